From an optimization exercise on the open Yosys and OpenROAD flow, aimed at small area, a short achievable clock period and few clock cycles per item; shortcuts taken in it are not production practice.
RTL that was checked went through simulation tests only; none was proved equivalent to the original.
The runs stand in the order in which they began. Some may have run side by side, so a run need not build on the results above it, and the first need not be the original design.
Some runs may be left out. An edit can pass the tests and still lose a function that they never use.
Only the layout flow was run in runs 5 to 10; the RTL was not checked for function there.

## flow/config.mk

```make
export PLATFORM = sky130hd
export DESIGN_NAME = sorting_top
export DESIGN_NICKNAME = sorting_top
export VERILOG_FILES = /design/flow/design.v
export SDC_FILE = /design/flow/constraint.sdc
export NUM_CORES = 4
export LEC_CHECK = 0
export CAP_MARGIN = 20
export CORE_MARGIN = 2
export CORE_UTILIZATION = 40
export SLEW_MARGIN = 20
```

## flow/constraint.sdc

```tcl
create_clock -name core_clock -period 5.0 [get_ports {clk}]
set_input_delay 1.0000 -clock core_clock [delete_from_list [all_inputs] [get_ports {clk}]]
set_output_delay 1.0000 -clock core_clock [all_outputs]
set_load 0.01 [all_outputs]
```

## flow/design.v

```verilog
module counter #(
    parameter N = 4  
)(
    input wire clk,
    input wire rst,
    input wire ld,         
    input wire en,         
    input wire [N-1:0] d,  
    output reg [N-1:0] q   
);
   always @(posedge clk) begin
    if (rst) begin
        q <= 0;  
    end else begin
        if (ld) begin
            q <= d;  
        end else if (en) begin
            q <= q + 1;  
        end
    end
end
endmodule
module regn #(parameter N = 16) (  
    input wire clk,                
    input wire rst,                
	input wire en,
    input wire [N-1:0] d,          
    output reg [N-1:0] q           
);
    always @(posedge clk) begin
        if (rst) begin
            q <= 0;  
        end else if (en) begin
            q <= d;  
        end
    end
endmodule
module RAM #(
    parameter addr_width = 2,   
    parameter data_width = 8    
)(
    input wire clk,                      
    input wire rst,                      
    input wire we,                       
    input wire [addr_width-1:0] addr,    
    input wire [data_width-1:0] din,     
    output wire [data_width-1:0] dout    
);
    reg [data_width-1:0] ram_memory [0:(2**addr_width)-1];
    reg [addr_width-1:0] addr_reg;
    integer i;
    always @(posedge clk) begin
        if (rst) begin
            for (i = 0; i < (2**addr_width); i = i + 1) begin
                ram_memory[i] <= 0;
            end
        end else if (we) begin
            ram_memory[addr] <= din;  
        end
        addr_reg <= addr;             
    end
    assign dout = ram_memory[addr_reg];
endmodule
module datapath #( 
    parameter N = 8,  
    parameter L = 4   
) (
    input wire clk,            
    input wire rst,            
    input wire busy,           
    input wire Rd,             
    input wire WrInit,         
    input wire [L-1:0] RAddr,  
    input wire [N-1:0] DataIn, 
    input wire Wr,             
    input wire Li,             
    input wire Ei,             
    input wire Lj,             
    input wire Ej,             
    input wire EA, EB,         
    input wire Asel,           
    input wire Csel,           
    input wire Bout,           
    output wire [N-1:0] DataOut,  
    output wire zi, 
    output wire zj,
    output wire AgtB
);
    localparam K = 16;
    wire [L-1:0] cntr_i, cntr_j, mux1_out, mux2_out, addr;
    wire [N-1:0] regA_out, regB_out, mux3_out, mux4_out, ABmux, din, Mij, regA_in;
    wire we;
    counter #(.N(L)) counter_inst1 (.clk(clk), .rst(rst), .ld(Li), .en(Ei), .d({L{1'b0}}), .q(cntr_i));
    assign zi = (cntr_i == K-2) ? 1'b1 : 1'b0;
    counter #(.N(L)) counter_inst2 (.clk(clk), .rst(rst), .ld(Lj), .en(Ej), .d(cntr_i + 1'b1), .q(cntr_j));
    assign zj = (cntr_j == K-1) ? 1'b1 : 1'b0;
    assign mux1_out = (Csel == 1'b0) ? cntr_i : cntr_j;
    assign mux2_out = (busy) ? mux1_out : RAddr;
    assign mux3_out = (busy == 1'b0) ? DataIn : ABmux;
    assign mux4_out = (Bout == 1'b0) ? regA_out : regB_out;
    assign addr = mux2_out;
    assign din = mux3_out;
    assign ABmux = mux4_out;
    assign we = WrInit | Wr;
    RAM #(.addr_width(L), .data_width(N)) RAM_inst (.clk(clk), .rst(rst), .we(we), .addr(addr), .din(din), .dout(Mij));
    assign regA_in = (Asel) ? regB_out : Mij;
    regn #(.N(N)) reg_A (.clk(clk), .rst(rst), .en(EA), .d(regA_in), .q(regA_out));
    regn #(.N(N)) reg_B (.clk(clk), .rst(rst), .en(EB), .d(Mij), .q(regB_out));
    assign AgtB = (regA_out > regB_out);
    assign DataOut = (Rd) ? Mij : {N{1'b0}};
endmodule
module controller (
    input wire clk,          
    input wire rst,          
    input wire start,        
    input wire AgtB,         
    input wire zi,           
    input wire zj,           
    output wire Wr,          
    output wire Li,          
    output wire Ei,          
    output wire Lj,          
    output wire Ej,          
    output wire EA,          
    output wire EB,          
    output wire Asel,        
    output wire Bout,        
    output wire Csel,        
    output wire busy,        
    output wire done         
);
    reg [3:0] state;
    localparam IDLE = 4'd0,   
               LDI  = 4'd1,   
               LDA  = 4'd2,   
               LDB  = 4'd3,   
               CMP  = 4'd4,   
               SWJ  = 4'd5,   
               SWI  = 4'd6,   
               DONE = 4'd7,   
               PRJ  = 4'd8;   
    wire [3:0] next_pair = zj ? (zi ? DONE : LDI) : PRJ;
    always @(posedge clk) begin
        if (rst) begin
            state <= IDLE;
        end else begin
            case (state)
                IDLE: if (start) state <= LDI;
                LDI:  state <= LDA;
                LDA:  state <= LDB;
                LDB:  state <= CMP;
                CMP:  if (AgtB) state <= SWJ; else state <= next_pair;
                SWJ:  state <= SWI;
                SWI:  state <= next_pair;
                PRJ:  state <= LDB;
                DONE: if (start) state <= LDI;
                default: state <= IDLE;
            endcase
        end
    end
    wire pair_end = ((state == CMP) && !AgtB) || (state == SWI);
    assign Wr   = (state == SWJ) || (state == SWI);
    assign Li   = (state == IDLE) || (state == DONE);
    assign Ei   = pair_end && zj && !zi;
    assign Lj   = (state == LDI);
    assign Ej   = pair_end && !zj;
    assign EA   = (state == LDA) || (state == SWI);
    assign Asel = (state == SWI);
    assign EB   = (state == LDB);
    assign Bout = (state == SWI);
    assign Csel = (state == LDA) || (state == LDB) || (state == CMP) ||
                  (state == SWJ) || (state == PRJ);
    assign busy = (state != IDLE) && (state != DONE);
    assign done = (state == DONE);
endmodule
module sorting_top #(
    parameter N = 8,
    parameter L = 4
)(
    input wire clk,
    input wire rst,
    input wire Rd,
    input wire WrInit,
    input wire [L-1:0] RAddr,
    input wire [N-1:0] DataIn,
    input wire start,
    output wire [N-1:0] DataOut,
    output wire done
);
    wire Wr, Li, Ei, Lj, Ej, EA, EB, Asel, Csel, Bout, busy;
    wire zi, zj, AgtB;
    datapath #(.N(N), .L(L)) dp (
        .clk(clk), .rst(rst), .busy(busy), .Rd(Rd), .WrInit(WrInit), .RAddr(RAddr), .DataIn(DataIn),
        .Wr(Wr), .Li(Li), .Ei(Ei), .Lj(Lj), .Ej(Ej), .EA(EA), .EB(EB), .Asel(Asel), .Csel(Csel), .Bout(Bout),
        .DataOut(DataOut), .zi(zi), .zj(zj), .AgtB(AgtB)
    );
    controller ctrl (
        .clk(clk), .rst(rst), .start(start), .AgtB(AgtB), .zi(zi), .zj(zj),
        .Wr(Wr), .Li(Li), .Ei(Ei), .Lj(Lj), .Ej(Ej), .EA(EA), .EB(EB), .Asel(Asel), .Bout(Bout), .Csel(Csel),
        .busy(busy), .done(done)
    );
endmodule
```

## flow/run.sh

```bash
#!/bin/bash
# synth_recipe.tcl (not shown) runs the flow's synth.tcl, then flattens the netlist and writes it again
# the make line also repeats each setting of config.mk as NAME=value (left out here)
make -C /OpenROAD-flow-scripts/flow DESIGN_CONFIG=/design/flow/config.mk WORK_HOME=/design/flow/orfs CLKGATE_MAP_FILE= SYNTH_SCRIPT=/design/flow/synth_recipe.tcl finish
```

==> results.sh, run 1 <==
export IMPL_path_clk_slew_ns=0.07
export IMPL_rsz0062_at_grt="false"
export IMPL_route_vias_total=5256
export IMPL_use_met3_pct=4.272
export IMPL_clkSinkCount=160
export IMPL_r2r_cells=5
export IMPL_initial_core_util_pct=40.52
export IMPL_synth_cells=633
export IMPL_drc=0
export IMPL_io_buffers=25
export IMPL_io_pins=26
export IMPL_critPathRequiredTime_ns=4.00
export IMPL_syn_area_um2=7860
export IMPL_worstPathArrival_ns=3.28
export IMPL_hold_path_class="reg -> reg"
export IMPL_ys_warn_count=4
export IMPL_clk_latency_ns=0.43
export IMPL_synthFlopType="edfxtp_1"
export IMPL_synth_top_cell_by_area="edfxtp_1"
export IMPL_diodes=0
export IMPL_end_kind="output pin"
export IMPL_grt_pass1_vias=5068
export IMPL_ys_types=63
export IMPL_r2r_end="dp.RAM_inst.ram_memory[9][4]"
export IMPL_dr_pass1_iters=5
export IMPL_die_w_um=144.2
export IMPL_fin_ws_ns=0.7223
export IMPL_wl_per_cell_um=21.36
export IMPL_clk_path_buf_depth=2
export IMPL_report_final_slew_viol_count=0
export IMPL_period_share_pct=85.55
export IMPL_core_rowCount=51
export IMPL_cts_tree="yes"
export IMPL_dp_hpwl_um=14170
export IMPL_cts_resized=0
export IMPL_tightest_slew_ns=0.8195
export IMPL_ctsHoldBuffers=0
export IMPL_hold_depth=2
export IMPL_start_kind="flip-flop"
export IMPL_netlist_area_leader_share_pct=48.90
export IMPL_fin_crit_ns=4.278
export IMPL_setup_viol=0
export IMPL_nNetsFinal=678
export IMPL_fin_area_um2=8977
export IMPL_synth_edff_count=128
export IMPL_status="timing/DRC/antenna clean"
export IMPL_rr_startpoint="ctrl.state[3]"
export IMPL_gp_congestion=0.9537
export IMPL_top_usage_layer="met2"
export IMPL_path_class="reg -> out"
export IMPL_h_tree_depth=4
export IMPL_pre_cts_slack_ns=1.137
export IMPL_skew_ns=0.006712
export IMPL_grtUsageMet2_pct=32.38
export IMPL_drt_iter0_markers=599
export IMPL_hold_viol=0
export IMPL_area_delta_synth_final_pct=14.22
export IMPL_drt_antenna_violating_nets=0
export IMPL_use_met1_pct=27.72
export IMPL_grt_overflow=0
export IMPL_via_per_inst=5.664
export IMPL_synth_yosys_seq_area_share_pct=57.05
export IMPL_max_cap_viol_count=0
export IMPL_finalWirelength_um=19820
export IMPL_syn_area_per_cell_um2=12.42
export IMPL_regToRegSetupSlack_ns=1.50
export IMPL_ys_top_cells_by_area="edfxtp_1, mux4_2, dfxtp_1"
export IMPL_crit_path_max_fanout=17
export IMPL_die_area_um2=20790
export IMPL_grt_pass1_wl_um=30560
export IMPL_slew_headroom_pct=45.11
export IMPL_cts_setup_buffers=0
export IMPL_antenna_found_initial=0
export IMPL_dieHeight_um=144.2
export IMPL_numCtsBuffers=17
export IMPL_grt_max_degree=33
export IMPL_clockRootBuffer="clkbuf_16"
export IMPL_place_area_um2=8376
export IMPL_worstHoldStart="dp.reg_A.q[0]"
export IMPL_drive_gt1_share_pct=17.80
export IMPL_synth_nets=661
export IMPL_synth_ff_latch_count=160
export IMPL_grt_use_total_pct=20.32
export IMPL_coreArea_um2=19400
export IMPL_min_to="dp.reg_A.q[0]"
export IMPL_timing_fmax_mhz=233.8
export IMPL_tns_ns=0
export IMPL_async_flop_share_pct=0
==> layout by cell type (no fill, tap or decap), types with 4 or more instances in the layout <==
| cell | instances |
|---|---|
| and3_1 | 5 |
| and2_1 | 10 |
| a21oi_2 | 7 |
| a211o_1 | 4 |
| ha_1 | 11 |
| nand3_1 | 8 |
| nand2_1 | 16 |
| a22o_1 | 8 |
| nor3_1 | 6 |
| mux4_2 | 40 |
| a21oi_1 | 13 |
| a211oi_1 | 11 |
| inv_8 | 4 |
| inv_1 | 17 |
| clkdlybuf4s50_1 | 25 |
| edfxtp_1 | 128 |
| mux2i_1 | 15 |
| o21ai_0 | 7 |
| dfxtp_1 | 31 |
| nor2_1 | 153 |
| buf_4 | 16 |
| nand2b_1 | 22 |
| clkbuf_16 | 17 |
| o31ai_1 | 5 |
| clkinv_4 | 5 |
| nand2_2 | 8 |
==> flip-flops by register name (all words and copies together) (netlist names), named ones only <==
| signal | count |
|---|---|
| ctrl.state | 4 |
| dp.RAM_inst.ram_memory | 128 |
| dp.counter_inst1.q | 4 |
| dp.counter_inst2.q | 4 |
| dp.reg_A.q | 8 |
| dp.reg_B.q | 8 |
==> cells by family (layout without fill, tap and decap cells) <==
kind of cell    count (synthesis)  count (layout)  synth area share [%]
buf+inv                        60              90                 3.247
fa+ha+maj                      11              11                 1.751
compound gates                 89              89                 8.739
mux                            55              55                 13.37
flops                         160             160                 57.05
xor+xnor                        4               4                0.4458
simple gates                  254             254                 15.39
==> Yosys cell counts, types with 4 or more instances <==
master and count:
o31ai_1 5, nand2_1 16, nor3_1 6, o21ai_0 7, buf_1 5, mux4_2 40, and3_1 5, clkbuf_1 18
a211o_1 4, a21oi_2 6, dfxtp_1 32, a211oi_1 11, inv_1 17, a21oi_1 14, edfxtp_1 128, buf_2 17
nand2b_1 22, a22o_1 8, nand2_2 8, mux2i_1 15, and2_1 10, ha_1 11, nor2_1 153, nand3_1 8
==> worst max-delay path, cell delays in order, from the launching register on <==
cell	delay (ns)
dfxtp_2	0.70
buf_4	0.40
mux4_2	0.54
mux4_2	0.54
and2_1	0.18
clkdlybuf4s50_1	0.47
==> through the flow <==
stage / hold WS [ns] / cells / util [%]
6_report: 0.5040 / 928 / 46.28
5_1_grt: 0.5335 / 928 / 46.28
4_1_cts: 0.5097 / 928 / 46.28
3_5_place_dp: 0.5005 / 896 / 43.18
3_3_place_gp: 0.4894 / 896 / 43.18
2_1_floorplan: 0.4781 / 633 / -
==> layer usage <==
layer  wire, µm  vias to the layer above
li1           -                     2387
met1       8432                     2624
met2       9418                      214
met3       1541                       31
met4        429                        0
met5          0                        -
==> layout make-up <==
cell class,count,area (µm²)
Multi-Input combinational cell,413,3124
Clock buffer,17,425.4
Tap cell,265,331.6
Inverter,17,63.81
Fill cell,1737,10420
Clock inverter,15,176.4
Sequential cell,160,4486
Timing Repair Buffer,41,370.4
==> worst max path at each step <==
stage                         start         end  slack (ns)  cells past startpoint
final                     flip-flop  DataOut[5]        0.72                      5
after global routing      flip-flop  DataOut[6]        0.51                      5
after CTS                 flip-flop  DataOut[0]        0.66                      5
after floorplan           flip-flop  DataOut[0]        1.99                      5
after detailed placement  flip-flop  DataOut[5]        1.14                      5
after global placement    flip-flop  DataOut[1]        1.18                      5
Testbench counts, summed over its fixed seeds: cycles 50,660, sorts 96.
Power of run 1 is not shown: the default activity estimate is doubtful for this run.
==> run 2, diff against run 1 <==
==> flow/design.v (replaced) <==
module sorting_top #(
    parameter N = 8,
    parameter L = 4
)(
    input wire clk,
    input wire rst,
    input wire Rd,
    input wire WrInit,
    input wire [L-1:0] RAddr,
    input wire [N-1:0] DataIn,
    input wire start,
    output wire [N-1:0] DataOut,
    output wire done
);
    localparam K = 16;
    reg [N-1:0] r [0:K-1];    
    reg [L-1:0] o;            
    reg [L-1:0] rp;           
    reg         busy;
    reg [3:0]   cnt;
    reg         done_r;
    wire idle = ~busy | done_r;
    wire go   = start & idle;
    wire wr   = WrInit & ~start & idle;
    wire run  = busy | go;
    wire [L-1:0] o1 = o + 1'b1;             
    wire [L-1:0] wp = RAddr + o1;           
    function automatic gt8(input [N-1:0] a, input [N-1:0] b);
        integer n;
        reg c;
        begin
            c = 1'b0;
            for (n = 0; n < N; n = n + 1)
                c = (a[n] & ~b[n]) | ((a[n] | ~b[n]) & c);
            gt8 = c;
        end
    endfunction
    wire [K/2-1:0] sw;
    genvar j;
    generate
        for (j = 0; j < K/2; j = j + 1) begin : g_ce
            assign sw[j] = run && (o != 2*j+1) && gt8(r[2*j], r[2*j+1]);
        end
    endgenerate
    integer i;
    always @(posedge clk) begin
        for (i = 0; i < K; i = i + 1) begin
            if (rst)
                r[i] <= {N{1'b0}};
            else if (wr && wp == i[L-1:0])
                r[i] <= DataIn;
            else if (i % 2 == 1)            
                r[i] <= sw[i/2] ? r[i] : r[i-1];
            else                            
                r[i] <= sw[((i+K-2)%K)/2] ? r[(i+K-2)%K] : r[(i+K-1)%K];
        end
    end
    always @(posedge clk) begin
        rp <= RAddr + o1;
        if (rst) o <= {L{1'b0}};
        else     o <= o1;
        if (rst) begin
            busy <= 1'b0;
            cnt <= 4'd0;
            done_r <= 1'b0;
        end else if (go) begin
            busy <= 1'b1;
            cnt <= 4'd0;
            done_r <= 1'b0;
        end else if (busy) begin
            cnt <= cnt + 4'd1;
            if (cnt == 4'd13) done_r <= 1'b1;
            if (cnt == 4'd14) busy <= 1'b0;
        end
    end
    assign DataOut = Rd ? r[rp] : {N{1'b0}};
    assign done = done_r;
endmodule
==> results.sh, run 2 <==
export IMPL_diodes=0
export IMPL_slowest_stage="dfxtp_1"
export IMPL_synth_xor_area_share_pct=0.9401
export IMPL_yosys_top_cells_count="nand2_1, nor2_1, dfxtp_1"
export IMPL_yosysMostFrequentCell="nand2_1"
export IMPL_numCtsBuffers=17
export IMPL_report_final_slew_viol_count=0
export IMPL_regToRegSetupSlack_ns=1.98
export IMPL_area_delta_synth_final_pct=10.33
export IMPL_clk_path_buf_depth=2
export IMPL_ctsHoldBuffers=0
export IMPL_synth_compound_area_share_pct=27.73
export IMPL_clkSinkCount=142
export IMPL_critPathRequiredTime_ns=4.00
export IMPL_io_pins=26
export IMPL_period_share_pct=89.21
export IMPL_dieHeight_um=153.3
export IMPL_max_stage_delay_ns=1.00
export IMPL_wl_per_cell_um=21.50
export IMPL_nNetsFinal=1139
export IMPL_synth_top_cell_by_area="dfxtp_1"
export IMPL_clockRootBuffer="clkbuf_16"
export IMPL_synthMuxAreaShare_pct=8.559
export IMPL_synth_top_family_by_area="compound AO/OA/AOI/OAI gates"
export IMPL_yosys_area_share_adder_pct=3.424
export IMPL_critPathTopFamily="buffers and inverters"
export IMPL_dr_pass1_iters=5
export IMPL_synth_edff_count=0
export IMPL_die_w_um=153.3
export IMPL_regMostFlops="r"
export IMPL_cts_resized=0
export IMPL_syn_area_per_cell_um2=7.829
export IMPL_tns_ns=0
export IMPL_drc=0
export IMPL_worstPathArrival_ns=3.46
export IMPL_pre_cts_slack_ns=1.157
export IMPL_coreArea_um2=21820
export IMPL_ys_warn_count=2
export IMPL_synthSimpleGateAreaFrac_pct=21.00
export IMPL_setup_viol=0
export IMPL_hold_path_class="reg -> reg"
export IMPL_synth_nets=1165
export IMPL_status="timing/DRC/antenna clean"
export IMPL_die_area_um2=23500
export IMPL_final_common_cell="nand2_1"
export IMPL_slew_headroom_pct=25.69
export IMPL_grt_max_degree=49
export IMPL_grt_pass1_vias=7687
export IMPL_cts_setup_buffers=0
export IMPL_tightest_slew_ns=1.111
export IMPL_drt_antenna_violating_nets=0
export IMPL_syn_area_um2=8917
export IMPL_grt_use_total_pct=25.67
export IMPL_end_kind="output pin"
export IMPL_gp_congestion=1.065
export IMPL_timing_fmax_mhz=224.2
export IMPL_skew_ns=0.008629
export IMPL_hold_viol=0
export IMPL_path_class="reg -> out"
export IMPL_synth_yosys_seq_area_share_pct=31.88
export IMPL_layout_common_cells="nand2_1, nor2_1, dfxtp_1"
export IMPL_path_clk_slew_ns=0.06
export IMPL_via_per_inst=5.950
export IMPL_fin_crit_ns=4.460
export IMPL_largest_reg_flops=128
export IMPL_h_tree_depth=4
export IMPL_drive_gt1_share_pct=9.520
export IMPL_synth_ff_latch_count=142
export IMPL_crit_path_max_fanout=30
export IMPL_ys_top_cells_by_area="dfxtp_1, mux2i_1, nand2_1"
export IMPL_io_buffers=25
export IMPL_grt_pass1_wl_um=46530
export IMPL_fill_cells=2175
export IMPL_synth_cells=1139
export IMPL_max_cap_viol_count=0
export IMPL_route_vias_total=8354
export IMPL_ys_types=64
export IMPL_drt_iter0_markers=831
export IMPL_dp_hpwl_um=21380
export IMPL_antenna_found_initial=0
export IMPL_clk_latency_ns=0.43
export IMPL_path_buf_inv=2
export IMPL_async_flop_share_pct=0
export IMPL_start_kind="flip-flop"
export IMPL_netlist_area_leader_share_pct=31.88
export IMPL_rsz0062_at_grt="false"
export IMPL_initial_core_util_pct=40.86
export IMPL_grt_overflow=0
export IMPL_cts_tree="yes"
export IMPL_synthFlopType="dfxtp_1"
export IMPL_finalWirelength_um=30190
export IMPL_worstPathCellList="buf_4 -> nand2b_1 -> o21ai_0 -> a31oi_1 -> clkdlybuf4s50_1"
export IMPL_fin_ws_ns=0.5397
export IMPL_core_rowCount=54
## run 2: cells by family after synthesis
| logic type | Yosys count |
|---|---|
| buffers and inverters | 141 |
| AO/OA/AOI/OAI | 312 |
| flip-flops | 142 |
| AND/OR/NAND/NOR | 437 |
| adder cells (fa/ha/maj) | 26 |
| XOR/XNOR | 8 |
| multiplexers | 73 |
## run 2: per-stage QoR
step	hold WS, ns	instance area, µm²	util [%]	instances
floorplan	0.4449	8917	-	1139
global placement	0.4756	9246	42.37	1374
detailed placement	0.4888	9246	42.37	1374
CTS	0.5036	9843	45.10	1404
global route	0.5239	9838	45.08	1404
finish	0.5105	9838	45.08	1404
## run 2: metal layers
layer,routed length [µm],vias to the layer above,global-route usage [%]
met4,914,0,9.568
met2,13020,315,38.90
met3,2178,61,4.763
met5,0,-,0
li1,-,4010,-
met1,14080,3968,36.27
## run 2: layout make-up
class,instances,area (µm²),share of cell area [%]
clock inverter,9,136.4,1.386
multi-input combinational,856,5498,55.88
inverter,60,225.2,2.289
sequential,142,2843,28.89
clock buffer,21,460.4,4.680
tap,280,350.3,3.561
timing repair buffer,36,325.3,3.307
## run 2: worst paths after layout
kind / from / end / cells past startpoint
hold / removal: o[0] / o[0] / 1
setup / recovery: rp[3] / DataOut[7] / 5
hold reg to reg: o[0] / o[0] / 1
setup reg to reg: o[0] / r[7][7] / 10
Testbench counts for the RTL of run 2, summed over its fixed seeds: cycles 4,520, sorts 96.
Power of run 2 is not shown: the default activity estimate is doubtful for this run.
==> run 3, diff against run 2 <==
--- a/flow/config.mk
+++ b/flow/config.mk
@@ -8,4 +8,5 @@
 export CAP_MARGIN = 20
 export CORE_MARGIN = 2
 export CORE_UTILIZATION = 40
+export SETUP_SLACK_MARGIN = 2.6
 export SLEW_MARGIN = 20
==> results.sh, run 3 <==
export IMPL_rr_startpoint="o[1]"
export IMPL_via_per_inst=6.413
export IMPL_yosys_top_cells_count="nand2_1, nor2_1, dfxtp_1"
export IMPL_antenna_found_initial=0
export IMPL_synth_yosys_seq_area_share_pct=31.88
export IMPL_drt_iter0_markers=1104
export IMPL_slowest_stage="dfxtp_4"
export IMPL_rsz0062_at_grt="true"
export IMPL_synth_top_cell_by_area="dfxtp_1"
export IMPL_dr_wl_met3_um=3411
export IMPL_cts_tree="yes"
export IMPL_tightest_slew_ns=1.091
export IMPL_grt_max_degree=78
export IMPL_core_rowCount=54
export IMPL_grt_use_total_pct=28.78
export IMPL_ys_warn_count=2
export IMPL_largest_reg_flops=128
export IMPL_netlist_area_leader_share_pct=31.88
export IMPL_drc=0
export IMPL_start_kind="flip-flop"
export IMPL_gp_congestion=0.9696
export IMPL_hold_path_class="reg -> reg"
export IMPL_ys_types=64
export IMPL_path_clk_slew_ns=0.07
export IMPL_coreArea_um2=21820
export IMPL_cp_startpoint="rp[2]"
export IMPL_clkSinkCount=142
export IMPL_tns_ns=0
export IMPL_period_share_pct=65.44
export IMPL_grt_pass1_wl_um=52430
export IMPL_regMostFlops="r"
export IMPL_clk_path_buf_depth=2
export IMPL_dieHeight_um=153.3
export IMPL_hold_viol=0
export IMPL_synth_nets=1165
export IMPL_diodes=0
export IMPL_clockRootBuffer="clkbuf_16"
export IMPL_io_buffers=25
export IMPL_synthFlopType="dfxtp_1"
export IMPL_synth_cells=1139
export IMPL_setup_viol=0
export IMPL_area_delta_synth_final_pct=43.37
export IMPL_clk_latency_ns=0.44
export IMPL_worstPathArrival_ns=2.27
export IMPL_drive_gt1_share_pct=39.82
export IMPL_grt_pass1_vias=8515
export IMPL_whs_ns=0.4882
export IMPL_max_stage_delay_ns=0.42
export IMPL_io_pins=26
export IMPL_skew_ns=0.01181
export IMPL_synth_edff_count=0
export IMPL_max_cap_viol_count=0
export IMPL_nNetsFinal=1231
export IMPL_worstPathCellList="buf_12 -> nor2b_4 -> nor2b_2 -> a32oi_1 -> o22a_1 -> a31oi_2 -> buf_2"
export IMPL_fin_crit_ns=3.272
export IMPL_syn_area_um2=8917
export IMPL_h_tree_depth=4
export IMPL_status="timing/DRC/antenna clean"
export IMPL_path_class="reg -> out"
export IMPL_critPathRequiredTime_ns=4.00
export IMPL_route_met2_wl_um=16120
export IMPL_die_area_um2=23500
export IMPL_crit_path_max_fanout=6
export IMPL_dr_pass1_iters=6
export IMPL_final_common_cell="nand2_1"
export IMPL_end_kind="output pin"
export IMPL_initial_core_util_pct=40.86
export IMPL_synth_ff_latch_count=142
export IMPL_async_flop_share_pct=0
export IMPL_drt_antenna_violating_nets=0
export IMPL_route_vias_total=9606
export IMPL_layout_common_cells="nand2_1, dfxtp_1, nor2_4"
export IMPL_grt_overflow=0
export IMPL_wl_per_cell_um=24.61
export IMPL_die_w_um=153.3
export IMPL_worstHoldStart="o[0]"
export IMPL_wl_met1_um=15390
export IMPL_syn_area_per_cell_um2=7.829
export IMPL_yosysMostFrequentCell="nand2_1"
export IMPL_ctsHoldBuffers=0
export IMPL_report_final_slew_viol_count=0
export IMPL_numCtsBuffers=17
export IMPL_timing_fmax_mhz=305.6
export IMPL_slew_headroom_pct=27.26
export IMPL_ys_top_cells_by_area="dfxtp_1, mux2i_1, nand2_1"
export IMPL_finalWirelength_um=36860
export IMPL_routed_top_layer="met4"
export IMPL_dp_hpwl_um=21220
[run 3: cell counts after synthesis]
No cell type changed its count.
[run 3: cell families (layout without fill, tap and decap cells)]
logic type	after synthesis	in the layout	synth area share (%)
multiplexers	73	73	8.559
flip-flops	142	142	31.88
AO/OA/AOI/OAI	312	312	27.73
buffers and inverters	141	204	6.468
AND/OR/NAND/NOR	437	453	21.00
XOR/XNOR	8	8	0.9401
adder cells (fa/ha/maj)	26	26	3.424
[run 3: routing by layer]
| layer | up-vias | track usage (%) |
|---|---|---|
| met1 | 4668 | 41.12 |
| met2 | 557 | 43.11 |
| li1 | 4239 | - |
| met4 | 0 | 11.77 |
| met5 | - | 0 |
| met3 | 142 | 4.593 |
[run 3: area by class of cell]
cell class / instances / area (µm²)
well taps: 280 / 350.3
clock inverters: 13 / 93.84
flip-flops and latches: 142 / 2856
multi-input cells: 872 / 7611
repair buffers: 112 / 1202
inverters: 60 / 227.7
fillers: 1811 / 9039
clock buffers: 19 / 442.9
[run 3: path summary, 6_finish.rpt]
kind / to / slack (ns) / depth (start not counted)
worst max-delay path: DataOut[1] / 1.73 / 7
worst min-delay path: o[0] / 0.49 / 1
worst max register to register: r[8][2] / 2.37 / 14
worst min register to register: o[0] / 0.49 / 1
[run 3: per-stage QoR]
stage	utilization (%)	setup WS, ns	cells	area [µm²]
5_1_grt	58.58	1.682	1498	12780
4_1_cts	53.30	1.778	1482	11630
2_1_floorplan	-	2.302	1139	9159
3_3_place_gp	42.85	1.244	1373	9351
3_5_place_dp	42.85	1.240	1373	9351
6_report	58.58	1.728	1498	12780
[run 3: timing repair]
item	CTS	global route
hold endpoints to repair	0	0
pin swaps	58	40
gates cloned	15	5
setup buffers	62	10
gates resized for setup	285	233
setup endpoints to repair	136	136
[run 3: worst max-delay path: cells and delay by family (launching register included)]
| kind | cells | cell delay (ns) |
|---|---|---|
| compound gates | 3 | 0.63 |
| buf+inv | 2 | 0.32 |
| simple gates | 2 | 0.45 |
| flops | 1 | 0.42 |
Power of run 3 is not shown: the default activity estimate is doubtful for this run.
==> run 4, diff against run 3 <==
--- a/flow/config.mk
+++ b/flow/config.mk
@@ -8,5 +8,5 @@
 export CAP_MARGIN = 20
 export CORE_MARGIN = 2
 export CORE_UTILIZATION = 40
-export SETUP_SLACK_MARGIN = 2.6
+export SETUP_SLACK_MARGIN = 2.0
 export SLEW_MARGIN = 20
==> results.sh, run 4 <==
export IMPL_slew_headroom_pct=24.55
export IMPL_regMostFlops="r"
export IMPL_fin_area_um2=11130
export IMPL_grt_max_degree=123
export IMPL_numCtsBuffers=17
export IMPL_gp_congestion=0.9760
export IMPL_report_final_slew_viol_count=0
export IMPL_finalWirelength_um=31880
export IMPL_place_area_um2=9251
export IMPL_wl_per_cell_um=21.79
export IMPL_dr_pass1_iters=6
export IMPL_yosys_top_cells_count="nand2_1, nor2_1, dfxtp_1"
export IMPL_syn_area_per_cell_um2=7.829
export IMPL_route_vias_total=8791
export IMPL_worstPathArrival_ns=2.20
export IMPL_timing_fmax_mhz=312.9
export IMPL_status="timing/DRC/antenna clean"
export IMPL_skew_ns=0.007793
export IMPL_hold_depth=2
export IMPL_end_kind="output pin"
export IMPL_cts_tree="yes"
export IMPL_h_tree_depth=4
export IMPL_synth_cells=1139
export IMPL_grt_pass1_vias=8119
export IMPL_ctsHoldBuffers=0
export IMPL_tightest_slew_ns=1.128
export IMPL_nNetsFinal=1196
export IMPL_max_cap_viol_count=0
export IMPL_rsz0062_at_grt="true"
export IMPL_async_flop_share_pct=0
export IMPL_r2r_cells=13
export IMPL_io_buffers=25
export IMPL_hold_path_class="reg -> reg"
export IMPL_clkSinkCount=142
export IMPL_largest_reg_flops=128
export IMPL_use_met3_pct=5.585
export IMPL_drive_gt1_share_pct=23.50
export IMPL_ys_types=64
export IMPL_synth_ff_latch_count=142
export IMPL_tns_ns=0
export IMPL_synth_nets=1165
export IMPL_grt_pass1_wl_um=48270
export IMPL_crit_path_max_fanout=12
export IMPL_top_usage_layer="met2"
export IMPL_area_delta_synth_final_pct=24.86
export IMPL_setup_viol=0
export IMPL_netlist_area_leader_share_pct=31.88
export IMPL_yosysMostFrequentCell="nand2_1"
export IMPL_initial_core_util_pct=40.86
export IMPL_via_per_inst=6.009
export IMPL_fin_crit_ns=3.196
export IMPL_dieHeight_um=153.3
export IMPL_layout_common_cells="nor2_1, nand2_1, dfxtp_1"
export IMPL_diodes=0
export IMPL_clockRootBuffer="clkbuf_16"
export IMPL_core_rowCount=54
export IMPL_grt_use_total_pct=26.59
export IMPL_drc=0
export IMPL_ys_top_cells_by_area="dfxtp_1, mux2i_1, nand2_1"
export IMPL_synth_edff_count=0
export IMPL_coreArea_um2=21820
export IMPL_drt_iter0_markers=860
export IMPL_ys_warn_count=2
export IMPL_syn_area_um2=8917
export IMPL_synth_top_cell_by_area="dfxtp_1"
export IMPL_die_w_um=153.3
export IMPL_period_share_pct=63.92
export IMPL_clk_path_buf_depth=2
export IMPL_dp_hpwl_um=21370
export IMPL_start_kind="flip-flop"
export IMPL_path_class="reg -> out"
export IMPL_synth_yosys_seq_area_share_pct=31.88
export IMPL_synthFlopType="dfxtp_1"
export IMPL_drt_antenna_violating_nets=0
export IMPL_path_clk_slew_ns=0.07
export IMPL_antenna_found_initial=1
export IMPL_die_area_um2=23500
export IMPL_grt_overflow=0
export IMPL_hold_viol=0
export IMPL_grtUsageMet2_pct=40.52
export IMPL_clk_latency_ns=0.44
export IMPL_use_met1_pct=36.26
export IMPL_final_common_cell="nor2_1"
export IMPL_critPathRequiredTime_ns=4.00
export IMPL_io_pins=26
-- run 4: cell counts after synthesis --
No cell type changed its count.
-- run 4: layout make-up --
class,instances,area [µm²]
Inverter,60,229.0
Clock inverter,12,183.9
Fill cell,2087,10690
Multi-Input combinational cell,857,6140
Sequential cell,142,2858
Tap cell,280,350.3
Timing Repair Buffer,92,907.1
Clock buffer,20,466.7
-- run 4: routing by layer --
| layer | wire (µm) | up-vias | part of all wire (%) |
|---|---|---|---|
| li1 | - | 4138 | - |
| met1 | 14380 | 4233 | 45 |
| met2 | 14230 | 339 | 45 |
| met3 | 2081 | 79 | 6.5 |
| met4 | 1179 | 2 | 3.7 |
| met5 | 12 | - | 0.038 |
-- run 4: worst max-delay path: stages, from the launching register on --
cell and delay, ns:
dfxtp_4 0.41, buf_12 0.15, mux4_2 0.56, a21oi_2 0.18
a21oi_2 0.08, o221a_2 0.25, buf_6 0.12
-- run 4: cells by family (layout without fill, tap and decap cells) --
| group | Yosys count | count (layout) | synth area share (%) |
|---|---|---|---|
| and+or+nand+nor | 437 | 438 | 21.00 |
| AOI/OAI and AO/OA | 312 | 312 | 27.73 |
| DFF | 142 | 142 | 31.88 |
| buffers and inverters | 141 | 184 | 6.468 |
| muxes | 73 | 73 | 8.559 |
| adders and majority gates | 26 | 26 | 3.424 |
| xor gates and xnor gates | 8 | 8 | 0.9401 |
-- run 4: what timing repair did --
action,in CTS,in global routing
endpoints found under the setup margin,136,135
gates cloned,2,1
buffers inserted,30,25
resized for setup,150,75
pin swaps,21,28
-- run 4: per-stage QoR --
step	setup slack [ns]	util, %	cells	hold WS (ns)
2_1_floorplan	2.114	-	1139	0.4449
3_3_place_gp	1.171	42.39	1373	0.4695
3_5_place_dp	1.120	42.39	1373	0.4840
4_1_cts	1.828	48.42	1437	0.4996
5_1_grt	1.769	51.02	1463	0.5236
6_report	1.804	51.02	1463	0.4987
-- run 4: path summary, 6_finish.rpt --
kind,end,from,slack (ns)
worst max-delay path,DataOut[4],rp[2],1.80
worst min-delay path,done_r,done_r,0.50
worst max register to register,r[6][2],o[1],2.30
worst min register to register,done_r,done_r,0.50
Power of run 4 is not shown: the default activity estimate is doubtful for this run.
==> run 5, diff against run 4 <==
--- a/flow/design.v
+++ b/flow/design.v
@@ -15,7 +15,7 @@
     localparam K = 16;
     reg [N-1:0] r [0:K-1];    
     reg [L-1:0] o;            
-    reg [L-1:0] rp;           
+    reg [N-1:0] rdat;         
     reg         busy;
     reg [3:0]   cnt;
     reg         done_r;
@@ -42,6 +42,10 @@
             assign sw[j] = run && (o != 2*j+1) && gt8(r[2*j], r[2*j+1]);
         end
     endgenerate
+    wire [2:0]   rj = wp[L-1:1] - {2'b0, ~wp[0]};    
+    wire [N-1:0] rx = r[{rj, 1'b0}];
+    wire [N-1:0] ry = r[{rj, 1'b1}];
+    wire [N-1:0] rv = (sw[rj] ^ ~wp[0]) ? ry : rx;
     integer i;
     always @(posedge clk) begin
         for (i = 0; i < K; i = i + 1) begin
@@ -56,7 +60,7 @@
         end
     end
     always @(posedge clk) begin
-        rp <= RAddr + o1;
+        rdat <= wr ? DataIn : rv;
         if (rst) o <= {L{1'b0}};
         else     o <= o1;
         if (rst) begin
@@ -73,6 +77,6 @@
             if (cnt == 4'd14) busy <= 1'b0;
         end
     end
-    assign DataOut = Rd ? r[rp] : {N{1'b0}};
+    assign DataOut = Rd ? rdat : {N{1'b0}};
     assign done = done_r;
 endmodule
--- a/flow/config.mk
+++ b/flow/config.mk
@@ -8,5 +8,5 @@
 export CAP_MARGIN = 20
 export CORE_MARGIN = 2
 export CORE_UTILIZATION = 40
-export SETUP_SLACK_MARGIN = 2.0
+export SETUP_SLACK_MARGIN = 2.6
 export SLEW_MARGIN = 20
==> results.sh, run 5 <==
export IMPL_die_w_um=157.7
export IMPL_core_rowCount=56
export IMPL_grt_pass1_wl_um=55310
export IMPL_tightest_slew_ns=1.329
export IMPL_clk_path_buf_depth=2
export IMPL_yosys_top_cells_count="nor2_1, dfxtp_1, a211oi_1"
export IMPL_synth_compound_area_share_pct=23.42
export IMPL_synth_top_family_by_area="compound AO/OA/AOI/OAI gates"
export IMPL_regMostFlops="r"
export IMPL_die_area_um2=24860
export IMPL_coreArea_um2=23330
export IMPL_final_common_cell="dfxtp_1"
export IMPL_hold_viol=0
export IMPL_end_kind="flip-flop"
export IMPL_finalWirelength_um=37640
export IMPL_path_clk_slew_ns=0.06
export IMPL_synthFlopType="dfxtp_1"
export IMPL_grt_use_total_pct=29.58
export IMPL_critPathRequiredTime_ns=5.30
export IMPL_hold_path_class="reg -> reg"
export IMPL_multi_input_area_um2=7521
export IMPL_synth_ff_latch_count=146
export IMPL_max_cap_viol_count=0
export IMPL_grt_max_degree=69
export IMPL_ys_warn_count=2
export IMPL_nNetsFinal=1261
export IMPL_report_final_slew_viol_count=0
export IMPL_status="timing/DRC/antenna clean"
export IMPL_numCtsBuffers=17
export IMPL_fill_cells=1937
export IMPL_start_kind="primary input"
export IMPL_tns_ns=0
export IMPL_antenna_found_initial=0
export IMPL_syn_area_um2=9447
export IMPL_synth_cells=1159
export IMPL_syn_area_per_cell_um2=8.151
export IMPL_synth_top_cell_by_area="dfxtp_1"
export IMPL_r2r_end="rdat[0]"
export IMPL_drt_iter0_markers=1090
export IMPL_seq_area_um2=2934
export IMPL_drt_antenna_violating_nets=0
export IMPL_synth_yosys_seq_area_share_pct=30.94
export IMPL_synthSimpleGateAreaFrac_pct=19.31
export IMPL_yosysMostFrequentCell="nor2_1"
export IMPL_grt_overflow=0
export IMPL_yosys_area_share_adder_pct=3.364
export IMPL_min_to="o[0]"
export IMPL_ys_top_cells_by_area="dfxtp_1, mux2i_1, a211oi_1"
export IMPL_dp_hpwl_um=23090
export IMPL_ys_types=67
export IMPL_clockRootBuffer="clkbuf_16"
export IMPL_dr_pass1_iters=5
export IMPL_clkSinkCount=146
export IMPL_layout_common_cells="dfxtp_1, nor2_1, mux2i_1"
export IMPL_crit_path_max_fanout=4
export IMPL_r2r_cells=17
export IMPL_h_tree_depth=4
export IMPL_rr_startpoint="o[0]"
export IMPL_reg_top3="r x128, rdat x8"
export IMPL_area_delta_synth_final_pct=39.60
export IMPL_dieHeight_um=157.7
export IMPL_diodes=0
export IMPL_place_area_um2=10480
export IMPL_drc=0
export IMPL_netlist_area_leader_share_pct=30.94
export IMPL_synth_edff_count=0
export IMPL_wl_per_cell_um=24.13
export IMPL_route_vias_total=9875
export IMPL_io_pins=26
export IMPL_fin_crit_ns=3.578
export IMPL_io_buffers=25
export IMPL_fin_area_um2=13190
export IMPL_largest_reg_flops=128
export IMPL_worstHoldStart="o[0]"
export IMPL_rsz0062_at_grt="true"
export IMPL_hold_depth=1
export IMPL_initial_core_util_pct=40.49
export IMPL_path_class="in -> reg"
export IMPL_timing_fmax_mhz=279.5
export IMPL_synth_xor_area_share_pct=1.497
export IMPL_worstPathArrival_ns=3.88
export IMPL_drive_gt1_share_pct=33.92
export IMPL_skew_ns=0.01440
export IMPL_async_flop_share_pct=0
export IMPL_period_share_pct=71.56
export IMPL_synth_nets=1191
export IMPL_clk_latency_ns=0.44
export IMPL_ctsHoldBuffers=0
export IMPL_cts_tree="yes"
export IMPL_grt_pass1_vias=9150
export IMPL_gp_congestion=0.9018
export IMPL_via_per_inst=6.330
export IMPL_slew_headroom_pct=11.14
export IMPL_setup_viol=0
export IMPL_regToRegSetupSlack_ns=1.54
export IMPL_synthMuxAreaShare_pct=15.31
[run 5: final cells by class]
| cell class | instances | area share (%) |
|---|---|---|
| inverters | 59 | 1.784 |
| multi-input cells | 874 | 57.03 |
| flip-flops and latches | 146 | 22.25 |
| clock inverters | 13 | 1.044 |
| well taps | 319 | 3.027 |
| repair buffers | 131 | 11.61 |
| clock buffers | 18 | 3.254 |
[run 5: timing repair]
| action | in CTS | in global routing |
|---|---|---|
| gates cloned | 11 | 4 |
| pin swaps | 78 | 43 |
| resized for setup | 171 | 131 |
| setup buffers | 52 | 27 |
| hold endpoints to repair | 0 | 0 |
| setup endpoints to repair | 144 | 144 |
[run 5: critical path, cell delays in order]
cell      delay (ns)
buf_6           0.08
ha_4            0.13
inv_2           0.03
fa_2            0.58
inv_2           0.07
ha_4            0.32
buf_8           0.12
buf_12          0.10
mux4_2          0.49
mux2i_1         0.15
nor2_1          0.05
a21oi_1         0.11
nor2_1          0.06
a221oi_2        0.22
nand2_1         0.12
nor3_2          0.20
a211oi_2        0.05
[run 5: how the worst max path moves through the flow]
stage / slack (ns) / from / endpoint / depth (start not counted)
floorplan: 1.03 / RAddr[0] / rdat[1] / 15
global placement: 0.19 / RAddr[0] / rdat[1] / 13
detailed placement: 0.08 / RAddr[0] / rdat[1] / 13
CTS: 1.50 / RAddr[0] / rdat[1] / 11
global route: 1.31 / RAddr[0] / rdat[5] / 17
finish: 1.42 / RAddr[0] / rdat[0] / 17
[run 5: cell families (layout without fill, tap and decap cells)]
group                    Yosys count  in the layout
multiplexers                     112            112
AO/OA/AOI/OAI                    308            308
AND/OR/NAND/NOR                  402            414
buffers and inverters            151            221
adder cells (fa/ha/maj)           27             27
flip-flops                       146            146
XOR/XNOR                          13             13
[run 5: layer usage]
metal | GRT usage, % | vias up | routed length (µm)
met5 | 0 | - | 0
met4 | 11.34 | 0 | 1610
met3 | 5.256 | 120 | 3068
met2 | 47.16 | 532 | 17260
met1 | 39.83 | 4802 | 15710
li1 | - | 4421 | -
[run 5: per-stage QoR]
stage / instances / util [%] / setup slack, ns / hold WS [ns]
floorplan: 1159 / - / 1.026 / 0.4407
global placement: 1435 / 44.93 / 0.1910 / 0.4566
detailed placement: 1435 / 44.93 / 0.07941 / 0.4651
CTS: 1529 / 52.53 / 1.501 / 0.4933
global route: 1560 / 56.52 / 1.313 / 0.5177
finish: 1560 / 56.52 / 1.422 / 0.4932
Power of run 5 is not shown: the default activity estimate is doubtful for this run.
==> run 6, diff against run 5 <==
--- a/flow/design.v
+++ b/flow/design.v
@@ -17,13 +17,11 @@
     reg [L-1:0] o;            
     reg [N-1:0] rdat;         
     reg         busy;
-    reg [3:0]   cnt;
     reg         done_r;
     wire idle = ~busy | done_r;
     wire go   = start & idle;
     wire wr   = WrInit & ~start & idle;
-    wire run  = busy | go;
-    wire [L-1:0] o1 = o + 1'b1;             
+    wire [L-1:0] o1 = (go ? {L{1'b0}} : o) + 1'b1;    
     wire [L-1:0] wp = RAddr + o1;           
     function automatic gt8(input [N-1:0] a, input [N-1:0] b);
         integer n;
@@ -39,7 +37,7 @@
     genvar j;
     generate
         for (j = 0; j < K/2; j = j + 1) begin : g_ce
-            assign sw[j] = run && (o != 2*j+1) && gt8(r[2*j], r[2*j+1]);
+            assign sw[j] = (go || (busy && o != 2*j+1)) && gt8(r[2*j], r[2*j+1]);
         end
     endgenerate
     wire [2:0]   rj = wp[L-1:1] - {2'b0, ~wp[0]};    
@@ -65,16 +63,13 @@
         else     o <= o1;
         if (rst) begin
             busy <= 1'b0;
-            cnt <= 4'd0;
             done_r <= 1'b0;
         end else if (go) begin
             busy <= 1'b1;
-            cnt <= 4'd0;
             done_r <= 1'b0;
         end else if (busy) begin
-            cnt <= cnt + 4'd1;
-            if (cnt == 4'd13) done_r <= 1'b1;
-            if (cnt == 4'd14) busy <= 1'b0;
+            if (o == 4'd14) done_r <= 1'b1;
+            if (o == 4'd15) busy <= 1'b0;
         end
     end
     assign DataOut = Rd ? rdat : {N{1'b0}};
--- a/flow/config.mk
+++ b/flow/config.mk
@@ -8,5 +8,5 @@
 export CAP_MARGIN = 20
 export CORE_MARGIN = 2
 export CORE_UTILIZATION = 40
-export SETUP_SLACK_MARGIN = 2.6
+export SETUP_SLACK_MARGIN = 2.0
 export SLEW_MARGIN = 20
==> results.sh, run 6 <==
export IMPL_status="timing/DRC/antenna clean"
export IMPL_pre_cts_slack_ns=0.1147
export IMPL_area_delta_synth_final_pct=23.20
export IMPL_timing_fmax_mhz=262.5
export IMPL_grt_overflow=0
export IMPL_clk_latency_ns=0.44
export IMPL_gp_congestion=0.9561
export IMPL_fin_ws_ns=1.190
export IMPL_die_w_um=153.6
export IMPL_end_kind="flip-flop"
export IMPL_setup_viol=0
export IMPL_tightest_slew_ns=1.200
export IMPL_synth_yosys_seq_area_share_pct=31.77
export IMPL_die_area_um2=23580
export IMPL_via_per_inst=6.110
export IMPL_reg_top3="r x128, rdat x8, o x4"
export IMPL_ys_top_cells_by_area="dfxtp_1, mux2i_1, a211oi_1"
export IMPL_crit_top_cell="ha_4"
export IMPL_core_rowCount=54
export IMPL_fill_cells=2156
export IMPL_clk_path_buf_depth=2
export IMPL_synth_edff_count=0
export IMPL_async_flop_share_pct=0
export IMPL_final_common_cell="nor2_1"
export IMPL_cts_tree="yes"
export IMPL_yosysMostFrequentCell="nor2_1"
export IMPL_synth_top_cell_by_area="dfxtp_1"
export IMPL_report_final_slew_viol_count=0
export IMPL_antenna_found_initial=0
export IMPL_largest_reg_flops=128
export IMPL_ys_types=74
export IMPL_skew_ns=0.01166
export IMPL_h_tree_depth=4
export IMPL_path_clk_slew_ns=0.07
export IMPL_critPathRequiredTime_ns=5.28
export IMPL_synth_cells=1165
export IMPL_grt_pass1_vias=8262
export IMPL_hold_path_class="reg -> reg"
export IMPL_hold_viol=0
export IMPL_start_kind="primary input"
export IMPL_yosys_top_cells_count="nor2_1, dfxtp_1, nand2_1"
export IMPL_wl_per_cell_um=23.14
export IMPL_io_pins=26
export IMPL_synthFlopType="dfxtp_1"
export IMPL_clockRootBuffer="clkbuf_16"
export IMPL_netlist_area_leader_share_pct=31.77
export IMPL_drt_antenna_violating_nets=0
export IMPL_fin_crit_ns=3.810
export IMPL_drc=0
export IMPL_diodes=0
export IMPL_syn_area_um2=8949
export IMPL_layout_common_cells="nor2_1, dfxtp_1, nand2_1"
export IMPL_io_buffers=25
export IMPL_slowest_stage="fa_2"
export IMPL_nNetsFinal=1218
export IMPL_slew_headroom_pct=19.77
export IMPL_rsz0062_at_grt="true"
export IMPL_period_share_pct=76.20
export IMPL_drive_gt1_share_pct=16.87
export IMPL_syn_area_per_cell_um2=7.681
export IMPL_finalWirelength_um=34320
export IMPL_regMostFlops="r"
export IMPL_coreArea_um2=21890
export IMPL_worstPathArrival_ns=4.09
export IMPL_post_route_util_pct=50.36
export IMPL_path_buf_inv=5
export IMPL_grt_use_total_pct=28.18
export IMPL_grt_max_degree=80
export IMPL_max_stage_delay_ns=0.46
export IMPL_tns_ns=0
export IMPL_drt_iter0_markers=987
export IMPL_dieHeight_um=153.6
export IMPL_ys_warn_count=2
export IMPL_path_class="in -> reg"
export IMPL_clkSinkCount=142
export IMPL_crit_path_max_fanout=13
export IMPL_dp_hpwl_um=23570
export IMPL_initial_core_util_pct=40.88
export IMPL_numCtsBuffers=17
export IMPL_max_cap_viol_count=0
export IMPL_worstPathCellList="buf_8 -> nand2_4 -> nand2_2 -> inv_2 -> ha_4 -> inv_2 -> fa_2 -> ha_4 -> ha_4 -> buf_4 -> xor3_2 -> buf_12 -> nor2_1 -> a21oi_1 -> o21ai_0 -> a221o_1 -> nand3_1 -> a31oi_1"
export IMPL_synth_nets=1193
export IMPL_synth_ff_latch_count=142
export IMPL_route_vias_total=9061
export IMPL_dr_pass1_iters=7
export IMPL_critPathTopFamily="adder cells"
export IMPL_grt_pass1_wl_um=50970
-- run 6: changes by cell type in the layout (fill, tap and decap cells not counted), moves of 14 or more --
cell	previous run	this run
nand3_1	26	66
nand2_1	66	97
nor2_4	30	11
o21ai_0	20	34
buf_12	27	2
nor2_2	21	2
a211oi_1	26	82
mux4_2	26	3
a211oi_2	79	20
nor2_1	136	169
nand3_4	26	1
-- run 6: routing by layer --
metal | wire length (µm) | global-route usage, % | up-vias
met5 | 0 | 0 | -
met4 | 1279 | 10.57 | 0
met3 | 2326 | 4.791 | 63
met2 | 15380 | 43.47 | 348
met1 | 15330 | 39.55 | 4402
li1 | - | - | 4248
-- run 6: what timing repair did --
action	in CTS	in global routing
gates cloned	2	3
resized for setup	57	72
pin swaps	20	39
setup buffers	15	10
setup endpoints to repair	144	144
hold buffers	0	0
-- run 6: path summary, 6_finish.rpt --
kind | start | endpoint | cells past startpoint | slack [ns]
setup / recovery | start | rdat[4] | 18 | 1.19
hold / removal | r[9][3] | r[10][3] | 2 | 0.49
setup reg to reg | done_r | rdat[4] | 16 | 1.27
hold reg to reg | r[9][3] | r[10][3] | 2 | 0.49
-- run 6: kinds of logic after synthesis --
| logic type | synth area share (%) |
|---|---|
| AOI/OAI and AO/OA | 24.73 |
| xor gates and xnor gates | 1.328 |
| adders and majority gates | 3.356 |
| buffers and inverters | 6.180 |
| DFF | 31.77 |
| muxes | 9.368 |
| and+or+nand+nor | 23.27 |
-- run 6: tightest hold or removal path: cells and delay by family (launching register included) --
kind / cells / cell delay (ns)
simple gates: 1 / 0.05
flops: 1 / 0.31
compound gates: 1 / 0.08
-- run 6: layout make-up --
class	count	area [µm²]	share of cell area, %
flip-flops and latches	142	2844	25.80
clock buffers	18	439.2	3.984
clock inverters	14	170.2	1.544
inverters	53	202.7	1.839
well taps	280	350.3	3.178
repair buffers	95	955.9	8.671
multi-input cells	881	6062	54.99
-- run 6: stage by stage --
step / hold WS, ns / area, µm² / instances
final: 0.4936 / 11020 / 1483
after global routing: 0.5289 / 11020 / 1483
after CTS: 0.4845 / 10540 / 1470
after detailed placement: 0.4748 / 9590 / 1421
after global placement: 0.4700 / 9590 / 1421
after floorplan: 0.4586 / 9042 / 1165
Power of run 6 is not shown: the default activity estimate is doubtful for this run.
==> run 7, diff against run 6 <==
==> flow/design.v (replaced) <==
module sorting_top #(
    parameter N = 8,
    parameter L = 4
)(
    input wire clk,
    input wire rst,
    input wire Rd,
    input wire WrInit,
    input wire [L-1:0] RAddr,
    input wire [N-1:0] DataIn,
    input wire start,
    output wire [N-1:0] DataOut,
    output wire done
);
    localparam K = 16;
    reg [N-1:0] r [0:K-1];    
    reg [L-1:0] o;            
    reg [N-1:0] rdat;         
    reg         busy;
    reg         done_r;
    wire go  = start & ~busy;
    wire wr  = WrInit & ~start & ~busy;
    wire rot = go | busy;     
    function automatic gt8(input [N-1:0] a, input [N-1:0] b);
        integer n;
        reg c;
        begin
            c = 1'b0;
            for (n = 0; n < N; n = n + 1)
                c = (a[n] & ~b[n]) | ((a[n] | ~b[n]) & c);
            gt8 = c;
        end
    endfunction
    wire [K/2-1:0] sw;
    genvar j;
    generate
        for (j = 0; j < K/2; j = j + 1) begin : g_ce
            assign sw[j] = rot && (o != 2*j+1) && gt8(r[2*j], r[2*j+1]);
        end
    endgenerate
    integer i;
    always @(posedge clk) begin
        for (i = 0; i < K; i = i + 1) begin
            if (rst)
                r[i] <= {N{1'b0}};
            else if (rot) begin
                if (i % 2 == 1)             
                    r[i] <= sw[i/2] ? r[i] : r[i-1];
                else                        
                    r[i] <= sw[((i+K-2)%K)/2] ? r[(i+K-2)%K] : r[(i+K-1)%K];
            end else if (wr && RAddr == i[L-1:0])
                r[i] <= DataIn;
        end
    end
    always @(posedge clk) begin
        rdat <= wr ? DataIn : r[RAddr];
        if (rst || !rot) o <= {L{1'b0}};
        else             o <= o + 1'b1;
        if (rst) begin
            busy <= 1'b0;
            done_r <= 1'b0;
        end else if (go) begin
            busy <= 1'b1;
            done_r <= 1'b0;
        end else if (busy && o == 4'd15) begin
            busy <= 1'b0;
            done_r <= 1'b1;
        end
    end
    assign DataOut = Rd ? rdat : {N{1'b0}};
    assign done = done_r;
endmodule
--- a/flow/config.mk
+++ b/flow/config.mk
@@ -8,5 +8,5 @@
 export CAP_MARGIN = 20
 export CORE_MARGIN = 2
 export CORE_UTILIZATION = 40
-export SETUP_SLACK_MARGIN = 2.0
+export SETUP_SLACK_MARGIN = 2.4
 export SLEW_MARGIN = 20
==> results.sh, run 7 <==
export IMPL_initial_core_util_pct=40.78
export IMPL_setup_viol=0
export IMPL_slew_headroom_pct=36.77
export IMPL_io_buffers=25
export IMPL_start_kind="primary input"
export IMPL_hold_viol=0
export IMPL_timing_fmax_mhz=387.6
export IMPL_synth_top_family_by_area="compound AO/OA/AOI/OAI gates"
export IMPL_grt_max_degree=79
export IMPL_grt_use_total_pct=30.68
export IMPL_finalWirelength_um=40090
export IMPL_h_tree_depth=4
export IMPL_ys_top_cells_by_area="dfxtp_1, mux2i_1, a21oi_1"
export IMPL_critPathRequiredTime_ns=5.35
export IMPL_synthSimpleGateAreaFrac_pct=22.02
export IMPL_synth_compound_area_share_pct=31.63
export IMPL_io_pins=26
export IMPL_synth_nets=1267
export IMPL_dieHeight_um=158.9
export IMPL_ys_types=72
export IMPL_async_flop_share_pct=0
export IMPL_regToRegSetupSlack_ns=2.52
export IMPL_route_vias_total=10354
export IMPL_path_clk_slew_ns=0.06
export IMPL_ctsHoldBuffers=0
export IMPL_dp_hpwl_um=27170
export IMPL_gp_congestion=1.018
export IMPL_numCtsBuffers=17
export IMPL_fin_crit_ns=2.580
export IMPL_via_per_inst=6.637
export IMPL_reg_top3="r x128, rdat x8, o x4"
export IMPL_grt_pass1_wl_um=59150
export IMPL_ys_warn_count=2
export IMPL_largest_reg_flops=128
export IMPL_cts_tree="yes"
export IMPL_rsz0062_at_grt="true"
export IMPL_clk_latency_ns=0.44
export IMPL_die_area_um2=25260
export IMPL_clockRootBuffer="clkbuf_16"
export IMPL_worstPathCellList="clkdlybuf4s50_1 -> nand2_1 -> nor2_1 -> a21oi_1 -> o221ai_1"
export IMPL_clk_path_buf_depth=2
export IMPL_path_class="in -> reg"
export IMPL_drive_gt1_share_pct=12.83
export IMPL_end_kind="flip-flop"
export IMPL_synth_xor_area_share_pct=0.1824
export IMPL_area_delta_synth_final_pct=12.90
export IMPL_dp_cells=1513
export IMPL_yosys_top_cells_count="dfxtp_1, nor2_1, a21oi_1"
export IMPL_slowest_stage="clkdlybuf4s50_1"
export IMPL_synth_yosys_seq_area_share_pct=29.61
export IMPL_max_cap_viol_count=0
export IMPL_skew_ns=0.01032
export IMPL_worstHoldStart="o[0]"
export IMPL_r2r_end="r[14][5]"
export IMPL_synth_cells=1248
export IMPL_max_stage_delay_ns=0.91
export IMPL_netlist_area_leader_share_pct=29.61
export IMPL_worstPathArrival_ns=2.93
export IMPL_r2r_cells=8
export IMPL_synth_top_cell_by_area="dfxtp_1"
export IMPL_synthFlopType="dfxtp_1"
export IMPL_die_w_um=158.9
export IMPL_nNetsFinal=1245
export IMPL_fill_cells=2369
export IMPL_grt_overflow=0
export IMPL_stdcell_count=1560
export IMPL_synth_ff_latch_count=142
export IMPL_drt_antenna_violating_nets=0
export IMPL_antenna_found_initial=1
export IMPL_yosysMostFrequentCell="dfxtp_1"
export IMPL_synthMuxAreaShare_pct=7.493
export IMPL_dr_pass1_iters=6
export IMPL_coreArea_um2=23540
export IMPL_wl_per_cell_um=25.70
export IMPL_layout_common_cells="dfxtp_1, nor2_1, a21oi_1"
export IMPL_synth_edff_count=0
export IMPL_hold_path_class="reg -> reg"
export IMPL_rr_startpoint="o[0]"
export IMPL_yosys_area_share_adder_pct=2.450
export IMPL_clkSinkCount=142
export IMPL_status="timing/DRC/antenna clean"
export IMPL_regMostFlops="r"
export IMPL_period_share_pct=51.61
export IMPL_drt_iter0_markers=1364
export IMPL_grt_pass1_vias=9131
export IMPL_tns_ns=0
export IMPL_tightest_slew_ns=0.9469
export IMPL_crit_path_max_fanout=9
export IMPL_final_common_cell="dfxtp_1"
export IMPL_core_rowCount=56
export IMPL_report_final_slew_viol_count=0
export IMPL_min_to="o[0]"
export IMPL_hold_depth=1
export IMPL_drc=0
export IMPL_syn_area_um2=9602
export IMPL_syn_area_per_cell_um2=7.694
run 7: per-stage QoR:
stage / cell area [µm²] / setup WS [ns] / hold WS [ns] / util [%]
6_report: 10840 / 2.420 / 0.4763 / 46.05
5_1_grt: 10840 / 2.366 / 0.4877 / 46.04
4_1_cts: 10780 / 2.401 / 0.4716 / 45.81
3_5_place_dp: 10040 / 0.9319 / 0.4642 / 42.63
3_3_place_gp: 10040 / 1.022 / 0.4479 / 42.63
2_1_floorplan: 9607 / 2.389 / 0.4337 / -
run 7: layout make-up:
class	instances	area [µm²]	share of cell area, %
multi-input cells	950	6317	58.28
flip-flops and latches	142	2843	26.22
repair buffers	64	506.7	4.675
clock buffers	24	491.7	4.536
well taps	319	399.1	3.682
inverters	51	195.2	1.801
clock inverters	8	82.58	0.7618
diodes	2	5.005	0.04617
run 7: logic make-up after synthesis:
family                     Yosys count
adders and majority gates           22
AOI/OAI and AO/OA                  432
and+or+nand+nor                    425
buffers and inverters              158
xor gates and xnor gates             2
muxes                               67
DFF                                142
run 7: worst max path at each step:
| stage | from | endpoint | slack, ns | depth (start not counted) |
|---|---|---|---|---|
| finish | DataIn[0] | r[8][0] | 2.42 | 5 |
| global route | WrInit | r[7][2] | 2.37 | 9 |
| CTS | Rd | DataOut[0] | 2.40 | 3 |
| detailed placement | WrInit | r[11][1] | 0.93 | 8 |
| global placement | WrInit | r[11][7] | 1.02 | 8 |
| floorplan | RAddr[0] | r[12][6] | 2.39 | 6 |
run 7: what timing repair did:
action,CTS,global route
endpoints found under the setup margin,144,101
gates resized for setup,67,30
pin swaps,3,2
gates cloned,2,0
setup buffers,8,3
run 7: layer usage:
| layer | GRT usage (%) | vias to the layer above | share of wire, % |
|---|---|---|---|
| met5 | 0 | - | 0 |
| met4 | 12.85 | 0 | 3.9 |
| met3 | 6.017 | 99 | 9.4 |
| met2 | 46.45 | 582 | 44 |
| met1 | 42.71 | 5034 | 43 |
| li1 | - | 4639 | - |
run 7: worst max-delay path, delay by kind of cell:
kind / cells / cell delay, ns
AOI/OAI and AO/OA: 2 / 0.24
buffers and inverters: 1 / 0.91
and+or+nand+nor: 2 / 0.77
Power of run 7 is not shown: the default activity estimate is doubtful for this run.
==> run 8, diff against run 7 <==
--- a/flow/config.mk
+++ b/flow/config.mk
@@ -8,5 +8,5 @@
 export CAP_MARGIN = 20
 export CORE_MARGIN = 2
 export CORE_UTILIZATION = 40
-export SETUP_SLACK_MARGIN = 2.4
+export SETUP_SLACK_MARGIN = 2.0
 export SLEW_MARGIN = 20
==> results.sh, run 8 <==
export IMPL_status="timing/DRC/antenna clean"
export IMPL_yosys_top_cells_count="dfxtp_1, nor2_1, a21oi_1"
export IMPL_drt_iter0_markers=1370
export IMPL_regMostFlops="r"
export IMPL_path_class="in -> out"
export IMPL_path_clk_slew_ns=0.06
export IMPL_io_buffers=25
export IMPL_fin_ws_ns=2.055
export IMPL_tightest_slew_ns=1.059
export IMPL_slowest_stage="clkdlybuf4s50_1"
export IMPL_cts_tree="yes"
export IMPL_ctsHoldBuffers=0
export IMPL_max_stage_delay_ns=0.53
export IMPL_tns_ns=0
export IMPL_ys_top_cells_by_area="dfxtp_1, mux2i_1, a21oi_1"
export IMPL_crit_path_max_fanout=8
export IMPL_dp_hpwl_um=26790
export IMPL_period_share_pct=58.91
export IMPL_antenna_found_initial=0
export IMPL_synthFlopType="dfxtp_1"
export IMPL_rr_startpoint="r[15][2]"
export IMPL_drt_antenna_violating_nets=0
export IMPL_clk_path_buf_depth=2
export IMPL_layout_common_cells="dfxtp_1, nor2_1, a21oi_1"
export IMPL_clkSinkCount=142
export IMPL_slew_headroom_pct=28.62
export IMPL_synth_ff_latch_count=142
export IMPL_synth_nets=1267
export IMPL_drive_gt1_share_pct=10.53
export IMPL_yosys_area_share_adder_pct=2.450
export IMPL_drc=0
export IMPL_synth_compound_area_share_pct=31.63
export IMPL_hold_viol=0
export IMPL_ys_warn_count=2
export IMPL_synth_edff_count=0
export IMPL_die_w_um=158.9
export IMPL_route_vias_total=10165
export IMPL_skew_ns=0.01197
export IMPL_synth_xor_area_share_pct=0.1824
export IMPL_finalWirelength_um=39220
export IMPL_seq_area_um2=2843
export IMPL_dr_pass1_iters=7
export IMPL_synth_top_cell_by_area="dfxtp_1"
export IMPL_synth_top_family_by_area="compound AO/OA/AOI/OAI gates"
export IMPL_worstPathCellList="clkdlybuf4s15_1 -> and2_1 -> clkdlybuf4s50_1"
export IMPL_syn_area_per_cell_um2=7.694
export IMPL_grt_overflow=0
export IMPL_diodes=0
export IMPL_die_area_um2=25260
export IMPL_whs_ns=0.4768
export IMPL_coreArea_um2=23540
export IMPL_area_delta_synth_final_pct=12.29
export IMPL_critPathRequiredTime_ns=4.00
export IMPL_clockRootBuffer="clkbuf_16"
export IMPL_syn_area_um2=9602
export IMPL_synth_yosys_seq_area_share_pct=29.61
export IMPL_final_common_cell="dfxtp_1"
export IMPL_rsz0062_at_grt="false"
export IMPL_end_kind="output pin"
export IMPL_hold_path_class="reg -> reg"
export IMPL_min_to="o[0]"
export IMPL_grt_pass1_wl_um=58730
export IMPL_dp_cells=1513
export IMPL_synth_cells=1248
export IMPL_worstPathArrival_ns=1.95
export IMPL_initial_core_util_pct=40.78
export IMPL_yosysMostFrequentCell="dfxtp_1"
export IMPL_regToRegSetupSlack_ns=2.33
export IMPL_r2r_cells=7
export IMPL_start_kind="primary input"
export IMPL_pre_cts_slack_ns=1.047
export IMPL_dieHeight_um=158.9
export IMPL_fin_crit_ns=2.945
export IMPL_io_pins=26
export IMPL_r2r_end="r[15][6]"
export IMPL_largest_reg_flops=128
export IMPL_synthSimpleGateAreaFrac_pct=22.02
export IMPL_via_per_inst=6.541
export IMPL_ys_types=72
export IMPL_max_cap_viol_count=0
export IMPL_async_flop_share_pct=0
export IMPL_h_tree_depth=4
export IMPL_clk_latency_ns=0.44
export IMPL_hold_depth=1
export IMPL_setup_viol=0
export IMPL_fill_cells=2407
export IMPL_stdcell_count=1554
export IMPL_netlist_area_leader_share_pct=29.61
export IMPL_wl_per_cell_um=25.24
export IMPL_grt_use_total_pct=30.22
export IMPL_worstHoldStart="o[0]"
export IMPL_synthMuxAreaShare_pct=7.493
export IMPL_grt_pass1_vias=9306
export IMPL_report_final_slew_viol_count=0
export IMPL_core_rowCount=56
export IMPL_nNetsFinal=1241
export IMPL_reg_top3="r x128, rdat x8, o x4"
export IMPL_numCtsBuffers=17
export IMPL_gp_congestion=1.074
export IMPL_grt_max_degree=89
export IMPL_multi_input_area_um2=6237
export IMPL_timing_fmax_mhz=339.5
## run 8: logic make-up after synthesis
group | after synthesis
mux | 67
xor+xnor | 2
flops | 142
compound gates | 432
simple gates | 425
fa+ha+maj | 22
buf+inv | 158
## run 8: through the flow
| step | util [%] | area [µm²] |
|---|---|---|
| 2_1_floorplan | - | 9602 |
| 3_3_place_gp | 42.67 | 10040 |
| 3_5_place_dp | 42.67 | 10040 |
| 4_1_cts | 45.69 | 10760 |
| 5_1_grt | 45.80 | 10780 |
| 6_report | 45.80 | 10780 |
## run 8: how the worst max path moves through the flow
stage	start	endpoint	slack (ns)	cells after the start
floorplan	RAddr[0]	r[0][5]	2.31	6
global placement	RAddr[0]	r[5][7]	1.06	6
detailed placement	WrInit	r[11][0]	1.05	9
CTS	start	r[1][7]	1.98	6
global route	Rd	DataOut[7]	2.01	3
finish	Rd	DataOut[0]	2.05	3
## run 8: critical path, delay by kind of cell
family	cells	cell delay, ns
buffers and inverters	2	0.78
AND/OR/NAND/NOR	1	0.16
## run 8: routing by layer
metal  vias to the layer above  routed length, µm  global-route usage [%]
met2                       535              16820                   44.82
met3                       128               3379                   6.147
li1                       4616                  -                       -
met4                         0               2135                   16.24
met1                      4886              16890                   41.31
met5                         -                  0                       0
## run 8: cell type report
cell class	instances	area share, %
clock inverters	13	1.543
repair buffers	58	4.746
multi-input cells	952	57.85
well taps	319	3.702
flip-flops and latches	142	26.37
clock buffers	19	4.015
inverters	51	1.776
## run 8: timing repair
action	in CTS	in global routing
gates cloned	4	0
pin swaps	3	2
setup endpoints to repair	116	40
resized for setup	25	8
buffers inserted	3	2
Power of run 8 is not shown: the default activity estimate is doubtful for this run.
==> run 9, diff against run 8 <==
--- a/flow/config.mk
+++ b/flow/config.mk
@@ -8,5 +8,5 @@
 export CAP_MARGIN = 20
 export CORE_MARGIN = 2
 export CORE_UTILIZATION = 40
-export SETUP_SLACK_MARGIN = 2.0
+export SETUP_SLACK_MARGIN = 2.8
 export SLEW_MARGIN = 20
==> results.sh, run 9 <==
export IMPL_fin_crit_ns=2.353
export IMPL_report_final_slew_viol_count=0
export IMPL_skew_ns=0.01350
export IMPL_synth_top_cell_by_area="dfxtp_1"
export IMPL_syn_area_per_cell_um2=7.694
export IMPL_initial_core_util_pct=40.78
export IMPL_nNetsFinal=1325
export IMPL_via_per_inst=6.705
export IMPL_slew_headroom_pct=47.10
export IMPL_start_kind="primary input"
export IMPL_regMostFlops="r"
export IMPL_ys_types=72
export IMPL_largest_reg_flops=128
export IMPL_dieHeight_um=158.9
export IMPL_h_tree_depth=4
export IMPL_max_stage_delay_ns=0.13
export IMPL_ys_top_cells_by_area="dfxtp_1, mux2i_1, a21oi_1"
export IMPL_netlist_area_leader_share_pct=29.61
export IMPL_grt_max_degree=83
export IMPL_dp_hpwl_um=26530
export IMPL_rsz0062_at_grt="true"
export IMPL_grt_overflow=0
export IMPL_grt_pass1_wl_um=62920
export IMPL_layout_common_cells="dfxtp_1, nor2_1, a21oi_1"
export IMPL_whs_ns=0.4727
export IMPL_slowest_stage="and2_4"
export IMPL_io_buffers=25
export IMPL_end_kind="output pin"
export IMPL_path_clk_slew_ns=0.06
export IMPL_yosys_top_cells_count="dfxtp_1, nor2_1, a21oi_1"
export IMPL_grt_pass1_vias=9922
export IMPL_synth_ff_latch_count=142
export IMPL_critPathRequiredTime_ns=4.00
export IMPL_yosysMostFrequentCell="dfxtp_1"
export IMPL_ys_warn_count=2
export IMPL_finalWirelength_um=43180
export IMPL_timing_fmax_mhz=425.0
export IMPL_hold_path_class="reg -> reg"
export IMPL_core_rowCount=56
export IMPL_synth_yosys_seq_area_share_pct=29.61
export IMPL_status="timing/DRC/antenna clean"
export IMPL_dr_pass1_iters=6
export IMPL_cts_tree="yes"
export IMPL_period_share_pct=47.05
export IMPL_clkSinkCount=142
export IMPL_io_pins=26
export IMPL_drive_gt1_share_pct=24.91
export IMPL_synth_edff_count=0
export IMPL_tns_ns=0
export IMPL_drt_antenna_violating_nets=0
export IMPL_clockRootBuffer="clkbuf_16"
export IMPL_synthFlopType="dfxtp_1"
export IMPL_worstPathArrival_ns=1.35
export IMPL_wl_per_cell_um=26.39
export IMPL_path_class="in -> out"
export IMPL_die_area_um2=25260
export IMPL_synth_nets=1267
export IMPL_clk_latency_ns=0.44
export IMPL_gp_congestion=0.9840
export IMPL_clk_path_buf_depth=2
export IMPL_numCtsBuffers=17
export IMPL_hold_viol=0
export IMPL_tightest_slew_ns=0.7936
export IMPL_grt_use_total_pct=32.59
export IMPL_die_w_um=158.9
export IMPL_drc=0
export IMPL_reg_top3="r x128, rdat x8, o x4"
export IMPL_final_common_cell="dfxtp_1"
export IMPL_antenna_found_initial=0
export IMPL_synth_cells=1248
export IMPL_crit_path_max_fanout=8
export IMPL_route_vias_total=10969
export IMPL_ctsHoldBuffers=0
export IMPL_coreArea_um2=23540
export IMPL_area_delta_synth_final_pct=29.29
export IMPL_syn_area_um2=9602
export IMPL_diodes=0
export IMPL_setup_viol=0
export IMPL_async_flop_share_pct=0
export IMPL_max_cap_viol_count=0
export IMPL_worstPathCellList="buf_8 -> and2_4 -> buf_6"
export IMPL_drt_iter0_markers=1442
==> run 9: timing repair <==
item / 4_1_cts / 5_1_grt
cloned: 12 / 3
pin swaps: 30 / 38
setup endpoints to repair: 150 / 108
gates resized for setup: 153 / 79
setup buffers: 54 / 26
==> run 9: metrics by stage <==
stage / instances / util (%) / setup WS [ns] / instance area, µm²
2_1_floorplan: 1248 / - / 2.463 / 10090
3_3_place_gp: 1511 / 43.71 / 1.303 / 10290
3_5_place_dp: 1511 / 43.71 / 1.249 / 10290
4_1_cts: 1607 / 50.58 / 2.631 / 11910
5_1_grt: 1636 / 52.73 / 2.637 / 12410
6_report: 1636 / 52.73 / 2.647 / 12410
==> run 9: area by class of cell <==
class	instances	area, µm²
well taps	319	399.1
fillers	2195	11130
multi-input cells	955	6867
clock inverters	5	81.33
flip-flops and latches	142	2872
clock buffers	25	495.5
repair buffers	139	1496
inverters	51	203.9
==> run 9: kinds of logic after synthesis <==
logic type      after synthesis  synth area share, %
xor+xnor                      2               0.1825
mux                          67                7.493
simple gates                425                22.02
buf+inv                     158                6.620
flops                       142                29.61
fa+ha+maj                    22                2.450
compound gates              432                31.63
==> run 9: worst max-delay path, delay by kind of cell <==
family        cells  cell delay (ns)
buf+inv           2             0.22
simple gates      1             0.13
==> run 9: path summary, 6_finish.rpt <==
check	endpoint	start	depth (start not counted)	slack, ns
max reg2reg	r[15][5]	r[14][2]	7	2.79
max	DataOut[2]	Rd	3	2.65
min	o[0]	o[0]	1	0.47
min reg2reg	o[0]	o[0]	1	0.47
==> run 9: metal layers <==
| metal | GRT usage (%) | routed length [µm] | vias up |
|---|---|---|---|
| li1 | - | - | 4817 |
| met5 | 0 | 0 | - |
| met1 | 43.00 | 16900 | 5258 |
| met4 | 18.39 | 2919 | 0 |
| met2 | 49.56 | 18690 | 719 |
| met3 | 6.929 | 4667 | 175 |
Power of run 9 is not shown: the default activity estimate is doubtful for this run.
==> run 10, diff against run 9 <==
--- a/flow/config.mk
+++ b/flow/config.mk
@@ -8,5 +8,5 @@
 export CAP_MARGIN = 20
 export CORE_MARGIN = 2
 export CORE_UTILIZATION = 40
-export SETUP_SLACK_MARGIN = 2.8
+export SETUP_SLACK_MARGIN = 3.2
 export SLEW_MARGIN = 20
==> results.sh, run 10 <==
export IMPL_grt_use_total_pct=35.74
export IMPL_grt_pass1_wl_um=69370
export IMPL_die_area_um2=25260
export IMPL_synth_ff_latch_count=142
export IMPL_max_stage_delay_ns=0.13
export IMPL_hold_viol=0
export IMPL_ys_top_cells_by_area="dfxtp_1, mux2i_1, a21oi_1"
export IMPL_dr_pass1_iters=6
export IMPL_nNetsFinal=1458
export IMPL_slowest_stage="and2_4"
export IMPL_cts_tree="yes"
export IMPL_drt_antenna_violating_nets=0
export IMPL_tns_ns=0
export IMPL_clkSinkCount=142
export IMPL_dieHeight_um=158.9
export IMPL_syn_area_per_cell_um2=7.694
export IMPL_clk_path_buf_depth=2
export IMPL_grt_max_degree=81
export IMPL_r2r_end="r[6][3]"
export IMPL_regMostFlops="r"
export IMPL_drc=0
export IMPL_async_flop_share_pct=0
export IMPL_ys_warn_count=2
export IMPL_worstHoldStart="o[0]"
export IMPL_max_cap_viol_count=0
export IMPL_synth_edff_count=0
export IMPL_core_rowCount=56
export IMPL_gp_congestion=0.9969
export IMPL_hold_depth=1
export IMPL_slew_headroom_pct=56.46
export IMPL_clockRootBuffer="clkbuf_16"
export IMPL_yosys_top_cells_count="dfxtp_1, nor2_1, a21oi_1"
export IMPL_timing_fmax_mhz=425.7
export IMPL_die_w_um=158.9
export IMPL_crit_path_max_fanout=8
export IMPL_area_delta_synth_final_pct=63.11
export IMPL_dp_hpwl_um=27060
export IMPL_netlist_area_leader_share_pct=29.61
export IMPL_io_buffers=25
export IMPL_largest_reg_flops=128
export IMPL_tightest_slew_ns=0.6463
export IMPL_status="timing/DRC/antenna clean"
export IMPL_grt_overflow=0
export IMPL_worstPathCellList="buf_12 -> and2_4 -> buf_6"
export IMPL_io_pins=26
export IMPL_final_common_cell="buf_4"
export IMPL_min_to="o[0]"
export IMPL_path_clk_slew_ns=0.07
export IMPL_skew_ns=0.01140
export IMPL_finalWirelength_um=50260
export IMPL_rr_startpoint="r[5][0]"
export IMPL_initial_core_util_pct=40.78
export IMPL_path_class="in -> out"
export IMPL_drive_gt1_share_pct=47.14
export IMPL_r2r_cells=9
export IMPL_synth_top_cell_by_area="dfxtp_1"
export IMPL_route_vias_total=12175
export IMPL_via_per_inst=6.875
export IMPL_clk_latency_ns=0.45
export IMPL_period_share_pct=46.98
export IMPL_synthFlopType="dfxtp_1"
export IMPL_antenna_found_initial=1
export IMPL_layout_common_cells="buf_4, dfxtp_1, buf_6"
export IMPL_regToRegSetupSlack_ns=2.81
export IMPL_synth_yosys_seq_area_share_pct=29.61
export IMPL_report_final_slew_viol_count=0
export IMPL_worstPathArrival_ns=1.35
export IMPL_fin_crit_ns=2.349
export IMPL_start_kind="primary input"
export IMPL_yosysMostFrequentCell="dfxtp_1"
export IMPL_reg_top3="r x128, rdat x8, o x4"
export IMPL_hold_path_class="reg -> reg"
export IMPL_synth_nets=1267
export IMPL_ys_types=72
export IMPL_critPathRequiredTime_ns=4.00
export IMPL_setup_viol=0
export IMPL_syn_area_um2=9602
export IMPL_coreArea_um2=23540
export IMPL_end_kind="output pin"
export IMPL_rsz0062_at_grt="true"
export IMPL_synth_cells=1248
export IMPL_wl_per_cell_um=28.38
export IMPL_ctsHoldBuffers=0
export IMPL_grt_pass1_vias=11155
export IMPL_numCtsBuffers=17
export IMPL_h_tree_depth=4
export IMPL_drt_iter0_markers=1891
-- run 10: cells by family after synthesis --
group                    synth area share (%)
AO/OA/AOI/OAI                           31.63
buffers and inverters                   6.620
AND/OR/NAND/NOR                         22.02
flip-flops                              29.61
XOR/XNOR                               0.1825
multiplexers                            7.493
adder cells (fa/ha/maj)                 2.450
-- run 10: cell type report --
cell class | instances | area, µm²
Clock buffer | 20 | 446.7
Antenna cell | 1 | 2.502
Timing Repair Buffer | 268 | 3264
Sequential cell | 142 | 2925
Multi-Input combinational cell | 958 | 8263
Inverter | 51 | 212.7
Timing Repair inverter | 1 | 5.005
Fill cell | 1763 | 7881
Tap cell | 319 | 399.1
Clock inverter | 11 | 142.6
-- run 10: how the worst max path moves through the flow --
stage	start	slack, ns	endpoint	cells after the start
2_1_floorplan	start	2.46	r[13][6]	9
3_3_place_gp	RAddr[1]	1.39	r[6][4]	8
3_5_place_dp	RAddr[1]	1.28	r[6][4]	8
4_1_cts	Rd	2.65	DataOut[6]	3
5_1_grt	Rd	2.64	DataOut[2]	3
6_report	Rd	2.65	DataOut[5]	3
-- run 10: repair_timing --
item,4_1_cts,5_1_grt
endpoints found under the setup margin,150,145
resized for setup,470,196
pin swaps,137,95
cloned,24,6
setup buffers,154,44
-- run 10: metrics by stage --
| stage | utilization [%] | setup WS, ns | hold WS [ns] | instance area [µm²] | std cells |
|---|---|---|---|---|---|
| final | 66.52 | 2.651 | 0.5095 | 15660 | 1771 |
| after global routing | 66.52 | 2.640 | 0.5616 | 15660 | 1771 |
| after CTS | 60.97 | 2.648 | 0.4772 | 14360 | 1720 |
| after detailed placement | 43.99 | 1.285 | 0.4585 | 10360 | 1511 |
| after global placement | 43.98 | 1.389 | 0.4479 | 10350 | 1511 |
| after floorplan | - | 2.464 | 0.4337 | 10270 | 1248 |
-- run 10: worst max-delay path: cells and delay by family --
kind,cells,cell delay [ns]
AND/OR/NAND/NOR,1,0.13
buffers and inverters,2,0.22
-- run 10: routing by layer --
metal	wire (µm)	up-vias	share of wire, %	GRT usage (%)
li1	-	5094	-	-
met3	5957	280	12	9.872
met4	4134	2	8.2	24.59
met5	57	-	0.11	0
met2	21880	892	44	53.81
met1	18230	5907	36	44.49
Power of run 10 is not shown: the default activity estimate is doubtful for this run.
==> run 11, diff against run 10 <==
--- a/flow/design.v
+++ b/flow/design.v
@@ -32,28 +32,57 @@
         end
     endfunction
     wire [K/2-1:0] sw;
-    genvar j;
+    genvar j, b;
     generate
         for (j = 0; j < K/2; j = j + 1) begin : g_ce
             assign sw[j] = rot && (o != 2*j+1) && gt8(r[2*j], r[2*j+1]);
         end
     endgenerate
+    wire [N-1:0] nx [0:K-1];
+    generate
+        for (j = 0; j < K; j = j + 1) begin : g_slot
+            wire ws = wr && RAddr == j;                  
+            if (j % 2 == 1) begin : g_lo                  
+                wire s_l = ~rst & rot & ~sw[j/2];          
+                wire s_d = ~rst & ws;                      
+                wire s_h = ~rst & ~s_l & ~ws;              
+                for (b = 0; b < N; b = b + 1) begin : g_b
+                    ao222 u_ao (.a(s_l), .x(r[j-1][b]), .c(s_d), .y(DataIn[b]),
+                                .e(s_h), .z(r[j][b]), .q(nx[j][b]));
+                end
+            end else begin : g_hi                          
+                wire s_2 = ~rst & rot & sw[((j+K-2)%K)/2];   
+                wire s_1 = ~rst & rot & ~sw[((j+K-2)%K)/2];  
+                wire s_d = ~rst & ws;
+                wire s_h = ~rst & ~rot & ~ws;
+                for (b = 0; b < N; b = b + 1) begin : g_b
+                    ao2222 u_ao (.a(s_2), .w(r[(j+K-2)%K][b]), .c(s_1), .x(r[(j+K-1)%K][b]),
+                                 .e(s_d), .y(DataIn[b]), .g(s_h), .z(r[j][b]), .q(nx[j][b]));
+                end
+            end
+        end
+    endgenerate
+    wire [K-1:0] rhot;
+    wire [N-1:0] rsel;
+    generate
+        for (j = 0; j < K; j = j + 1) begin : g_rhot
+            assign rhot[j] = RAddr == j;
+        end
+        for (b = 0; b < N; b = b + 1) begin : g_rmux
+            wire [K-1:0] col;
+            for (j = 0; j < K; j = j + 1) begin : g_col
+                assign col[j] = r[j][b];
+            end
+            ao16 u_rm (.s(rhot), .d(col), .q(rsel[b]));
+        end
+    endgenerate
     integer i;
     always @(posedge clk) begin
-        for (i = 0; i < K; i = i + 1) begin
-            if (rst)
-                r[i] <= {N{1'b0}};
-            else if (rot) begin
-                if (i % 2 == 1)             
-                    r[i] <= sw[i/2] ? r[i] : r[i-1];
-                else                        
-                    r[i] <= sw[((i+K-2)%K)/2] ? r[(i+K-2)%K] : r[(i+K-1)%K];
-            end else if (wr && RAddr == i[L-1:0])
-                r[i] <= DataIn;
-        end
+        for (i = 0; i < K; i = i + 1)
+            r[i] <= nx[i];
     end
     always @(posedge clk) begin
-        rdat <= wr ? DataIn : r[RAddr];
+        rdat <= wr ? DataIn : rsel;
         if (rst || !rot) o <= {L{1'b0}};
         else             o <= o + 1'b1;
         if (rst) begin
@@ -70,3 +99,22 @@
     assign DataOut = Rd ? rdat : {N{1'b0}};
     assign done = done_r;
 endmodule
+module ao222 (
+    input wire a, x, c, y, e, z,
+    output wire q
+);
+    assign q = (a & x) | (c & y) | (e & z);
+endmodule
+module ao2222 (
+    input wire a, w, c, x, e, y, g, z,
+    output wire q
+);
+    assign q = (a & w) | (c & x) | (e & y) | (g & z);
+endmodule
+module ao16 (
+    input wire [15:0] s,
+    input wire [15:0] d,
+    output wire q
+);
+    assign q = |(s & d);
+endmodule
--- a/flow/config.mk
+++ b/flow/config.mk
@@ -8,5 +8,7 @@
 export CAP_MARGIN = 20
 export CORE_MARGIN = 2
 export CORE_UTILIZATION = 40
-export SETUP_SLACK_MARGIN = 3.2
+export SETUP_SLACK_MARGIN = 2.4
 export SLEW_MARGIN = 20
+export SYNTH_HIERARCHICAL = 1
+export SYNTH_MINIMUM_KEEP_SIZE = 0
==> results.sh, run 11 <==
export IMPL_status="timing/DRC/antenna clean"
export IMPL_gp_congestion=1.097
export IMPL_synth_ff_latch_count=142
export IMPL_ctsHoldBuffers=0
export IMPL_syn_area_per_cell_um2=8.749
export IMPL_end_kind="flip-flop"
export IMPL_drive_gt1_share_pct=18.89
export IMPL_die_area_um2=20550
export IMPL_final_common_cell="dfxtp_1"
export IMPL_path_class="in -> reg"
export IMPL_grt_use_total_pct=31.50
export IMPL_synth_top_cell_by_area="dfxtp_1"
export IMPL_clockRootBuffer="clkbuf_16"
export IMPL_hold_path_class="reg -> reg"
export IMPL_worstPathArrival_ns=2.89
export IMPL_io_buffers=25
export IMPL_fill_cells=1847
export IMPL_fin_crit_ns=2.569
export IMPL_ys_types=45
export IMPL_skew_ns=0.008082
export IMPL_h_tree_depth=4
export IMPL_route_vias_total=8118
export IMPL_max_cap_viol_count=0
export IMPL_synth_edff_count=0
export IMPL_synth_nets=907
export IMPL_grt_pass1_vias=7477
export IMPL_regMostFlops="r"
export IMPL_coreArea_um2=18890
export IMPL_drt_iter0_markers=1409
export IMPL_grt_overflow=0
export IMPL_numCtsBuffers=17
export IMPL_clk_latency_ns=0.43
export IMPL_synthFlopType="dfxtp_1"
export IMPL_path_clk_slew_ns=0.06
export IMPL_yosys_top_cells_count="dfxtp_1, a22oi_1, inv_1"
export IMPL_layout_common_cells="dfxtp_1, a22oi_1, inv_1"
export IMPL_timing_fmax_mhz=389.3
export IMPL_critPathRequiredTime_ns=5.32
export IMPL_start_kind="primary input"
export IMPL_dp_hpwl_um=22430
export IMPL_drc=0
export IMPL_initial_core_util_pct=41.12
export IMPL_period_share_pct=51.37
export IMPL_syn_area_um2=7769
export IMPL_synth_yosys_seq_area_share_pct=36.59
export IMPL_clk_path_buf_depth=2
export IMPL_antenna_found_initial=0
export IMPL_dieHeight_um=143.4
export IMPL_finalWirelength_um=31830
export IMPL_synth_cells=888
export IMPL_area_delta_synth_final_pct=22.34
export IMPL_largest_reg_flops=128
export IMPL_yosysMostFrequentCell="dfxtp_1"
export IMPL_netlist_area_leader_share_pct=36.59
export IMPL_async_flop_share_pct=0
export IMPL_io_pins=26
export IMPL_tns_ns=0
export IMPL_ys_top_cells_by_area="dfxtp_1, a22oi_1, a222oi_1"
export IMPL_grt_max_degree=18
export IMPL_ys_warn_count=9
export IMPL_tightest_slew_ns=1.128
export IMPL_dr_pass1_iters=7
export IMPL_crit_path_max_fanout=10
export IMPL_clkSinkCount=142
export IMPL_setup_viol=0
export IMPL_slew_headroom_pct=24.57
export IMPL_report_final_slew_viol_count=0
export IMPL_hold_viol=0
export IMPL_drt_antenna_violating_nets=0
export IMPL_via_per_inst=6.665
export IMPL_core_rowCount=50
export IMPL_die_w_um=143.4
export IMPL_grt_pass1_wl_um=47700
export IMPL_reg_top3="r x128, rdat x8, o x4"
export IMPL_rsz0062_at_grt="true"
export IMPL_wl_per_cell_um=26.14
export IMPL_cts_tree="yes"
export IMPL_nNetsFinal=964
export IMPL_diodes=0
[run 11: cell types whose count changed in the layout (fill, tap and decap cells not counted), sizes merged, moves of 23 or more]
| cell | before | now |
|---|---|---|
| a22oi | 15 | 129 |
| a222oi | 1 | 65 |
| nor2 | 138 | 57 |
| nor3 | 38 | 6 |
| inv | 48 | 114 |
| a21oi | 108 | 25 |
| o21ai | 59 | 17 |
| a21o | 24 | 1 |
| a22o | 7 | 35 |
| mux2i | 55 | 0 |
| o221ai | 37 | 5 |
| a31oi | 35 | 8 |
| buf | 251 | 26 |
[run 11: what timing repair did]
action,4_1_cts,5_1_grt
setup endpoints to repair,144,111
buffers inserted,7,8
gates resized for setup,119,27
pin swaps,8,9
gates cloned,0,1
[run 11: path summary, 6_finish.rpt]
path | startpoint | end | slack (ns) | cells after the start
worst min-delay path | o[0] | o[0] | 0.46 | 1
worst max register to register | r[3][0] | r[3][0] | 2.50 | 8
worst max-delay path | RAddr[3] | rdat[3] | 2.43 | 7
worst min register to register | o[0] | o[0] | 0.46 | 1
[run 11: cell type report]
type / instances / area, µm² / share of cell area [%]
Clock buffer: 25 / 475.5 / 5.003
Clock inverter: 7 / 110.1 / 1.159
Inverter: 114 / 427.9 / 4.502
Multi-Input combinational cell: 620 / 4868 / 51.22
Sequential cell: 142 / 2848 / 29.96
Tap cell: 260 / 325.3 / 3.423
Timing Repair Buffer: 50 / 449.2 / 4.726
[run 11: per-module statistics from Yosys (local to each module, per instance)]
module       copies in the design  flops+latches  area (µm²)  cells
ao222                          64              0       13.76      2
ao2222                         64              0       18.77      3
ao16                            8              0       101.3      9
sorting_top                     1            142        4876    496
[run 11: cell families after synthesis]
logic type,after synthesis,synth area share (%)
DFF,142,36.59
and+or+nand+nor,240,14.87
xor gates and xnor gates,1,0.1128
buffers and inverters,127,6.136
muxes,8,1.160
AOI/OAI and AO/OA,348,38.19
adders and majority gates,22,2.947
[run 11: worst max-delay path: stages]
cell	delay, ns
clkdlybuf4s18_2	0.35
nand2_4	0.28
nor2_1	0.18
a22o_1	0.32
a221oi_4	0.30
nand4_1	0.16
mux2_2	0.29
[run 11: layer usage]
layer	global-route usage (%)	up-vias	wire [µm]
li1	-	3615	-
met1	43.03	3928	13470
met2	47.42	485	13940
met3	7.531	90	3109
met4	13.47	0	1319
met5	0	-	0
[run 11: stage by stage]
step | instances | area (µm²) | setup WS (ns) | util (%) | hold slack, ns
5_1_grt | 1218 | 9504 | 2.358 | 50.30 | 0.5031
2_1_floorplan | 888 | 7792 | 2.401 | - | 0.4334
6_report | 1218 | 9504 | 2.432 | 50.30 | 0.4646
4_1_cts | 1209 | 9370 | 2.401 | 49.60 | 0.4738
3_3_place_gp | 1170 | 8391 | 1.312 | 44.41 | 0.4691
3_5_place_dp | 1170 | 8391 | 1.229 | 44.41 | 0.4602
Testbench counts for the RTL of run 11, summed over its fixed seeds: cycles 4,616, sorts 96.
Power of run 11 is not shown: the default activity estimate is doubtful for this run.
==> run 12, diff against run 11 <==
--- a/flow/config.mk
+++ b/flow/config.mk
@@ -8,7 +8,7 @@
 export CAP_MARGIN = 20
 export CORE_MARGIN = 2
 export CORE_UTILIZATION = 40
-export SETUP_SLACK_MARGIN = 2.4
+export SETUP_SLACK_MARGIN = 2.6
 export SLEW_MARGIN = 20
 export SYNTH_HIERARCHICAL = 1
 export SYNTH_MINIMUM_KEEP_SIZE = 0
==> results.sh, run 12 <==
export IMPL_multi_input_area_um2=5094
export IMPL_die_area_um2=20550
export IMPL_wl_met1_um=13320
export IMPL_synth_cells=888
export IMPL_tns_ns=0
export IMPL_layout_common_cells="a22oi_1, dfxtp_1, inv_1"
export IMPL_clk_latency_ns=0.43
export IMPL_wl_per_cell_um=25.93
export IMPL_r2r_cells=8
export IMPL_period_share_pct=47.63
export IMPL_synth_top_cell_by_area="dfxtp_1"
export IMPL_max_cap_viol_count=0
export IMPL_synthFlopType="dfxtp_1"
export IMPL_synth_compound_area_share_pct=38.19
export IMPL_grt_overflow=0
export IMPL_drc=0
export IMPL_initial_core_util_pct=41.12
export IMPL_clk_path_buf_depth=2
export IMPL_regToRegSetupSlack_ns=2.62
export IMPL_area_delta_synth_final_pct=27.64
export IMPL_cp_num_cells=8
export IMPL_via_per_inst=6.571
export IMPL_grt_pass1_vias=7329
export IMPL_h_tree_depth=4
export IMPL_async_flop_share_pct=0
export IMPL_hold_path_class="reg -> reg"
export IMPL_crit_path_max_fanout=5
export IMPL_route_vias_total=8122
export IMPL_synth_edff_count=0
export IMPL_critPathRequiredTime_ns=5.31
export IMPL_antenna_found_initial=0
export IMPL_dr_pass1_iters=7
export IMPL_ctsHoldBuffers=0
export IMPL_coreArea_um2=18890
export IMPL_netlist_area_leader_share_pct=36.59
export IMPL_finalWirelength_um=32050
export IMPL_clkSinkCount=142
export IMPL_crit_top_cell="maj3_2"
export IMPL_largest_reg_flops=128
export IMPL_max_stage_delay_ns=0.36
export IMPL_regMostFlops="r"
export IMPL_fill_cells=1800
export IMPL_cp_startpoint="r[3][0]"
export IMPL_timing_fmax_mhz=419.9
export IMPL_synth_yosys_seq_area_share_pct=36.59
export IMPL_synth_top_family_by_area="compound AO/OA/AOI/OAI gates"
export IMPL_critPathTopFamily="adder cells"
export IMPL_ys_types=45
export IMPL_tightest_slew_ns=1.191
export IMPL_cts_tree="yes"
export IMPL_dp_hpwl_um=22220
export IMPL_clockRootBuffer="clkbuf_16"
export IMPL_synth_xor_area_share_pct=0.1127
export IMPL_setup_viol=0
export IMPL_ys_top_cells_by_area="dfxtp_1, a22oi_1, a222oi_1"
export IMPL_dieHeight_um=143.4
export IMPL_synthMuxAreaShare_pct=1.160
export IMPL_rsz0062_at_grt="true"
export IMPL_start_kind="flip-flop"
export IMPL_path_buf_inv=1
export IMPL_worstPathCellList="nand2b_4 -> maj3_2 -> maj3_2 -> maj3_2 -> a31o_4 -> and2_2 -> a222oi_1 -> inv_1"
export IMPL_routed_top_layer="met4"
export IMPL_drt_antenna_violating_nets=0
export IMPL_fin_crit_ns=2.382
export IMPL_ys_warn_count=9
export IMPL_reg_top3="r x128, rdat x8, o x4"
export IMPL_slew_headroom_pct=20.32
export IMPL_synth_ff_latch_count=142
export IMPL_final_common_cell="a22oi_1"
export IMPL_end_kind="flip-flop"
export IMPL_r2r_end="r[3][0]"
export IMPL_route_met2_wl_um=14170
export IMPL_diodes=0
export IMPL_io_buffers=25
export IMPL_die_w_um=143.4
export IMPL_slowest_stage="dfxtp_4"
export IMPL_grt_max_degree=18
export IMPL_grt_use_total_pct=31.33
export IMPL_synthSimpleGateAreaFrac_pct=14.87
export IMPL_yosys_top_cells_count="dfxtp_1, a22oi_1, inv_1"
export IMPL_core_rowCount=50
export IMPL_drive_gt1_share_pct=26.33
export IMPL_drt_iter0_markers=1354
export IMPL_yosysMostFrequentCell="dfxtp_1"
export IMPL_rr_startpoint="r[3][0]"
export IMPL_grt_pass1_wl_um=47220
export IMPL_worstPathArrival_ns=2.69
export IMPL_seq_area_um2=2872
export IMPL_io_pins=26
export IMPL_dr_wl_met3_um=3188
export IMPL_syn_area_per_cell_um2=8.749
export IMPL_synth_nets=907
export IMPL_path_clk_slew_ns=0.06
export IMPL_gp_congestion=1.023
export IMPL_yosys_area_share_adder_pct=2.947
export IMPL_numCtsBuffers=17
export IMPL_report_final_slew_viol_count=0
export IMPL_status="timing/DRC/antenna clean"
export IMPL_hold_viol=0
export IMPL_path_class="reg -> reg"
export IMPL_nNetsFinal=982
export IMPL_syn_area_um2=7769
export IMPL_skew_ns=0.01119
export IMPL_crit_end="r[3][0]"
-- run 12: final cells by class --
cell class,instances,share of cell area [%]
Clock buffer,22,4.580
Timing Repair Buffer,68,6.334
Sequential cell,142,28.96
Clock inverter,10,1.161
Tap cell,260,3.281
Multi-Input combinational cell,620,51.37
Inverter,114,4.315
-- run 12: stage by stage --
step / cells / setup slack, ns / util [%] / instance area (µm²) / hold slack [ns]
floorplan: 888 / 2.595 / - / 7885 / 0.4332
CTS: 1221 / 2.571 / 50.78 / 9594 / 0.4687
global placement: 1164 / 1.285 / 44.50 / 8408 / 0.4477
global route: 1236 / 2.551 / 52.48 / 9916 / 0.5138
finish: 1236 / 2.618 / 52.48 / 9916 / 0.4717
detailed placement: 1164 / 1.268 / 44.50 / 8408 / 0.4621
-- run 12: worst min path at each step --
stage | from | slack, ns | end | depth (start not counted)
global route | o[0] | 0.51 | o[0] | 1
detailed placement | o[0] | 0.46 | o[0] | 1
floorplan | o[0] | 0.43 | o[0] | 1
finish | o[0] | 0.47 | o[0] | 1
global placement | o[0] | 0.45 | o[0] | 1
CTS | o[0] | 0.47 | o[0] | 1
-- run 12: per-module statistics from Yosys (local to each module, per instance) --
module       cells inside  area (µm²)
ao2222                  3       18.77
ao16                    9       101.3
ao222                   2       13.76
sorting_top           496        4876
-- run 12: repair_timing --
item | in CTS | in global routing
gates resized for setup | 171 | 54
endpoints found under the setup margin | 144 | 137
setup buffers | 25 | 13
cloned | 0 | 2
pin swaps | 12 | 34
-- run 12: layer usage --
layer  up-vias  track usage, %
li1       3644               -
met1      3928           43.39
met2       472           46.29
met3        78           7.398
met4         0           13.93
met5         -               0
-- run 12: cells by family after synthesis --
| family | Yosys count |
|---|---|
| DFF | 142 |
| adders and majority gates | 22 |
| xor gates and xnor gates | 1 |
| and+or+nand+nor | 240 |
| muxes | 8 |
| buffers and inverters | 127 |
| AOI/OAI and AO/OA | 348 |
Power of run 12 is not shown: the default activity estimate is doubtful for this run.
==> run 13, diff against run 12 <==
--- a/flow/config.mk
+++ b/flow/config.mk
@@ -8,7 +8,7 @@
 export CAP_MARGIN = 20
 export CORE_MARGIN = 2
 export CORE_UTILIZATION = 40
-export SETUP_SLACK_MARGIN = 2.6
+export SETUP_SLACK_MARGIN = 2.8
 export SLEW_MARGIN = 20
 export SYNTH_HIERARCHICAL = 1
 export SYNTH_MINIMUM_KEEP_SIZE = 0
==> results.sh, run 13 <==
export IMPL_status="timing/DRC/antenna clean"
export IMPL_crit_path_max_fanout=8
export IMPL_grt_overflow=0
export IMPL_seq_area_um2=2925
export IMPL_core_rowCount=50
export IMPL_die_w_um=143.4
export IMPL_grt_use_total_pct=33.09
export IMPL_drt_iter0_markers=1130
export IMPL_synth_top_cell_by_area="dfxtp_1"
export IMPL_nNetsFinal=1007
export IMPL_clkSinkCount=142
export IMPL_multi_input_area_um2=5460
export IMPL_via_per_inst=6.588
export IMPL_path_class="in -> out"
export IMPL_crit_end="DataOut[6]"
export IMPL_synth_ff_latch_count=142
export IMPL_period_share_pct=47.09
export IMPL_start_kind="primary input"
export IMPL_finalWirelength_um=33780
export IMPL_timing_fmax_mhz=424.7
export IMPL_setup_viol=0
export IMPL_fin_crit_ns=2.355
export IMPL_gp_congestion=1.076
export IMPL_area_delta_synth_final_pct=37.64
export IMPL_io_buffers=25
export IMPL_drive_gt1_share_pct=36.16
export IMPL_die_area_um2=20550
export IMPL_syn_area_um2=7769
export IMPL_tightest_slew_ns=1.141
export IMPL_ctsHoldBuffers=0
export IMPL_r2r_cells=8
export IMPL_end_kind="output pin"
export IMPL_synth_nets=907
export IMPL_h_tree_depth=4
export IMPL_netlist_area_leader_share_pct=36.59
export IMPL_r2r_end="r[3][7]"
export IMPL_rr_startpoint="r[3][0]"
export IMPL_numCtsBuffers=17
export IMPL_tns_ns=0
export IMPL_grt_pass1_wl_um=50050
export IMPL_fill_cells=1709
export IMPL_hold_viol=0
export IMPL_layout_common_cells="inv_1, dfxtp_1, a22oi_1"
export IMPL_cp_startpoint="Rd"
export IMPL_async_flop_share_pct=0
export IMPL_coreArea_um2=18890
export IMPL_skew_ns=0.008654
export IMPL_final_common_cell="inv_1"
export IMPL_synth_cells=888
export IMPL_slew_headroom_pct=23.92
export IMPL_io_pins=26
export IMPL_drt_antenna_violating_nets=0
export IMPL_yosysMostFrequentCell="dfxtp_1"
export IMPL_drc=0
export IMPL_regToRegSetupSlack_ns=2.68
export IMPL_cts_tree="yes"
export IMPL_initial_core_util_pct=41.12
export IMPL_clk_path_buf_depth=2
export IMPL_synthFlopType="dfxtp_1"
export IMPL_antenna_found_initial=0
export IMPL_largest_reg_flops=128
export IMPL_diodes=0
export IMPL_regMostFlops="r"
export IMPL_dr_pass1_iters=9
export IMPL_grt_max_degree=18
export IMPL_yosys_top_cells_count="dfxtp_1, a22oi_1, inv_1"
export IMPL_clk_latency_ns=0.43
export IMPL_hold_path_class="reg -> reg"
export IMPL_synth_edff_count=0
export IMPL_max_cap_viol_count=0
export IMPL_dp_hpwl_um=22810
export IMPL_critPathRequiredTime_ns=4.00
export IMPL_clockRootBuffer="clkbuf_16"
export IMPL_ys_top_cells_by_area="dfxtp_1, a22oi_1, a222oi_1"
export IMPL_place_area_um2=8611
export IMPL_ys_types=45
export IMPL_grt_pass1_vias=7834
export IMPL_synth_yosys_seq_area_share_pct=36.59
export IMPL_syn_area_per_cell_um2=8.749
export IMPL_dieHeight_um=143.4
export IMPL_ys_warn_count=9
export IMPL_report_final_slew_viol_count=0
export IMPL_wl_per_cell_um=26.79
export IMPL_fin_area_um2=10690
export IMPL_rsz0062_at_grt="true"
export IMPL_path_clk_slew_ns=0.06
export IMPL_worstPathArrival_ns=1.35
export IMPL_route_vias_total=8307
export IMPL_reg_top3="r x128, rdat x8, o x4"
## run 13: changes by cell type in the layout (fill, tap and decap cells not counted), sizes merged
cell           previous run  this run
buf                      51        80
bufinv                    2         4
clkbuf                   26        24
clkdlybuf4s50             8         0
clkinvlp                  3         2
dlygate4sd2               0         7
clkinv                    5         4
clkdlybuf4s15             2         0
a21oi                    25        26
## run 13: layout make-up
type                            instances  area share (%)
Clock buffer                           22           4.528
Clock inverter                         10           1.486
Inverter                              114           4.002
Multi-Input combinational cell        621           51.06
Sequential cell                       142           27.36
Tap cell                              260           3.042
Timing Repair Buffer                   92           8.519
## run 13: layer usage
metal  GRT usage (%)  routed length [µm]
met1           44.08               14380
met2           51.73               15280
met3           7.198                2506
met4           14.14                1622
met5               0                   0
## run 13: cells by family after synthesis
family	share of synthesized area, %
DFF	36.59
AOI/OAI and AO/OA	38.19
buffers and inverters	6.136
muxes	1.160
xor gates and xnor gates	0.1128
and+or+nand+nor	14.87
adders and majority gates	2.947
## run 13: critical path: stages
cell and delay [ns]:
buf_8 0.11, and2_4 0.13, buf_6 0.12
## run 13: worst min path at each step
stage	end	startpoint	depth (start not counted)	slack, ns
CTS	o[0]	o[0]	1	0.47
floorplan	o[0]	o[0]	1	0.43
global route	r[12][3]	r[12][3]	2	0.53
finish	o[0]	o[0]	1	0.47
global placement	o[0]	o[0]	1	0.45
detailed placement	o[0]	o[0]	1	0.46
## run 13: timing repair
action / in CTS / in global routing
gates cloned: 4 / 0
pin swaps: 50 / 70
endpoints found under the setup margin: 150 / 134
gates resized for setup: 206 / 98
setup buffers: 39 / 25
## run 13: per-stage QoR
stage | hold WS (ns) | setup slack [ns] | utilization [%] | std cells
floorplan | 0.4333 | 2.623 | - | 888
global route | 0.5317 | 2.585 | 56.60 | 1261
global placement | 0.4460 | 1.101 | 45.58 | 1161
finish | 0.4707 | 2.645 | 56.60 | 1261
detailed placement | 0.4628 | 1.133 | 45.58 | 1161
CTS | 0.4703 | 2.633 | 53.68 | 1236
## run 13: Yosys stat by module (local to each module, per instance)
| module | cell area [µm²] | copies in the design | flops+latches | cells |
|---|---|---|---|---|
| ao222 | 13.76 | 64 | 0 | 2 |
| ao2222 | 18.77 | 64 | 0 | 3 |
| ao16 | 101.3 | 8 | 0 | 9 |
| sorting_top | 4876 | 1 | 142 | 496 |
Power of run 13 is not shown: the default activity estimate is doubtful for this run.
==> run 14, diff against run 13 <==
--- a/flow/config.mk
+++ b/flow/config.mk
@@ -8,7 +8,10 @@
 export CAP_MARGIN = 20
 export CORE_MARGIN = 2
 export CORE_UTILIZATION = 40
-export SETUP_SLACK_MARGIN = 2.8
+export CTS_BUF_LIST = sky130_fd_sc_hd__clkbuf_8
+export CTS_CLUSTER_DIAMETER = 60
+export CTS_CLUSTER_SIZE = 20
+export SETUP_SLACK_MARGIN = 2.6
 export SLEW_MARGIN = 20
 export SYNTH_HIERARCHICAL = 1
 export SYNTH_MINIMUM_KEEP_SIZE = 0
==> results.sh, run 14 <==
export IMPL_hold_viol=0
export IMPL_nNetsFinal=985
export IMPL_layout_common_cells="dfxtp_1, a22oi_1, inv_1"
export IMPL_path_class="in -> reg"
export IMPL_drc=0
export IMPL_syn_area_um2=7769
export IMPL_grt_pass1_wl_um=47110
export IMPL_final_common_cell="dfxtp_1"
export IMPL_pre_cts_slack_ns=1.268
export IMPL_dp_hpwl_um=22220
export IMPL_grt_max_degree=18
export IMPL_netlist_area_leader_share_pct=36.59
export IMPL_die_area_um2=20550
export IMPL_largest_reg_flops=128
export IMPL_skew_ns=0.01632
export IMPL_core_rowCount=50
export IMPL_drt_iter0_markers=1360
export IMPL_h_tree_depth=4
export IMPL_synth_edff_count=0
export IMPL_numCtsBuffers=17
export IMPL_finalWirelength_um=32050
export IMPL_drt_antenna_violating_nets=0
export IMPL_tightest_slew_ns=1.201
export IMPL_clkSinkCount=142
export IMPL_synth_ff_latch_count=142
export IMPL_ctsHoldBuffers=0
export IMPL_max_cap_viol_count=0
export IMPL_cts_tree="yes"
export IMPL_dr_pass1_iters=9
export IMPL_syn_area_per_cell_um2=8.749
export IMPL_rsz0062_at_grt="true"
export IMPL_grt_overflow=0
export IMPL_synth_yosys_seq_area_share_pct=36.59
export IMPL_yosysMostFrequentCell="dfxtp_1"
export IMPL_antenna_found_initial=0
export IMPL_ys_top_cells_by_area="dfxtp_1, a22oi_1, a222oi_1"
export IMPL_dieHeight_um=143.4
export IMPL_coreArea_um2=18890
export IMPL_synth_nets=907
export IMPL_gp_congestion=1.023
export IMPL_grt_use_total_pct=31.17
export IMPL_regMostFlops="r"
export IMPL_clk_path_buf_depth=2
export IMPL_critPathRequiredTime_ns=5.34
export IMPL_ys_warn_count=9
export IMPL_multi_input_area_um2=5100
export IMPL_period_share_pct=47.82
export IMPL_fin_crit_ns=2.391
export IMPL_end_kind="flip-flop"
export IMPL_clockRootBuffer="clkbuf_8"
export IMPL_area_delta_synth_final_pct=25.69
export IMPL_setup_viol=0
export IMPL_reg_top3="r x128, rdat x8, o x4"
export IMPL_report_final_slew_viol_count=0
export IMPL_seq_area_um2=2885
export IMPL_fill_cells=1844
export IMPL_io_buffers=25
export IMPL_via_per_inst=6.508
export IMPL_path_clk_slew_ns=0.08
export IMPL_wl_per_cell_um=25.87
export IMPL_clk_latency_ns=0.47
export IMPL_synthFlopType="dfxtp_1"
export IMPL_worstPathArrival_ns=2.73
export IMPL_start_kind="primary input"
export IMPL_drive_gt1_share_pct=26.46
export IMPL_diodes=0
export IMPL_tns_ns=0
export IMPL_grt_pass1_vias=7383
export IMPL_slew_headroom_pct=19.71
export IMPL_async_flop_share_pct=0
export IMPL_die_w_um=143.4
export IMPL_yosys_top_cells_count="dfxtp_1, a22oi_1, inv_1"
export IMPL_timing_fmax_mhz=418.3
export IMPL_fin_ws_ns=2.609
export IMPL_initial_core_util_pct=41.12
export IMPL_status="timing/DRC/antenna clean"
export IMPL_stdcell_count=1239
export IMPL_io_pins=26
export IMPL_ys_types=45
export IMPL_dp_cells=1164
export IMPL_synth_top_cell_by_area="dfxtp_1"
export IMPL_synth_cells=888
export IMPL_crit_path_max_fanout=10
export IMPL_hold_path_class="reg -> reg"
export IMPL_route_vias_total=8064
run 14: area by class of cell:
type	instances	share of cell area (%)
inverter	114	4.382
tap	260	3.332
clock buffer	18	2.537
multi-input combinational	620	52.23
timing repair buffer	71	6.638
clock inverter	14	1.333
sequential	142	29.55
run 14: critical path, stage by stage:
cell and delay (ns):
buf_2 0.31, nand2b_4 0.24, nor2_2 0.09, a22o_1 0.29, a221oi_2 0.36, nand4_1 0.13
mux2_2 0.30
run 14: kinds of logic after synthesis:
kind of cell,share of synthesized area [%]
adder cells (fa/ha/maj),2.947
AND/OR/NAND/NOR,14.87
flip-flops,36.59
multiplexers,1.160
XOR/XNOR,0.1128
buffers and inverters,6.136
AO/OA/AOI/OAI,38.19
run 14: final timing paths:
check                               from  endpoint  slack (ns)  cells after the start
worst max register to register   r[9][0]   r[9][0]        2.64                      9
worst max-delay path            RAddr[3]   rdat[6]        2.61                      7
worst min register to register      o[0]      o[0]        0.48                      1
worst min-delay path                o[0]      o[0]        0.48                      1
run 14: timing repair:
action,4_1_cts,5_1_grt
pin swaps,10,29
cloned,0,3
setup endpoints to repair,144,136
buffers inserted,24,15
resized for setup,161,69
run 14: through the flow:
step	util [%]	instance area [µm²]	hold slack (ns)
detailed placement	44.50	8408	0.4621
floorplan	-	7885	0.4332
global route	51.68	9764	0.5188
global placement	44.50	8408	0.4477
CTS	49.59	9369	0.4732
finish	51.68	9764	0.4761
run 14: layer usage:
layer	global-route usage [%]	vias up	part of all wire [%]
met5	0	-	0
met4	13.42	0	4.1
met3	7.331	83	9.5
met1	42.91	3888	42
met2	46.59	447	44
li1	-	3646	-
run 14: Yosys stat by module, one instance, submodules excluded:
module | times used | cells inside | flip-flops and latches | cell area (µm²)
ao2222 | 64 | 3 | 0 | 18.77
sorting_top | 1 | 496 | 142 | 4876
ao222 | 64 | 2 | 0 | 13.76
ao16 | 8 | 9 | 0 | 101.3
Power of run 14 is not shown: the default activity estimate is doubtful for this run.
==> run 15, diff against run 14 <==
--- a/flow/design.v
+++ b/flow/design.v
@@ -66,14 +66,14 @@
     wire [N-1:0] rsel;
     generate
         for (j = 0; j < K; j = j + 1) begin : g_rhot
-            assign rhot[j] = RAddr == j;
+            assign rhot[j] = ~wr && RAddr == j;
         end
         for (b = 0; b < N; b = b + 1) begin : g_rmux
             wire [K-1:0] col;
             for (j = 0; j < K; j = j + 1) begin : g_col
                 assign col[j] = r[j][b];
             end
-            ao16 u_rm (.s(rhot), .d(col), .q(rsel[b]));
+            ao17 u_rm (.s({wr, rhot}), .d({DataIn[b], col}), .q(rsel[b]));
         end
     endgenerate
     integer i;
@@ -82,7 +82,7 @@
             r[i] <= nx[i];
     end
     always @(posedge clk) begin
-        rdat <= wr ? DataIn : rsel;
+        rdat <= rsel;
         if (rst || !rot) o <= {L{1'b0}};
         else             o <= o + 1'b1;
         if (rst) begin
@@ -111,9 +111,9 @@
 );
     assign q = (a & w) | (c & x) | (e & y) | (g & z);
 endmodule
-module ao16 (
-    input wire [15:0] s,
-    input wire [15:0] d,
+module ao17 (
+    input wire [16:0] s,
+    input wire [16:0] d,
     output wire q
 );
     assign q = |(s & d);
==> results.sh, run 15 <==
export IMPL_grt_max_degree=18
export IMPL_largest_reg_flops=128
export IMPL_reg_top3="r x128, rdat x8, o x4"
export IMPL_stdcell_count=1175
export IMPL_h_tree_depth=4
export IMPL_use_met3_pct=8.786
export IMPL_critPathRequiredTime_ns=5.32
export IMPL_layout_common_cells="a22oi_1, dfxtp_1, inv_1"
export IMPL_die_w_um=140.4
export IMPL_fill_cells=1617
export IMPL_start_kind="primary input"
export IMPL_synth_edff_count=0
export IMPL_status="timing/DRC/antenna clean"
export IMPL_yosysMostFrequentCell="a22oi_1"
export IMPL_core_rowCount=49
export IMPL_syn_area_per_cell_um2=8.642
export IMPL_max_cap_viol_count=0
export IMPL_dp_cells=1113
export IMPL_antenna_found_initial=1
export IMPL_yosys_top_cells_count="a22oi_1, dfxtp_1, inv_1"
export IMPL_fin_crit_ns=2.394
export IMPL_skew_ns=0.01250
export IMPL_coreArea_um2=18090
export IMPL_dieHeight_um=140.4
export IMPL_grt_use_total_pct=31.01
export IMPL_timing_fmax_mhz=417.7
export IMPL_tightest_slew_ns=0.8422
export IMPL_synth_cells=861
export IMPL_report_final_slew_viol_count=0
export IMPL_setup_viol=0
export IMPL_path_clk_slew_ns=0.08
export IMPL_regMostFlops="r"
export IMPL_synth_ff_latch_count=142
export IMPL_initial_core_util_pct=41.14
export IMPL_hold_path_class="reg -> reg"
export IMPL_drt_iter0_markers=1569
export IMPL_cts_tree="yes"
export IMPL_drc=0
export IMPL_via_per_inst=6.800
export IMPL_synthFlopType="dfxtp_1"
export IMPL_path_class="in -> reg"
export IMPL_clkSinkCount=142
export IMPL_synth_top_cell_by_area="dfxtp_1"
export IMPL_final_common_cell="a22oi_1"
export IMPL_ys_types=49
export IMPL_top_usage_layer="met2"
export IMPL_io_pins=26
export IMPL_slew_headroom_pct=43.76
export IMPL_die_area_um2=19710
export IMPL_io_buffers=25
export IMPL_grt_overflow=0
export IMPL_area_delta_synth_final_pct=27.54
export IMPL_use_met1_pct=42.55
export IMPL_clk_latency_ns=0.47
export IMPL_rsz0062_at_grt="true"
export IMPL_tns_ns=0
export IMPL_numCtsBuffers=17
export IMPL_ys_warn_count=9
export IMPL_syn_area_um2=7441
export IMPL_nNetsFinal=952
export IMPL_end_kind="flip-flop"
export IMPL_grtUsageMet2_pct=45.07
export IMPL_route_vias_total=7990
export IMPL_crit_path_max_fanout=10
export IMPL_diodes=0
export IMPL_hold_viol=0
export IMPL_dr_pass1_iters=7
export IMPL_drive_gt1_share_pct=23.57
export IMPL_clockRootBuffer="clkbuf_8"
export IMPL_grt_pass1_vias=7311
export IMPL_worstPathArrival_ns=2.71
export IMPL_netlist_area_leader_share_pct=38.20
export IMPL_gp_congestion=1.026
export IMPL_ys_top_cells_by_area="dfxtp_1, a22oi_1, a222oi_1"
export IMPL_dp_hpwl_um=21150
export IMPL_wl_per_cell_um=26.17
export IMPL_drt_antenna_violating_nets=0
export IMPL_async_flop_share_pct=0
export IMPL_synth_nets=880
export IMPL_clk_path_buf_depth=2
export IMPL_grt_pass1_wl_um=46030
export IMPL_period_share_pct=47.88
export IMPL_synth_yosys_seq_area_share_pct=38.20
export IMPL_ctsHoldBuffers=0
export IMPL_finalWirelength_um=30740
[run 15: cells by family (layout without fill, tap and decap cells)]
logic type | count (synthesis) | after routing | share of synthesized area, %
compound gates | 324 | 324 | 36.04
xor+xnor | 2 | 2 | 0.2355
fa+ha+maj | 27 | 27 | 3.766
buf+inv | 132 | 216 | 6.659
flops | 142 | 142 | 38.20
simple gates | 234 | 235 | 15.10
[run 15: layout make-up]
cell class              count  area (µm²)  share of cell area, %
clock buffers              19       261.5                  2.755
clock inverters            13       219.0                  2.307
inverters                 121       454.2                  4.786
multi-input cells         588        4825                  50.84
flip-flops and latches    142        2872                  30.26
well taps                 229       286.5                  3.019
repair buffers             63       573.1                  6.038
[run 15: modules after synthesis (local to each module, per instance)]
module	cell area, µm²	cells inside
ao2222	18.77	3
ao17	87.58	11
sorting_top	4658	453
ao222	13.76	2
[run 15: final timing paths]
kind | startpoint | endpoint | slack [ns] | depth (start not counted)
setup reg to reg | o[2] | r[13][7] | 2.64 | 8
hold / removal | o[0] | o[0] | 0.47 | 1
hold reg to reg | o[0] | o[0] | 0.47 | 1
setup / recovery | RAddr[1] | rdat[7] | 2.61 | 7
[run 15: through the flow]
stage	hold WS (ns)	area, µm²	setup WS, ns	utilization [%]
finish	0.4664	9490	2.606	52.47
global route	0.4916	9490	2.517	52.47
CTS	0.4732	9080	2.597	50.20
detailed placement	0.4553	8238	1.196	45.55
global placement	0.4494	8238	1.274	45.55
floorplan	0.4334	7684	2.464	-
[run 15: what timing repair did]
item / 4_1_cts / 5_1_grt
gates resized for setup: 129 / 77
buffers inserted: 11 / 18
setup endpoints to repair: 144 / 141
pin swaps: 11 / 26
hold endpoints to repair: 0 / 0
cloned: 0 / 1
[run 15: routing by layer]
layer	share of wire [%]	vias to the layer above	wire length (µm)
li1	-	3532	-
met1	41	3790	12520
met2	43	572	13240
met3	12	94	3716
met4	4.1	2	1262
met5	0.023	-	7
[run 15: worst max-delay path, stage by stage]
cell,delay (ns)
clkdlybuf4s15_2,0.37
nand2_1,0.36
nor2_2,0.16
a22o_1,0.27
a221oi_2,0.16
and3_1,0.25
nand3_1,0.13
Testbench counts for the RTL of run 15, summed over its fixed seeds: cycles 4,616, sorts 96.
Power of run 15 is not shown: the default activity estimate is doubtful for this run.
==> run 16, diff against run 15 <==
--- a/flow/config.mk
+++ b/flow/config.mk
@@ -15,3 +15,4 @@
 export SLEW_MARGIN = 20
 export SYNTH_HIERARCHICAL = 1
 export SYNTH_MINIMUM_KEEP_SIZE = 0
+export TNS_END_PERCENT = 5
==> results.sh, run 16 <==
export IMPL_grt_pass1_wl_um=45130
export IMPL_report_final_slew_viol_count=0
export IMPL_status="timing/DRC/antenna clean"
export IMPL_min_to="o[0]"
export IMPL_ys_warn_count=9
export IMPL_area_delta_synth_final_pct=25.98
export IMPL_rr_startpoint="r[12][0]"
export IMPL_period_share_pct=49.81
export IMPL_die_w_um=140.4
export IMPL_reg_top3="r x128, rdat x8, o x4"
export IMPL_timing_fmax_mhz=401.5
export IMPL_r2r_end="r[13][2]"
export IMPL_synth_edff_count=0
export IMPL_drive_gt1_share_pct=22.33
export IMPL_dr_pass1_iters=8
export IMPL_synth_top_cell_by_area="dfxtp_1"
export IMPL_fin_ws_ns=2.510
export IMPL_worstHoldStart="o[0]"
export IMPL_async_flop_share_pct=0
export IMPL_place_area_um2=8199
export IMPL_die_area_um2=19710
export IMPL_ys_top_cells_by_area="dfxtp_1, a22oi_1, a222oi_1"
export IMPL_rsz0062_at_grt="true"
export IMPL_max_cap_viol_count=0
export IMPL_end_kind="flip-flop"
export IMPL_worstPathCellList="clkdlybuf4s50_1 -> nand2_4 -> nand2_4 -> nor2_2 -> a22o_1 -> a221oi_2 -> and3_1 -> nand3_1"
export IMPL_path_class="in -> reg"
export IMPL_start_kind="primary input"
export IMPL_grt_max_degree=18
export IMPL_core_rowCount=49
export IMPL_fin_area_um2=9374
export IMPL_diodes=0
export IMPL_io_pins=26
export IMPL_via_per_inst=6.790
export IMPL_drt_antenna_violating_nets=0
export IMPL_wl_per_cell_um=25.76
export IMPL_tightest_slew_ns=0.6116
export IMPL_initial_core_util_pct=41.14
export IMPL_synth_nets=880
export IMPL_syn_area_um2=7441
export IMPL_slew_headroom_pct=59.23
export IMPL_hold_path_class="reg -> reg"
export IMPL_gp_congestion=0.9684
export IMPL_route_vias_total=7972
export IMPL_critPathRequiredTime_ns=5.33
export IMPL_ys_types=49
export IMPL_regToRegSetupSlack_ns=2.61
export IMPL_slowest_stage="clkdlybuf4s50_1"
export IMPL_crit_path_max_fanout=9
export IMPL_regMostFlops="r"
export IMPL_final_common_cell="a22oi_1"
export IMPL_syn_area_per_cell_um2=8.642
export IMPL_skew_ns=0.01523
export IMPL_largest_reg_flops=128
export IMPL_layout_common_cells="a22oi_1, dfxtp_1, inv_1"
export IMPL_nNetsFinal=951
export IMPL_h_tree_depth=4
export IMPL_clk_latency_ns=0.48
export IMPL_hold_depth=1
export IMPL_drc=0
export IMPL_finalWirelength_um=30240
export IMPL_netlist_area_leader_share_pct=38.20
export IMPL_cts_tree="yes"
export IMPL_clockRootBuffer="clkbuf_8"
export IMPL_worstPathArrival_ns=2.82
export IMPL_dp_hpwl_um=20730
export IMPL_grt_overflow=0
export IMPL_cp_num_cells=8
export IMPL_synth_yosys_seq_area_share_pct=38.20
export IMPL_coreArea_um2=18090
export IMPL_synth_cells=861
export IMPL_tns_ns=0
export IMPL_clk_path_buf_depth=2
export IMPL_clkSinkCount=142
export IMPL_r2r_cells=8
export IMPL_yosys_top_cells_count="a22oi_1, dfxtp_1, inv_1"
export IMPL_path_buf_inv=1
export IMPL_synth_ff_latch_count=142
export IMPL_antenna_found_initial=0
export IMPL_grt_use_total_pct=30.47
export IMPL_drt_iter0_markers=1536
export IMPL_pre_cts_slack_ns=1.280
export IMPL_grt_pass1_vias=7158
export IMPL_fin_crit_ns=2.490
export IMPL_max_stage_delay_ns=0.57
export IMPL_path_clk_slew_ns=0.09
export IMPL_io_buffers=25
export IMPL_numCtsBuffers=17
export IMPL_dieHeight_um=140.4
export IMPL_fill_cells=1623
export IMPL_whs_ns=0.4744
export IMPL_critPathTopFamily="simple AND/OR/NAND/NOR gates"
export IMPL_yosysMostFrequentCell="a22oi_1"
export IMPL_hold_viol=0
export IMPL_crit_top_cell="nand2_4"
export IMPL_synthFlopType="dfxtp_1"
export IMPL_setup_viol=0
[run 16: area by class of cell]
class	count	area [µm²]	share of cell area (%)
Clock buffer	17	234.0	2.496
Tap cell	229	286.5	3.057
Timing Repair Buffer	63	586.8	6.260
Sequential cell	142	2858	30.49
Clock inverter	15	183.9	1.962
Multi-Input combinational cell	587	4771	50.89
Inverter	121	454.2	4.845
[run 16: cells by family after synthesis]
kind of cell	share of synthesized area (%)
flip-flops	38.20
adder cells (fa/ha/maj)	3.766
AO/OA/AOI/OAI	36.04
AND/OR/NAND/NOR	15.10
XOR/XNOR	0.2355
buffers and inverters	6.659
[run 16: worst max-delay path by stage]
stage,startpoint,endpoint,slack [ns]
after global routing,WrInit,rdat[6],2.49
after global placement,start,r[15][1],1.32
after floorplan,start,r[13][0],2.46
after CTS,RAddr[3],rdat[1],2.47
final,WrInit,rdat[4],2.51
after detailed placement,start,r[15][1],1.28
[run 16: per-stage QoR]
step / instances / util (%)
2_1_floorplan: 861 / -
6_report: 1174 / 51.83
3_5_place_dp: 1114 / 45.33
3_3_place_gp: 1114 / 45.33
4_1_cts: 1157 / 49.99
5_1_grt: 1174 / 51.83
[run 16: what timing repair did]
item	in CTS	in global routing
resized for setup	126	54
setup buffers	11	17
endpoints found under the setup margin	144	145
pin swaps	9	20
hold buffers	0	0
[run 16: modules after synthesis, one instance, submodules excluded]
module | area [µm²] | flops+latches | times used | cells inside
sorting_top | 4658 | 142 | 1 | 453
ao17 | 87.58 | 0 | 8 | 11
ao2222 | 18.77 | 0 | 64 | 3
ao222 | 13.76 | 0 | 64 | 2
[run 16: routing by layer]
metal,share of wire [%],wire length [µm],vias to the layer above,GRT usage (%)
met4,4.8,1462,0,14.09
li1,-,-,3525,-
met3,11,3237,117,5.744
met5,0,0,-,0
met1,42,12620,3823,43.52
met2,43,12920,507,44.32
[run 16: worst reg2reg max path: stages (launching register included)]
cell and delay (ns):
dfxtp_1 0.37, nor2b_1 0.16, maj3_2 0.31, maj3_1 0.36, o21a_1 0.21, a311oi_4 0.37, a211oi_4 0.12, a222oi_1 0.32
inv_1 0.07
Power of run 16 is not shown: the default activity estimate is doubtful for this run.
==> run 17, diff against run 16 <==
==> flow/flow/run.sh (new file) <==
#!/bin/bash
# The standard layout (standard.sh, standard synthesis unchanged),
# with clock tree synthesis told not to add dummy load cells.
set -euo pipefail
CTS="-sink_clustering_enable -repair_clock_nets -dont_use_dummy_load"
CTS="$CTS -buf_list sky130_fd_sc_hd__clkbuf_8 -sink_clustering_size 20 -sink_clustering_max_diameter 60"
bash standard.sh "CTS_ARGS=$CTS" finish > standard_finish.log 2>&1
==> flow/standard.sh (new file) <==
#!/bin/bash
# synth_recipe.tcl (not shown) runs the flow's synth.tcl, then flattens the netlist and writes it again
# the make line also repeats each setting of config.mk as NAME=value (left out here)
make -C /OpenROAD-flow-scripts/flow DESIGN_CONFIG=/design/flow/config.mk WORK_HOME=/design/flow/orfs CLKGATE_MAP_FILE= SYNTH_SCRIPT=/design/flow/synth_recipe.tcl "${@:-finish}"
--- a/flow/config.mk
+++ b/flow/config.mk
@@ -15,4 +15,3 @@
 export SLEW_MARGIN = 20
 export SYNTH_HIERARCHICAL = 1
 export SYNTH_MINIMUM_KEEP_SIZE = 0
-export TNS_END_PERCENT = 5
removed: flow/run.sh
==> results.sh, run 17 <==
export IMPL_yosys_top_cells_count="a22oi_1, dfxtp_1, inv_1"
export IMPL_start_kind="primary input"
export IMPL_io_pins=26
export IMPL_coreArea_um2=18090
export IMPL_place_area_um2=8238
export IMPL_worstPathArrival_ns=1.39
export IMPL_layout_common_cells="a22oi_1, dfxtp_1, inv_1"
export IMPL_ys_top_cells_by_area="dfxtp_1, a22oi_1, a222oi_1"
export IMPL_yosysMostFrequentCell="a22oi_1"
export IMPL_cts_tree="yes"
export IMPL_dieHeight_um=140.4
export IMPL_synthFlopType="dfxtp_1"
export IMPL_reg_top3="r x128, rdat x8, o x4"
export IMPL_rsz0062_at_grt="true"
export IMPL_nNetsFinal=951
export IMPL_synth_ff_latch_count=142
export IMPL_core_rowCount=49
export IMPL_synth_top_cell_by_area="dfxtp_1"
export IMPL_post_route_util_pct=50.99
export IMPL_finalWirelength_um=30880
export IMPL_dp_hpwl_um=21150
export IMPL_multi_input_area_um2=4796
export IMPL_clk_latency_ns=0.45
export IMPL_skew_ns=0.02051
export IMPL_wl_per_cell_um=26.65
export IMPL_slew_headroom_pct=44.53
export IMPL_gp_congestion=1.026
export IMPL_die_area_um2=19710
export IMPL_critPathRequiredTime_ns=4.00
export IMPL_syn_area_per_cell_um2=8.642
export IMPL_hold_viol=0
export IMPL_fin_area_um2=9223
export IMPL_tightest_slew_ns=0.8306
export IMPL_grt_use_total_pct=30.94
export IMPL_h_tree_depth=4
export IMPL_synth_cells=861
export IMPL_clockRootBuffer="clkbuf_8"
export IMPL_clk_path_buf_depth=2
export IMPL_seq_area_um2=2878
export IMPL_numCtsBuffers=17
export IMPL_grt_max_degree=18
export IMPL_final_common_cell="a22oi_1"
export IMPL_report_final_slew_viol_count=0
export IMPL_via_per_inst=6.846
export IMPL_fill_cells=1644
export IMPL_synth_yosys_seq_area_share_pct=38.20
export IMPL_route_vias_total=7934
export IMPL_status="timing/DRC/antenna clean"
export IMPL_timing_fmax_mhz=418.0
export IMPL_hold_path_class="reg -> reg"
export IMPL_io_buffers=25
export IMPL_drc=0
export IMPL_regMostFlops="r"
export IMPL_area_delta_synth_final_pct=23.94
export IMPL_syn_area_um2=7441
export IMPL_max_cap_viol_count=0
export IMPL_clkSinkCount=142
export IMPL_fin_crit_ns=2.392
export IMPL_netlist_area_leader_share_pct=38.20
export IMPL_tns_ns=0
export IMPL_ys_types=49
export IMPL_drt_antenna_violating_nets=0
export IMPL_path_clk_slew_ns=0.07
export IMPL_antenna_found_initial=1
export IMPL_synth_nets=880
export IMPL_async_flop_share_pct=0
export IMPL_diodes=0
export IMPL_stdcell_count=1159
export IMPL_drt_iter0_markers=1571
export IMPL_grt_pass1_wl_um=46090
export IMPL_dr_pass1_iters=9
export IMPL_die_w_um=140.4
export IMPL_ctsHoldBuffers=0
export IMPL_setup_viol=0
export IMPL_dp_cells=1113
export IMPL_initial_core_util_pct=41.14
export IMPL_period_share_pct=47.85
export IMPL_end_kind="output pin"
export IMPL_drive_gt1_share_pct=22.15
export IMPL_synth_edff_count=0
export IMPL_grt_overflow=0
export IMPL_ys_warn_count=9
export IMPL_path_class="in -> out"
export IMPL_grt_pass1_vias=7325
export IMPL_crit_path_max_fanout=8
export IMPL_largest_reg_flops=128
==> run 17: cell counts after synthesis <==
Identical to the previous run, type by type.
==> run 17: worst max-delay path: stages <==
cell    delay (ns)
buf_4         0.13
and2_1        0.13
buf_2         0.13
==> run 17: stage by stage <==
stage	hold slack [ns]	setup WS [ns]
final	0.4634	2.608
after global routing	0.4887	2.528
after CTS	0.4703	2.593
after detailed placement	0.4553	1.196
after global placement	0.4494	1.274
after floorplan	0.4334	2.464
==> run 17: repair_timing <==
action,4_1_cts,5_1_grt
resized for setup,133,70
buffers inserted,13,15
endpoints found under the setup margin,144,135
pin swaps,13,25
cloned,0,1
==> run 17: logic make-up (layout without fill, tap and decap cells) <==
group,after synthesis,in the layout,synth area share [%]
xor+xnor,2,2,0.2355
simple gates,234,235,15.10
compound gates,324,324,36.04
flops,142,142,38.20
buf+inv,132,200,6.659
fa+ha+maj,27,27,3.766
==> run 17: modules after synthesis (local to each module, per instance) <==
module | cell area [µm²] | times used | cells inside
ao222 | 13.76 | 64 | 2
ao2222 | 18.77 | 64 | 3
ao17 | 87.58 | 8 | 11
sorting_top | 4658 | 1 | 453
==> run 17: layout make-up <==
type	instances	area share [%]
Clock buffer	17	2.537
Sequential cell	142	31.20
Tap cell	229	3.107
Multi-Input combinational cell	588	52.00
Inverter	121	4.925
Timing Repair Buffer	62	6.227
==> run 17: final timing paths <==
path	from	endpoint	slack [ns]	depth (start not counted)
max	Rd	DataOut[6]	2.61	3
min	o[0]	o[0]	0.46	1
max reg2reg	r[12][0]	r[13][7]	2.66	8
min reg2reg	o[0]	o[0]	0.46	1
==> run 17: routing by layer <==
metal / track usage [%] / vias to the layer above / part of all wire [%]
met1: 41.82 / 3760 / 41
li1: - / 3511 / -
met5: 0 / - / 0.023
met4: 13.72 / 2 / 4.4
met2: 45.43 / 557 / 43
met3: 9.538 / 104 / 11
Power of run 17 is not shown: the default activity estimate is doubtful for this run.
==> run 18, diff against run 17 <==
==> flow/flow/run.sh (replaced) <==
#!/bin/bash
# The standard layout (standard.sh, standard synthesis unchanged),
# with clock tree synthesis told not to add dummy load cells.
set -euo pipefail
CTS="-sink_clustering_enable -repair_clock_nets -dont_use_dummy_load"
CTS="$CTS -buf_list sky130_fd_sc_hd__clkbuf_4 -sink_clustering_size 12 -sink_clustering_max_diameter 50"
bash standard.sh "CTS_ARGS=$CTS" finish > standard_finish.log 2>&1
--- a/flow/config.mk
+++ b/flow/config.mk
@@ -8,9 +8,9 @@
 export CAP_MARGIN = 20
 export CORE_MARGIN = 2
 export CORE_UTILIZATION = 40
-export CTS_BUF_LIST = sky130_fd_sc_hd__clkbuf_8
-export CTS_CLUSTER_DIAMETER = 60
-export CTS_CLUSTER_SIZE = 20
+export CTS_BUF_LIST = sky130_fd_sc_hd__clkbuf_4
+export CTS_CLUSTER_DIAMETER = 50
+export CTS_CLUSTER_SIZE = 12
 export SETUP_SLACK_MARGIN = 2.6
 export SLEW_MARGIN = 20
 export SYNTH_HIERARCHICAL = 1
==> results.sh, run 18 <==
export IMPL_grt_pass1_vias=7350
export IMPL_synth_cells=861
export IMPL_top_usage_layer="met2"
export IMPL_yosys_top_cells_count="a22oi_1, dfxtp_1, inv_1"
export IMPL_setup_viol=0
export IMPL_hold_path_class="reg -> reg"
export IMPL_clkSinkCount=142
export IMPL_synth_top_cell_by_area="dfxtp_1"
export IMPL_path_class="reg -> reg"
export IMPL_netlist_area_leader_share_pct=38.20
export IMPL_dieHeight_um=140.4
export IMPL_slowest_stage="dfxtp_1"
export IMPL_multi_input_area_um2=4822
export IMPL_end_kind="flip-flop"
export IMPL_hold_depth=1
export IMPL_gp_congestion=1.026
export IMPL_use_met1_pct=42.38
export IMPL_io_pins=26
export IMPL_initial_core_util_pct=41.14
export IMPL_core_rowCount=49
export IMPL_grt_max_degree=18
export IMPL_place_area_um2=8238
export IMPL_clk_latency_ns=0.56
export IMPL_synth_ff_latch_count=142
export IMPL_reg_top3="r x128, rdat x8, o x4"
export IMPL_worstPathCellList="inv_1 -> maj3_1 -> maj3_1 -> o21ai_2 -> a221oi_2 -> buf_4 -> a222oi_1 -> inv_1"
export IMPL_max_stage_delay_ns=0.49
export IMPL_io_buffers=25
export IMPL_h_tree_depth=4
export IMPL_clockRootBuffer="clkbuf_4"
export IMPL_synth_edff_count=0
export IMPL_skew_ns=0.03097
export IMPL_slew_headroom_pct=46.69
export IMPL_final_common_cell="a22oi_1"
export IMPL_drc=0
export IMPL_cts_tree="yes"
export IMPL_rsz0062_at_grt="true"
export IMPL_worstPathArrival_ns=2.89
export IMPL_coreArea_um2=18090
export IMPL_die_area_um2=19710
export IMPL_via_per_inst=6.886
export IMPL_grt_overflow=0
export IMPL_nNetsFinal=952
export IMPL_critPathRequiredTime_ns=5.44
export IMPL_min_to="o[0]"
export IMPL_ctsHoldBuffers=0
export IMPL_max_cap_viol_count=0
export IMPL_ys_top_cells_by_area="dfxtp_1, a22oi_1, a222oi_1"
export IMPL_fin_crit_ns=2.459
export IMPL_report_final_slew_viol_count=0
export IMPL_tightest_slew_ns=0.7972
export IMPL_finalWirelength_um=30860
export IMPL_grt_pass1_wl_um=46090
export IMPL_drt_iter0_markers=1516
export IMPL_route_vias_total=7995
export IMPL_period_share_pct=49.18
export IMPL_worstHoldStart="o[0]"
export IMPL_drt_antenna_violating_nets=0
export IMPL_path_buf_inv=3
export IMPL_start_kind="flip-flop"
export IMPL_synth_nets=880
export IMPL_syn_area_per_cell_um2=8.642
export IMPL_use_met3_pct=9.368
export IMPL_dr_pass1_iters=16
export IMPL_status="timing/DRC/antenna clean"
export IMPL_ys_warn_count=9
export IMPL_synthFlopType="dfxtp_1"
export IMPL_area_delta_synth_final_pct=23.04
export IMPL_fin_area_um2=9155
export IMPL_grtUsageMet2_pct=45.49
export IMPL_yosysMostFrequentCell="a22oi_1"
export IMPL_largest_reg_flops=128
export IMPL_regToRegSetupSlack_ns=2.54
export IMPL_die_w_um=140.4
export IMPL_drive_gt1_share_pct=23.31
export IMPL_crit_path_max_fanout=8
export IMPL_timing_fmax_mhz=406.7
export IMPL_regMostFlops="r"
export IMPL_synth_yosys_seq_area_share_pct=38.20
export IMPL_hold_viol=0
export IMPL_layout_common_cells="a22oi_1, inv_1, dfxtp_1"
export IMPL_wl_per_cell_um=26.58
export IMPL_ys_types=49
export IMPL_async_flop_share_pct=0
export IMPL_critPathTopFamily="adder cells"
export IMPL_syn_area_um2=7441
export IMPL_fill_cells=1660
export IMPL_clk_path_buf_depth=2
export IMPL_tns_ns=0
export IMPL_grt_use_total_pct=30.95
export IMPL_numCtsBuffers=17
export IMPL_dp_hpwl_um=21150
export IMPL_seq_area_um2=2883
export IMPL_antenna_found_initial=1
export IMPL_r2r_cells=8
export IMPL_r2r_end="r[3][7]"
export IMPL_rr_startpoint="r[3][6]"
export IMPL_path_clk_slew_ns=0.11
run 18: cell type report:
cell class                 instances  area share (%)
antenna                            1         0.02733
sequential                       142           31.49
tap                              229           3.130
timing repair buffer              63           6.328
multi-input combinational        588           52.67
inverter                         121           4.961
clock buffer                      17           1.394
run 18: worst register-to-register path, delay by kind of cell (launching register included):
kind / cells / cell delay, ns
AO/OA/AOI/OAI: 3 / 0.71
adder cells (fa/ha/maj): 2 / 0.74
buffers and inverters: 3 / 0.41
flip-flops: 1 / 0.49
run 18: kinds of logic (layout without fill, tap and decap cells):
group	after synthesis	count (layout)	synth area share, %
buf+inv	132	201	6.659
xor+xnor	2	2	0.2355
other cells	0	1	0
fa+ha+maj	27	27	3.766
compound gates	324	324	36.04
flops	142	142	38.20
simple gates	234	235	15.10
run 18: through the flow:
| stage | worst slack [ns] | util (%) | hold WS, ns | cells |
|---|---|---|---|---|
| final | 2.541 | 50.62 | 0.4701 | 1161 |
| after global routing | 2.510 | 50.62 | 0.4969 | 1161 |
| after CTS | 2.590 | 48.29 | 0.4778 | 1142 |
| after detailed placement | 1.196 | 45.55 | 0.4553 | 1113 |
| after global placement | 1.274 | 45.55 | 0.4494 | 1113 |
| after floorplan | 2.464 | - | 0.4334 | 861 |
run 18: per-layer routing:
| layer | wire, µm | share of wire (%) | vias to the layer above |
|---|---|---|---|
| met2 | 13170 | 43 | 614 |
| met5 | 0 | 0 | - |
| met3 | 3810 | 12 | 107 |
| li1 | - | - | 3513 |
| met4 | 1355 | 4.4 | 0 |
| met1 | 12520 | 41 | 3761 |
run 18: worst max-delay path by stage:
stage	from	to	cells past startpoint
after global routing	r[6][2]	r[7][3]	7
after global placement	start	r[7][3]	8
after detailed placement	start	r[7][3]	8
after CTS	r[2][5]	r[3][5]	8
after floorplan	start	r[13][0]	8
final	r[3][6]	r[3][7]	8
run 18: per-module statistics from Yosys (local to each module, per instance):
module,flip-flops and latches,copies in the design,area [µm²]
sorting_top,142,1,4658
ao17,0,8,87.58
ao2222,0,64,18.77
ao222,0,64,13.76
run 18: what timing repair did:
item | in CTS | in global routing
cloned | 0 | 1
pin swaps | 12 | 25
buffers inserted | 12 | 17
setup endpoints to repair | 145 | 126
gates resized for setup | 125 | 78
Power of run 18 is not shown: the default activity estimate is doubtful for this run.
==> run 19, diff against run 18 <==
==> flow/flow/run.sh (replaced) <==
#!/bin/bash
# The standard layout (standard.sh, standard synthesis unchanged),
# with clock tree synthesis told not to add dummy load cells.
set -euo pipefail
CTS="-sink_clustering_enable -repair_clock_nets -dont_use_dummy_load"
CTS="$CTS -buf_list sky130_fd_sc_hd__clkbuf_8 -sink_clustering_size 20 -sink_clustering_max_diameter 60"
bash standard.sh "CTS_ARGS=$CTS" finish > standard_finish.log 2>&1
--- a/flow/config.mk
+++ b/flow/config.mk
@@ -8,10 +8,10 @@
 export CAP_MARGIN = 20
 export CORE_MARGIN = 2
 export CORE_UTILIZATION = 40
-export CTS_BUF_LIST = sky130_fd_sc_hd__clkbuf_4
-export CTS_CLUSTER_DIAMETER = 50
-export CTS_CLUSTER_SIZE = 12
-export SETUP_SLACK_MARGIN = 2.6
+export CTS_BUF_LIST = sky130_fd_sc_hd__clkbuf_8
+export CTS_CLUSTER_DIAMETER = 60
+export CTS_CLUSTER_SIZE = 20
+export SETUP_SLACK_MARGIN = 2.5
 export SLEW_MARGIN = 20
 export SYNTH_HIERARCHICAL = 1
 export SYNTH_MINIMUM_KEEP_SIZE = 0
==> results.sh, run 19 <==
export IMPL_hold_path_class="reg -> reg"
export IMPL_path_clk_slew_ns=0.08
export IMPL_route_vias_total=7944
export IMPL_status="timing/DRC/antenna clean"
export IMPL_fin_crit_ns=2.473
export IMPL_largest_reg_flops=128
export IMPL_synth_top_family_by_area="compound AO/OA/AOI/OAI gates"
export IMPL_async_flop_share_pct=0
export IMPL_core_rowCount=49
export IMPL_cts_tree="yes"
export IMPL_synth_cells=861
export IMPL_tightest_slew_ns=1.090
export IMPL_reg_top3="r x128, rdat x8, o x4"
export IMPL_regMostFlops="r"
export IMPL_ctsHoldBuffers=0
export IMPL_drt_iter0_markers=1326
export IMPL_report_final_slew_viol_count=0
export IMPL_wl_per_cell_um=26.90
export IMPL_synth_ff_latch_count=142
export IMPL_coreArea_um2=18090
export IMPL_path_class="in -> reg"
export IMPL_synth_edff_count=0
export IMPL_syn_area_um2=7441
export IMPL_period_share_pct=49.46
export IMPL_skew_ns=0.03286
export IMPL_dr_pass1_iters=8
export IMPL_nNetsFinal=942
export IMPL_synth_compound_area_share_pct=36.03
export IMPL_worstPathArrival_ns=2.86
export IMPL_synthMuxAreaShare_pct=0
export IMPL_h_tree_depth=4
export IMPL_critPathRequiredTime_ns=5.39
export IMPL_rsz0062_at_grt="true"
export IMPL_crit_path_max_fanout=10
export IMPL_multi_input_area_um2=4633
export IMPL_dieHeight_um=140.4
export IMPL_setup_viol=0
export IMPL_fill_cells=1733
export IMPL_yosys_area_share_adder_pct=3.767
export IMPL_clkSinkCount=142
export IMPL_dp_hpwl_um=21840
export IMPL_synthFlopType="dfxtp_1"
export IMPL_grt_pass1_vias=7294
export IMPL_area_delta_synth_final_pct=19.83
export IMPL_diodes=0
export IMPL_drive_gt1_share_pct=19.00
export IMPL_syn_area_per_cell_um2=8.642
export IMPL_antenna_found_initial=0
export IMPL_grt_pass1_wl_um=46120
export IMPL_layout_common_cells="a22oi_1, dfxtp_1, inv_1"
export IMPL_ys_warn_count=9
export IMPL_max_cap_viol_count=0
export IMPL_clockRootBuffer="clkbuf_8"
export IMPL_die_w_um=140.4
export IMPL_slew_headroom_pct=27.24
export IMPL_timing_fmax_mhz=404.4
export IMPL_gp_congestion=1.028
export IMPL_end_kind="flip-flop"
export IMPL_numCtsBuffers=17
export IMPL_yosysMostFrequentCell="a22oi_1"
export IMPL_ys_top_cells_by_area="dfxtp_1, a22oi_1, a222oi_1"
export IMPL_die_area_um2=19710
export IMPL_netlist_area_leader_share_pct=38.20
export IMPL_synth_nets=880
export IMPL_synth_xor_area_share_pct=0.2354
export IMPL_yosys_top_cells_count="a22oi_1, dfxtp_1, inv_1"
export IMPL_final_common_cell="a22oi_1"
export IMPL_synthSimpleGateAreaFrac_pct=15.10
export IMPL_drt_antenna_violating_nets=0
export IMPL_drc=0
export IMPL_io_pins=26
export IMPL_grt_overflow=0
export IMPL_clk_latency_ns=0.46
export IMPL_grt_use_total_pct=31.16
export IMPL_synth_yosys_seq_area_share_pct=38.20
export IMPL_clk_path_buf_depth=2
export IMPL_synth_top_cell_by_area="dfxtp_1"
export IMPL_via_per_inst=6.908
export IMPL_ys_types=49
export IMPL_hold_viol=0
export IMPL_initial_core_util_pct=41.14
export IMPL_finalWirelength_um=30940
export IMPL_grt_max_degree=18
export IMPL_tns_ns=0
export IMPL_start_kind="primary input"
export IMPL_whs_ns=0.4768
export IMPL_seq_area_um2=2863
export IMPL_io_buffers=25
run 19: cell types whose count changed in the layout (fill, tap and decap cells not counted), moves of 4 or more:
cell | previous run | this run
buf_4 | 33 | 24
clkbuf_8 | 0 | 17
nor3_4 | 11 | 6
dfxtp_2 | 17 | 13
clkbuf_2 | 1 | 8
dfxtp_4 | 5 | 1
and2_1 | 1 | 8
nor3_1 | 5 | 10
dfxtp_1 | 120 | 128
clkbuf_4 | 17 | 0
and2_4 | 14 | 2
and2_2 | 1 | 6
a21oi_4 | 4 | 0
run 19: layer usage:
layer  share of wire [%]  vias to the layer above  global-route usage [%]  routed length (µm)
li1                    -                     3491                       -                   -
met1                  40                     3795                   41.74               12440
met2                  44                      570                   47.45               13670
met3                  11                       88                   8.103                3509
met4                 4.3                        0                   13.50                1315
met5                   0                        -                       0                   0
run 19: layout make-up:
type | count | share of cell area (%)
multi-input cells | 589 | 51.96
clock buffers | 17 | 2.624
inverters | 121 | 5.094
well taps | 229 | 3.214
repair buffers | 52 | 4.996
flip-flops and latches | 142 | 32.11
run 19: what timing repair did:
item | 4_1_cts | 5_1_grt
gates cloned | 0 | 2
setup buffers | 7 | 3
resized for setup | 103 | 78
endpoints found under the setup margin | 144 | 140
pin swaps | 6 | 11
run 19: cells by family (layout without fill, tap and decap cells):
family          count (synthesis)  count (layout)
compound gates                324             324
simple gates                  234             236
flops                         142             142
buf+inv                       132             190
fa+ha+maj                      27              27
xor+xnor                        2               2
run 19: critical path: stages:
cell and delay [ns]:
clkdlybuf4s18_2 0.37, nand2b_1 0.40, or3_4 0.49, nor3_4 0.19, buf_4 0.19, a22oi_1 0.09
nand2_1 0.13
run 19: final timing paths:
kind                                from  endpoint  slack, ns  cells after the start
worst max register to register   r[2][0]   r[4][7]       2.60                      8
worst min-delay path                o[0]      o[0]       0.48                      1
worst max-delay path            RAddr[0]   r[2][7]       2.53                      7
worst min register to register      o[0]      o[0]       0.48                      1
run 19: modules after synthesis (local to each module, per instance):
module | cells | copies in the design | area (µm²) | flip-flops and latches
ao17 | 11 | 8 | 87.58 | 0
ao2222 | 3 | 64 | 18.77 | 0
sorting_top | 453 | 1 | 4658 | 142
ao222 | 2 | 64 | 13.76 | 0
run 19: stage by stage:
step                cells  worst slack [ns]  util (%)  area, µm²
floorplan             861             2.364         -       7483
global placement     1121             1.160     44.81       8105
detailed placement   1121             1.148     44.81       8105
CTS                  1145             2.405     47.98       8677
global route         1150             2.480     49.30       8916
finish               1150             2.527     49.30       8916
Power of run 19 is not shown: the default activity estimate is doubtful for this run.

static timing again, ports no longer ideal:
No port has a modelled driver above. Below, the same layouts with a new extraction and two added sets of constraints. Step 1 sets driving cells, clkbuf_16 on the clock port and buf_2 on the other inputs (assumed; they add their load-dependent delay and slew). Step 2 moves the port delays by t, midway between the first and last clock arrival at a register: inputs arrive t later, outputs are due t later. That takes back most of the time a late clock gives input paths. Three values: ideal ports, drivers, drivers and shift; two values: the first two.
| run | t (ns) | slack for setup (ns) | latest minus earliest clock arrival (ns) | worst register clock-pin slew, ns | worst data-port slew with drivers (ns) |
|---|---|---|---|---|---|
| run 1 | 0.475 | 0.722 / 0.678 / 1.153 | 0.007 / 0.007 | 0.07 / 0.07 | 0.07 |
| run 2 | 0.477 | 0.540 / 0.492 / 0.969 | 0.009 / 0.010 | 0.06 / 0.06 | 0.04 |
| run 3 | 0.485 | 1.728 / 1.678 / 1.816 | 0.012 / 0.012 | 0.07 / 0.07 | 0.04 |
| run 4 | 0.485 | 1.804 / 1.759 / 1.560 | 0.008 / 0.008 | 0.07 / 0.07 | 0.03 |
| run 5 | 0.478 | 1.422 / 1.429 / 0.950 | 0.015 / 0.015 | 0.07 / 0.07 | 0.04 |
| run 6 | 0.481 | 1.190 / 1.180 / 0.698 | 0.013 / 0.013 | 0.07 / 0.07 | 0.06 |
| run 7 | 0.480 | 2.420 / 2.424 / 1.944 | 0.011 / 0.011 | 0.07 / 0.07 | 0.07 |
| run 8 | 0.478 | 2.055 / 2.026 / 1.656 | 0.012 / 0.012 | 0.07 / 0.07 | 0.04 |
| run 9 | 0.482 | 2.647 / 2.609 / 2.271 | 0.014 / 0.014 | 0.07 / 0.07 | 0.08 |
| run 10 | 0.489 | 2.651 / 2.605 / 2.222 | 0.014 / 0.014 | 0.07 / 0.07 | 0.21 |
| run 11 | 0.476 | 2.432 / 2.460 / 1.984 | 0.008 / 0.008 | 0.06 / 0.06 | 0.03 |
| run 12 | 0.474 | 2.618 / 2.597 / 2.176 | 0.011 / 0.011 | 0.06 / 0.06 | 0.04 |
| run 13 | 0.476 | 2.645 / 2.600 / 2.306 | 0.010 / 0.009 | 0.06 / 0.06 | 0.06 |
| run 14 | 0.499 | 2.609 / 2.598 / 2.126 | 0.016 / 0.017 | 0.09 / 0.09 | 0.04 |
| run 15 | 0.497 | 2.606 / 2.582 / 2.120 | 0.013 / 0.013 | 0.09 / 0.09 | 0.03 |
| run 16 | 0.514 | 2.510 / 2.523 / 2.009 | 0.016 / 0.015 | 0.09 / 0.09 | 0.03 |
| run 17 | 0.483 | 2.608 / 2.582 / 2.141 | 0.021 / 0.020 | 0.08 / 0.08 | 0.03 |
| run 18 | 0.587 | 2.541 / 2.541 / 2.001 | 0.031 / 0.031 | 0.12 / 0.12 | 0.03 |
| run 19 | 0.490 | 2.527 / 2.550 / 2.060 | 0.034 / 0.034 | 0.09 / 0.09 | 0.04 |
After both steps every run listed still meets setup and hold. The setup slack of run 18, which loses most, moves by 0.000 ns with the drivers and by -0.540 ns with both steps.
